Background: an optimization exercise with open tools, aiming at a short achievable clock period and few clock cycles. Do not read the settings as production practice.
RTL that was checked went through simulation tests only; none was proved equivalent to the original.
The runs stand in the order in which they began. Some may have run side by side, so a run need not build on the results above it, and the first need not be the original design.
Not every run is shown, and edits may drop behaviour that the tests do not exercise.
The RTL of runs 2 and 3 was laid out without a check of its function.

===== design/flow/config.mk =====
export PLATFORM = sky130hd
export DESIGN_NAME = SimTop
export DESIGN_NICKNAME = SimTop
export VERILOG_FILES = /design/flow/design.v
export SDC_FILE = /design/flow/constraint.sdc
export NUM_CORES = 8
export LEC_CHECK = 0
export CAP_MARGIN = 20
export CORE_MARGIN = 2
export CORE_UTILIZATION = 35
export SETUP_SLACK_MARGIN = 5
export SLEW_MARGIN = 20
export TNS_END_PERCENT = 0

===== design/flow/run.sh =====
#!/bin/bash
# synth_recipe.tcl (not shown) runs the flow's synth.tcl, then flattens the netlist and writes it again
# the make line also repeats each setting of config.mk as NAME=value (left out here)
make -C /OpenROAD-flow-scripts/flow DESIGN_CONFIG=/design/flow/config.mk WORK_HOME=/design/flow/orfs CLKGATE_MAP_FILE= SYNTH_SCRIPT=/design/flow/synth_recipe.tcl finish

===== design/flow/design.v =====
`timescale 1ns / 1ps
`timescale 1ns / 1ps
module if_stage(
  input wire clk,
  input wire rst,
  input wire[2 : 0] jump,
  input wire zero,
  input wire [63 : 0]imm,
  input wire [63 : 0] r_data1,
  output wire [63 : 0]pc_o
);
reg [63 : 0]pc;
always@( posedge clk ) begin
  if( rst == 1'b1 )
    pc <= 64'h00000000_80000000;
  else if(jump == 3'b001 || ((jump == 3'b010 || jump == 3'b101) && zero) || ((jump == 3'b011) && ~zero))
    pc <= pc + imm;  
  else if(jump == 3'b100)
    pc <= (r_data1 + imm) & ~64'd1;
  else
    pc <= pc + 4;
end
assign pc_o = pc;
endmodule
`timescale 1ns / 1ps
module id_stage(
  input wire rst,
  input wire [31 : 0]inst,
  input wire [63 : 0]rs1_data,
  input wire [63 : 0]rs2_data,
  input wire [63 : 0]  inst_addr,
  input wire [63 : 0]exe_data,
  output wire rs1_r_ena,
  output wire [4 : 0]rs1_r_addr,
  output wire rs2_r_ena,
  output wire [4 : 0]rs2_r_addr,
  output wire rd_w_ena,
  output wire [4 : 0]rd_w_addr,
  output wire [4 : 0]inst_type,
  output reg [7 : 0]inst_opcode,
  output reg [63 : 0]op1,
  output reg [63 : 0]op2,
  output reg [63 : 0]imm,
  output reg [1  : 0]mpc, 
  output reg [2  : 0]jump_o,         
  output reg [3:0] alumem_reg, 
  output reg mem_wen,        
  output reg[63 : 0] mem_wdata,
  output reg[63 : 0] wmask
);
wire [6  : 0]opcode;
wire [4  : 0]rd;
wire [2  : 0]func3;
wire [4  : 0]rs1;
wire [11 : 0]immi;
wire [6  : 0]func7;
wire [4  : 0]rs2;
reg [2  : 0]rs2_im; 
reg [1  : 0]rs1_pc; 
reg [2  : 0]exop; 
assign opcode = inst[6  :  0];
assign rd     = inst[11 :  7];
assign func3  = inst[14 : 12];
assign func7  = inst[31 : 25];
assign rs1    = inst[19 : 15];
assign rs2    = inst[24 : 20];
assign immi   = inst[31 : 20];
assign inst_type[3] = (~opcode[6] & opcode[5] & ~opcode[4] & ~opcode[3] & ~opcode[2] & opcode[1] & opcode[0]) || (opcode[6] & opcode[5] & ~opcode[4] & ~opcode[3] & ~opcode[2] & opcode[1] & opcode[0]);
assign inst_type[4] = ( rst == 1'b1 ) ? 0 : 1;
assign rs1_r_ena  = ( rst == 1'b1 ) ? 0 : inst_type[4];
assign rs1_r_addr = ( rst == 1'b1 ) ? 0 : ( inst_type[4] == 1'b1 ? rs1 : 0 );
assign rs2_r_ena  = ( rst == 1'b1 ) ? 0 : inst_type[4];
assign rs2_r_addr = ( rst == 1'b1 ) ? 0 : ( inst_type[4] == 1'b1 ? rs2 : 0 );
assign rd_w_ena   = ( rst == 1'b1 ) ? 0 : ~inst_type[3];
assign rd_w_addr  = ( rst == 1'b1 ) ? 0 : ( inst_type[4] == 1'b1 ? rd  : 0 );
always@(*) begin
  rs1_pc = 2'b00;
  mpc = 2'b00;
  mem_wen = 0;
  alumem_reg = 4'b0000;
  jump_o = 3'b000;
  inst_opcode = 8'hFF;
  rs2_im = 3'b000;
  imm = 64'd0;
  wmask = 64'd0;
  mem_wdata = 64'd0;
  case(opcode)
    7'b0010011:begin		 
      rs2_im = 3'b000; 
      case(func3)
        3'b000: begin inst_opcode = 8'h00; end    
        3'b111: begin inst_opcode = 8'h01; end    
        3'b110: begin inst_opcode = 8'h02; end    
        3'b001: begin inst_opcode = 8'h06; end    
        3'b010: begin inst_opcode = 8'h07; end    
        3'b011: begin inst_opcode = 8'h08; end    
        3'b100: begin inst_opcode = 8'h04; end    
        3'b101: begin
          imm = { {58{1'b0}}, inst[25 : 20] };
          inst_opcode = inst[30] ? 8'h09 : 8'h05;
          case(inst[30])
            1: begin rs2_im = 3'b100; end    
            0: begin rs2_im = 3'b100; end    
            default   : begin inst_opcode = 8'hFF; end
          endcase				
        end
        default: begin inst_opcode = 8'hFF; end
      endcase
    end
    7'b0011011:begin		 
      rs2_im = 3'b000; 
      case(func3)
        3'b000: begin   
          inst_opcode = 8'h00; 
          alumem_reg = 4'b0010;
        end    
        3'b101: begin        
          case(func7)
            7'b0100000: begin  
              rs1_pc = 2'b10;
              rs2_im = 3'b100;
              alumem_reg = 4'b0010;
              imm = { {58{inst[25]}}, inst[25 : 20] };
              inst_opcode = 8'h09; 
            end   
            7'b0000000: begin  
              rs1_pc = 2'b11;
              rs2_im = 3'b100;
              alumem_reg = 4'b0010;
              imm = { {58{inst[25]}}, inst[25 : 20] };
              inst_opcode = 8'h05; 
            end   
            default   : begin inst_opcode = 8'hFF; end
          endcase				
        end
        3'b001: begin   
          inst_opcode = 8'h06;
          alumem_reg = 4'b0010;
        end      		  
        default: begin inst_opcode = 8'hFF; end
      endcase
    end
	 7'b0000011:begin    
	   rs1_pc = 2'b00;
	   rs2_im = 3'b100;
	   inst_opcode = 8'h00;
	   imm = {{52{inst[31]}} , inst[31:20]};	   
	   case(func3)
		  3'b000: begin alumem_reg = 4'b0100; end    
		  3'b100: begin alumem_reg = 4'b0101; end    
		  3'b011: begin alumem_reg = 4'b0011; end    
		  3'b001: begin alumem_reg = 4'b0110; end    
		  3'b101: begin alumem_reg = 4'b0111; end    
		  3'b010: begin alumem_reg = 4'b0001; end    
		  3'b110: begin alumem_reg = 4'b1000; end    
		  default: begin inst_opcode = 8'hFF; end
		endcase
	 end
	 7'b0110011:begin    
	   rs2_im = 3'b001;
	   case(func7)
		  7'b0000000:begin
		    case(func3)
		      3'b000: begin inst_opcode = 8'h00; end    
		      3'b111: begin inst_opcode = 8'h01; end    
		      3'b110: begin inst_opcode = 8'h02; end    
		      3'b100: begin inst_opcode = 8'h04; end    
		      3'b101: begin inst_opcode = 8'h05; end    
		      3'b001: begin inst_opcode = 8'h06; end    
		      3'b010: begin inst_opcode = 8'h07; end    
		      3'b011: begin inst_opcode = 8'h08; end    
		      default: begin inst_opcode = 8'hFF; end
		    endcase
		  end		
		  7'b0100000:begin
		    case(func3)
			   3'b000: begin inst_opcode = 8'h03; end    
				3'b101: begin inst_opcode = 8'h09; end    
				default   : begin inst_opcode = 8'hFF; end
		    endcase
		  end	 
		  default   : begin inst_opcode = 8'hFF; end
	   endcase
	 end
	 7'b0111011:begin    
	   rs1_pc = 2'b00;
	   rs2_im = 3'b001;
	   case(func7)
		  7'b0000000:begin
		    case(func3)
		      3'b000: begin  
		        inst_opcode = 8'h00;
		        alumem_reg = 4'b0010;		        
		      end
		      3'b001: begin  
		        inst_opcode = 8'h06;
		        alumem_reg = 4'b0010;		        
		      end
		      3'b101: begin  
		        rs1_pc = 2'b11;
		        inst_opcode = 8'h09;
		        alumem_reg = 4'b0010;		        
		      end
		      default   : begin inst_opcode = 8'hFF; end 		      
		    endcase
		  end
		  7'b0100000:begin
		    case(func3)
		      3'b000: begin  
		        inst_opcode = 8'h03;
		        alumem_reg = 4'b0010;		        
		      end
		      3'b101: begin  
		        rs1_pc = 2'b10;
		        inst_opcode = 8'h09;
		        alumem_reg = 4'b0010;		        
		      end
		      default   : begin inst_opcode = 8'hFF; end		      
		    endcase
		  end
		  default   : begin inst_opcode = 8'hFF; end 		  
	   endcase
	 end
	 7'b1100011:begin    
	   rs1_pc = 2'b00;
	   rs2_im = 3'b001;
	   imm = {{52{inst[31]}}, inst[7], inst[30:25], inst[11:8], 1'b0};	   
	   case(func3)
	     3'b000: begin  
	       inst_opcode = 8'h03;
	       jump_o = 3'b011;
	     end   
	     3'b101: begin  
	       inst_opcode = 8'h0a;
	       jump_o = 3'b101;
	     end   
	     3'b111: begin  
	       inst_opcode = 8'h0c;
	       jump_o = 3'b101;
	     end   
	     3'b100: begin 
	       inst_opcode = 8'h07;
	       jump_o = 3'b101;
	     end    
	     3'b110: begin   
	       inst_opcode = 8'h08; 
	       jump_o = 3'b101;
	     end  
	     3'b001: begin  
	       inst_opcode = 8'h03;
	       jump_o = 3'b010;
	     end   
	     default   : begin inst_opcode = 8'hFF; end
	   endcase
	 end
	 7'b0100011:begin    
	   mem_wen = 1;
	   rs1_pc = 2'b00;
	   rs2_im = 3'b100;
	   inst_opcode = 8'h00;
	   imm = {{52{inst[31]}}, inst[31:25], inst[11:7]};	   
	   case(func3)    
		  3'b000: begin            
		    case(exe_data[2 : 0])
		      3'b000:begin
		        wmask = 64'h00000000_000000ff;
		        mem_wdata = rs2_data;
		      end
		      3'b001:begin
		        wmask = 64'h00000000_0000ff00;
		        mem_wdata = {48'h00000000_0000, rs2_data[7 : 0], 8'h00};
		      end
		      3'b010:begin
		        wmask = 64'h00000000_00ff0000;
		        mem_wdata = {40'h00000000_00, rs2_data[7 : 0], 16'h0000};
		      end
		      3'b011:begin
		        wmask = 64'h00000000_ff000000;
		        mem_wdata = {32'h00000000, rs2_data[7 : 0], 24'h000000};
		      end
		      3'b100:begin
		        wmask = 64'h000000ff_00000000;
		        mem_wdata = {24'h000000, rs2_data[7 : 0], 32'h00000000};
		      end
		      3'b101:begin
		        wmask = 64'h0000ff00_00000000;
		        mem_wdata = {16'h0000, rs2_data[7 : 0], 40'h00_00000000};
		      end
		      3'b110:begin
		        wmask = 64'h00ff0000_00000000;
		        mem_wdata = {8'h00, rs2_data[7 : 0], 48'h0000_00000000};
		      end
		      3'b111:begin
		        wmask = 64'hff000000_00000000;
		        mem_wdata = {rs2_data[7 : 0], 56'h000000_00000000};
		      end
		    endcase	
		  end   
		  3'b011: begin  
		    wmask = 64'hffffffff_ffffffff;	
		    mem_wdata = rs2_data;	    
		  end   
		  3'b001: begin   
		    case(exe_data[2 : 1])
		      2'b00:begin
		        wmask = 64'h00000000_0000ffff;
		        mem_wdata = rs2_data;
		      end
		      2'b01:begin
		        wmask = 64'h00000000_ffff0000;
		        mem_wdata = {32'h00000000, rs2_data[15 : 0], 16'h0000};
		      end
		      2'b10:begin
		        wmask = 64'h0000ffff_00000000;
		        mem_wdata = {16'h0000, rs2_data[15 : 0], 32'h00000000};
		      end
		      2'b11:begin
		        wmask = 64'hffff0000_00000000;
		        mem_wdata = {rs2_data[15 : 0], 48'h0000_00000000};
		      end
		    endcase
		  end  
		  3'b010: begin   
		    case(exe_data[2])
		      0:begin
		        wmask = 64'h00000000_ffffffff;
		        mem_wdata = rs2_data;
		      end
		      1:begin
		        wmask = 64'hffffffff_00000000;
		        mem_wdata = {rs2_data, 32'h00000000};
		      end
		    endcase		    
		  end  
		  default: begin inst_opcode = 8'hFF; end
		endcase
	 end
	 7'b0010111:begin    
	   rs1_pc = 2'b01;
	   rs2_im = 3'b010;
	   inst_opcode = 8'h00;
	 end
	 7'b0110111:begin    
	   imm = {{32{inst[31]}}, inst[31:12], 12'b0};
	   rs2_im = 3'b100;
	   inst_opcode = 8'h0b;
	 end
	 7'b1101111:begin    
	   jump_o = 3'b001;
	   rs1_pc = 2'b01;
	   rs2_im = 3'b011;
	   imm = {{44{inst[31]}}, inst[19:12], inst[20], inst[30:21], 1'b0};
	   inst_opcode = 8'h00;
	 end
	 7'b1100111:begin    
	   case(func3)
	     3'b000:begin 
	       jump_o = 3'b100;
	       rs1_pc = 2'b01;
	       rs2_im = 3'b011;
	       imm = {{52{inst[31]}} , inst[31:20]};
	       inst_opcode = 8'h00;
	     end
	     default   : begin inst_opcode = 8'hFF; end
	   endcase
	 end
	 default   : begin inst_opcode = 8'hFF; end
  endcase
end
always@(*) begin
  if(rst == 1'b1) begin
    op2 = 0;
    op1 = 0; 
  end
  else begin
    case(rs2_im)
      3'b000:       begin op2 = { {52{immi[11]}}, immi }; end   	
      3'b001:       begin op2 = rs2_data;               end
      3'b010:       begin op2 = {{32{inst[31]}}, inst[31:12], 12'b0}; end
      3'b011:       begin op2 = 4; end
      3'b100:       begin op2 = imm; end
      default: begin op2 = 64'h00000000_00000000;             end	 	
    endcase
    case(rs1_pc)
      2'b00:       begin op1 = rs1_data;               end   	
      2'b01:       begin op1 = inst_addr;              end
      2'b10:       begin op1 = {{32{rs1_data[31]}}, rs1_data[31 : 0] };               end
      2'b11:       begin op1 = {{32{1'b0}}, rs1_data[31 : 0] };               end 
      default: begin op1 = 64'h00000000_00000000;             end
	 endcase	
  end
end
endmodule
`timescale 1ns / 1ps
module exe_stage(
  input wire rst,
  input wire [4 : 0]inst_type_i,
  input wire [7 : 0]inst_opcode,
  input wire [63 : 0]op1,
  input wire [63 : 0]op2,
  input wire [3:0] alumem_reg,
  input wire [63 : 0]memr_data,
  input wire [31 : 0]inst,
  output wire [4 : 0]inst_type_o,
  output reg  [63 : 0]exe_data,
  output reg  [63 : 0]rd_data,
  output reg  zero
);
wire [63 : 0] memr_data2;
wire [5 : 0] shamt;
reg sign;
assign inst_type_o = inst_type_i;
assign shamt = (alumem_reg == 4'b0010) ? {1'b0, op2[4 : 0]} : op2[5 : 0];
always@(*)begin
  if( rst == 1'b1 ) begin
    exe_data = 64'h00000000_00000000;
  end
  else begin
    case(inst_opcode)
      8'h00:  begin exe_data = op1 + op2;   end
      8'h01:  begin exe_data = op1 & op2;   end
      8'h02 :  begin exe_data = op1 | op2;   end
      8'h03:  begin exe_data = op1 - op2;   end
      8'h04:  begin exe_data = op1 ^ op2;   end
      8'h05:  begin exe_data = op1 >> shamt;  end
      8'h06:  begin exe_data = op1 << shamt;  end
      8'h08: begin exe_data = (op1 < op2); end
      8'h09    :  begin exe_data = $signed(op1) >>> shamt;  end
      8'h0b    :  begin exe_data = op2;  end
      8'h0c    :  begin exe_data = (op1 >= op2);  end
      default:    begin exe_data = 64'h00000000_00000000;  end
    endcase
  end
  if (inst_opcode == 8'h0a)  begin 
    if(op1[63] == 0 && op2[63] == 1)
      exe_data = 1;
    else if(op1[63] == 1 && op2[63] == 0)
      exe_data = 0;
    else
      exe_data = (op1 >= op2);
  end
  if (inst_opcode == 8'h07)  begin 
    if(op1[63] == 0 && op2[63] == 1)
      exe_data = 0;
    else if(op1[63] == 1 && op2[63] == 0)
      exe_data = 1;
    else
      exe_data = (op1 < op2);
  end
  if(exe_data == 0)
    zero = 0; 
  else zero = 1;
end
assign memr_data2 = exe_data[2] ? memr_data[63 : 32] : memr_data[31 : 0];
always@(*) begin
    case(alumem_reg)
	   4'b0000:  begin rd_data = exe_data;  end
	   4'b0001:  begin rd_data = {{32{memr_data2[31]}}, memr_data2[31 : 0]}; end  	
	   4'b0010:  begin rd_data = {{32{exe_data[31]}}, exe_data[31 : 0]};  end
	   4'b0011:  begin rd_data = memr_data;  end
	   4'b0100:  begin
	     case(exe_data[2 : 0])
	       3'b000: begin rd_data = {{56{memr_data[7]}}, memr_data[7 : 0]}; end
	       3'b001: begin rd_data = {{56{memr_data[15]}}, memr_data[15 : 8]}; end
	       3'b010: begin rd_data = {{56{memr_data[23]}}, memr_data[23 : 16]}; end
	       3'b011: begin rd_data = {{56{memr_data[31]}}, memr_data[31 : 24]}; end
	       3'b100: begin rd_data = {{56{memr_data[39]}}, memr_data[39 : 32]}; end
	       3'b101: begin rd_data = {{56{memr_data[47]}}, memr_data[47 : 40]}; end
	       3'b110: begin rd_data = {{56{memr_data[55]}}, memr_data[55 : 48]}; end
	       3'b111: begin rd_data = {{56{memr_data[63]}}, memr_data[63 : 56]}; end
	     endcase
	   end
	   4'b0101:  begin
	     case(exe_data[2 : 0])
	       3'b000: begin rd_data = {{56{1'b0}}, memr_data[7 : 0]}; end
	       3'b001: begin rd_data = {{56{1'b0}}, memr_data[15 : 8]}; end
	       3'b010: begin rd_data = {{56{1'b0}}, memr_data[23 : 16]}; end
	       3'b011: begin rd_data = {{56{1'b0}}, memr_data[31 : 24]}; end
	       3'b100: begin rd_data = {{56{1'b0}}, memr_data[39 : 32]}; end
	       3'b101: begin rd_data = {{56{1'b0}}, memr_data[47 : 40]}; end
	       3'b110: begin rd_data = {{56{1'b0}}, memr_data[55 : 48]}; end
	       3'b111: begin rd_data = {{56{1'b0}}, memr_data[63 : 56]}; end
	     endcase
	   end
	   4'b0110:  begin
	     case(exe_data[2 : 1])
	       2'b00: begin rd_data = {{48{memr_data[15]}}, memr_data[15 : 0]}; end
	       2'b01: begin rd_data = {{48{memr_data[31]}}, memr_data[31 : 16]}; end
	       2'b10: begin rd_data = {{48{memr_data[47]}}, memr_data[47 : 32]}; end
	       2'b11: begin rd_data = {{48{memr_data[63]}}, memr_data[63 : 48]}; end
	     endcase
	   end
	   4'b0111:  begin
	     case(exe_data[2 : 1])
	       2'b00: begin rd_data = {{48{1'b0}}, memr_data[15 : 0]}; end
	       2'b01: begin rd_data = {{48{1'b0}}, memr_data[31 : 16]}; end
	       2'b10: begin rd_data = {{48{1'b0}}, memr_data[47 : 32]}; end
	       2'b11: begin rd_data = {{48{1'b0}}, memr_data[63 : 48]}; end
	     endcase
	   end
	   4'b1000:  begin rd_data = {{32{1'b0}}, memr_data2[31 : 0]}; end
	   default: begin rd_data = exe_data;  end	 	
    endcase
end
endmodule
`timescale 1ns / 1ps
module regfile(
    input  wire clk,
	input  wire rst,
	input  wire  [4  : 0] w_addr,
	input  wire  [63 : 0] w_data,
	input  wire 		  w_ena,
	input  wire  [4  : 0] r_addr1,
	output reg   [63 : 0] r_data1,
	input  wire 		  r_ena1,
	input  wire  [4  : 0] r_addr2,
	output reg   [63 : 0] r_data2,
	input  wire 		  r_ena2
    );
	reg [63 : 0] 	regs[0 : 31];
	always @(posedge clk) 
	begin
		if ( rst == 1'b1 ) 
		begin
			regs[ 0] <= 64'h00000000_00000000;
			regs[ 1] <= 64'h00000000_00000000;
			regs[ 2] <= 64'h00000000_00000000;
			regs[ 3] <= 64'h00000000_00000000;
			regs[ 4] <= 64'h00000000_00000000;
			regs[ 5] <= 64'h00000000_00000000;
			regs[ 6] <= 64'h00000000_00000000;
			regs[ 7] <= 64'h00000000_00000000;
			regs[ 8] <= 64'h00000000_00000000;
			regs[ 9] <= 64'h00000000_00000000;
			regs[10] <= 64'h00000000_00000000;
			regs[11] <= 64'h00000000_00000000;
			regs[12] <= 64'h00000000_00000000;
			regs[13] <= 64'h00000000_00000000;
			regs[14] <= 64'h00000000_00000000;
			regs[15] <= 64'h00000000_00000000;
			regs[16] <= 64'h00000000_00000000;
			regs[17] <= 64'h00000000_00000000;
			regs[18] <= 64'h00000000_00000000;
			regs[19] <= 64'h00000000_00000000;
			regs[20] <= 64'h00000000_00000000;
			regs[21] <= 64'h00000000_00000000;
			regs[22] <= 64'h00000000_00000000;
			regs[23] <= 64'h00000000_00000000;
			regs[24] <= 64'h00000000_00000000;
			regs[25] <= 64'h00000000_00000000;
			regs[26] <= 64'h00000000_00000000;
			regs[27] <= 64'h00000000_00000000;
			regs[28] <= 64'h00000000_00000000;
			regs[29] <= 64'h00000000_00000000;
			regs[30] <= 64'h00000000_00000000;
			regs[31] <= 64'h00000000_00000000;
		end
		else 
		begin
			if ((w_ena == 1'b1) && (w_addr != 5'h00))	
				regs[w_addr] <= w_data;
		end
	end
	always @(*) begin
		if (rst == 1'b1)
			r_data1 = 64'h00000000_00000000;
		else if (r_ena1 == 1'b1)
			r_data1 = regs[r_addr1];
		else
			r_data1 = 64'h00000000_00000000;
	end
	always @(*) begin
		if (rst == 1'b1)
			r_data2 = 64'h00000000_00000000;
		else if (r_ena2 == 1'b1)
			r_data2 = regs[r_addr2];
		else
			r_data2 = 64'h00000000_00000000;
	end
endmodule
`timescale 1ns / 1ps
module SimTop(
    input         clock,
    input         reset,
    output [63:0] imem_addr,
    input  [63:0] imem_rdata,
    output [63:0] dmem_addr,
    input  [63:0] dmem_rdata,
    output        dmem_wen,
    output [63:0] dmem_wdata,
    output [63:0] dmem_wmask,
    output        commit_valid,
    output [63:0] commit_pc,
    output [31:0] commit_inst,
    output        commit_wen,
    output [4:0]  commit_wdest,
    output [63:0] commit_wdata
);
wire [63 : 0] pc;
wire [31 : 0] inst;
wire inst_ena;
wire rs1_r_ena;
wire [4 : 0]rs1_r_addr;
wire rs2_r_ena;
wire [4 : 0]rs2_r_addr;
wire rd_w_ena;
wire [4 : 0]rd_w_addr;
wire [4 : 0]inst_type;
wire [7 : 0]inst_opcode;
wire [63 : 0]op1;
wire [63 : 0]op2;
wire [3:0] alumem_reg;
wire [1  : 0]mpc;
wire [63 : 0]imm;
wire [2  : 0]jump;
wire wen;
wire[63 : 0] wdata;
wire[63 : 0] wmask;
wire [63 : 0] r_data1;
wire [63 : 0] r_data2;
wire [4 : 0]inst_type_o;
wire [63 : 0]memr_data;
wire [63 : 0]exe_data;
wire zero;
wire [63 : 0]rd_data;
wire [63:0] rdata;
assign imem_addr = pc;
assign rdata     = imem_rdata;
assign inst = pc[2] ? rdata[63 : 32] : rdata[31 : 0];
assign dmem_addr  = exe_data;
assign dmem_wen   = wen & ~reset;
assign dmem_wdata = wdata;
assign dmem_wmask = wmask;
assign memr_data  = dmem_rdata;
if_stage If_stage(
  .clk(clock),
  .rst(reset),
  .imm(imm),
  .jump(jump),
  .pc_o(pc),
  .zero(zero),
  .r_data1         (r_data1)
);
id_stage Id_stage(
  .rst              (reset),
  .inst             (inst),
  .rs1_data         (r_data1),
  .rs2_data         (r_data2),
  .inst_addr        (pc),
  .exe_data(exe_data),
  .rs1_r_ena        (rs1_r_ena),
  .rs1_r_addr       (rs1_r_addr),
  .rs2_r_ena        (rs2_r_ena),
  .rs2_r_addr       (rs2_r_addr),
  .rd_w_ena         (rd_w_ena),
  .rd_w_addr        (rd_w_addr),
  .inst_type        (inst_type),
  .inst_opcode      (inst_opcode),
  .op1              (op1),
  .op2              (op2),
  .mpc              (mpc),
  .imm              (imm),
  .jump_o           (jump),
  .alumem_reg(alumem_reg),
  .mem_wen(wen),        
  .mem_wdata(wdata),
  .wmask            (wmask)
);
exe_stage Exe_stage(
  .rst              (reset),
  .inst_type_i      (inst_type),
  .inst_opcode      (inst_opcode),
  .op1              (op1),
  .op2              (op2),
  .inst             (inst),
  .alumem_reg(alumem_reg),
  .memr_data(memr_data),
  .exe_data(exe_data),
  .inst_type_o      (inst_type_o),
  .rd_data          (rd_data),
  .zero(zero)
);
regfile Regfile(
  .clk              (clock),
  .rst              (reset),
  .w_addr           (rd_w_addr),
  .w_data           (rd_data),
  .w_ena            (rd_w_ena),
  .r_addr1          (rs1_r_addr),
  .r_data1          (r_data1),
  .r_ena1           (rs1_r_ena),
  .r_addr2          (rs2_r_addr),
  .r_data2          (r_data2),
  .r_ena2           (rs2_r_ena)
);
reg cmt_wen;
reg [4:0]cmt_wdest;
reg [63 : 0] cmt_wdata;
reg [63 : 0] cmt_pc;
reg [31:0]cmt_inst;
reg vaild;
always @(posedge clock) begin
  if (reset) begin
    {cmt_wen, cmt_wdest, cmt_wdata, cmt_pc, cmt_inst, vaild} <= 0;
  end
  else begin
    cmt_wen <= rd_w_ena;
    cmt_wdest <= rd_w_addr;
    cmt_wdata <= rd_data;
    cmt_pc <= pc;
    cmt_inst <= inst;
    vaild <= 1'd1;
  end
end
assign commit_valid = vaild;
assign commit_pc    = cmt_pc;
assign commit_inst  = cmt_inst;
assign commit_wen   = cmt_wen;
assign commit_wdest = cmt_wdest;
assign commit_wdata = cmt_wdata;
endmodule

===== design/flow/constraint.sdc =====
create_clock -name core_clock -period 15.5 [get_ports {clock}]
set_input_delay 3.1000 -clock core_clock [delete_from_list [all_inputs] [get_ports {clock}]]
set_output_delay 3.1000 -clock core_clock [all_outputs]
set_load 0.01 [all_outputs]

==> qor.yml, run 1 <==
timing:
  max_freq_mhz: 67.7
  max_slew_margin_pct: 5.74
  fin_crit_sh_pct: 95.3
  hold_viol: 0
  hold_slack_ps: 489
  fin_crit_ps: 14770
  rsz0062_at_grt: "true"
  report.final.slew_viol_count: 0
  worst_slew_pin_slew_ps: 1400
  finalSetupViolCount: 0
  clock_skew_ps: 125
critical_path:
  worst-path-max-fanout: 12
  rr_worst_depth: 36
  critPathCaptureType: "primary output"
  crit_type: "in -> out"
  cp_slowest_cell: "or4_1"
  crit_top_cell: "buf_4"
  critPathArrivalTime_ps: 11670
  cp-start-kind: "input port"
  crit_required_ps: 12400
  cpPeakStageDelay_ps: 870
cells_and_area:
  layout_common_cells: "2840 x nor2_1, 2048 x edfxtp_1, 1785 x nand2_1"
  drive_above_1_share_pct: 17.0
  final_area_um2: 189000
  areaGrowthSynthToFinish_pct: 23.4
  nets: 18733
  fillers: 42526
  regArea_um2: 66100
  final_common_cell: "nor2_1"
  multi_input_area_um2: 82500
global_routing:
  antenna_found_initial: 145
  gr-total-overflow: 0
  grt_usage_pct: 48.3
  grt_pass1_wl_um: 1450000
  grt_max_degree: 161
  grt_pass1_vias: 156251
placed_design:
  portBuffers: 553
  dpl.hpwl_um: 776000
  placed_area_um2: 175000
  gp_congestion: 1.09
clock_tree:
  hold_buffers: 0
  htreeDepth: 5
  root_buffer: "clkbuf_16"
  clock_latency_ps: 1040
  cts_tree: "built"
  max-clock-path-buffers: 4
  clk_pin_slew_worst_paths_ps: 50
  cts_sinks: 2279
  numCtsBuffers: 277
floorplanning:
  std_cell_rows: 242
  die_w_um: 665
  dieHeight_um: 665
  start_util_pct: 35.2
  io-pin-count: 554
  coreArea_um2: 435000
  dieArea_um2: 442000
detailed_routing:
  viasPerCell: 7.08
  drcViolationCount: 0
  dr.pass1.iters: 10
  via_count: 172422
  routed_wl_um: 1120000
  drt_iter0_markers: 32597
  final_antenna_net_count: 0
  wl_per_cell_um: 45.9
yosys:
  synth-seq-cells: 2279
  yosysSeqAreaShare_pct: 43.3
  ys_types: 121
  async_flop_share_pct: 0
  synthFlopType: "edfxtp_1"
  synth.cell_area_um2: 153000
  synth_edf_count: 2048
  syn_avg_cell_area_um2: 8.83
  synthCells: 17307
  yosys_warnings: 5
flow_run:
  drv_cap: 0
status:
  status: "timing/DRC/antenna clean"
hold_path:
  holdCritPathClass: "reg -> reg"
  hold_depth: 1
==> through the flow <==
stage	TNS [ps]	setup slack (ps)	cells	utilization, %
floorplan	0	2300	17370	-
detailed placement	-6830	-436	23537	40.2
CTS	0	1210	24190	43.2
global placement	-23180	-472	23531	40.1
finish	0	726	24352	43.4
global route	0	776	24229	43.3
==> synthesized netlist by cell type (47+ instances only) <==
cell | number | share of area (%)
nand4_1 | 110 | 0.45
ha_1 | 325 | 2.7
nor2b_1 | 143 | 0.59
inv_1 | 249 | 0.61
o22a_1 | 55 | 0.32
nand2b_1 | 71 | 0.29
dfxtp_1 | 231 | 3.0
mux4_2 | 77 | 1.1
buf_6 | 55 | 0.41
mux2i_1 | 600 | 3.9
buf_2 | 189 | 0.62
a221o_1 | 53 | 0.35
a2111oi_0 | 84 | 0.48
and3_1 | 97 | 0.40
and2_1 | 47 | 0.19
o31ai_1 | 57 | 0.28
mux2_2 | 89 | 0.66
a31oi_1 | 193 | 0.79
or2_2 | 87 | 0.36
nor4_1 | 76 | 0.31
a21oi_1 | 942 | 3.1
or3_1 | 53 | 0.22
buf_4 | 81 | 0.40
a311oi_1 | 154 | 0.88
buf_1 | 198 | 0.49
a22oi_1 | 120 | 0.59
nand2_1 | 1867 | 4.6
o21ai_0 | 787 | 2.6
edfxtp_1 | 2048 | 40
o211ai_1 | 95 | 0.47
o221ai_1 | 65 | 0.37
xnor2_1 | 134 | 0.77
nor3_1 | 497 | 1.6
a211oi_1 | 488 | 2.4
nor2_1 | 2902 | 7.1
clkbuf_1 | 1212 | 3.0
o21a_1 | 49 | 0.24
a21o_1 | 141 | 0.69
nand3_1 | 935 | 3.1
a221oi_1 | 476 | 2.7
o22ai_1 | 264 | 1.1
xor2_1 | 75 | 0.43
o21bai_1 | 67 | 0.33
==> registers in the layout, indices dropped and copies added (netlist names) <==
| name | flops |
|---|---|
| Regfile.regs | 2048 |
| If_stage.pc | 64 |
| cmt_wen | 1 |
| cmt_inst | 32 |
| cmt_wdata | 64 |
| vaild | 1 |
| cmt_pc | 64 |
| cmt_wdest | 5 |
==> critical path: cells and delay by family <==
family | cells | cell delay (ps)
AND/OR/NAND/NOR | 8 | 1670
buffers and inverters | 17 | 4160
AO/OA/AOI/OAI | 8 | 2310
multiplexers | 2 | 330
==> layout make-up <==
type	instances	share of cell area [%]
Antenna cell	139	0.184
Clock inverter	144	0.771
Clock buffer	340	3.93
Tap cell	5734	3.80
Timing Repair inverter	8	0.0524
Inverter	263	0.597
Timing Repair Buffer	2350	11.9
Multi-Input combinational cell	13095	43.7
Sequential cell	2279	35.0
==> layer usage <==
| metal | track usage, % | up-vias | routed length, um |
|---|---|---|---|
| met4 | 40.3 | 86 | 118000 |
| met2 | 66.0 | 16889 | 435000 |
| li1 | - | 66434 | - |
| met5 | 1.22 | - | 1260 |
| met3 | 22.6 | 4827 | 178000 |
| met1 | 57.0 | 84186 | 387000 |
==> logic make-up (layout without fill, tap and decap cells) <==
group	Yosys count	after routing	share of synthesized area [%]
xor+xnor	209	209	1.20
compound gates	4627	4627	21.0
fa+ha+maj	329	329	2.71
mux	832	833	6.30
buf+inv	1998	3105	5.53
other cells	1	203	0.00245
flops	2279	2279	43.3
simple gates	7032	7033	20.0
==> worst paths after layout <==
| kind | start | endpoint | slack [ps] |
|---|---|---|---|
| max | imem_rdata[47] | dmem_wdata[38] | 730 |
| min | If_stage.pc[39] | cmt_pc[39] | 490 |
| max reg2reg | If_stage.pc[2] | If_stage.pc[3] | 2670 |
| min reg2reg | If_stage.pc[39] | cmt_pc[39] | 490 |
==> repair_timing <==
item	in CTS	in global routing
resized for setup	483	48
pin swaps	103	33
endpoints found under the setup margin	2304	2304
buffers inserted	127	19
gates cloned	42	1
Testbench counts, summed over its fixed seeds: cycles 42,608.
Power of run 1 is not shown: the default activity estimate is doubtful for this run.
==> inputs of run 2 (changes only) <==
==> design/flow/design.v (replaced) <==
`timescale 1ns / 1ps
 `timescale 1ns / 1ps
module if_stage(
  input  wire [63 : 0] fp,
  input  wire [63 : 0] rdata,
  output wire [31 : 0] inst,
  output wire          pred,
  output wire [15 : 0] tgt
);
  wire [31 : 0] lo = rdata[31 : 0];
  wire [31 : 0] hi = rdata[63 : 32];
  function [15 : 0] joff(input [31 : 0] i);
    joff = {i[15 : 12], i[20], i[30 : 21], 1'b0};
  endfunction
  function [15 : 0] boff(input [31 : 0] i);
    boff = {{4{i[31]}}, i[7], i[30 : 25], i[11 : 8], 1'b0};
  endfunction
  wire [15 : 0] tj_lo = fp[15 : 0] + joff(lo);
  wire [15 : 0] tb_lo = fp[15 : 0] + boff(lo);
  wire [15 : 0] tj_hi = fp[15 : 0] + joff(hi);
  wire [15 : 0] tb_hi = fp[15 : 0] + boff(hi);
  wire pj_lo = (lo[6 : 0] == 7'b1101111);
  wire pb_lo = (lo[6 : 0] == 7'b1100011) & lo[31];
  wire pj_hi = (hi[6 : 0] == 7'b1101111);
  wire pb_hi = (hi[6 : 0] == 7'b1100011) & hi[31];
  assign inst = fp[2] ? hi : lo;
  assign pred = fp[2] ? (pj_hi | pb_hi) : (pj_lo | pb_lo);
  assign tgt  = fp[2] ? (hi[3] ? tj_hi : tb_hi) : (lo[3] ? tj_lo : tb_lo);
endmodule
 `timescale 1ns / 1ps
module id_stage(
  input  wire [31 : 0] inst,
  output wire [4 : 0]  rs1,
  output wire [4 : 0]  rs2,
  output wire [4 : 0]  rd,
  output wire          uses_rs1,
  output wire          uses_rs2,
  output wire          b_is_rs2,    
  output wire [63 : 0] imm,         
  output wire [63 : 0] pcimm,       
  output wire          is_lui,
  output wire          is_auipc,
  output wire          is_jal,
  output wire          is_jalr,
  output wire          is_branch,
  output wire          is_load,
  output wire          is_store,
  output wire          wen,         
  output wire          sub,
  output wire          sel_add,
  output wire          sel_slt,
  output wire          sel_sltu,
  output wire          sel_and,
  output wire          sel_or,
  output wire          sel_xor,
  output wire          sel_sll,
  output wire          sel_sr,
  output wire          sra,
  output wire          word,
  output wire          sel_early
);
  wire [6 : 0] op = inst[6 : 0];
  wire [2 : 0] f3 = inst[14 : 12];
  assign rs1 = inst[19 : 15];
  assign rs2 = inst[24 : 20];
  assign rd  = inst[11 : 7];
  assign is_lui    = (op == 7'b0110111);
  assign is_auipc  = (op == 7'b0010111);
  assign is_jal    = (op == 7'b1101111);
  assign is_jalr   = (op == 7'b1100111);
  assign is_branch = (op == 7'b1100011);
  assign is_load   = (op == 7'b0000011);
  assign is_store  = (op == 7'b0100011);
  wire is_opimm    = (op == 7'b0010011);
  wire is_opimm32  = (op == 7'b0011011);
  wire is_op       = (op == 7'b0110011);
  wire is_op32     = (op == 7'b0111011);
  wire alu_r = is_op | is_op32;
  wire alu_i = is_opimm | is_opimm32;
  wire alu   = alu_r | alu_i;
  assign uses_rs1 = ~(is_lui | is_auipc | is_jal);
  assign uses_rs2 = alu_r | is_branch | is_store;
  assign b_is_rs2 = alu_r | is_branch;
  assign wen      = ~(is_branch | is_store);
  wire [63 : 0] imm_i = {{52{inst[31]}}, inst[31 : 20]};
  wire [63 : 0] imm_s = {{52{inst[31]}}, inst[31 : 25], inst[11 : 7]};
  wire [63 : 0] imm_b = {{52{inst[31]}}, inst[7], inst[30 : 25], inst[11 : 8], 1'b0};
  wire [63 : 0] imm_j = {{44{inst[31]}}, inst[19 : 12], inst[20], inst[30 : 21], 1'b0};
  wire [63 : 0] imm_u = {{32{inst[31]}}, inst[31 : 12], 12'b0};
  assign imm   = is_store ? imm_s : imm_i;
  assign pcimm = is_branch ? imm_b : is_jal ? imm_j : imm_u;
  assign word      = is_op32 | is_opimm32;
  assign sub       = is_op & inst[30] & (f3 == 3'b000) | is_op32 & inst[30] & (f3 == 3'b000);
  assign sel_add   = (alu & (f3 == 3'b000)) | is_load | is_store;
  assign sel_slt   = alu & (f3 == 3'b010);
  assign sel_sltu  = alu & (f3 == 3'b011);
  assign sel_xor   = alu & (f3 == 3'b100);
  assign sel_or    = alu & (f3 == 3'b110);
  assign sel_and   = alu & (f3 == 3'b111);
  assign sel_sll   = alu & (f3 == 3'b001);
  assign sel_sr    = alu & (f3 == 3'b101);
  assign sra       = inst[30];
  assign sel_early = is_lui | is_auipc | is_jal | is_jalr;
endmodule
 `timescale 1ns / 1ps
module exe_stage(
  input  wire [63 : 0] a,           
  input  wire [63 : 0] b,           
  input  wire            sub,         
  input  wire            sel_add,
  input  wire            sel_slt,
  input  wire            sel_sltu,
  input  wire            sel_and,
  input  wire            sel_or,
  input  wire            sel_xor,
  input  wire            sel_sll,
  input  wire            sel_sr,
  input  wire            sra,         
  input  wire            word,        
  input  wire            sel_early,   
  input  wire [63 : 0] early,
  input  wire [2 : 0]    f3,          
  output wire [63 : 0] sum,         
  output wire [63 : 0] result,
  output wire            taken
);
  wire [63 : 0] addsub = sub ? (a - b) : (a + b);
  assign sum = a + b;
  wire eq  = (a == b);
  wire ltu = (a < b);
  wire lt  = ($signed(a) < $signed(b));
  wire [5 : 0]    shamt = word ? {1'b0, b[4 : 0]} : b[5 : 0];
  wire [63 : 0] sa    = word ? {{32{sra & a[31]}}, a[31 : 0]} : a;
  wire [64 : 0]   sr65  = $signed({sra & sa[63], sa}) >>> shamt;
  wire [63 : 0] srv   = sr65[63 : 0];
  wire [63 : 0] slv   = a << shamt;
  wire [63 : 0] r =
      ({64{sel_add}}   & addsub)
    | ({64{sel_slt}}   & {63'd0, lt})
    | ({64{sel_sltu}}  & {63'd0, ltu})
    | ({64{sel_and}}   & (a & b))
    | ({64{sel_or}}    & (a | b))
    | ({64{sel_xor}}   & (a ^ b))
    | ({64{sel_sll}}   & slv)
    | ({64{sel_sr}}    & srv)
    | ({64{sel_early}} & early);
  assign result = word ? {{32{r[31]}}, r[31 : 0]} : r;
  reg t;
  always @(*) begin
    case (f3)
      3'b000:  t = eq;
      3'b001:  t = ~eq;
      3'b100:  t = lt;
      3'b101:  t = ~lt;
      3'b110:  t = ltu;
      3'b111:  t = ~ltu;
      default: t = 1'b0;
    endcase
  end
  assign taken = t;
endmodule
 `timescale 1ns / 1ps
module regfile(
  input  wire            clk,
  input  wire            rst,
  input  wire [4 : 0]    w_addr,
  input  wire [63 : 0] w_data,
  input  wire            w_ena,
  input  wire [4 : 0]    r_addr1,
  output wire [63 : 0] r_data1,
  input  wire [4 : 0]    r_addr2,
  output wire [63 : 0] r_data2
);
  reg [63 : 0] regs [0 : 31];
  integer i;
  always @(posedge clk) begin
    if (rst) begin
      for (i = 0; i < 32; i = i + 1) regs[i] <= 64'h00000000_00000000;
    end else if (w_ena && (w_addr != 5'd0)) begin
      regs[w_addr] <= w_data;
    end
  end
  assign r_data1 = (r_addr1 == 5'd0) ? 64'h00000000_00000000 : regs[r_addr1];
  assign r_data2 = (r_addr2 == 5'd0) ? 64'h00000000_00000000 : regs[r_addr2];
endmodule
 `timescale 1ns / 1ps
module SimTop(
    input         clock,
    input         reset,
    output [63:0] imem_addr,
    input  [63:0] imem_rdata,
    output [63:0] dmem_addr,
    input  [63:0] dmem_rdata,
    output        dmem_wen,
    output [63:0] dmem_wdata,
    output [63:0] dmem_wmask,
    output        commit_valid,
    output [63:0] commit_pc,
    output [31:0] commit_inst,
    output        commit_wen,
    output [4:0]  commit_wdest,
    output [63:0] commit_wdata
);
reg  [63:0] fp;                        
reg         d_valid;
reg  [31:0] d_ir;
reg         d_pred;
reg  [63:0] d_pc;                      
reg         x_valid;
reg  [63:0] x_pc;
reg  [31:0] x_ir;
reg  [4:0]  x_rd;
reg         x_wen, x_rfw;
reg         x_load, x_store, x_branch, x_jalr, x_pred;
reg  [2:0]  x_f3;
reg  [63:0] x_a, x_b, x_sd;
reg         x_fa_m, x_fa_w, x_fb_m, x_fb_w, x_fs_m, x_fs_w;
reg         x_sub, x_sel_add, x_sel_slt, x_sel_sltu, x_sel_and, x_sel_or, x_sel_xor;
reg         x_sel_sll, x_sel_sr, x_sra, x_word, x_sel_early;
reg  [63:0] x_early;
reg  [63:0] x_tgt;                     
reg  [63:0] x_pc4;                     
reg         m_valid;
reg  [63:0] m_pc;
reg  [31:0] m_ir;
reg  [4:0]  m_rd;
reg         m_wen, m_rfw, m_load;
reg  [2:0]  m_f3;
reg  [63:0] m_res;
reg         m_dwen;
reg  [63:0] m_wdata;
reg  [7:0]  m_bmask;
reg         w_valid;
reg  [63:0] w_pc;
reg  [31:0] w_ir;
reg  [4:0]  w_rd;
reg         w_wen, w_rfw;
reg  [63:0] w_data;
wire [31:0] f_inst;
wire        f_pred;
wire [15:0] f_tgt;
if_stage If_stage(
  .fp    (fp),
  .rdata (imem_rdata),
  .inst  (f_inst),
  .pred  (f_pred),
  .tgt   (f_tgt)
);
assign imem_addr = fp;
wire [4:0]  d_rs1, d_rs2, d_rd;
wire        d_uses_rs1, d_uses_rs2, d_b_is_rs2;
wire [63:0] d_imm, d_pcimm;
wire        d_is_lui, d_is_auipc, d_is_jal, d_is_jalr, d_is_branch, d_is_load, d_is_store, d_wen;
wire        d_sub, d_sel_add, d_sel_slt, d_sel_sltu, d_sel_and, d_sel_or, d_sel_xor;
wire        d_sel_sll, d_sel_sr, d_sra, d_word, d_sel_early;
id_stage Id_stage(
  .inst      (d_ir),
  .rs1       (d_rs1),
  .rs2       (d_rs2),
  .rd        (d_rd),
  .uses_rs1  (d_uses_rs1),
  .uses_rs2  (d_uses_rs2),
  .b_is_rs2  (d_b_is_rs2),
  .imm       (d_imm),
  .pcimm     (d_pcimm),
  .is_lui    (d_is_lui),
  .is_auipc  (d_is_auipc),
  .is_jal    (d_is_jal),
  .is_jalr   (d_is_jalr),
  .is_branch (d_is_branch),
  .is_load   (d_is_load),
  .is_store  (d_is_store),
  .wen       (d_wen),
  .sub       (d_sub),
  .sel_add   (d_sel_add),
  .sel_slt   (d_sel_slt),
  .sel_sltu  (d_sel_sltu),
  .sel_and   (d_sel_and),
  .sel_or    (d_sel_or),
  .sel_xor   (d_sel_xor),
  .sel_sll   (d_sel_sll),
  .sel_sr    (d_sel_sr),
  .sra       (d_sra),
  .word      (d_word),
  .sel_early (d_sel_early)
);
wire [63:0] rf_r1, rf_r2;
regfile Regfile(
  .clk     (clock),
  .rst     (reset),
  .w_addr  (w_rd),
  .w_data  (w_data),
  .w_ena   (w_valid & w_rfw),
  .r_addr1 (d_rs1),
  .r_data1 (rf_r1),
  .r_addr2 (d_rs2),
  .r_data2 (rf_r2)
);
wire w_hit1 = w_valid & w_rfw & (w_rd == d_rs1);
wire w_hit2 = w_valid & w_rfw & (w_rd == d_rs2);
wire [63:0] d_r1 = w_hit1 ? w_data : rf_r1;
wire [63:0] d_r2 = w_hit2 ? w_data : rf_r2;
wire x_hit1 = x_valid & x_rfw & (x_rd == d_rs1);
wire x_hit2 = x_valid & x_rfw & (x_rd == d_rs2);
wire m_hit1 = m_valid & m_rfw & (m_rd == d_rs1);
wire m_hit2 = m_valid & m_rfw & (m_rd == d_rs2);
wire stall = d_valid & x_valid & x_load &
             ((d_uses_rs1 & x_hit1) | (d_uses_rs2 & x_hit2));
wire [63:0] d_pcadd = d_pc + d_pcimm;
wire [63:0] d_pc4   = d_pc + 64'd4;
wire [63:0] d_npc   = d_pred ? d_pcadd : d_pc4;
wire [63:0] d_early = d_is_lui ? d_pcimm : d_is_auipc ? d_pcadd : d_pc4;
wire [63:0] x_av = x_fa_m ? m_res : x_fa_w ? w_data : x_a;
wire [63:0] x_bv = x_fb_m ? m_res : x_fb_w ? w_data : x_b;
wire [63:0] x_sv = x_fs_m ? m_res : x_fs_w ? w_data : x_sd;
wire [63:0] x_sum, x_result;
wire        x_taken;
exe_stage Exe_stage(
  .a         (x_av),
  .b         (x_bv),
  .sub       (x_sub),
  .sel_add   (x_sel_add),
  .sel_slt   (x_sel_slt),
  .sel_sltu  (x_sel_sltu),
  .sel_and   (x_sel_and),
  .sel_or    (x_sel_or),
  .sel_xor   (x_sel_xor),
  .sel_sll   (x_sel_sll),
  .sel_sr    (x_sel_sr),
  .sra       (x_sra),
  .word      (x_word),
  .sel_early (x_sel_early),
  .early     (x_early),
  .f3        (x_f3),
  .sum       (x_sum),
  .result    (x_result),
  .taken     (x_taken)
);
wire x_redirect = x_valid & (x_jalr | (x_branch & (x_taken != x_pred)));
wire [63:0] x_target = x_jalr ? {x_sum[63:1], 1'b0} : (x_taken ? x_tgt : x_pc4);
reg [63:0] x_wdata;
reg [7:0]  x_bmask;
always @(*) begin
  case (x_f3[1:0])
    2'b00:   begin x_wdata = {8{x_sv[7:0]}};  x_bmask = 8'b0000_0001 << x_sum[2:0]; end
    2'b01:   begin x_wdata = {4{x_sv[15:0]}}; x_bmask = 8'b0000_0011 << x_sum[2:0]; end
    2'b10:   begin x_wdata = {2{x_sv[31:0]}}; x_bmask = 8'b0000_1111 << x_sum[2:0]; end
    default: begin x_wdata = x_sv;            x_bmask = 8'b1111_1111; end
  endcase
end
assign dmem_addr  = m_res;
assign dmem_wen   = m_dwen;
assign dmem_wdata = m_wdata;
assign dmem_wmask = {{8{m_bmask[7]}}, {8{m_bmask[6]}}, {8{m_bmask[5]}}, {8{m_bmask[4]}},
                     {8{m_bmask[3]}}, {8{m_bmask[2]}}, {8{m_bmask[1]}}, {8{m_bmask[0]}}};
wire [63:0] m_sh = dmem_rdata >> {m_res[2:0], 3'b000};
reg  [63:0] m_ld;
always @(*) begin
  case (m_f3)
    3'b000:  m_ld = {{56{m_sh[7]}},  m_sh[7:0]};
    3'b001:  m_ld = {{48{m_sh[15]}}, m_sh[15:0]};
    3'b010:  m_ld = {{32{m_sh[31]}}, m_sh[31:0]};
    3'b100:  m_ld = {56'd0, m_sh[7:0]};
    3'b101:  m_ld = {48'd0, m_sh[15:0]};
    3'b110:  m_ld = {32'd0, m_sh[31:0]};
    default: m_ld = dmem_rdata;
  endcase
end
wire [63:0] m_data = m_load ? m_ld : m_res;
assign commit_valid = w_valid;
assign commit_pc    = w_pc;
assign commit_inst  = w_ir;
assign commit_wen   = w_wen;
assign commit_wdest = w_rd;
assign commit_wdata = w_data;
always @(posedge clock) begin
  if (reset) begin
    fp      <= 64'h00000000_80000000;
    d_valid <= 1'b0;
    d_pc    <= 64'h00000000_80000000;
    x_valid <= 1'b0;
    m_valid <= 1'b0;
    m_dwen  <= 1'b0;
    w_valid <= 1'b0;
  end else begin
    if (x_redirect)
      fp <= x_target;
    else if (!stall) begin
      if (f_pred) fp[15:0] <= f_tgt;
      else        fp <= fp + 64'd4;
    end
    if (x_redirect) begin
      d_valid <= 1'b0;
      d_pc    <= x_target;
    end else if (!stall) begin
      d_valid <= 1'b1;
      if (d_valid) d_pc <= d_npc;
    end
    x_valid <= d_valid & ~stall & ~x_redirect;
    m_valid <= x_valid;
    m_dwen  <= x_valid & x_store;
    w_valid <= m_valid;
  end
  if (!stall && !x_redirect) begin
    d_ir   <= f_inst;
    d_pred <= f_pred;
  end
  x_pc        <= d_pc;
  x_ir        <= d_ir;
  x_rd        <= d_rd;
  x_wen       <= d_wen;
  x_rfw       <= d_wen & (d_rd != 5'd0);
  x_load      <= d_is_load;
  x_store     <= d_is_store;
  x_branch    <= d_is_branch;
  x_jalr      <= d_is_jalr;
  x_pred      <= d_pred;
  x_f3        <= d_ir[14:12];
  x_a         <= d_r1;
  x_b         <= d_b_is_rs2 ? d_r2 : d_imm;
  x_sd        <= d_r2;
  x_fa_m      <= x_hit1;
  x_fa_w      <= m_hit1;
  x_fb_m      <= d_b_is_rs2 & x_hit2;
  x_fb_w      <= d_b_is_rs2 & m_hit2;
  x_fs_m      <= x_hit2;
  x_fs_w      <= m_hit2;
  x_sub       <= d_sub;
  x_sel_add   <= d_sel_add;
  x_sel_slt   <= d_sel_slt;
  x_sel_sltu  <= d_sel_sltu;
  x_sel_and   <= d_sel_and;
  x_sel_or    <= d_sel_or;
  x_sel_xor   <= d_sel_xor;
  x_sel_sll   <= d_sel_sll;
  x_sel_sr    <= d_sel_sr;
  x_sra       <= d_sra;
  x_word      <= d_word;
  x_sel_early <= d_sel_early;
  x_early     <= d_early;
  x_tgt       <= d_pcadd;
  x_pc4       <= d_pc4;
  m_pc    <= x_pc;
  m_ir    <= x_ir;
  m_rd    <= x_rd;
  m_wen   <= x_wen;
  m_rfw   <= x_rfw;
  m_load  <= x_load;
  m_f3    <= x_f3;
  m_res   <= x_result;
  m_wdata <= x_wdata;
  m_bmask <= x_bmask;
  w_pc   <= m_pc;
  w_ir   <= m_ir;
  w_rd   <= m_rd;
  w_wen  <= m_wen;
  w_rfw  <= m_rfw;
  w_data <= m_data;
end
endmodule
==> run 2 against run 1 <==
Routed wire length is 30% lower. Synthesized area is 13% higher. First-iteration DRC count is 36% lower.
==> qor.yml, run 2 <==
hold_path:
  hold_depth: 0  # -1
  holdCritPathClass: "reg -> reg"
  min-delay-start: "m_ir[3]"
  hold-path-endpoint: "w_ir[3]"
floorplanning:
  start_util_pct: 35.2  # about the same
  die_w_um: 706  # +6.1%
  io-pin-count: 554  # unchanged
  dieArea_um2: 498000  # +13%
  coreArea_um2: 490000  # +13%
  std_cell_rows: 257  # +6.2%
  dieHeight_um: 706  # +6.1%
placed_design:
  placed_area_um2: 185000  # +5.9%
  portBuffers: 553  # unchanged
  dp_slack_ps: 7450  # +7890 ps
  dpl.hpwl_um: 523000  # -33%
  gp_congestion: 1.04  # -4.4%
  post-place-cells: 20437  # -13%
status:
  status: "timing/DRC/antenna clean"
clock_tree:
  htreeDepth: 5  # unchanged
  clock_latency_ps: 1060  # +20 ps
  cts_setup_buffers: 0  # -100%
  cts_tree: "built"
  cts_sinks: 3122  # +37%
  hold_buffers: 0  # unchanged
  numCtsBuffers: 344  # +24%
  root_buffer: "clkbuf_16"
  max-clock-path-buffers: 4  # unchanged
  clk_pin_slew_worst_paths_ps: 60  # about the same
  cts_resized: 0  # -100%
global_routing:
  grt_max_degree: 112  # -30%
  grt_usage_pct: 30.3  # -18 points
  grt_pass1_vias: 125289  # -20%
  antenna_found_initial: 114  # -21%
  grt_pass1_wl_um: 1060000  # -27%
  gr-total-overflow: 0  # unchanged
detailed_routing:
  via_count: 131837  # -24%
  viasPerCell: 6.24  # -12%
  drt_iter0_markers: 20791  # -36%
  wl_per_cell_um: 37.0  # -19%
  dr.pass1.iters: 9  # -1
  routed_wl_um: 781000  # -30%
  drcViolationCount: 0  # unchanged
  final_antenna_net_count: 0  # unchanged
critical_path:
  worst-path-max-fanout: 75  # +63
  rr_startpoint: "x_fa_w"
  crit_type: "reg -> reg"
  r2r_setup_slack_ps: 7230  # +4560 ps
  cp-start-kind: "flip-flop"
  critPathCaptureType: "flip-flop"
  crit_required_ps: 16340  # +3940 ps
  rr_worst_depth: 17  # -53%
  r2r-end: "d_pc[4]"
  critPathArrivalTime_ps: 9110  # -2560 ps
timing:
  hold_viol: 0  # unchanged
  postLayoutSetupSlackWorst_ps: 7230  # +6500 ps
  fin_crit_ps: 8270  # -6500 ps
  max_slew_margin_pct: 11.4  # +5.6 points
  rsz0062_at_grt: "false"
  clock_skew_ps: 136  # +10.7 ps
  report.final.slew_viol_count: 0  # unchanged
  fin_tns_setup_ps: 0  # unchanged
  max_freq_mhz: 121  # +79%
  worst_slew_pin_slew_ps: 1320  # -87.3 ps
  finalSetupViolCount: 0  # unchanged
  fin_crit_sh_pct: 53.4  # -42 points
yosys:
  synth-seq-cells: 3122  # +37%
  synth_common_cells: "2081 x edfxtp_1, 2016 x and2_1, 1298 x mux4_2"
  synth_edf_count: 2081  # +1.6%
  async_flop_share_pct: 0  # unchanged
  syn_avg_cell_area_um2: 12.0  # +36%
  yosysSeqAreaShare_pct: 48.4  # +5.1 points
  synth_top_area_share_pct: 36.3  # -4.0 points
  synthCells: 14310  # -17%
  synthFlopType: "edfxtp_1"
  ys_types: 104  # -14%
  yosys_warnings: 4  # -1
  ys_top_cells_by_area: "edfxtp_1 36%, mux4_2 17%, dfxtp_1 12%, and2_1 7.3%, mux2i_1 3.9%"
  synth.most_common_cell: "edfxtp_1"
  synth_top_area_cell: "edfxtp_1"
  synth.cell_area_um2: 172000  # +13%
cells_and_area:
  areaGrowthSynthToFinish_pct: 13.8
  fillers: 46200  # +8.6%
  instances_no_fill: 21133  # -13%
  largest-register: "Regfile.regs"
  final_common_cell: "edfxtp_1"
  layout_common_cells: "2081 x edfxtp_1, 2015 x and2_1, 1298 x mux4_2"
  drive_above_1_share_pct: 17.6  # +0.61 points
  final_area_um2: 196000  # +3.9%
  largest_reg_flops: 2048  # unchanged
  nets: 14719  # -21%
flow_run:
  drv_cap: 0  # unchanged
[run 2: per-stage QoR]
stage	utilization, %	hold slack [ps]
6_report	40.0	275
5_1_grt	40.0	277
4_1_cts	40.0	272
3_5_place_dp	37.7	312
3_3_place_gp	37.7	311
2_1_floorplan	-	310
[run 2: kinds of logic (layout without fill, tap and decap cells)]
family          count (synthesis)  after routing  synth area share (%)
fa+ha+maj                     281            281                  2.06
mux                          2105           2105                  21.8
xor+xnor                      308            308                  1.57
other cells                     1            134               0.00218
buf+inv                      1689           1904                  3.88
flops                        3122           3122                  48.4
compound gates               2566           2566                  9.44
simple gates                 4238           4238                  12.9
[run 2: final cells by class]
type,instances,area [um2],share of cell area (%)
clock buffer,448,9340,4.76
inverter,302,1140,0.583
multi-input combinational,9562,83300,42.5
clock inverter,178,1660,0.845
timing repair buffer,976,8950,4.56
tap,6475,8100,4.13
antenna,70,175,0.0893
sequential,3122,83400,42.5
[run 2: worst max-delay path by stage]
stage | startpoint | endpoint | cells after the start
5_1_grt | x_fa_w | d_pc[33] | 17
6_report | x_fa_w | d_pc[4] | 17
4_1_cts | x_fa_w | d_pc[23] | 17
2_1_floorplan | reset | Regfile.regs[28][0] | 4
3_3_place_gp | x_fa_w | d_pc[24] | 17
3_5_place_dp | x_fa_w | d_pc[23] | 17
[run 2: per-layer routing]
metal	routed length, um	global-route usage [%]	vias up
li1	-	-	53208
met1	288000	39.0	66943
met2	330000	44.0	9744
met3	112000	11.5	1860
met4	50800	16.4	82
met5	569	0	-
[run 2: critical path: stages, from the launching register on]
cell and delay [ps]:
dfxtp_4 740, buf_4 690, mux2_2 410, mux2i_1 530, ha_1 490, or4_4 560, or3_1 490, or4b_4 660
o41ai_2 490, and4_1 340, nor3_4 70, nor2b_1 260, or3_4 550, o21a_4 500, buf_4 670, o21ai_0 220
o22ai_1 180, nor2_1 60
Power of run 2 is not shown: the default activity estimate is doubtful for this run.
==> inputs of run 3 (changes only) <==
--- a/design/flow/design.v
+++ b/design/flow/design.v
@@ -1,12 +1,33 @@
 `timescale 1ns / 1ps
  `timescale 1ns / 1ps
 module if_stage(
-  input  wire [63 : 0] fp,
+  input  wire          clk,
+  input  wire          rst,
+  input  wire [15 : 0] fp,
   input  wire [63 : 0] rdata,
+  input  wire          upd,
+  input  wire [15 : 0] upd_pc,
+  input  wire          upd_taken,
   output wire [31 : 0] inst,
   output wire          pred,
   output wire [15 : 0] tgt
 );
+  reg  [31 : 0] bt_valid;
+  reg  [31 : 0] bt_bit;
+  reg  [3 : 0]  bt_tag [0 : 31];
+  always @(posedge clk) begin
+    if (rst) begin
+      bt_valid <= 32'd0;
+    end else if (upd) begin
+      bt_valid[upd_pc[6 : 2]] <= 1'b1;
+    end
+    if (upd) begin
+      bt_bit[upd_pc[6 : 2]] <= upd_taken;
+      bt_tag[upd_pc[6 : 2]] <= upd_pc[10 : 7];
+    end
+  end
+  wire bt_hit   = bt_valid[fp[6 : 2]] & (bt_tag[fp[6 : 2]] == fp[10 : 7]);
+  wire bt_taken = bt_bit[fp[6 : 2]];
   wire [31 : 0] lo = rdata[31 : 0];
   wire [31 : 0] hi = rdata[63 : 32];
   function [15 : 0] joff(input [31 : 0] i);
@@ -15,14 +36,17 @@
   function [15 : 0] boff(input [31 : 0] i);
     boff = {{4{i[31]}}, i[7], i[30 : 25], i[11 : 8], 1'b0};
   endfunction
-  wire [15 : 0] tj_lo = fp[15 : 0] + joff(lo);
-  wire [15 : 0] tb_lo = fp[15 : 0] + boff(lo);
-  wire [15 : 0] tj_hi = fp[15 : 0] + joff(hi);
-  wire [15 : 0] tb_hi = fp[15 : 0] + boff(hi);
+  function bpred(input [31 : 0] i, input hit, input taken);
+    bpred = hit ? taken : (i[31] | (i[14 : 12] == 3'b001) | (i[14 : 12] == 3'b111));
+  endfunction
+  wire [15 : 0] tj_lo = fp + joff(lo);
+  wire [15 : 0] tb_lo = fp + boff(lo);
+  wire [15 : 0] tj_hi = fp + joff(hi);
+  wire [15 : 0] tb_hi = fp + boff(hi);
   wire pj_lo = (lo[6 : 0] == 7'b1101111);
-  wire pb_lo = (lo[6 : 0] == 7'b1100011) & lo[31];
+  wire pb_lo = (lo[6 : 0] == 7'b1100011) & bpred(lo, bt_hit, bt_taken);
   wire pj_hi = (hi[6 : 0] == 7'b1101111);
-  wire pb_hi = (hi[6 : 0] == 7'b1100011) & hi[31];
+  wire pb_hi = (hi[6 : 0] == 7'b1100011) & bpred(hi, bt_hit, bt_taken);
   assign inst = fp[2] ? hi : lo;
   assign pred = fp[2] ? (pj_hi | pb_hi) : (pj_lo | pb_lo);
   assign tgt  = fp[2] ? (hi[3] ? tj_hi : tb_hi) : (lo[3] ? tj_lo : tb_lo);
@@ -166,22 +190,29 @@
   input  wire [4 : 0]    w_addr,
   input  wire [63 : 0] w_data,
   input  wire            w_ena,
-  input  wire [4 : 0]    r_addr1,
-  output wire [63 : 0] r_data1,
-  input  wire [4 : 0]    r_addr2,
-  output wire [63 : 0] r_data2
+  input  wire [31 : 0]   r_sel1,      
+  output reg  [63 : 0] r_data1,
+  input  wire [31 : 0]   r_sel2,
+  output reg  [63 : 0] r_data2
 );
-  reg [63 : 0] regs [0 : 31];
-  integer i;
+  reg [64 * 32 - 1 : 0] regs;         
+  integer k;
   always @(posedge clk) begin
-    if (rst) begin
-      for (i = 0; i < 32; i = i + 1) regs[i] <= 64'h00000000_00000000;
-    end else if (w_ena && (w_addr != 5'd0)) begin
-      regs[w_addr] <= w_data;
+    for (k = 1; k < 32; k = k + 1) begin
+      if (rst)
+        regs[k * 64 +: 64] <= 64'h00000000_00000000;
+      else if (w_ena && (w_addr == k))
+        regs[k * 64 +: 64] <= w_data;
+    end
+  end
+  always @(*) begin
+    r_data1 = 64'h00000000_00000000;
+    r_data2 = 64'h00000000_00000000;
+    for (k = 1; k < 32; k = k + 1) begin
+      r_data1 = r_data1 | ({64{r_sel1[k]}} & regs[k * 64 +: 64]);
+      r_data2 = r_data2 | ({64{r_sel2[k]}} & regs[k * 64 +: 64]);
     end
   end
-  assign r_data1 = (r_addr1 == 5'd0) ? 64'h00000000_00000000 : regs[r_addr1];
-  assign r_data2 = (r_addr2 == 5'd0) ? 64'h00000000_00000000 : regs[r_addr2];
 endmodule
  `timescale 1ns / 1ps
 module SimTop(
@@ -201,31 +232,37 @@
     output [4:0]  commit_wdest,
     output [63:0] commit_wdata
 );
-reg  [63:0] fp;                        
+reg  [15:0] fp;                        
 reg         d_valid;
 reg  [31:0] d_ir;
 reg         d_pred;
 reg  [63:0] d_pc;                      
+reg  [63:0] d_imm, d_pcimm;
+reg         d_is_lui, d_is_auipc, d_is_jalr, d_is_load, d_is_store, d_is_branch;
+reg         d_b_is_rs2, d_wen, d_rfw, d_early, d_brx;
+reg         d_sub, d_sel_add, d_sel_slt, d_sel_sltu, d_sel_and, d_sel_or, d_sel_xor;
+reg         d_sel_sll, d_sel_sr, d_sra, d_word;
+reg  [31:0] d_oh1, d_oh2;              
+reg         d_m1x, d_m1m, d_m1w, d_m2x, d_m2m, d_m2w;
+reg         d_e1;                      
+reg         d_l1m;                     
+reg         d_stall;                   
+reg         d_rs1z;                    
 reg         x_valid;
 reg  [63:0] x_pc;
 reg  [31:0] x_ir;
-reg  [4:0]  x_rd;
-reg         x_wen, x_rfw;
-reg         x_load, x_store, x_branch, x_jalr, x_pred;
-reg  [2:0]  x_f3;
+reg         x_wen, x_rfw, x_load, x_store, x_brx, x_jalr, x_pred, x_early_sel;
 reg  [63:0] x_a, x_b, x_sd;
 reg         x_fa_m, x_fa_w, x_fb_m, x_fb_w, x_fs_m, x_fs_w;
 reg         x_sub, x_sel_add, x_sel_slt, x_sel_sltu, x_sel_and, x_sel_or, x_sel_xor;
-reg         x_sel_sll, x_sel_sr, x_sra, x_word, x_sel_early;
+reg         x_sel_sll, x_sel_sr, x_sra, x_word;
 reg  [63:0] x_early;
 reg  [63:0] x_tgt;                     
 reg  [63:0] x_pc4;                     
 reg         m_valid;
 reg  [63:0] m_pc;
 reg  [31:0] m_ir;
-reg  [4:0]  m_rd;
-reg         m_wen, m_rfw, m_load;
-reg  [2:0]  m_f3;
+reg         m_wen, m_rfw, m_load, m_brx, m_taken;
 reg  [63:0] m_res;
 reg         m_dwen;
 reg  [63:0] m_wdata;
@@ -233,57 +270,77 @@
 reg         w_valid;
 reg  [63:0] w_pc;
 reg  [31:0] w_ir;
-reg  [4:0]  w_rd;
 reg         w_wen, w_rfw;
 reg  [63:0] w_data;
+reg         p_x, p_d;
+reg         px_jalr, px_taken;
+reg  [63:0] px_sum, px_tgt, px_pc4;
+reg  [63:0] pd_base, pd_imm;
+wire [4:0] d_rd = d_ir[11:7];
+wire [4:0] x_rd = x_ir[11:7];
+wire [4:0] m_rd = m_ir[11:7];
+wire [4:0] w_rd = w_ir[11:7];
 wire [31:0] f_inst;
 wire        f_pred;
 wire [15:0] f_tgt;
 if_stage If_stage(
-  .fp    (fp),
-  .rdata (imem_rdata),
-  .inst  (f_inst),
-  .pred  (f_pred),
-  .tgt   (f_tgt)
+  .clk       (clock),
+  .rst       (reset),
+  .fp        (fp),
+  .rdata     (imem_rdata),
+  .upd       (m_valid & m_brx),
+  .upd_pc    (m_pc[15:0]),
+  .upd_taken (m_taken),
+  .inst      (f_inst),
+  .pred      (f_pred),
+  .tgt       (f_tgt)
 );
-assign imem_addr = fp;
-wire [4:0]  d_rs1, d_rs2, d_rd;
-wire        d_uses_rs1, d_uses_rs2, d_b_is_rs2;
-wire [63:0] d_imm, d_pcimm;
-wire        d_is_lui, d_is_auipc, d_is_jal, d_is_jalr, d_is_branch, d_is_load, d_is_store, d_wen;
-wire        d_sub, d_sel_add, d_sel_slt, d_sel_sltu, d_sel_and, d_sel_or, d_sel_xor;
-wire        d_sel_sll, d_sel_sr, d_sra, d_word, d_sel_early;
+wire [4:0]  f_rs1, f_rs2, f_rd;
+wire        f_uses_rs1, f_uses_rs2, f_b_is_rs2;
+wire [63:0] f_imm, f_pcimm;
+wire        f_is_lui, f_is_auipc, f_is_jal, f_is_jalr, f_is_branch, f_is_load, f_is_store, f_wen;
+wire        f_sub, f_sel_add, f_sel_slt, f_sel_sltu, f_sel_and, f_sel_or, f_sel_xor;
+wire        f_sel_sll, f_sel_sr, f_sra, f_word, f_sel_early;
 id_stage Id_stage(
-  .inst      (d_ir),
-  .rs1       (d_rs1),
-  .rs2       (d_rs2),
-  .rd        (d_rd),
-  .uses_rs1  (d_uses_rs1),
-  .uses_rs2  (d_uses_rs2),
-  .b_is_rs2  (d_b_is_rs2),
-  .imm       (d_imm),
-  .pcimm     (d_pcimm),
-  .is_lui    (d_is_lui),
-  .is_auipc  (d_is_auipc),
-  .is_jal    (d_is_jal),
-  .is_jalr   (d_is_jalr),
-  .is_branch (d_is_branch),
-  .is_load   (d_is_load),
-  .is_store  (d_is_store),
-  .wen       (d_wen),
-  .sub       (d_sub),
-  .sel_add   (d_sel_add),
-  .sel_slt   (d_sel_slt),
-  .sel_sltu  (d_sel_sltu),
-  .sel_and   (d_sel_and),
-  .sel_or    (d_sel_or),
-  .sel_xor   (d_sel_xor),
-  .sel_sll   (d_sel_sll),
-  .sel_sr    (d_sel_sr),
-  .sra       (d_sra),
-  .word      (d_word),
-  .sel_early (d_sel_early)
+  .inst      (f_inst),
+  .rs1       (f_rs1),
+  .rs2       (f_rs2),
+  .rd        (f_rd),
+  .uses_rs1  (f_uses_rs1),
+  .uses_rs2  (f_uses_rs2),
+  .b_is_rs2  (f_b_is_rs2),
+  .imm       (f_imm),
+  .pcimm     (f_pcimm),
+  .is_lui    (f_is_lui),
+  .is_auipc  (f_is_auipc),
+  .is_jal    (f_is_jal),
+  .is_jalr   (f_is_jalr),
+  .is_branch (f_is_branch),
+  .is_load   (f_is_load),
+  .is_store  (f_is_store),
+  .wen       (f_wen),
+  .sub       (f_sub),
+  .sel_add   (f_sel_add),
+  .sel_slt   (f_sel_slt),
+  .sel_sltu  (f_sel_sltu),
+  .sel_and   (f_sel_and),
+  .sel_or    (f_sel_or),
+  .sel_xor   (f_sel_xor),
+  .sel_sll   (f_sel_sll),
+  .sel_sr    (f_sel_sr),
+  .sra       (f_sra),
+  .word      (f_word),
+  .sel_early (f_sel_early)
 );
+wire f_m1x = d_valid & d_rfw & (d_rd == f_rs1);
+wire f_m1m = x_valid & x_rfw & (x_rd == f_rs1);
+wire f_m1w = m_valid & m_rfw & (m_rd == f_rs1);
+wire f_m2x = d_valid & d_rfw & (d_rd == f_rs2);
+wire f_m2m = x_valid & x_rfw & (x_rd == f_rs2);
+wire f_m2w = m_valid & m_rfw & (m_rd == f_rs2);
+wire [31:0] f_oh1 = 32'd1 << f_rs1;
+wire [31:0] f_oh2 = 32'd1 << f_rs2;
+assign imem_addr = {d_pc[63:16], fp};
 wire [63:0] rf_r1, rf_r2;
 regfile Regfile(
   .clk     (clock),
@@ -291,25 +348,22 @@
   .w_addr  (w_rd),
   .w_data  (w_data),
   .w_ena   (w_valid & w_rfw),
-  .r_addr1 (d_rs1),
+  .r_sel1  (d_oh1),
   .r_data1 (rf_r1),
-  .r_addr2 (d_rs2),
+  .r_sel2  (d_oh2),
   .r_data2 (rf_r2)
 );
-wire w_hit1 = w_valid & w_rfw & (w_rd == d_rs1);
-wire w_hit2 = w_valid & w_rfw & (w_rd == d_rs2);
-wire [63:0] d_r1 = w_hit1 ? w_data : rf_r1;
-wire [63:0] d_r2 = w_hit2 ? w_data : rf_r2;
-wire x_hit1 = x_valid & x_rfw & (x_rd == d_rs1);
-wire x_hit2 = x_valid & x_rfw & (x_rd == d_rs2);
-wire m_hit1 = m_valid & m_rfw & (m_rd == d_rs1);
-wire m_hit2 = m_valid & m_rfw & (m_rd == d_rs2);
-wire stall = d_valid & x_valid & x_load &
-             ((d_uses_rs1 & x_hit1) | (d_uses_rs2 & x_hit2));
+wire [63:0] d_r1 = d_m1w ? w_data : rf_r1;
+wire [63:0] d_r2 = d_m2w ? w_data : rf_r2;
+wire stall = d_valid & d_stall;
+wire d_j_ok = d_is_jalr & ~(d_m1x & ~d_e1) & ~(~d_m1x & d_m1m & d_l1m);
+wire [63:0] d_jbase = d_m1x ? x_early : d_m1m ? m_res : d_r1;
+wire [15:0] d_jlo   = d_jbase[15:0] + d_imm[15:0];
+wire d_redirect = d_valid & d_j_ok;
 wire [63:0] d_pcadd = d_pc + d_pcimm;
 wire [63:0] d_pc4   = d_pc + 64'd4;
 wire [63:0] d_npc   = d_pred ? d_pcadd : d_pc4;
-wire [63:0] d_early = d_is_lui ? d_pcimm : d_is_auipc ? d_pcadd : d_pc4;
+wire [63:0] d_earlyv = d_is_lui ? d_pcimm : d_is_auipc ? d_pcadd : d_pc4;
 wire [63:0] x_av = x_fa_m ? m_res : x_fa_w ? w_data : x_a;
 wire [63:0] x_bv = x_fb_m ? m_res : x_fb_w ? w_data : x_b;
 wire [63:0] x_sv = x_fs_m ? m_res : x_fs_w ? w_data : x_sd;
@@ -329,19 +383,19 @@
   .sel_sr    (x_sel_sr),
   .sra       (x_sra),
   .word      (x_word),
-  .sel_early (x_sel_early),
+  .sel_early (x_early_sel),
   .early     (x_early),
-  .f3        (x_f3),
+  .f3        (x_ir[14:12]),
   .sum       (x_sum),
   .result    (x_result),
   .taken     (x_taken)
 );
-wire x_redirect = x_valid & (x_jalr | (x_branch & (x_taken != x_pred)));
-wire [63:0] x_target = x_jalr ? {x_sum[63:1], 1'b0} : (x_taken ? x_tgt : x_pc4);
+wire x_redirect = x_valid & (x_jalr | (x_brx & (x_taken != x_pred)));
+wire [15:0] x_tlo = x_jalr ? {x_sum[15:1], 1'b0} : (x_taken ? x_tgt[15:0] : x_pc4[15:0]);
 reg [63:0] x_wdata;
 reg [7:0]  x_bmask;
 always @(*) begin
-  case (x_f3[1:0])
+  case (x_ir[13:12])
     2'b00:   begin x_wdata = {8{x_sv[7:0]}};  x_bmask = 8'b0000_0001 << x_sum[2:0]; end
     2'b01:   begin x_wdata = {4{x_sv[15:0]}}; x_bmask = 8'b0000_0011 << x_sum[2:0]; end
     2'b10:   begin x_wdata = {2{x_sv[31:0]}}; x_bmask = 8'b0000_1111 << x_sum[2:0]; end
@@ -356,7 +410,7 @@
 wire [63:0] m_sh = dmem_rdata >> {m_res[2:0], 3'b000};
 reg  [63:0] m_ld;
 always @(*) begin
-  case (m_f3)
+  case (m_ir[14:12])
     3'b000:  m_ld = {{56{m_sh[7]}},  m_sh[7:0]};
     3'b001:  m_ld = {{48{m_sh[15]}}, m_sh[15:0]};
     3'b010:  m_ld = {{32{m_sh[31]}}, m_sh[31:0]};
@@ -375,56 +429,108 @@
 assign commit_wdata = w_data;
 always @(posedge clock) begin
   if (reset) begin
-    fp      <= 64'h00000000_80000000;
+    fp      <= 16'h0000;               
     d_valid <= 1'b0;
     d_pc    <= 64'h00000000_80000000;
     x_valid <= 1'b0;
     m_valid <= 1'b0;
     m_dwen  <= 1'b0;
     w_valid <= 1'b0;
+    p_x     <= 1'b0;
+    p_d     <= 1'b0;
   end else begin
     if (x_redirect)
-      fp <= x_target;
-    else if (!stall) begin
-      if (f_pred) fp[15:0] <= f_tgt;
-      else        fp <= fp + 64'd4;
-    end
-    if (x_redirect) begin
+      fp <= x_tlo;
+    else if (d_redirect)
+      fp <= {d_jlo[15:1], 1'b0};
+    else if (!stall)
+      fp <= f_pred ? f_tgt : fp + 16'd4;
+    if (x_redirect | d_redirect)
       d_valid <= 1'b0;
-      d_pc    <= x_target;
-    end else if (!stall) begin
+    else if (!stall)
       d_valid <= 1'b1;
-      if (d_valid) d_pc <= d_npc;
-    end
+    p_x <= x_redirect;
+    p_d <= d_redirect & ~x_redirect;
+    if (p_x)
+      d_pc <= px_jalr ? {px_sum[63:1], 1'b0} : (px_taken ? px_tgt : px_pc4);
+    else if (p_d)
+      d_pc <= (pd_base + pd_imm) & ~64'd1;
+    else if (d_valid & ~stall & ~d_redirect)
+      d_pc <= d_npc;
     x_valid <= d_valid & ~stall & ~x_redirect;
     m_valid <= x_valid;
     m_dwen  <= x_valid & x_store;
     w_valid <= m_valid;
   end
-  if (!stall && !x_redirect) begin
-    d_ir   <= f_inst;
-    d_pred <= f_pred;
+  if (!stall) begin
+    d_ir        <= f_inst;
+    d_pred      <= f_pred;
+    d_imm       <= f_imm;
+    d_pcimm     <= f_pcimm;
+    d_is_lui    <= f_is_lui;
+    d_is_auipc  <= f_is_auipc;
+    d_is_jalr   <= f_is_jalr;
+    d_is_load   <= f_is_load;
+    d_is_store  <= f_is_store;
+    d_is_branch <= f_is_branch;
+    d_b_is_rs2  <= f_b_is_rs2;
+    d_wen       <= f_wen;
+    d_rfw       <= f_wen & (f_rd != 5'd0);
+    d_early     <= f_sel_early;
+    d_brx       <= f_is_branch & (f_pcimm != 64'd4);
+    d_sub       <= f_sub;
+    d_sel_add   <= f_sel_add;
+    d_sel_slt   <= f_sel_slt;
+    d_sel_sltu  <= f_sel_sltu;
+    d_sel_and   <= f_sel_and;
+    d_sel_or    <= f_sel_or;
+    d_sel_xor   <= f_sel_xor;
+    d_sel_sll   <= f_sel_sll;
+    d_sel_sr    <= f_sel_sr;
+    d_sra       <= f_sra;
+    d_word      <= f_word;
+    d_oh1       <= f_oh1;
+    d_oh2       <= f_oh2;
+    d_m1x       <= f_m1x;
+    d_m1m       <= f_m1m;
+    d_m1w       <= f_m1w;
+    d_m2x       <= f_m2x;
+    d_m2m       <= f_m2m;
+    d_m2w       <= f_m2w;
+    d_e1        <= f_m1x & d_early;
+    d_l1m       <= f_m1m & x_load;
+    d_stall     <= (f_uses_rs1 & f_m1x & d_is_load) | (f_uses_rs2 & f_m2x & d_is_load);
+    d_rs1z      <= (f_rs1 == 5'd0);
+  end else begin
+    d_m1x   <= 1'b0;
+    d_m1m   <= d_m1x;
+    d_m1w   <= d_m1m;
+    d_m2x   <= 1'b0;
+    d_m2m   <= d_m2x;
+    d_m2w   <= d_m2m;
+    d_e1    <= 1'b0;
+    d_l1m   <= d_m1x;                  
+    d_stall <= 1'b0;
   end
   x_pc        <= d_pc;
   x_ir        <= d_ir;
-  x_rd        <= d_rd;
   x_wen       <= d_wen;
-  x_rfw       <= d_wen & (d_rd != 5'd0);
+  x_rfw       <= d_rfw;
   x_load      <= d_is_load;
   x_store     <= d_is_store;
-  x_branch    <= d_is_branch;
-  x_jalr      <= d_is_jalr;
+  x_brx       <= d_brx;
+  x_jalr      <= d_is_jalr & ~d_j_ok;
   x_pred      <= d_pred;
-  x_f3        <= d_ir[14:12];
+  x_early_sel <= d_early;
   x_a         <= d_r1;
   x_b         <= d_b_is_rs2 ? d_r2 : d_imm;
   x_sd        <= d_r2;
-  x_fa_m      <= x_hit1;
-  x_fa_w      <= m_hit1;
-  x_fb_m      <= d_b_is_rs2 & x_hit2;
-  x_fb_w      <= d_b_is_rs2 & m_hit2;
-  x_fs_m      <= x_hit2;
-  x_fs_w      <= m_hit2;
+  x_fa_m      <= d_m1x;
+  x_fa_w      <= ~d_m1x & d_m1m;
+  x_fb_m      <= d_b_is_rs2 & d_m2x;
+  x_fb_w      <= d_b_is_rs2 & ~d_m2x & d_m2m;
+  x_fs_m      <= d_m2x;
+  x_fs_w      <= ~d_m2x & d_m2m;
   x_sub       <= d_sub;
   x_sel_add   <= d_sel_add;
   x_sel_slt   <= d_sel_slt;
@@ -436,23 +542,28 @@
   x_sel_sr    <= d_sel_sr;
   x_sra       <= d_sra;
   x_word      <= d_word;
-  x_sel_early <= d_sel_early;
-  x_early     <= d_early;
+  x_early     <= d_earlyv;
   x_tgt       <= d_pcadd;
   x_pc4       <= d_pc4;
+  pd_base <= d_jbase;
+  pd_imm  <= d_imm;
+  px_jalr  <= x_jalr;
+  px_taken <= x_taken;
+  px_sum   <= x_sum;
+  px_tgt   <= x_tgt;
+  px_pc4   <= x_pc4;
   m_pc    <= x_pc;
   m_ir    <= x_ir;
-  m_rd    <= x_rd;
   m_wen   <= x_wen;
   m_rfw   <= x_rfw;
   m_load  <= x_load;
-  m_f3    <= x_f3;
+  m_brx   <= x_brx;
+  m_taken <= x_taken;
   m_res   <= x_result;
   m_wdata <= x_wdata;
   m_bmask <= x_bmask;
   w_pc   <= m_pc;
   w_ir   <= m_ir;
-  w_rd   <= m_rd;
   w_wen  <= m_wen;
   w_rfw  <= m_rfw;
   w_data <= m_data;
==> design/flow/flow/run.sh (new file) <==
#!/bin/bash
set -euo pipefail
MARGIN=$(cat flow/margin.txt)
sed "s|CLKGATE_MAP_FILE= |CLKGATE_MAP_FILE= SETUP_SLACK_MARGIN=${MARGIN} |" standard.sh > standard_margin.sh
bash standard_margin.sh finish > flow_make.log 2>&1
==> design/flow/flow/margin.txt (new file) <==
11
==> design/flow/standard.sh (new file) <==
#!/bin/bash
# synth_recipe.tcl (not shown) runs the flow's synth.tcl, then flattens the netlist and writes it again
# the make line also repeats each setting of config.mk as NAME=value (left out here)
make -C /OpenROAD-flow-scripts/flow DESIGN_CONFIG=/design/flow/config.mk WORK_HOME=/design/flow/orfs CLKGATE_MAP_FILE= SYNTH_SCRIPT=/design/flow/synth_recipe.tcl "${@:-finish}"
--- a/design/flow/config.mk
+++ b/design/flow/config.mk
@@ -8,6 +8,5 @@
 export CAP_MARGIN = 20
 export CORE_MARGIN = 2
 export CORE_UTILIZATION = 35
-export SETUP_SLACK_MARGIN = 5
 export SLEW_MARGIN = 20
-export TNS_END_PERCENT = 0
+export TNS_END_PERCENT = 100
removed: design/flow/run.sh
==> run 3 against run 2 <==
Now fails the layout checks on antenna rules, capacitance limit. Critical path depth grew 2. Count of clock-buffer cells in the layout grew 93. Non-clock buffer count grew 900. Die area grew 2.2%.
==> qor.yml, run 3 <==
status:
  status: "complete, but fails checks"
  violations: "antenna rules, capacitance limit"
yosys:
  ys_top_cells_by_area: "dfxtp_1 37%, nand2_1 10%, a21oi_1 8.4%, edfxtp_1 5.3%, mux2i_1 4.1%"
  muxShareOfSynthArea_pct: 5.65  # -16 points
  yosysSeqAreaShare_pct: 42.5  # -5.9 points
  synth.most_common_cell: "nand2_1"
  synthCells: 21690  # +52%
  yosys_warnings: 4  # unchanged
  synth_edf_count: 310  # -85%
  synth.cell_area_um2: 176000  # +2.3%
  synth_top_area_share_pct: 37.2  # +0.94 points
  async_flop_share_pct: 0  # unchanged
  ys_types: 91  # -13%
  synthSimpleGateAreaFrac_pct: 16.5  # +3.6 points
  syn_avg_cell_area_um2: 8.12  # -33%
  synthFlopType: "dfxtp_1"
  synth_top_area_cell: "dfxtp_1"
  synth-xor-area-share_pct: 1.74  # +0.18 points
  synth_top_family_by_area: "compound AO/OA/AOI/OAI gates"
  synthAdderAreaFrac_pct: 2.60  # +0.55 points
  synth_common_cells: "4924 x nand2_1, 3275 x dfxtp_1, 2968 x a21oi_1"
  synth-compound-area-share_pct: 25.4  # +16 points
  synth-seq-cells: 3585  # +15%
detailed_routing:
  drt_iter0_markers: 43632  # +110%
  drcViolationCount: 0  # unchanged
  wl_per_cell_um: 41.2  # +12%
  viasPerCell: 6.98  # +12%
  final_antenna_net_count: 1  # +1
  dr.pass1.iters: 17  # +8
  routed_wl_um: 1200000  # +54%
  via_count: 203889  # +55%
cells_and_area:
  areaGrowthSynthToFinish_pct: 23.1
  fillers: 49239  # +6.6%
  nets: 22411  # +52%
  layout_common_cells: "4891 x nand2_1, 2954 x dfxtp_1, 2835 x a21oi_1"
  final_common_cell: "nand2_1"
  largest_reg_flops: 1984  # -3.1%
  largest-register: "Regfile.regs"
  drive_above_1_share_pct: 16.4  # -1.2 points
floorplanning:
  dieHeight_um: 714  # +1.1%
  coreArea_um2: 501000  # +2.3%
  die_w_um: 714  # +1.1%
  dieArea_um2: 509000  # +2.2%
  std_cell_rows: 260  # +1.2%
  io-pin-count: 554  # unchanged
  start_util_pct: 35.1  # about the same
global_routing:
  grt_max_degree: 209  # +87%
  grt_usage_pct: 44.6  # +14 points
  gr-total-overflow: 0  # unchanged
  antenna_found_initial: 188  # +65%
  grt_pass1_wl_um: 1580000  # +49%
  grt_pass1_vias: 178337  # +42%
timing:
  report.final.slew_viol_count: 0  # unchanged
  max_slew_margin_pct: 0.661  # -11 points
  max_freq_mhz: 183  # +51%
  worst_slew_pin_slew_ps: 1480  # +164 ps
  clock_skew_ps: 159  # +22.4 ps
  rsz0062_at_grt: "true"
  hold_viol: 0  # unchanged
  fin_crit_sh_pct: 35.3  # -18 points
  finalSetupViolCount: 0  # unchanged
  fin_tns_setup_ps: 0  # unchanged
  fin_crit_ps: 5470  # -2800 ps
placed_design:
  portBuffers: 553  # unchanged
  gp_congestion: 1.05  # +0.60%
  dpl.hpwl_um: 716000  # +37%
clock_tree:
  clock_latency_ps: 1180  # +120 ps
  clk_pin_slew_worst_paths_ps: 60  # about the same
  numCtsBuffers: 395  # +15%
  htreeDepth: 5  # unchanged
  root_buffer: "clkbuf_16"
  max-clock-path-buffers: 4  # unchanged
  cts_tree: "built"
  hold_buffers: 0  # unchanged
  cts_sinks: 3585  # +15%
critical_path:
  cpPeakStageDelay_ps: 500  # -240 ps
  critPathCaptureType: "flip-flop"
  rr_startpoint: "d_oh1[14]"
  r2r_setup_slack_ps: 10030  # +2800 ps
  cp-start-kind: "flip-flop"
  worst-path-max-fanout: 43  # -43%
  crit_required_ps: 16470  # +130 ps
  crit_top_cell: "o31ai_1"
  critPathArrivalTime_ps: 6440  # -2670 ps
  cp-startpoint: "d_oh1[14]"
  rr_worst_depth: 19  # +2
  r2r-end: "fp[15]"
  crit_type: "reg -> reg"
  path_cells: "buf_12, buf_8, a22oi_1, nand4_1, nor3_1, buf_4, a21oi_1, mux2i_2, o21ai_0, ha_1, and2_1, and4_1, a32o_1, a31oi_2, nor4b_4, o31ai_1, xnor2_1, nor2_1, o31ai_1"
  cp_slowest_cell: "buf_8"
flow_run:
  drv_cap: 1  # +1
hold_path:
  hold-path-endpoint: "m_rfw"
  hold_depth: 0  # unchanged
  holdCritPathClass: "reg -> reg"
  min-delay-start: "x_rfw"
==> run 3: metal layers <==
metal	vias up	global-route usage [%]	share of wire (%)
li1	78017	-	-
met1	96741	49.8	33
met2	21398	58.4	37
met3	7614	24.6	17
met4	119	42.1	13
met5	-	8.40	0.38
==> run 3: cell type report <==
| cell class | instances | area [um2] | area share (%) |
|---|---|---|---|
| flip-flops and latches | 3585 | 75800 | 34.9 |
| clock inverters | 178 | 2310 | 1.07 |
| clock buffers | 541 | 11300 | 5.23 |
| multi-input cells | 15592 | 96000 | 44.2 |
| repair buffers | 1876 | 20600 | 9.48 |
| repair inverters | 2 | 17.5 | 0.00808 |
| well taps | 6681 | 8360 | 3.85 |
| diodes | 305 | 763 | 0.352 |
| inverters | 466 | 1810 | 0.836 |
==> run 3: through the flow <==
step           hold slack, ps  util, %  area, um2  cells  setup WS, ps
2_1_floorplan             310        -     177000  21690          9610
3_3_place_gp              310     37.6     188000  27472          8080
3_5_place_dp              312     37.6     188000  27474          8030
4_1_cts                   301     42.5     213000  28793         10060
5_1_grt                   321     43.2     216000  29045         10040
6_report                  310     43.3     217000  29226         10030
==> run 3: timing repair <==
action,in CTS,in global routing
resized for setup,3427,495
cloned,78,9
pin swaps,102,136
hold endpoints to repair,0,0
buffers inserted,522,112
endpoints found under the setup margin,1582,916
==> run 3: worst max-delay path, delay by kind of cell (launching register included) <==
family          cells  cell delay (ps)
buf+inv             3             1180
fa+ha+maj           1              350
simple gates        6             1060
flops               1              390
mux                 1              220
compound gates      7             1840
xor+xnor            1              280
==> run 3: cell families (layout without fill, tap and decap cells) <==
family,Yosys count,after routing
other,0,305
and+or+nand+nor,7069,7070
muxes,899,899
adders and majority gates,363,363
buffers and inverters,2519,3063
xor gates and xnor gates,351,351
AOI/OAI and AO/OA,6904,6909
DFF,3585,3585
==> run 3: worst max-delay path by stage <==
stage / end / slack, ps
final: fp[15] / 10030
after detailed placement: flip-flop / 8030
after global placement: flip-flop / 8080
after CTS: fp[14] / 10060
after floorplan: fp[14] / 9610
after global routing: fp[14] / 10040
Power of run 3 is not shown: the default activity estimate is doubtful for this run.
==> inputs of run 4 (changes only) <==
--- a/design/flow/design.v
+++ b/design/flow/design.v
@@ -9,8 +9,10 @@
   input  wire [15 : 0] upd_pc,
   input  wire          upd_taken,
   output wire [31 : 0] inst,
-  output wire          pred,
-  output wire [15 : 0] tgt
+  output wire          pred,        
+  output wire [15 : 0] tgt,
+  output wire          far,         
+  output wire          near         
 );
   reg  [31 : 0] bt_valid;
   reg  [31 : 0] bt_bit;
@@ -30,26 +32,47 @@
   wire bt_taken = bt_bit[fp[6 : 2]];
   wire [31 : 0] lo = rdata[31 : 0];
   wire [31 : 0] hi = rdata[63 : 32];
-  function [15 : 0] joff(input [31 : 0] i);
-    joff = {i[15 : 12], i[20], i[30 : 21], 1'b0};
+  wire [7 : 0] up = fp[15 : 8] + 8'd1;
+  wire [7 : 0] dn = fp[15 : 8] - 8'd1;
+  function [8 : 0] jlow(input [15 : 0] f, input [31 : 0] i);
+    jlow = {1'b0, f[7 : 0]} + {1'b0, i[27 : 21], 1'b0};
   endfunction
-  function [15 : 0] boff(input [31 : 0] i);
-    boff = {{4{i[31]}}, i[7], i[30 : 25], i[11 : 8], 1'b0};
+  function [8 : 0] blow(input [15 : 0] f, input [31 : 0] i);
+    blow = {1'b0, f[7 : 0]} + {1'b0, i[27 : 25], i[11 : 8], 1'b0};
+  endfunction
+  function jnear(input [31 : 0] i);
+    jnear = (i[31] ? (&i[19 : 12]) & i[20] & (&i[30 : 28])
+                   : ~((|i[19 : 12]) | i[20] | (|i[30 : 28])));
+  endfunction
+  function bnear(input [31 : 0] i);
+    bnear = (i[31] ? i[7] & (&i[30 : 28]) : ~(i[7] | (|i[30 : 28])));
   endfunction
   function bpred(input [31 : 0] i, input hit, input taken);
     bpred = hit ? taken : (i[31] | (i[14 : 12] == 3'b001) | (i[14 : 12] == 3'b111));
   endfunction
-  wire [15 : 0] tj_lo = fp + joff(lo);
-  wire [15 : 0] tb_lo = fp + boff(lo);
-  wire [15 : 0] tj_hi = fp + joff(hi);
-  wire [15 : 0] tb_hi = fp + boff(hi);
-  wire pj_lo = (lo[6 : 0] == 7'b1101111);
-  wire pb_lo = (lo[6 : 0] == 7'b1100011) & bpred(lo, bt_hit, bt_taken);
-  wire pj_hi = (hi[6 : 0] == 7'b1101111);
-  wire pb_hi = (hi[6 : 0] == 7'b1100011) & bpred(hi, bt_hit, bt_taken);
+  function [15 : 0] target(input [8 : 0] low, input neg, input [15 : 0] f,
+                           input [7 : 0] u, input [7 : 0] d);
+    target = {(low[8] & ~neg) ? u : (~low[8] & neg) ? d : f[15 : 8], low[7 : 0]};
+  endfunction
+  wire [8 : 0] jl_lo = jlow(fp, lo), bl_lo = blow(fp, lo);
+  wire [8 : 0] jl_hi = jlow(fp, hi), bl_hi = blow(fp, hi);
+  wire is_j_lo = (lo[6 : 0] == 7'b1101111);
+  wire is_b_lo = (lo[6 : 0] == 7'b1100011);
+  wire is_j_hi = (hi[6 : 0] == 7'b1101111);
+  wire is_b_hi = (hi[6 : 0] == 7'b1100011);
+  wire bp_lo = bpred(lo, bt_hit, bt_taken);
+  wire bp_hi = bpred(hi, bt_hit, bt_taken);
+  wire pred_lo = is_j_lo & jnear(lo) | is_b_lo & bp_lo & bnear(lo);
+  wire pred_hi = is_j_hi & jnear(hi) | is_b_hi & bp_hi & bnear(hi);
+  wire far_lo  = is_j_lo & ~jnear(lo) | is_b_lo & bp_lo & ~bnear(lo);
+  wire far_hi  = is_j_hi & ~jnear(hi) | is_b_hi & bp_hi & ~bnear(hi);
+  wire [15 : 0] t_lo = lo[3] ? target(jl_lo, lo[31], fp, up, dn) : target(bl_lo, lo[31], fp, up, dn);
+  wire [15 : 0] t_hi = hi[3] ? target(jl_hi, hi[31], fp, up, dn) : target(bl_hi, hi[31], fp, up, dn);
   assign inst = fp[2] ? hi : lo;
-  assign pred = fp[2] ? (pj_hi | pb_hi) : (pj_lo | pb_lo);
-  assign tgt  = fp[2] ? (hi[3] ? tj_hi : tb_hi) : (lo[3] ? tj_lo : tb_lo);
+  assign pred = fp[2] ? pred_hi : pred_lo;
+  assign far  = fp[2] ? far_hi : far_lo;
+  assign tgt  = fp[2] ? t_hi : t_lo;
+  assign near = fp[2] ? bnear(hi) : bnear(lo);
 endmodule
  `timescale 1ns / 1ps
 module id_stage(
@@ -190,29 +213,22 @@
   input  wire [4 : 0]    w_addr,
   input  wire [63 : 0] w_data,
   input  wire            w_ena,
-  input  wire [31 : 0]   r_sel1,      
-  output reg  [63 : 0] r_data1,
-  input  wire [31 : 0]   r_sel2,
-  output reg  [63 : 0] r_data2
+  input  wire [4 : 0]    r_addr1,
+  output wire [63 : 0] r_data1,
+  input  wire [4 : 0]    r_addr2,
+  output wire [63 : 0] r_data2
 );
-  reg [64 * 32 - 1 : 0] regs;         
-  integer k;
+  reg [63 : 0] regs [0 : 31];
+  integer i;
   always @(posedge clk) begin
-    for (k = 1; k < 32; k = k + 1) begin
-      if (rst)
-        regs[k * 64 +: 64] <= 64'h00000000_00000000;
-      else if (w_ena && (w_addr == k))
-        regs[k * 64 +: 64] <= w_data;
-    end
-  end
-  always @(*) begin
-    r_data1 = 64'h00000000_00000000;
-    r_data2 = 64'h00000000_00000000;
-    for (k = 1; k < 32; k = k + 1) begin
-      r_data1 = r_data1 | ({64{r_sel1[k]}} & regs[k * 64 +: 64]);
-      r_data2 = r_data2 | ({64{r_sel2[k]}} & regs[k * 64 +: 64]);
+    if (rst) begin
+      for (i = 0; i < 32; i = i + 1) regs[i] <= 64'h00000000_00000000;
+    end else if (w_ena && (w_addr != 5'd0)) begin
+      regs[w_addr] <= w_data;
     end
   end
+  assign r_data1 = (r_addr1 == 5'd0) ? 64'h00000000_00000000 : regs[r_addr1];
+  assign r_data2 = (r_addr2 == 5'd0) ? 64'h00000000_00000000 : regs[r_addr2];
 endmodule
  `timescale 1ns / 1ps
 module SimTop(
@@ -232,38 +248,51 @@
     output [4:0]  commit_wdest,
     output [63:0] commit_wdata
 );
+function [185-1:0] pack(
+  input [31:0] ir, input [63:0] imm, input [63:0] pcimm,
+  input is_lui, input is_auipc, input is_jal, input is_jalr, input is_load, input is_store,
+  input is_branch, input b_is_rs2, input wen, input rfw, input early, input brx,
+  input sub, input sel_add, input sel_slt, input sel_sltu, input sel_and, input sel_or,
+  input sel_xor, input sel_sll, input sel_sr, input sra, input word, input uses_rs1,
+  input uses_rs2);
+  pack = {ir, imm, pcimm, is_lui, is_auipc, is_jal, is_jalr, is_load, is_store,
+          is_branch, b_is_rs2, wen, rfw, early, brx, sub, sel_add, sel_slt, sel_sltu,
+          sel_and, sel_or, sel_xor, sel_sll, sel_sr, sra, word, uses_rs1, uses_rs2};
+endfunction
 reg  [15:0] fp;                        
 reg         d_valid;
-reg  [31:0] d_ir;
+reg  [185-1:0] d_dec;
 reg         d_pred;
 reg  [63:0] d_pc;                      
-reg  [63:0] d_imm, d_pcimm;
-reg         d_is_lui, d_is_auipc, d_is_jalr, d_is_load, d_is_store, d_is_branch;
-reg         d_b_is_rs2, d_wen, d_rfw, d_early, d_brx;
-reg         d_sub, d_sel_add, d_sel_slt, d_sel_sltu, d_sel_and, d_sel_or, d_sel_xor;
-reg         d_sel_sll, d_sel_sr, d_sra, d_word;
-reg  [31:0] d_oh1, d_oh2;              
 reg         d_m1x, d_m1m, d_m1w, d_m2x, d_m2m, d_m2w;
-reg         d_e1;                      
-reg         d_l1m;                     
 reg         d_stall;                   
-reg         d_rs1z;                    
+reg         d_use_alt;                 
+reg         d_altok;                   
+reg         d_far;                     
+reg         a_valid;
+reg  [185-1:0] a_dec, a2_dec;       
+reg         a_pred, a2_pred;
+reg  [15:0] a_addr, a_off;
+reg         a_m1w, a_m2w;
+wire [15:0] a_next = a_addr + (a_pred ? a_off : 16'd4);    
 reg         x_valid;
 reg  [63:0] x_pc;
 reg  [31:0] x_ir;
-reg         x_wen, x_rfw, x_load, x_store, x_brx, x_jalr, x_pred, x_early_sel;
+reg         x_wen, x_rfw, x_load, x_store, x_jalr, x_early_sel;
 reg  [63:0] x_a, x_b, x_sd;
-reg         x_fa_m, x_fa_w, x_fb_m, x_fb_w, x_fs_m, x_fs_w;
+reg         x_fa_m, x_fb_m, x_fs_m;
 reg         x_sub, x_sel_add, x_sel_slt, x_sel_sltu, x_sel_and, x_sel_or, x_sel_xor;
 reg         x_sel_sll, x_sel_sr, x_sra, x_word;
 reg  [63:0] x_early;
-reg  [63:0] x_tgt;                     
-reg  [63:0] x_pc4;                     
+reg  [63:0] x_rtgt;                    
+reg         x_c_eq, x_c_ne, x_c_lt, x_c_ge, x_c_ltu, x_c_geu;
+reg         x_brx;
 reg         m_valid;
 reg  [63:0] m_pc;
 reg  [31:0] m_ir;
 reg         m_wen, m_rfw, m_load, m_brx, m_taken;
 reg  [63:0] m_res;
+reg  [63:0] m_addr;                    
 reg         m_dwen;
 reg  [63:0] m_wdata;
 reg  [7:0]  m_bmask;
@@ -272,16 +301,34 @@
 reg  [31:0] w_ir;
 reg         w_wen, w_rfw;
 reg  [63:0] w_data;
-reg         p_x, p_d;
-reg         px_jalr, px_taken;
-reg  [63:0] px_sum, px_tgt, px_pc4;
-reg  [63:0] pd_base, pd_imm;
-wire [4:0] d_rd = d_ir[11:7];
+reg         p_x;
+reg         px_jalr;
+reg  [63:0] px_sum, px_rtgt;
 wire [4:0] x_rd = x_ir[11:7];
 wire [4:0] m_rd = m_ir[11:7];
 wire [4:0] w_rd = w_ir[11:7];
+wire [185-1:0] e_dec = d_use_alt ? a2_dec : d_dec;
+wire [31:0] e_ir;
+wire [63:0] e_imm, e_pcimm;
+wire        e_is_lui, e_is_auipc, e_is_jal, e_is_jalr, e_is_load, e_is_store, e_is_branch;
+wire        e_b_is_rs2, e_wen, e_rfw, e_early, e_brx;
+wire        e_sub, e_sel_add, e_sel_slt, e_sel_sltu, e_sel_and, e_sel_or, e_sel_xor;
+wire        e_sel_sll, e_sel_sr, e_sra, e_word, e_uses_rs1, e_uses_rs2;
+assign {e_ir, e_imm, e_pcimm, e_is_lui, e_is_auipc, e_is_jal, e_is_jalr,
+        e_is_load, e_is_store, e_is_branch, e_b_is_rs2, e_wen, e_rfw, e_early, e_brx,
+        e_sub, e_sel_add, e_sel_slt, e_sel_sltu, e_sel_and, e_sel_or, e_sel_xor,
+        e_sel_sll, e_sel_sr, e_sra, e_word, e_uses_rs1, e_uses_rs2} = e_dec;
+wire        e_pred = d_use_alt ? a2_pred : d_pred;
+wire [63:0] e_pc   = d_use_alt ? px_rtgt : d_pc;
+wire        e_m1w  = d_use_alt ? a_m1w : d_m1w;
+wire        e_m2w  = d_use_alt ? a_m2w : d_m2w;
+wire        e_m1x  = d_m1x & ~d_use_alt;
+wire        e_m1m  = d_m1m & ~d_use_alt;
+wire        e_m2x  = d_m2x & ~d_use_alt;
+wire        e_m2m  = d_m2m & ~d_use_alt;
+wire [4:0]  e_rd   = e_ir[11:7];
 wire [31:0] f_inst;
-wire        f_pred;
+wire        f_pred, f_far, f_near;
 wire [15:0] f_tgt;
 if_stage If_stage(
   .clk       (clock),
@@ -293,7 +340,9 @@
   .upd_taken (m_taken),
   .inst      (f_inst),
   .pred      (f_pred),
-  .tgt       (f_tgt)
+  .tgt       (f_tgt),
+  .far       (f_far),
+  .near      (f_near)
 );
 wire [4:0]  f_rs1, f_rs2, f_rd;
 wire        f_uses_rs1, f_uses_rs2, f_b_is_rs2;
@@ -332,14 +381,32 @@
   .word      (f_word),
   .sel_early (f_sel_early)
 );
-wire f_m1x = d_valid & d_rfw & (d_rd == f_rs1);
+wire f_brx = f_is_branch & (f_pcimm != 64'd4);
+wire [185-1:0] f_dec = pack(f_inst, f_imm, f_pcimm,
+  f_is_lui, f_is_auipc, f_is_jal, f_is_jalr, f_is_load, f_is_store, f_is_branch,
+  f_b_is_rs2, f_wen, f_wen & (f_rd != 5'd0), f_sel_early, f_brx, f_sub, f_sel_add,
+  f_sel_slt, f_sel_sltu, f_sel_and, f_sel_or, f_sel_xor, f_sel_sll, f_sel_sr, f_sra,
+  f_word, f_uses_rs1, f_uses_rs2);
+wire f_m1x = d_valid & e_rfw & (e_rd == f_rs1);
 wire f_m1m = x_valid & x_rfw & (x_rd == f_rs1);
 wire f_m1w = m_valid & m_rfw & (m_rd == f_rs1);
-wire f_m2x = d_valid & d_rfw & (d_rd == f_rs2);
+wire f_m2x = d_valid & e_rfw & (e_rd == f_rs2);
 wire f_m2m = x_valid & x_rfw & (x_rd == f_rs2);
 wire f_m2w = m_valid & m_rfw & (m_rd == f_rs2);
-wire [31:0] f_oh1 = 32'd1 << f_rs1;
-wire [31:0] f_oh2 = 32'd1 << f_rs2;
+wire [63:0] e_earlyv;
+wire        f_jnear = (f_imm[11:8] == 4'h0) | (f_imm[11:8] == 4'hf);
+wire        f_jpred = f_is_jalr & ((f_rs1 == 5'd0) | (f_m1x & e_early & f_jnear));
+wire [7:0]  f_jb_up = e_earlyv[15:8] + 8'd1;
+wire [7:0]  f_jb_dn = e_earlyv[15:8] - 8'd1;
+wire [8:0]  f_jl_lo = {1'b0, e_earlyv[7:0]} + {1'b0, imem_rdata[27:20]};
+wire [8:0]  f_jl_hi = {1'b0, e_earlyv[7:0]} + {1'b0, imem_rdata[59:52]};
+wire [8:0]  f_jl    = fp[2] ? f_jl_hi : f_jl_lo;
+wire        f_jneg  = f_inst[31];
+wire [15:0] f_jsum  = (f_rs1 == 5'd0) ? f_imm[15:0] :
+                      {(f_jl[8] & ~f_jneg) ? f_jb_up : (~f_jl[8] & f_jneg) ? f_jb_dn : e_earlyv[15:8],
+                       f_jl[7:0]};
+wire [15:0] f_jtgt  = {f_jsum[15:1], 1'b0};
+wire [15:0] f_alt = (f_pred | f_far) ? fp + 16'd4 : f_tgt;
 assign imem_addr = {d_pc[63:16], fp};
 wire [63:0] rf_r1, rf_r2;
 regfile Regfile(
@@ -348,25 +415,23 @@
   .w_addr  (w_rd),
   .w_data  (w_data),
   .w_ena   (w_valid & w_rfw),
-  .r_sel1  (d_oh1),
+  .r_addr1 (e_ir[19:15]),
   .r_data1 (rf_r1),
-  .r_sel2  (d_oh2),
+  .r_addr2 (e_ir[24:20]),
   .r_data2 (rf_r2)
 );
-wire [63:0] d_r1 = d_m1w ? w_data : rf_r1;
-wire [63:0] d_r2 = d_m2w ? w_data : rf_r2;
-wire stall = d_valid & d_stall;
-wire d_j_ok = d_is_jalr & ~(d_m1x & ~d_e1) & ~(~d_m1x & d_m1m & d_l1m);
-wire [63:0] d_jbase = d_m1x ? x_early : d_m1m ? m_res : d_r1;
-wire [15:0] d_jlo   = d_jbase[15:0] + d_imm[15:0];
-wire d_redirect = d_valid & d_j_ok;
-wire [63:0] d_pcadd = d_pc + d_pcimm;
-wire [63:0] d_pc4   = d_pc + 64'd4;
-wire [63:0] d_npc   = d_pred ? d_pcadd : d_pc4;
-wire [63:0] d_earlyv = d_is_lui ? d_pcimm : d_is_auipc ? d_pcadd : d_pc4;
-wire [63:0] x_av = x_fa_m ? m_res : x_fa_w ? w_data : x_a;
-wire [63:0] x_bv = x_fb_m ? m_res : x_fb_w ? w_data : x_b;
-wire [63:0] x_sv = x_fs_m ? m_res : x_fs_w ? w_data : x_sd;
+wire [63:0] d_r1 = e_m1w ? w_data : rf_r1;
+wire [63:0] d_r2 = e_m2w ? w_data : rf_r2;
+wire stall = d_valid & d_stall & ~d_use_alt;
+wire d_redirect = d_valid & d_far & ~d_use_alt & ~stall;
+wire [63:0] d_jsum  = (e_m1x ? x_early : 64'd0) + e_imm;
+wire [63:0] d_pcadd = e_pc + e_pcimm;
+wire [63:0] d_pc4   = e_pc + 64'd4;
+wire [63:0] d_npc   = e_is_jalr ? {d_jsum[63:1], 1'b0} : e_pred ? d_pcadd : d_pc4;
+assign      e_earlyv = e_is_lui ? e_pcimm : e_is_auipc ? d_pcadd : d_pc4;
+wire [63:0] x_av = x_fa_m ? m_res : x_a;
+wire [63:0] x_bv = x_fb_m ? m_res : x_b;
+wire [63:0] x_sv = x_fs_m ? m_res : x_sd;
 wire [63:0] x_sum, x_result;
 wire        x_taken;
 exe_stage Exe_stage(
@@ -390,8 +455,24 @@
   .result    (x_result),
   .taken     (x_taken)
 );
-wire x_redirect = x_valid & (x_jalr | (x_brx & (x_taken != x_pred)));
-wire [15:0] x_tlo = x_jalr ? {x_sum[15:1], 1'b0} : (x_taken ? x_tgt[15:0] : x_pc4[15:0]);
+function misp(input [63:0] a, input [63:0] b, input c_eq, input c_ne, input c_lt,
+              input c_ge, input c_ltu, input c_geu);
+  reg eq, lt, ltu;
+  begin
+    eq   = (a == b);
+    ltu  = (a < b);
+    lt   = ($signed(a) < $signed(b));
+    misp = (c_eq & eq) | (c_ne & ~eq) | (c_lt & lt) | (c_ge & ~lt) | (c_ltu & ltu) | (c_geu & ~ltu);
+  end
+endfunction
+wire x_misp_rr = misp(x_a,   x_b,   x_c_eq, x_c_ne, x_c_lt, x_c_ge, x_c_ltu, x_c_geu);
+wire x_misp_mr = misp(m_res, x_b,   x_c_eq, x_c_ne, x_c_lt, x_c_ge, x_c_ltu, x_c_geu);
+wire x_misp_rm = misp(x_a,   m_res, x_c_eq, x_c_ne, x_c_lt, x_c_ge, x_c_ltu, x_c_geu);
+wire x_misp_mm = x_c_eq | x_c_ge | x_c_geu;        
+wire x_misp = x_fa_m ? (x_fb_m ? x_misp_mm : x_misp_mr) : (x_fb_m ? x_misp_rm : x_misp_rr);
+wire x_redirect = x_valid & (x_jalr | x_misp);
+wire x_alt = a_valid & ~x_jalr;
+wire [15:0] x_tlo = x_jalr ? {x_sum[15:1], 1'b0} : x_alt ? a_next : x_rtgt[15:0];
 reg [63:0] x_wdata;
 reg [7:0]  x_bmask;
 always @(*) begin
@@ -402,12 +483,13 @@
     default: begin x_wdata = x_sv;            x_bmask = 8'b1111_1111; end
   endcase
 end
-assign dmem_addr  = m_res;
+wire x_mem = x_valid & (x_load | x_store);
+assign dmem_addr  = m_addr;
 assign dmem_wen   = m_dwen;
 assign dmem_wdata = m_wdata;
 assign dmem_wmask = {{8{m_bmask[7]}}, {8{m_bmask[6]}}, {8{m_bmask[5]}}, {8{m_bmask[4]}},
                      {8{m_bmask[3]}}, {8{m_bmask[2]}}, {8{m_bmask[1]}}, {8{m_bmask[0]}}};
-wire [63:0] m_sh = dmem_rdata >> {m_res[2:0], 3'b000};
+wire [63:0] m_sh = dmem_rdata >> {m_addr[2:0], 3'b000};
 reg  [63:0] m_ld;
 always @(*) begin
   case (m_ir[14:12])
@@ -421,41 +503,94 @@
   endcase
 end
 wire [63:0] m_data = m_load ? m_ld : m_res;
+wire [31:0] g_inst = m_addr[2] ? dmem_rdata[63:32] : dmem_rdata[31:0];
+wire [4:0]  g_rs1, g_rs2, g_rd;
+wire        g_uses_rs1, g_uses_rs2, g_b_is_rs2;
+wire [63:0] g_imm, g_pcimm;
+wire        g_is_lui, g_is_auipc, g_is_jal, g_is_jalr, g_is_branch, g_is_load, g_is_store, g_wen;
+wire        g_sub, g_sel_add, g_sel_slt, g_sel_sltu, g_sel_and, g_sel_or, g_sel_xor;
+wire        g_sel_sll, g_sel_sr, g_sra, g_word, g_sel_early;
+id_stage Alt_dec(
+  .inst      (g_inst),
+  .rs1       (g_rs1),
+  .rs2       (g_rs2),
+  .rd        (g_rd),
+  .uses_rs1  (g_uses_rs1),
+  .uses_rs2  (g_uses_rs2),
+  .b_is_rs2  (g_b_is_rs2),
+  .imm       (g_imm),
+  .pcimm     (g_pcimm),
+  .is_lui    (g_is_lui),
+  .is_auipc  (g_is_auipc),
+  .is_jal    (g_is_jal),
+  .is_jalr   (g_is_jalr),
+  .is_branch (g_is_branch),
+  .is_load   (g_is_load),
+  .is_store  (g_is_store),
+  .wen       (g_wen),
+  .sub       (g_sub),
+  .sel_add   (g_sel_add),
+  .sel_slt   (g_sel_slt),
+  .sel_sltu  (g_sel_sltu),
+  .sel_and   (g_sel_and),
+  .sel_or    (g_sel_or),
+  .sel_xor   (g_sel_xor),
+  .sel_sll   (g_sel_sll),
+  .sel_sr    (g_sel_sr),
+  .sra       (g_sra),
+  .word      (g_word),
+  .sel_early (g_sel_early)
+);
+wire g_brx = g_is_branch & (g_pcimm != 64'd4);
+wire [185-1:0] g_dec = pack(g_inst, g_imm, g_pcimm,
+  g_is_lui, g_is_auipc, g_is_jal, g_is_jalr, g_is_load, g_is_store, g_is_branch,
+  g_b_is_rs2, g_wen, g_wen & (g_rd != 5'd0), g_sel_early, g_brx, g_sub, g_sel_add,
+  g_sel_slt, g_sel_sltu, g_sel_and, g_sel_or, g_sel_xor, g_sel_sll,
+  g_sel_sr, g_sra, g_word, g_uses_rs1, g_uses_rs2);
+wire g_pred = g_is_jal | (g_is_branch & g_inst[31]);
+wire [15:0] g_off = g_is_jal ? {g_inst[15:12], g_inst[20], g_inst[30:21], 1'b0}
+                             : {{4{g_inst[31]}}, g_inst[7], g_inst[30:25], g_inst[11:8], 1'b0};
+wire g_take = d_valid & d_altok & e_brx & ~d_use_alt & ~stall & ~x_redirect & ~g_is_jalr;
 assign commit_valid = w_valid;
 assign commit_pc    = w_pc;
 assign commit_inst  = w_ir;
 assign commit_wen   = w_wen;
 assign commit_wdest = w_rd;
 assign commit_wdata = w_data;
+wire use_alt_next = x_redirect & x_alt;
 always @(posedge clock) begin
   if (reset) begin
-    fp      <= 16'h0000;               
-    d_valid <= 1'b0;
-    d_pc    <= 64'h00000000_80000000;
-    x_valid <= 1'b0;
-    m_valid <= 1'b0;
-    m_dwen  <= 1'b0;
-    w_valid <= 1'b0;
-    p_x     <= 1'b0;
-    p_d     <= 1'b0;
+    fp        <= 16'h0000;             
+    d_valid   <= 1'b0;
+    d_pc      <= 64'h00000000_80000000;
+    d_use_alt <= 1'b0;
+    d_altok   <= 1'b0;
+    a_valid   <= 1'b0;
+    x_valid   <= 1'b0;
+    m_valid   <= 1'b0;
+    m_dwen    <= 1'b0;
+    w_valid   <= 1'b0;
+    p_x       <= 1'b0;
   end else begin
     if (x_redirect)
       fp <= x_tlo;
     else if (d_redirect)
-      fp <= {d_jlo[15:1], 1'b0};
+      fp <= d_pcadd[15:0];
     else if (!stall)
-      fp <= f_pred ? f_tgt : fp + 16'd4;
-    if (x_redirect | d_redirect)
+      fp <= f_pred ? f_tgt : f_jpred ? f_jtgt : fp + 16'd4;
+    if (x_redirect)
+      d_valid <= x_alt;
+    else if (d_redirect)
       d_valid <= 1'b0;
     else if (!stall)
       d_valid <= 1'b1;
-    p_x <= x_redirect;
-    p_d <= d_redirect & ~x_redirect;
+    d_use_alt <= use_alt_next;
+    d_altok   <= ~x_mem & ~stall & ~x_redirect & ~d_redirect & (f_pred | f_far | f_near);
+    a_valid   <= g_take;
+    p_x <= x_redirect & ~x_alt;
     if (p_x)
-      d_pc <= px_jalr ? {px_sum[63:1], 1'b0} : (px_taken ? px_tgt : px_pc4);
-    else if (p_d)
-      d_pc <= (pd_base + pd_imm) & ~64'd1;
-    else if (d_valid & ~stall & ~d_redirect)
+      d_pc <= px_jalr ? {px_sum[63:1], 1'b0} : px_rtgt;
+    else if (d_valid & ~stall)
       d_pc <= d_npc;
     x_valid <= d_valid & ~stall & ~x_redirect;
     m_valid <= x_valid;
@@ -463,44 +598,16 @@
     w_valid <= m_valid;
   end
   if (!stall) begin
-    d_ir        <= f_inst;
-    d_pred      <= f_pred;
-    d_imm       <= f_imm;
-    d_pcimm     <= f_pcimm;
-    d_is_lui    <= f_is_lui;
-    d_is_auipc  <= f_is_auipc;
-    d_is_jalr   <= f_is_jalr;
-    d_is_load   <= f_is_load;
-    d_is_store  <= f_is_store;
-    d_is_branch <= f_is_branch;
-    d_b_is_rs2  <= f_b_is_rs2;
-    d_wen       <= f_wen;
-    d_rfw       <= f_wen & (f_rd != 5'd0);
-    d_early     <= f_sel_early;
-    d_brx       <= f_is_branch & (f_pcimm != 64'd4);
-    d_sub       <= f_sub;
-    d_sel_add   <= f_sel_add;
-    d_sel_slt   <= f_sel_slt;
-    d_sel_sltu  <= f_sel_sltu;
-    d_sel_and   <= f_sel_and;
-    d_sel_or    <= f_sel_or;
-    d_sel_xor   <= f_sel_xor;
-    d_sel_sll   <= f_sel_sll;
-    d_sel_sr    <= f_sel_sr;
-    d_sra       <= f_sra;
-    d_word      <= f_word;
-    d_oh1       <= f_oh1;
-    d_oh2       <= f_oh2;
-    d_m1x       <= f_m1x;
-    d_m1m       <= f_m1m;
-    d_m1w       <= f_m1w;
-    d_m2x       <= f_m2x;
-    d_m2m       <= f_m2m;
-    d_m2w       <= f_m2w;
-    d_e1        <= f_m1x & d_early;
-    d_l1m       <= f_m1m & x_load;
-    d_stall     <= (f_uses_rs1 & f_m1x & d_is_load) | (f_uses_rs2 & f_m2x & d_is_load);
-    d_rs1z      <= (f_rs1 == 5'd0);
+    d_dec   <= f_dec;
+    d_pred  <= f_pred | f_jpred | f_far;
+    d_far   <= f_far;
+    d_m1x   <= f_m1x;
+    d_m1m   <= f_m1m;
+    d_m1w   <= f_m1w;
+    d_m2x   <= f_m2x;
+    d_m2m   <= f_m2m;
+    d_m2w   <= f_m2w;
+    d_stall <= (f_uses_rs1 & f_m1x & e_is_load) | (f_uses_rs2 & f_m2x & e_is_load);
   end else begin
     d_m1x   <= 1'b0;
     d_m1m   <= d_m1x;
@@ -508,50 +615,53 @@
     d_m2x   <= 1'b0;
     d_m2m   <= d_m2x;
     d_m2w   <= d_m2m;
-    d_e1    <= 1'b0;
-    d_l1m   <= d_m1x;                  
     d_stall <= 1'b0;
   end
-  x_pc        <= d_pc;
-  x_ir        <= d_ir;
-  x_wen       <= d_wen;
-  x_rfw       <= d_rfw;
-  x_load      <= d_is_load;
-  x_store     <= d_is_store;
-  x_brx       <= d_brx;
-  x_jalr      <= d_is_jalr & ~d_j_ok;
-  x_pred      <= d_pred;
-  x_early_sel <= d_early;
-  x_a         <= d_r1;
-  x_b         <= d_b_is_rs2 ? d_r2 : d_imm;
-  x_sd        <= d_r2;
-  x_fa_m      <= d_m1x;
-  x_fa_w      <= ~d_m1x & d_m1m;
-  x_fb_m      <= d_b_is_rs2 & d_m2x;
-  x_fb_w      <= d_b_is_rs2 & ~d_m2x & d_m2m;
-  x_fs_m      <= d_m2x;
-  x_fs_w      <= ~d_m2x & d_m2m;
-  x_sub       <= d_sub;
-  x_sel_add   <= d_sel_add;
-  x_sel_slt   <= d_sel_slt;
-  x_sel_sltu  <= d_sel_sltu;
-  x_sel_and   <= d_sel_and;
-  x_sel_or    <= d_sel_or;
-  x_sel_xor   <= d_sel_xor;
-  x_sel_sll   <= d_sel_sll;
-  x_sel_sr    <= d_sel_sr;
-  x_sra       <= d_sra;
-  x_word      <= d_word;
-  x_early     <= d_earlyv;
-  x_tgt       <= d_pcadd;
-  x_pc4       <= d_pc4;
-  pd_base <= d_jbase;
-  pd_imm  <= d_imm;
+  a_dec   <= g_dec;
+  a_pred  <= g_pred;
+  a_addr  <= m_addr[15:0];
+  a_off   <= g_off;
+  a2_dec  <= a_dec;
+  a2_pred <= a_pred;
+  a_m1w <= m_valid & m_rfw & (m_rd == a_dec[185-13 -: 5]);
+  a_m2w <= m_valid & m_rfw & (m_rd == a_dec[185-8 -: 5]);
+  x_pc        <= e_pc;
+  x_ir        <= e_ir;
+  x_wen       <= e_wen;
+  x_rfw       <= e_rfw;
+  x_load      <= e_is_load;
+  x_store     <= e_is_store;
+  x_brx       <= e_brx;
+  x_jalr      <= e_is_jalr & ~e_pred;
+  x_early_sel <= e_early;
+  x_a         <= e_m1m ? m_data : d_r1;
+  x_b         <= ~e_b_is_rs2 ? e_imm : e_m2m ? m_data : d_r2;
+  x_sd        <= e_m2m ? m_data : d_r2;
+  x_fa_m      <= e_m1x;
+  x_fb_m      <= e_b_is_rs2 & e_m2x;
+  x_fs_m      <= e_m2x;
+  x_c_eq      <= e_brx & ((e_ir[14:12] == 3'b000) & ~e_pred | (e_ir[14:12] == 3'b001) & e_pred);
+  x_c_ne      <= e_brx & ((e_ir[14:12] == 3'b000) & e_pred | (e_ir[14:12] == 3'b001) & ~e_pred);
+  x_c_lt      <= e_brx & ((e_ir[14:12] == 3'b100) & ~e_pred | (e_ir[14:12] == 3'b101) & e_pred);
+  x_c_ge      <= e_brx & ((e_ir[14:12] == 3'b100) & e_pred | (e_ir[14:12] == 3'b101) & ~e_pred);
+  x_c_ltu     <= e_brx & ((e_ir[14:12] == 3'b110) & ~e_pred | (e_ir[14:12] == 3'b111) & e_pred);
+  x_c_geu     <= e_brx & ((e_ir[14:12] == 3'b110) & e_pred | (e_ir[14:12] == 3'b111) & ~e_pred);
+  x_rtgt      <= e_pred ? d_pc4 : d_pcadd;
+  x_sub       <= e_sub;
+  x_sel_add   <= e_sel_add;
+  x_sel_slt   <= e_sel_slt;
+  x_sel_sltu  <= e_sel_sltu;
+  x_sel_and   <= e_sel_and;
+  x_sel_or    <= e_sel_or;
+  x_sel_xor   <= e_sel_xor;
+  x_sel_sll   <= e_sel_sll;
+  x_sel_sr    <= e_sel_sr;
+  x_sra       <= e_sra;
+  x_word      <= e_word;
+  x_early     <= e_earlyv;
   px_jalr  <= x_jalr;
-  px_taken <= x_taken;
   px_sum   <= x_sum;
-  px_tgt   <= x_tgt;
-  px_pc4   <= x_pc4;
+  px_rtgt  <= x_rtgt;
   m_pc    <= x_pc;
   m_ir    <= x_ir;
   m_wen   <= x_wen;
@@ -560,6 +670,7 @@
   m_brx   <= x_brx;
   m_taken <= x_taken;
   m_res   <= x_result;
+  m_addr  <= x_mem ? x_sum : {x_sum[63:16], f_alt};
   m_wdata <= x_wdata;
   m_bmask <= x_bmask;
   w_pc   <= m_pc;
--- a/design/flow/config.mk
+++ b/design/flow/config.mk
@@ -7,6 +7,6 @@
 export LEC_CHECK = 0
 export CAP_MARGIN = 20
 export CORE_MARGIN = 2
-export CORE_UTILIZATION = 35
+export CORE_UTILIZATION = 55
 export SLEW_MARGIN = 20
 export TNS_END_PERCENT = 100
==> run 4 against run 3 <==
Now clean on timing, DRC and antenna. Cell count up 1.6%. Clock skew down 69 ps. Non-clock buffer count rose by 261. Synthesized area increased by 18%. Largest cell class unchanged.
==> qor.yml, run 4 <==
critical_path:
  cp.depth: 18  # -1
  crit_family: "compound AO/OA/AOI/OAI gates"
  worst-path-max-fanout: 4  # -91%
  critPathArrivalTime_ps: 6230  # -210 ps
  r2r-end: "fp[15]"
  cp-startpoint: "imem_rdata[52]"
  crit_required_ps: 16430  # -40 ps
  cp-start-kind: "input port"
  critPathCaptureType: "flip-flop"
  crit_top_cell: "nand2_2"
  crit_type: "in -> reg"
  path_cells: "buf_8, mux2i_4, inv_2, nand2_2, fa_2, nor2b_4, o21ai_2, a21o_1, a31oi_4, nand2_2, or3_1, mux2i_2, a21boi_2, xnor2_1, a21oi_1, o211ai_1, a311o_1, o21ai_1"
  cp_slowest_cell: "fa_2"
  cpPeakStageDelay_ps: 410  # -90 ps
  rr_startpoint: "d_use_alt"
  path_buf_inv: 2  # -1
  rr_worst_depth: 23  # +4
  crit_end: "fp[15]"
  r2r_setup_slack_ps: 10370  # +340 ps
yosys:
  synth.cell_area_um2: 207000  # +18%
  synth_top_family_by_area: "simple AND/OR/NAND/NOR gates"
  synth_top_area_share_pct: 33.3  # -3.9 points
  async_flop_share_pct: 0  # unchanged
  yosys_warnings: 4  # unchanged
  synthSimpleGateAreaFrac_pct: 25.8  # +9.3 points
  synth_common_cells: "5175 x nand2_1, 2297 x edfxtp_1, 2239 x nand3_1"
  synth.most_common_cell: "nand2_1"
  synthFlopType: "edfxtp_1"
  ys_types: 97  # +6.6%
  syn_avg_cell_area_um2: 8.76  # +7.9%
  synthAdderAreaFrac_pct: 3.53  # +0.92 points
  ys_top_cells_by_area: "edfxtp_1 33%, dfxtp_1 13%, nand2_1 9.4%, and2_1 6.3%, nand3_1 5.4%"
  synthCells: 23648  # +9.0%
  muxShareOfSynthArea_pct: 4.40  # -1.3 points
  yosysSeqAreaShare_pct: 46.0  # +3.5 points
  synth-compound-area-share_pct: 13.3  # -12 points
  synth_edf_count: 2297  # +640%
  synth_top_area_cell: "edfxtp_1"
  synth-xor-area-share_pct: 1.66  # -0.088 points
  synth-seq-cells: 3616  # +0.86%
cells_and_area:
  final_common_cell: "nand2_1"
  layout_common_cells: "5142 x nand2_1, 2297 x edfxtp_1, 2221 x nand3_1"
  areaGrowthSynthToFinish_pct: 23.8
  regArea_um2: 96300  # +27%
  largest_reg_flops: 2048  # +3.2%
  fillers: 28631  # -42%
  nets: 24861  # +11%
  largest-register: "Regfile.regs"
  drive_above_1_share_pct: 19.6  # +3.3 points
  multi_input_area_um2: 112000  # +16%
  finalCoreUtilization_pct: 68.4  # +25 points
timing:
  fin_crit_sh_pct: 34.2  # -1.1 points
  report.final.slew_viol_count: 0  # unchanged
  max_slew_margin_pct: 8.96  # +8.3 points
  fin_tns_setup_ps: 0  # unchanged
  finalSetupViolCount: 0  # unchanged
  max_freq_mhz: 189  # +3.2%
  rsz0062_at_grt: "true"
  clock_skew_ps: 89.1  # -69.4 ps
  hold_viol: 0  # unchanged
  worst_slew_pin_slew_ps: 1360  # -119 ps
  fin_crit_ps: 5300  # -172 ps
hold_path:
  holdCritPathClass: "reg -> reg"
detailed_routing:
  viasPerCell: 7.06  # +1.2%
  drt_iter0_markers: 37651  # -14%
  wl_per_cell_um: 37.4  # -9.3%
  via_count: 209716  # +2.9%
  drcViolationCount: 0  # unchanged
  final_antenna_net_count: 0  # -1
  dr.pass1.iters: 13  # -4
  routed_wl_um: 1110000  # -7.9%
clock_tree:
  max-clock-path-buffers: 4  # unchanged
  cts_tree: "built"
  numCtsBuffers: 393  # -0.51%
  clk_pin_slew_worst_paths_ps: 60  # about the same
  hold_buffers: 0  # unchanged
  root_buffer: "clkbuf_16"
  cts_sinks: 3616  # +0.86%
  clock_latency_ps: 1080  # -100 ps
  htreeDepth: 5  # unchanged
flow_run:
  drv_cap: 0  # -1
placed_design:
  dpl.hpwl_um: 660000  # -7.8%
  portBuffers: 553  # unchanged
  gp_congestion: 1.10  # +4.9%
floorplanning:
  start_util_pct: 55.2  # +20 points
  io-pin-count: 554  # unchanged
  coreArea_um2: 375000  # -25%
  dieHeight_um: 618  # -13%
  dieArea_um2: 382000  # -25%
  die_w_um: 618  # -13%
  std_cell_rows: 225  # -13%
global_routing:
  grt_pass1_vias: 188269  # +5.6%
  grt_max_degree: 150  # -28%
  gr-total-overflow: 0  # unchanged
  grt_pass1_wl_um: 1490000  # -5.6%
  grt_usage_pct: 55.3  # +11 points
  antenna_found_initial: 195  # +3.7%
status:
  status: "timing/DRC/antenna clean"
[run 4: worst register-to-register path, cell delays in order, from the launching register on]
cell      delay, ps
dfxtp_4         440
buf_8           210
mux2i_4         320
inv_1            90
ha_1            300
a21o_1          190
a21oi_1         240
xor2_2          130
nand2_1          70
o21ai_0          80
a21oi_1         550
ha_4            230
nand2_1          50
a21o_1          190
a31oi_4         270
nand2_2         130
or3_1           330
mux2i_2         210
a21boi_2        210
xnor2_1          70
a21oi_1         190
o211ai_1        110
a311o_1         350
o21ai_1          70
[run 4: cell families (layout without fill, tap and decap cells)]
family | Yosys count | in the layout
AOI/OAI and AO/OA | 4089 | 4094
xor gates and xnor gates | 392 | 392
adders and majority gates | 578 | 578
buffers and inverters | 2708 | 3442
DFF | 3616 | 3616
muxes | 811 | 815
other | 1 | 284
and+or+nand+nor | 11453 | 11485
[run 4: timing repair]
item | in CTS | in global routing
hold endpoints to repair | 0 | 0
endpoints found under the setup margin | 4692 | 2802
setup buffers | 690 | 280
gates resized for setup | 4564 | 958
pin swaps | 289 | 303
gates cloned | 166 | 30
[run 4: final cells by class]
cell class / count / area share [%]
multi-input cells: 17428 / 43.5
repair inverters: 10 / 0.0419
clock inverters: 214 / 1.04
flip-flops and latches: 3616 / 37.5
inverters: 567 / 0.920
well taps: 4994 / 2.44
diodes: 220 / 0.215
repair buffers: 2137 / 10.0
clock buffers: 514 / 4.30
[run 4: metal layers]
layer / part of all wire (%) / vias to the layer above / track usage [%]
li1: - / 84376 / -
met3: 17 / 6274 / 26.7
met4: 12 / 120 / 51.8
met2: 39 / 20293 / 75.1
met1: 32 / 98653 / 62.9
met5: 0.28 / - / 2.94
[run 4: worst min-delay path by stage]
stage / slack [ps] / end / start / cells past startpoint
floorplan: 310 / a2_dec[10] / a_dec[10] / 0
global placement: 310 / w_pc[43] / m_pc[43] / 0
detailed placement: 310 / a2_dec[11] / a_dec[11] / 0
CTS: 310 / w_ir[29] / m_ir[29] / 0
global route: 310 / a2_dec[163] / a_dec[163] / 0
finish: 310 / w_ir[29] / m_ir[29] / 0
[run 4: through the flow]
stage	instance area (um2)	hold slack, ps	instances	worst slack, ps
6_report	257000	308	29700	10200
5_1_grt	256000	307	29569	10070
4_1_cts	249000	310	29166	10270
3_5_place_dp	217000	312	27582	7700
3_3_place_gp	217000	310	27578	7730
2_1_floorplan	211000	310	23711	9550
Testbench counts for the RTL of run 4, summed over its fixed seeds: cycles 44,577.
Power of run 4 is not shown: the default activity estimate is doubtful for this run.
==> inputs of run 5 (changes only) <==
--- a/design/flow/design.v
+++ b/design/flow/design.v
@@ -297,16 +297,18 @@
 reg  [63:0] m_wdata;
 reg  [7:0]  m_bmask;
 reg         w_valid;
-reg  [63:0] w_pc;
-reg  [31:0] w_ir;
-reg         w_wen, w_rfw;
+reg  [63:0] c_pc, c_data;
+reg  [31:0] c_inst;
+reg         c_wen;
+reg  [2:0]  m_off;                     
+reg  [4:0]  w_rd;
+reg         w_rfw;
 reg  [63:0] w_data;
 reg         p_x;
 reg         px_jalr;
 reg  [63:0] px_sum, px_rtgt;
 wire [4:0] x_rd = x_ir[11:7];
 wire [4:0] m_rd = m_ir[11:7];
-wire [4:0] w_rd = w_ir[11:7];
 wire [185-1:0] e_dec = d_use_alt ? a2_dec : d_dec;
 wire [31:0] e_ir;
 wire [63:0] e_imm, e_pcimm;
@@ -472,7 +474,8 @@
 wire x_misp = x_fa_m ? (x_fb_m ? x_misp_mm : x_misp_mr) : (x_fb_m ? x_misp_rm : x_misp_rr);
 wire x_redirect = x_valid & (x_jalr | x_misp);
 wire x_alt = a_valid & ~x_jalr;
-wire [15:0] x_tlo = x_jalr ? {x_sum[15:1], 1'b0} : x_alt ? a_next : x_rtgt[15:0];
+wire [15:0] x_tlo = x_alt ? a_next : x_rtgt[15:0];
+wire        p_j   = p_x & px_jalr;
 reg [63:0] x_wdata;
 reg [7:0]  x_bmask;
 always @(*) begin
@@ -489,7 +492,7 @@
 assign dmem_wdata = m_wdata;
 assign dmem_wmask = {{8{m_bmask[7]}}, {8{m_bmask[6]}}, {8{m_bmask[5]}}, {8{m_bmask[4]}},
                      {8{m_bmask[3]}}, {8{m_bmask[2]}}, {8{m_bmask[1]}}, {8{m_bmask[0]}}};
-wire [63:0] m_sh = dmem_rdata >> {m_addr[2:0], 3'b000};
+wire [63:0] m_sh = dmem_rdata >> {m_off, 3'b000};
 reg  [63:0] m_ld;
 always @(*) begin
   case (m_ir[14:12])
@@ -552,11 +555,11 @@
                              : {{4{g_inst[31]}}, g_inst[7], g_inst[30:25], g_inst[11:8], 1'b0};
 wire g_take = d_valid & d_altok & e_brx & ~d_use_alt & ~stall & ~x_redirect & ~g_is_jalr;
 assign commit_valid = w_valid;
-assign commit_pc    = w_pc;
-assign commit_inst  = w_ir;
-assign commit_wen   = w_wen;
-assign commit_wdest = w_rd;
-assign commit_wdata = w_data;
+assign commit_pc    = c_pc;
+assign commit_inst  = c_inst;
+assign commit_wen   = c_wen;
+assign commit_wdest = c_inst[11:7];
+assign commit_wdata = c_data;
 wire use_alt_next = x_redirect & x_alt;
 always @(posedge clock) begin
   if (reset) begin
@@ -574,18 +577,20 @@
   end else begin
     if (x_redirect)
       fp <= x_tlo;
+    else if (p_j)
+      fp <= {px_sum[15:1], 1'b0};
     else if (d_redirect)
       fp <= d_pcadd[15:0];
     else if (!stall)
       fp <= f_pred ? f_tgt : f_jpred ? f_jtgt : fp + 16'd4;
     if (x_redirect)
       d_valid <= x_alt;
-    else if (d_redirect)
+    else if (p_j | d_redirect)
       d_valid <= 1'b0;
     else if (!stall)
       d_valid <= 1'b1;
     d_use_alt <= use_alt_next;
-    d_altok   <= ~x_mem & ~stall & ~x_redirect & ~d_redirect & (f_pred | f_far | f_near);
+    d_altok   <= ~x_mem & ~stall & ~x_redirect & ~p_j & ~d_redirect & (f_pred | f_far | f_near);
     a_valid   <= g_take;
     p_x <= x_redirect & ~x_alt;
     if (p_x)
@@ -671,12 +676,17 @@
   m_taken <= x_taken;
   m_res   <= x_result;
   m_addr  <= x_mem ? x_sum : {x_sum[63:16], f_alt};
+  m_off   <= x_sum[2:0];
   m_wdata <= x_wdata;
   m_bmask <= x_bmask;
-  w_pc   <= m_pc;
-  w_ir   <= m_ir;
-  w_wen  <= m_wen;
   w_rfw  <= m_rfw;
-  w_data <= m_data;
+  if (m_valid & m_rfw) begin
+    w_rd   <= m_ir[11:7];
+    w_data <= m_data;
+  end
+  c_pc   <= m_pc;
+  c_inst <= m_ir;
+  c_wen  <= m_wen;
+  c_data <= m_data;
 end
 endmodule
==> design/flow/flow/run.sh (replaced) <==
#!/bin/bash
# Own layout flow: the standard ORFS flow (standard.sh, unchanged
# synthesis and floorplan), with
#  - after global routing, antenna diodes also where a net comes within
#    30% of its antenna limit (flow/grt_post.tcl), so that detailed routing
#    seldom needs further antenna repair rounds.
# Each ORFS step writes its own log under orfs/logs/; make's output goes to
# flow_make.log.
set -euo pipefail
MARGIN=$(cat flow/margin.txt)
export POST_GLOBAL_ROUTE_TCL=$PWD/flow/grt_post.tcl
sed "s|CLKGATE_MAP_FILE= |CLKGATE_MAP_FILE= SETUP_SLACK_MARGIN=${MARGIN} |" standard.sh > standard_margin.sh
bash standard_margin.sh finish > flow_make.log 2>&1
==> design/flow/flow/grt_post.tcl (new file) <==
# Run after ORFS's global routing (POST_GLOBAL_ROUTE_TCL): add antenna diodes
# with a 30% ratio margin, then rewrite the route guides for detailed routing.
puts "Repair antennas with margin..."
repair_antennas -ratio_margin 30 -iterations 3
check_placement -verbose
check_antennas
write_guides $::env(RESULTS_DIR)/route.guide
--- a/design/flow/config.mk
+++ b/design/flow/config.mk
@@ -5,8 +5,8 @@
 export SDC_FILE = /design/flow/constraint.sdc
 export NUM_CORES = 8
 export LEC_CHECK = 0
-export CAP_MARGIN = 20
+export CAP_MARGIN = 40
 export CORE_MARGIN = 2
 export CORE_UTILIZATION = 55
-export SLEW_MARGIN = 20
+export SLEW_MARGIN = 30
 export TNS_END_PERCENT = 100
==> run 5 against run 4 <==
Now fails the layout checks on capacitance limit, slew limit. Routed wire length decreased by 5.8%. Sequential share of layout area increased by 0.82 points. Cell count increased by 0.52%.
==> qor.yml, run 5 <==
yosys:
  synthCells: 23730  # +0.35%
  synth-seq-cells: 3686  # +1.9%
  synth-compound-area-share_pct: 13.6  # +0.26 points
  synth_top_area_share_pct: 33.9  # +0.58 points
  syn_avg_cell_area_um2: 8.84  # +0.88%
  synth-xor-area-share_pct: 1.65  # -0.012 points
  synth_common_cells: "5115 x nand2_1, 2366 x edfxtp_1, 2195 x nand3_1"
  yosysSeqAreaShare_pct: 46.5  # +0.44 points
  muxShareOfSynthArea_pct: 4.46  # +0.064 points
  ys_types: 97  # unchanged
  ys_top_cells_by_area: "edfxtp_1 34%, dfxtp_1 13%, nand2_1 9.2%, and2_1 6.3%, nand3_1 5.2%"
  synth.most_common_cell: "nand2_1"
  synth_top_family_by_area: "simple AND/OR/NAND/NOR gates"
  synthSimpleGateAreaFrac_pct: 25.2  # -0.63 points
  synthFlopType: "edfxtp_1"
  synth_edf_count: 2366  # +3.0%
  async_flop_share_pct: 0  # unchanged
  yosys_warnings: 4  # unchanged
  synthAdderAreaFrac_pct: 3.48  # -0.043 points
  synth.cell_area_um2: 210000  # +1.2%
  synth_top_area_cell: "edfxtp_1"
floorplanning:
  coreArea_um2: 379000  # +1.0%
  start_util_pct: 55.3  # +0.098 points
  std_cell_rows: 226  # +0.44%
  io-pin-count: 554  # unchanged
  dieHeight_um: 622  # +0.61%
  dieArea_um2: 386000  # +1.2%
  die_w_um: 622  # +0.61%
cells_and_area:
  largest-register: "Regfile.regs"
  areaGrowthSynthToFinish_pct: 22.1
  nets: 25000  # +0.56%
  final_common_cell: "nand2_1"
  layout_common_cells: "5082 x nand2_1, 2366 x edfxtp_1, 2179 x nand3_1"
  largest_reg_flops: 2048  # unchanged
  drive_above_1_share_pct: 20.0  # +0.36 points
placed_design:
  gp_congestion: 1.12  # +1.4%
  dpl.hpwl_um: 659000  # about the same
  portBuffers: 553  # unchanged
timing:
  fin_crit_ps: 5420  # +120 ps
  worst_slew_pin_slew_ps: 2070  # +706 ps
  fin_crit_sh_pct: 35.0  # +0.78 points
  finalSetupViolCount: 0  # unchanged
  max_freq_mhz: 184  # -2.2%
  clock_skew_ps: 117  # +27.7 ps
  max_slew_margin_pct: -37.8  # -47 points
  fin_tns_setup_ps: 0  # unchanged
  report.final.slew_viol_count: 2  # +2
  hold_viol: 0  # unchanged
hold_path:
  min-delay-start: "x_ir[6]"
  holdCritPathClass: "reg -> reg"
status:
  violations: "capacitance limit, slew limit"
  status: "complete, but fails checks"
clock_tree:
  root_buffer: "clkbuf_16"
  cts_resized: 4242  # -7.1%
  cts_sinks: 3686  # +1.9%
  max-clock-path-buffers: 4  # unchanged
  clock_latency_ps: 1080  # about the same
  htreeDepth: 5  # unchanged
  cts_setup_buffers: 643  # -6.8%
  clk_pin_slew_worst_paths_ps: 60  # about the same
  numCtsBuffers: 399  # +1.5%
  hold_buffers: 0  # unchanged
  cts_tree: "built"
detailed_routing:
  final_antenna_net_count: 0  # unchanged
  via_count: 205188  # -2.2%
  viasPerCell: 6.87  # -2.7%
  drcViolationCount: 0  # unchanged
  dr.pass1.iters: 13  # unchanged
  routed_wl_um: 1050000  # -5.8%
  drt_iter0_markers: 36398  # -3.3%
  wl_per_cell_um: 35.0  # -6.3%
critical_path:
  worst-path-max-fanout: 5  # +1
  critPathCaptureType: "flip-flop"
  cp-startpoint: "imem_rdata[22]"
  cp-start-kind: "input port"
  rr_startpoint: "d_use_alt"
  crit_type: "in -> reg"
  r2r_setup_slack_ps: 10100  # -270 ps
  crit_required_ps: 16410  # -20 ps
  critPathArrivalTime_ps: 6330  # +100 ps
global_routing:
  grt_max_degree: 140  # -6.7%
  grt_pass1_wl_um: 1420000  # -4.8%
  gr-total-overflow: 0  # unchanged
  grt_pass1_vias: 185657  # -1.4%
  antenna_found_initial: 103  # -47%
  grt_usage_pct: 51.2  # -4.1 points
flow_run:
  drv_cap: 1  # +1
==> run 5: changes by cell type in the layout (fill, tap and decap cells not counted), moves of 68 or more <==
| cell | delta |
|---|---|
| buf_6 | +75 |
| bufbuf_16 | -73 |
| edfxtp_1 | +69 |
| a21o_1 | +134 |
| buf_4 | +75 |
| a211oi_1 | -68 |
==> run 5: cells by family after synthesis <==
kind of cell,after synthesis
adders and majority gates,578
DFF,3686
and+or+nand+nor,11303
other,1
AOI/OAI and AO/OA,4225
xor gates and xnor gates,394
muxes,846
buffers and inverters,2697
==> run 5: routing by layer <==
metal  vias up  GRT usage (%)  part of all wire [%]
met3      5075           18.1                    15
met4        60           46.1                    12
met2     18297           73.2                    41
met1     96829           60.4                    33
li1      84927              -                     -
met5         -          0.259                 0.059
==> run 5: area by class of cell <==
cell class / instances / area, um2
inverter: 560 / 2340
tap: 5016 / 6280
fill: 29360 / 123000
timing repair buffer: 2190 / 23700
sequential: 3686 / 98300
timing repair inverter: 5 / 42.5
multi-input combinational: 17450 / 112000
antenna: 213 / 533
clock inverter: 214 / 2180
clock buffer: 519 / 10700
==> run 5: path summary, 6_finish.rpt <==
check	endpoint	cells after the start
max	fp[13]	19
min	m_ir[6]	0
max reg2reg	fp[13]	26
min reg2reg	m_ir[6]	0
==> run 5: per-stage QoR <==
stage	setup WS [ps]	cell area [um2]	hold WS, ps	instances	utilization (%)
floorplan	9460	212000	310	23793	-
global placement	8040	220000	310	27735	57.9
detailed placement	8060	221000	312	27841	58.3
CTS	10190	248000	311	29304	65.4
finish	10080	256000	316	29853	67.6
==> run 5: worst max-delay path, cell delays in order <==
cell      delay (ps)
buf_8            110
mux2i_4          290
inv_2            100
ha_4             250
nor2b_4          120
o21a_1           180
o211ai_1         170
buf_4            160
a31oi_4          130
buf_6            160
nor2b_4          160
nand2_2           80
o31ai_4          330
nand2_2          100
xnor2_2          140
a21oi_1          150
o211ai_1         110
a31o_2           230
a221oi_2         250
Testbench counts for the RTL of run 5, summed over its fixed seeds: cycles 44,577.
Power of run 5 is not shown: the default activity estimate is doubtful for this run.
==> inputs of run 6 (changes only) <==
==> design/flow/flow/run.sh (replaced) <==
#!/bin/bash
# Own layout flow: the standard ORFS flow (standard.sh, unchanged
# synthesis and floorplan), with
#  - port buffers of a plain buffer cell (buf_4) rather than the delay cell
#    buffer_ports picks by default; every port is still buffered;
#  - after global routing, antenna diodes also where a net comes within
#    30% of its antenna limit (flow/grt_post.tcl), so that detailed routing
#    seldom needs further antenna repair rounds.
# Each ORFS step writes its own log under orfs/logs/; make's output goes to
# flow_make.log.
set -euo pipefail
MARGIN=$(cat flow/margin.txt)
export POST_GLOBAL_ROUTE_TCL=$PWD/flow/grt_post.tcl
export BUFFER_PORTS_ARGS="-inputs -outputs -buffer_cell sky130_fd_sc_hd__buf_4"
sed "s|CLKGATE_MAP_FILE= |CLKGATE_MAP_FILE= SETUP_SLACK_MARGIN=${MARGIN} |" standard.sh > standard_margin.sh
bash standard_margin.sh finish > flow_make.log 2>&1
==> run 6 against run 5 <==
Via count is 0.24% lower. Hold slack improved by 2.5 ps. Non-clock buffer count is 14 lower. Synthesized area is the same. Routed wire length fell by 0.37%. Clock skew down 12 ps. Die area is the same. Sequential share of layout area is 0.24 points lower. Count of clock-buffer cells in the layout rose by 4. Design area is 0.60% higher. The run now finishes clean. Critical path type unchanged.
==> qor.yml, run 6 <==
critical_path:
  crit_top_cell: "nand2_1"
  worst-path-max-fanout: 4  # -1
  critPathCaptureType: "flip-flop"
  cp-start-kind: "input port"
  crit_type: "in -> reg"
  r2r-end: "fp[13]"
  rr_worst_depth: 23  # -12%
  r2r_setup_slack_ps: 10240  # +140 ps
  cpPeakStageDelay_ps: 410  # +80 ps
  path_cells: "buf_4, mux2i_2, inv_1, ha_1, nor3_1, a31oi_4, nor2b_4, nand2_1, o31ai_4, nand2_1, xnor2_2, a21oi_1, o211ai_1, a31o_2, a221oi_2"
  cp_slowest_cell: "mux2i_2"
  critPathArrivalTime_ps: 6380  # +50 ps
  rr_startpoint: "d_use_alt"
  crit_required_ps: 16400  # about the same
yosys:
  synth_common_cells: "5115 x nand2_1, 2366 x edfxtp_1, 2195 x nand3_1"
  synth_top_area_share_pct: 33.9  # unchanged
  yosys_warnings: 4  # unchanged
  synth.cell_area_um2: 210000  # unchanged
  synth_edf_count: 2366  # unchanged
  synth-seq-cells: 3686  # unchanged
  ys_top_cells_by_area: "edfxtp_1 34%, dfxtp_1 13%, nand2_1 9.2%, and2_1 6.3%, nand3_1 5.2%"
  synth_top_area_cell: "edfxtp_1"
  syn_avg_cell_area_um2: 8.84  # unchanged
  yosysSeqAreaShare_pct: 46.5  # unchanged
  async_flop_share_pct: 0  # unchanged
  synthFlopType: "edfxtp_1"
  ys_types: 97  # unchanged
  synth.most_common_cell: "nand2_1"
  synthCells: 23730  # unchanged
hold_path:
  hold_depth: 0  # unchanged
  min-delay-start: "x_rtgt[34]"
  holdCritPathClass: "reg -> reg"
  hold-path-endpoint: "px_rtgt[34]"
timing:
  max_slew_margin_pct: 26.9  # +65 points
  worst_slew_pin_slew_ps: 1090  # -978 ps
  clock_skew_ps: 104  # -12.4 ps
  postLayoutSetupSlackWorst_ps: 10030  # -50.9 ps
  hold_viol: 0  # unchanged
  fin_crit_sh_pct: 35.3  # +0.33 points
  finalSetupViolCount: 0  # unchanged
  max_freq_mhz: 183  # -0.93%
  fin_crit_ps: 5470  # +50.9 ps
  report.final.slew_viol_count: 0  # -2
  fin_tns_setup_ps: 0  # unchanged
placed_design:
  portBuffers: 553  # unchanged
  dpl.hpwl_um: 652000  # -1.0%
  gp_congestion: 1.08  # -3.5%
  dp_slack_ps: 8010  # -48.2 ps
clock_tree:
  hold_buffers: 0  # unchanged
  cts_sinks: 3686  # unchanged
  root_buffer: "clkbuf_16"
  max-clock-path-buffers: 4  # unchanged
  numCtsBuffers: 399  # unchanged
  clk_pin_slew_worst_paths_ps: 60  # about the same
  cts_resized: 2274  # -46%
  cts_tree: "built"
  htreeDepth: 5  # unchanged
  clock_latency_ps: 1070  # about the same
  cts_setup_buffers: 619  # -3.7%
detailed_routing:
  wl_per_cell_um: 35.0  # -0.17%
  dr.pass1.iters: 10  # -3
  routed_wl_um: 1040000  # -0.37%
  drt_iter0_markers: 36908  # +1.4%
  via_count: 204690  # -0.24%
  final_antenna_net_count: 0  # unchanged
  drcViolationCount: 0  # unchanged
  viasPerCell: 6.87  # about the same
cells_and_area:
  nets: 24985  # -0.060%
  largest_reg_flops: 2048  # unchanged
  layout_common_cells: "5083 x nand2_1, 2366 x edfxtp_1, 2181 x nand3_1"
  areaGrowthSynthToFinish_pct: 22.9
  fillers: 29259  # -0.34%
  largest-register: "Regfile.regs"
  final_common_cell: "nand2_1"
  drive_above_1_share_pct: 20.1  # +0.057 points
global_routing:
  grt_max_degree: 149  # +6.4%
  grt_usage_pct: 50.6  # -0.52 points
  use_met1_pct: 60.4  # about the same
  busiest_layer: "met2"
  grt_pass1_vias: 185413  # -0.13%
  antenna_found_initial: 98  # -4.9%
  met2_usage_pct: 73.7  # +0.54 points
  grt_pass1_wl_um: 1400000  # -0.76%
  use_met3_pct: 15.6  # -2.5 points
  gr-total-overflow: 0  # unchanged
floorplanning:
  dieArea_um2: 386000  # unchanged
  io-pin-count: 554  # unchanged
  start_util_pct: 55.3  # unchanged
  die_w_um: 622  # unchanged
  coreArea_um2: 379000  # unchanged
  std_cell_rows: 226  # unchanged
  dieHeight_um: 622  # unchanged
status:
  status: "timing/DRC/antenna clean"
flow_run:
  drv_cap: 0  # -1
==> run 6: cells by family (layout without fill, tap and decap cells) <==
group                    after synthesis  count (layout)  share of synthesized area, %
AND/OR/NAND/NOR                    11303           11337                          25.2
AO/OA/AOI/OAI                       4225            4226                          13.6
flip-flops                          3686            3686                          46.5
buffers and inverters               2697            3486                          5.17
multiplexers                         846             848                          4.46
adder cells (fa/ha/maj)              578             578                          3.48
XOR/XNOR                             394             394                          1.65
other                                  1             220                       0.00179
==> run 6: layout make-up <==
type / count / area, um2 / share of cell area, %
Clock buffer: 523 / 11100 / 4.32
Sequential cell: 3686 / 98200 / 38.1
Inverter: 560 / 2460 / 0.954
Tap cell: 5016 / 6280 / 2.44
Timing Repair inverter: 7 / 61.3 / 0.0238
Multi-Input combinational cell: 17447 / 111000 / 43.3
Timing Repair Buffer: 2176 / 25200 / 9.77
Clock inverter: 220 / 2490 / 0.966
Antenna cell: 156 / 390 / 0.151
==> run 6: how the worst max path moves through the flow <==
stage                         from                   to  depth (start not counted)
finish              imem_rdata[59]               fp[13]                         15
CTS                 imem_rdata[52]               fp[13]                         20
detailed placement           reset  Regfile.regs[3][39]                          8
global placement             reset  Regfile.regs[3][39]                          8
floorplan           imem_rdata[25]               fp[14]                         15
==> run 6: routing by layer <==
layer,vias up,part of all wire [%]
met5,-,0.045
met4,34,12
met3,5047,15
met2,18256,41
met1,96564,33
li1,84789,-
==> run 6: critical path: cells and delay by family <==
kind	cells	cell delay, ps
AOI/OAI and AO/OA	6	1280
and+or+nand+nor	4	730
muxes	1	410
buffers and inverters	2	380
adders and majority gates	1	300
xor gates and xnor gates	1	160
==> run 6: per-stage QoR <==
step	cell area, um2	utilization, %	hold slack [ps]	cells
6_report	258000	68.0	318	29791
4_1_cts	249000	65.8	317	29294
3_5_place_dp	220000	58.0	312	27837
3_3_place_gp	218000	57.5	310	27718
2_1_floorplan	212000	-	310	23793
Power of run 6 is not shown: the default activity estimate is doubtful for this run.
==> inputs of run 7 (changes only) <==
--- a/design/flow/design.v
+++ b/design/flow/design.v
@@ -3,16 +3,22 @@
 module if_stage(
   input  wire          clk,
   input  wire          rst,
-  input  wire [15 : 0] fp,
   input  wire [63 : 0] rdata,
+  output reg  [15 : 0] fa,           
   input  wire          upd,
   input  wire [15 : 0] upd_pc,
   input  wire          upd_taken,
-  output wire [31 : 0] inst,
-  output wire          pred,        
-  output wire [15 : 0] tgt,
-  output wire          far,         
-  output wire          near         
+  output wire          c_valid,
+  output wire [31 : 0] c_inst,
+  output wire          c_pred,       
+  output wire [15 : 0] c_alt,        
+  output wire          c_fresh,      
+  output wire [31 : 0] q_inst,       
+  output wire [15 : 0] q_alt,        
+  input  wire          take,         
+  input  wire          redir,        
+  input  wire [15 : 0] redir_pc,
+  input  wire          squash        
 );
   reg  [31 : 0] bt_valid;
   reg  [31 : 0] bt_bit;
@@ -28,51 +34,83 @@
       bt_tag[upd_pc[6 : 2]] <= upd_pc[10 : 7];
     end
   end
-  wire bt_hit   = bt_valid[fp[6 : 2]] & (bt_tag[fp[6 : 2]] == fp[10 : 7]);
-  wire bt_taken = bt_bit[fp[6 : 2]];
-  wire [31 : 0] lo = rdata[31 : 0];
-  wire [31 : 0] hi = rdata[63 : 32];
-  wire [7 : 0] up = fp[15 : 8] + 8'd1;
-  wire [7 : 0] dn = fp[15 : 8] - 8'd1;
-  function [8 : 0] jlow(input [15 : 0] f, input [31 : 0] i);
-    jlow = {1'b0, f[7 : 0]} + {1'b0, i[27 : 21], 1'b0};
+  function bpred(input [31 : 0] i, input [15 : 0] pc, input [31 : 0] valid,
+                 input [31 : 0] bits, input [3 : 0] tag);
+    bpred = (valid[pc[6 : 2]] & (tag == pc[10 : 7])) ? bits[pc[6 : 2]]
+          : (i[31] | (i[14 : 12] == 3'b001) | (i[14 : 12] == 3'b111));
   endfunction
-  function [8 : 0] blow(input [15 : 0] f, input [31 : 0] i);
-    blow = {1'b0, f[7 : 0]} + {1'b0, i[27 : 25], i[11 : 8], 1'b0};
+  function [15 : 0] offset(input [31 : 0] i);
+    offset = i[3] ? {i[15 : 12], i[20], i[30 : 21], 1'b0}                     
+                  : {{4{i[31]}}, i[7], i[30 : 25], i[11 : 8], 1'b0};          
   endfunction
-  function jnear(input [31 : 0] i);
-    jnear = (i[31] ? (&i[19 : 12]) & i[20] & (&i[30 : 28])
-                   : ~((|i[19 : 12]) | i[20] | (|i[30 : 28])));
-  endfunction
-  function bnear(input [31 : 0] i);
-    bnear = (i[31] ? i[7] & (&i[30 : 28]) : ~(i[7] | (|i[30 : 28])));
-  endfunction
-  function bpred(input [31 : 0] i, input hit, input taken);
-    bpred = hit ? taken : (i[31] | (i[14 : 12] == 3'b001) | (i[14 : 12] == 3'b111));
-  endfunction
-  function [15 : 0] target(input [8 : 0] low, input neg, input [15 : 0] f,
-                           input [7 : 0] u, input [7 : 0] d);
-    target = {(low[8] & ~neg) ? u : (~low[8] & neg) ? d : f[15 : 8], low[7 : 0]};
-  endfunction
-  wire [8 : 0] jl_lo = jlow(fp, lo), bl_lo = blow(fp, lo);
-  wire [8 : 0] jl_hi = jlow(fp, hi), bl_hi = blow(fp, hi);
-  wire is_j_lo = (lo[6 : 0] == 7'b1101111);
-  wire is_b_lo = (lo[6 : 0] == 7'b1100011);
-  wire is_j_hi = (hi[6 : 0] == 7'b1101111);
-  wire is_b_hi = (hi[6 : 0] == 7'b1100011);
-  wire bp_lo = bpred(lo, bt_hit, bt_taken);
-  wire bp_hi = bpred(hi, bt_hit, bt_taken);
-  wire pred_lo = is_j_lo & jnear(lo) | is_b_lo & bp_lo & bnear(lo);
-  wire pred_hi = is_j_hi & jnear(hi) | is_b_hi & bp_hi & bnear(hi);
-  wire far_lo  = is_j_lo & ~jnear(lo) | is_b_lo & bp_lo & ~bnear(lo);
-  wire far_hi  = is_j_hi & ~jnear(hi) | is_b_hi & bp_hi & ~bnear(hi);
-  wire [15 : 0] t_lo = lo[3] ? target(jl_lo, lo[31], fp, up, dn) : target(bl_lo, lo[31], fp, up, dn);
-  wire [15 : 0] t_hi = hi[3] ? target(jl_hi, hi[31], fp, up, dn) : target(bl_hi, hi[31], fp, up, dn);
-  assign inst = fp[2] ? hi : lo;
-  assign pred = fp[2] ? pred_hi : pred_lo;
-  assign far  = fp[2] ? far_hi : far_lo;
-  assign tgt  = fp[2] ? t_hi : t_lo;
-  assign near = fp[2] ? bnear(hi) : bnear(lo);
+  localparam EW = 49;
+  reg  [EW - 1 : 0] q [0 : 3];
+  reg  [2 : 0]  qn;
+  reg           jp;                  
+  reg  [15 : 0] jp_t;
+  wire [15 : 0] pc_lo = {fa[15 : 3], 3'b000};
+  wire [15 : 0] pc_hi = {fa[15 : 3], 3'b100};
+  wire [31 : 0] w_lo  = rdata[31 : 0];
+  wire [31 : 0] w_hi  = rdata[63 : 32];
+  wire j_lo = (w_lo[6 : 0] == 7'b1101111), b_lo = (w_lo[6 : 0] == 7'b1100011);
+  wire j_hi = (w_hi[6 : 0] == 7'b1101111), b_hi = (w_hi[6 : 0] == 7'b1100011);
+  wire p_lo = j_lo | b_lo & bpred(w_lo, pc_lo, bt_valid, bt_bit, bt_tag[pc_lo[6 : 2]]);
+  wire p_hi = j_hi | b_hi & bpred(w_hi, pc_hi, bt_valid, bt_bit, bt_tag[pc_hi[6 : 2]]);
+  wire [15 : 0] t_lo = pc_lo + offset(w_lo);
+  wire [15 : 0] t_hi = pc_hi + offset(w_hi);
+  wire [15 : 0] alt_lo = p_lo ? pc_lo + 16'd4 : t_lo;
+  wire [15 : 0] alt_hi = p_hi ? pc_hi + 16'd4 : t_hi;
+  wire          av     = ~squash & ~jp;
+  wire [31 : 0] a0_i   = fa[2] ? w_hi : w_lo;
+  wire          a0_p   = fa[2] ? p_hi : p_lo;
+  wire [15 : 0] a0_t   = fa[2] ? t_hi : t_lo;
+  wire [15 : 0] a0_a   = fa[2] ? alt_hi : alt_lo;
+  wire          a1_v   = ~fa[2] & ~p_lo;
+  wire [EW - 1 : 0] a0_e = {a0_i, a0_p, a0_a};
+  wire [EW - 1 : 0] a1_e = {w_hi, p_hi, alt_hi};
+  assign c_fresh = (qn == 3'd0);
+  assign c_valid = ~c_fresh | av;
+  wire [EW - 1 : 0] c_e = c_fresh ? a0_e : q[0];
+  assign c_inst  = c_e[48 : 17];
+  assign c_pred  = c_e[16];
+  assign c_alt   = c_e[15 : 0];
+  assign q_inst  = q[0][48 : 17];
+  assign q_alt   = q[0][15 : 0];
+  wire acc   = av & (qn <= 3'd2);          
+  wire cq    = take & ~c_fresh;            
+  wire cf    = take & c_fresh & av;        
+  wire [2 : 0] nb = cq ? qn - 3'd1 : qn;   
+  wire          w0_v = acc & (cf ? a1_v : 1'b1);
+  wire [EW - 1 : 0] w0 = cf ? a1_e : a0_e;
+  wire          w1_v = acc & ~cf & a1_v;
+  integer k;
+  always @(posedge clk) begin
+    for (k = 0; k < 4; k = k + 1) begin
+      if (k < nb)
+        q[k] <= cq ? q[(k + 1) % 4] : q[k];
+      else if (k == nb)
+        q[k] <= w0;
+      else if (k == nb + 1)
+        q[k] <= a1_e;
+    end
+    if (rst) begin
+      fa <= 16'h0000;                      
+      qn <= 3'd0;
+      jp <= 1'b0;
+    end else if (redir) begin
+      fa <= redir_pc;
+      qn <= 3'd0;
+      jp <= 1'b0;
+    end else begin
+      qn <= nb + {2'b00, w0_v} + {2'b00, w1_v};
+      jp <= acc & (a0_p | a1_v & p_hi);
+      if (jp)
+        fa <= jp_t;
+      else if (acc)
+        fa <= {fa[15 : 3] + 13'd1, 3'b000};
+    end
+    jp_t <= a0_p ? a0_t : t_hi;
+  end
 endmodule
  `timescale 1ns / 1ps
 module id_stage(
@@ -259,7 +297,6 @@
           is_branch, b_is_rs2, wen, rfw, early, brx, sub, sel_add, sel_slt, sel_sltu,
           sel_and, sel_or, sel_xor, sel_sll, sel_sr, sra, word, uses_rs1, uses_rs2};
 endfunction
-reg  [15:0] fp;                        
 reg         d_valid;
 reg  [185-1:0] d_dec;
 reg         d_pred;
@@ -268,7 +305,11 @@
 reg         d_stall;                   
 reg         d_use_alt;                 
 reg         d_altok;                   
-reg         d_far;                     
+reg  [15:0] d_altaddr;                 
+reg         d_altv;                    
+reg         m_late;                    
+reg         d_alt_late;                
+reg  [4:0]  d_rs1, d_rs2;              
 reg         a_valid;
 reg  [185-1:0] a_dec, a2_dec;       
 reg         a_pred, a2_pred;
@@ -309,7 +350,7 @@
 reg  [63:0] px_sum, px_rtgt;
 wire [4:0] x_rd = x_ir[11:7];
 wire [4:0] m_rd = m_ir[11:7];
-wire [185-1:0] e_dec = d_use_alt ? a2_dec : d_dec;
+wire [185-1:0] e_dec = d_use_alt ? (d_alt_late ? a_dec : a2_dec) : d_dec;
 wire [31:0] e_ir;
 wire [63:0] e_imm, e_pcimm;
 wire        e_is_lui, e_is_auipc, e_is_jal, e_is_jalr, e_is_load, e_is_store, e_is_branch;
@@ -320,7 +361,7 @@
         e_is_load, e_is_store, e_is_branch, e_b_is_rs2, e_wen, e_rfw, e_early, e_brx,
         e_sub, e_sel_add, e_sel_slt, e_sel_sltu, e_sel_and, e_sel_or, e_sel_xor,
         e_sel_sll, e_sel_sr, e_sra, e_word, e_uses_rs1, e_uses_rs2} = e_dec;
-wire        e_pred = d_use_alt ? a2_pred : d_pred;
+wire        e_pred = d_use_alt ? (~d_alt_late & a2_pred) : d_pred;
 wire [63:0] e_pc   = d_use_alt ? px_rtgt : d_pc;
 wire        e_m1w  = d_use_alt ? a_m1w : d_m1w;
 wire        e_m2w  = d_use_alt ? a_m2w : d_m2w;
@@ -329,22 +370,32 @@
 wire        e_m2x  = d_m2x & ~d_use_alt;
 wire        e_m2m  = d_m2m & ~d_use_alt;
 wire [4:0]  e_rd   = e_ir[11:7];
+wire [15:0] fa;
 wire [31:0] f_inst;
-wire        f_pred, f_far, f_near;
-wire [15:0] f_tgt;
+wire        f_valid, f_pred, f_fresh;
+wire [15:0] f_alt, fq_alt;
+wire [31:0] fq_inst;
+wire        f_take, f_redir, f_squash;
+wire [15:0] f_redir_pc;
 if_stage If_stage(
   .clk       (clock),
   .rst       (reset),
-  .fp        (fp),
   .rdata     (imem_rdata),
+  .fa        (fa),
   .upd       (m_valid & m_brx),
   .upd_pc    (m_pc[15:0]),
   .upd_taken (m_taken),
-  .inst      (f_inst),
-  .pred      (f_pred),
-  .tgt       (f_tgt),
-  .far       (f_far),
-  .near      (f_near)
+  .c_valid   (f_valid),
+  .c_inst    (f_inst),
+  .c_pred    (f_pred),
+  .c_alt     (f_alt),
+  .c_fresh   (f_fresh),
+  .q_inst    (fq_inst),
+  .q_alt     (fq_alt),
+  .take      (f_take),
+  .redir     (f_redir),
+  .redir_pc  (f_redir_pc),
+  .squash    (f_squash)
 );
 wire [4:0]  f_rs1, f_rs2, f_rd;
 wire        f_uses_rs1, f_uses_rs2, f_b_is_rs2;
@@ -396,20 +447,13 @@
 wire f_m2m = x_valid & x_rfw & (x_rd == f_rs2);
 wire f_m2w = m_valid & m_rfw & (m_rd == f_rs2);
 wire [63:0] e_earlyv;
-wire        f_jnear = (f_imm[11:8] == 4'h0) | (f_imm[11:8] == 4'hf);
-wire        f_jpred = f_is_jalr & ((f_rs1 == 5'd0) | (f_m1x & e_early & f_jnear));
-wire [7:0]  f_jb_up = e_earlyv[15:8] + 8'd1;
-wire [7:0]  f_jb_dn = e_earlyv[15:8] - 8'd1;
-wire [8:0]  f_jl_lo = {1'b0, e_earlyv[7:0]} + {1'b0, imem_rdata[27:20]};
-wire [8:0]  f_jl_hi = {1'b0, e_earlyv[7:0]} + {1'b0, imem_rdata[59:52]};
-wire [8:0]  f_jl    = fp[2] ? f_jl_hi : f_jl_lo;
-wire        f_jneg  = f_inst[31];
-wire [15:0] f_jsum  = (f_rs1 == 5'd0) ? f_imm[15:0] :
-                      {(f_jl[8] & ~f_jneg) ? f_jb_up : (~f_jl[8] & f_jneg) ? f_jb_dn : e_earlyv[15:8],
-                       f_jl[7:0]};
+wire        fq_jalr = (fq_inst[6:0] == 7'b1100111);
+wire        fq_rs10 = (fq_inst[19:15] == 5'd0);
+wire        f_jpred = fq_jalr & ~f_fresh &
+                      (fq_rs10 | (d_valid & e_rfw & e_early & (e_rd == fq_inst[19:15])));
+wire [15:0] f_jsum  = (fq_rs10 ? 16'd0 : e_earlyv[15:0]) + {{4{fq_inst[31]}}, fq_inst[31:20]};
 wire [15:0] f_jtgt  = {f_jsum[15:1], 1'b0};
-wire [15:0] f_alt = (f_pred | f_far) ? fp + 16'd4 : f_tgt;
-assign imem_addr = {d_pc[63:16], fp};
+assign imem_addr = {d_pc[63:16], fa};
 wire [63:0] rf_r1, rf_r2;
 regfile Regfile(
   .clk     (clock),
@@ -417,19 +461,20 @@
   .w_addr  (w_rd),
   .w_data  (w_data),
   .w_ena   (w_valid & w_rfw),
-  .r_addr1 (e_ir[19:15]),
+  .r_addr1 (d_rs1),
   .r_data1 (rf_r1),
-  .r_addr2 (e_ir[24:20]),
+  .r_addr2 (d_rs2),
   .r_data2 (rf_r2)
 );
 wire [63:0] d_r1 = e_m1w ? w_data : rf_r1;
 wire [63:0] d_r2 = e_m2w ? w_data : rf_r2;
 wire stall = d_valid & d_stall & ~d_use_alt;
-wire d_redirect = d_valid & d_far & ~d_use_alt & ~stall;
 wire [63:0] d_jsum  = (e_m1x ? x_early : 64'd0) + e_imm;
 wire [63:0] d_pcadd = e_pc + e_pcimm;
 wire [63:0] d_pc4   = e_pc + 64'd4;
 wire [63:0] d_npc   = e_is_jalr ? {d_jsum[63:1], 1'b0} : e_pred ? d_pcadd : d_pc4;
+wire d_jok = e_is_jalr & ~e_pred & ((e_ir[19:15] == 5'd0) | (e_m1x & x_early_sel));
+wire d_redirect = d_valid & d_jok;
 assign      e_earlyv = e_is_lui ? e_pcimm : e_is_auipc ? d_pcadd : d_pc4;
 wire [63:0] x_av = x_fa_m ? m_res : x_a;
 wire [63:0] x_bv = x_fb_m ? m_res : x_b;
@@ -473,8 +518,9 @@
 wire x_misp_mm = x_c_eq | x_c_ge | x_c_geu;        
 wire x_misp = x_fa_m ? (x_fb_m ? x_misp_mm : x_misp_mr) : (x_fb_m ? x_misp_rm : x_misp_rr);
 wire x_redirect = x_valid & (x_jalr | x_misp);
-wire x_alt = a_valid & ~x_jalr;
-wire [15:0] x_tlo = x_alt ? a_next : x_rtgt[15:0];
+wire x_alt_late = m_late & ~(g_is_jal | g_is_jalr | g_is_branch);
+wire x_alt = (a_valid | x_alt_late) & ~x_jalr;
+wire [15:0] x_tlo = x_alt ? (m_late ? m_addr[15:0] + 16'd4 : a_next) : x_rtgt[15:0];
 wire        p_j   = p_x & px_jalr;
 reg [63:0] x_wdata;
 reg [7:0]  x_bmask;
@@ -554,6 +600,12 @@
 wire [15:0] g_off = g_is_jal ? {g_inst[15:12], g_inst[20], g_inst[30:21], 1'b0}
                              : {{4{g_inst[31]}}, g_inst[7], g_inst[30:25], g_inst[11:8], 1'b0};
 wire g_take = d_valid & d_altok & e_brx & ~d_use_alt & ~stall & ~x_redirect & ~g_is_jalr;
+wire f_jr = f_valid & ~stall & f_jpred & ~x_redirect & ~p_j & ~d_redirect;
+assign f_take     = ~stall;
+assign f_redir    = x_redirect | p_j | d_redirect | f_jr;
+assign f_redir_pc = x_redirect ? x_tlo : p_j ? {px_sum[15:1], 1'b0} :
+                    d_redirect ? {d_jsum[15:1], 1'b0} : f_jtgt;
+assign f_squash   = p_j;
 assign commit_valid = w_valid;
 assign commit_pc    = c_pc;
 assign commit_inst  = c_inst;
@@ -561,14 +613,17 @@
 assign commit_wdest = c_inst[11:7];
 assign commit_wdata = c_data;
 wire use_alt_next = x_redirect & x_alt;
+wire late_next = d_valid & e_brx & ~d_use_alt & ~d_altok & d_altv & ~x_mem & ~stall &
+                 ~x_redirect;
 always @(posedge clock) begin
   if (reset) begin
-    fp        <= 16'h0000;             
     d_valid   <= 1'b0;
     d_pc      <= 64'h00000000_80000000;
     d_use_alt <= 1'b0;
     d_altok   <= 1'b0;
     a_valid   <= 1'b0;
+    m_late    <= 1'b0;
+    d_alt_late <= 1'b0;
     x_valid   <= 1'b0;
     m_valid   <= 1'b0;
     m_dwen    <= 1'b0;
@@ -576,21 +631,15 @@
     p_x       <= 1'b0;
   end else begin
     if (x_redirect)
-      fp <= x_tlo;
-    else if (p_j)
-      fp <= {px_sum[15:1], 1'b0};
-    else if (d_redirect)
-      fp <= d_pcadd[15:0];
-    else if (!stall)
-      fp <= f_pred ? f_tgt : f_jpred ? f_jtgt : fp + 16'd4;
-    if (x_redirect)
       d_valid <= x_alt;
     else if (p_j | d_redirect)
       d_valid <= 1'b0;
     else if (!stall)
-      d_valid <= 1'b1;
+      d_valid <= f_valid;
     d_use_alt <= use_alt_next;
-    d_altok   <= ~x_mem & ~stall & ~x_redirect & ~p_j & ~d_redirect & (f_pred | f_far | f_near);
+    d_alt_late <= use_alt_next & m_late;
+    d_altok   <= ~x_mem & ~stall & ~x_redirect & ~p_j & ~d_redirect & ~f_fresh & ~late_next;
+    m_late    <= late_next;
     a_valid   <= g_take;
     p_x <= x_redirect & ~x_alt;
     if (p_x)
@@ -602,10 +651,18 @@
     m_dwen  <= x_valid & x_store;
     w_valid <= m_valid;
   end
+  if (use_alt_next) begin
+    d_rs1 <= m_late ? g_rs1 : a_dec[185-13 -: 5];
+    d_rs2 <= m_late ? g_rs2 : a_dec[185-8 -: 5];
+  end else if (!stall) begin
+    d_rs1 <= f_rs1;
+    d_rs2 <= f_rs2;
+  end
   if (!stall) begin
     d_dec   <= f_dec;
-    d_pred  <= f_pred | f_jpred | f_far;
-    d_far   <= f_far;
+    d_pred  <= f_pred | f_jpred;
+    d_altaddr <= f_alt;
+    d_altv  <= f_valid;
     d_m1x   <= f_m1x;
     d_m1m   <= f_m1m;
     d_m1w   <= f_m1w;
@@ -628,8 +685,8 @@
   a_off   <= g_off;
   a2_dec  <= a_dec;
   a2_pred <= a_pred;
-  a_m1w <= m_valid & m_rfw & (m_rd == a_dec[185-13 -: 5]);
-  a_m2w <= m_valid & m_rfw & (m_rd == a_dec[185-8 -: 5]);
+  a_m1w <= m_valid & m_rfw & (m_rd == (m_late ? g_rs1 : a_dec[185-13 -: 5]));
+  a_m2w <= m_valid & m_rfw & (m_rd == (m_late ? g_rs2 : a_dec[185-8 -: 5]));
   x_pc        <= e_pc;
   x_ir        <= e_ir;
   x_wen       <= e_wen;
@@ -637,7 +694,7 @@
   x_load      <= e_is_load;
   x_store     <= e_is_store;
   x_brx       <= e_brx;
-  x_jalr      <= e_is_jalr & ~e_pred;
+  x_jalr      <= e_is_jalr & ~e_pred & ~d_jok;
   x_early_sel <= e_early;
   x_a         <= e_m1m ? m_data : d_r1;
   x_b         <= ~e_b_is_rs2 ? e_imm : e_m2m ? m_data : d_r2;
@@ -675,7 +732,7 @@
   m_brx   <= x_brx;
   m_taken <= x_taken;
   m_res   <= x_result;
-  m_addr  <= x_mem ? x_sum : {x_sum[63:16], f_alt};
+  m_addr  <= x_mem ? x_sum : {x_sum[63:16], late_next ? d_altaddr : fq_alt};
   m_off   <= x_sum[2:0];
   m_wdata <= x_wdata;
   m_bmask <= x_bmask;
==> design/flow/flow/run.sh (replaced) <==
#!/bin/bash
# Own layout flow: the standard ORFS flow (standard.sh, unchanged
# synthesis and floorplan), with
#  - port buffers of a plain buffer cell (buf_4) rather than the delay cell
#    buffer_ports picks by default; every port is still buffered.
# Each ORFS step writes its own log under orfs/logs/; make's output goes to
# flow_make.log.
set -euo pipefail
MARGIN=$(cat flow/margin.txt)
export BUFFER_PORTS_ARGS="-inputs -outputs -buffer_cell sky130_fd_sc_hd__buf_4"
sed "s|CLKGATE_MAP_FILE= |CLKGATE_MAP_FILE= SETUP_SLACK_MARGIN=${MARGIN} |" standard.sh > standard_margin.sh
bash standard_margin.sh finish > flow_make.log 2>&1
--- a/design/flow/config.mk
+++ b/design/flow/config.mk
@@ -5,8 +5,8 @@
 export SDC_FILE = /design/flow/constraint.sdc
 export NUM_CORES = 8
 export LEC_CHECK = 0
-export CAP_MARGIN = 40
+export CAP_MARGIN = 20
 export CORE_MARGIN = 2
 export CORE_UTILIZATION = 55
-export SLEW_MARGIN = 30
+export SLEW_MARGIN = 20
 export TNS_END_PERCENT = 100
removed: design/flow/flow/grt_post.tcl
==> run 7 against run 6 <==
Clock skew shrank 20 ps. Fmax grew 9.6%. Cell count shrank 16%. First-iteration DRC count shrank 30%. Critical path depth is the same. Die area grew 3.9%. Sequential share of layout area grew 2.2 points. Critical endpoint is now If_stage.q[3][14].
==> qor.yml, run 7 <==
status:
  status: "timing/DRC/antenna clean"
cells_and_area:
  largest-register: "Regfile.regs"
  largest_reg_flops: 2048  # unchanged
  layout_common_cells: "2588 x edfxtp_1, 2115 x and2_1, 1346 x mux4_2"
  final_common_cell: "edfxtp_1"
  drive_above_1_share_pct: 29.8  # +9.7 points
  nets: 20142  # -19%
  areaGrowthSynthToFinish_pct: 20.1
clock_tree:
  cts_sinks: 3938  # +6.8%
  max-clock-path-buffers: 4  # unchanged
  htreeDepth: 5  # unchanged
  clk_pin_slew_worst_paths_ps: 70  # about the same
  numCtsBuffers: 422  # +5.8%
  cts_tree: "built"
  hold_buffers: 0  # unchanged
  clock_latency_ps: 1070  # about the same
  root_buffer: "clkbuf_16"
yosys:
  synth_top_family_by_area: "multiplexers"
  synth_top_area_share_pct: 35.7  # +1.8 points
  synthFlopType: "edfxtp_1"
  yosys_warnings: 5  # +1
  synth-xor-area-share_pct: 1.65  # +0.0069 points
  muxShareOfSynthArea_pct: 19.4  # +15 points
  synthCells: 18734  # -21%
  synthAdderAreaFrac_pct: 3.41  # -0.077 points
  async_flop_share_pct: 0  # unchanged
  ys_top_cells_by_area: "edfxtp_1 36%, mux4_2 14%, dfxtp_1 12%, and2_1 6.1%, mux2i_1 4.1%"
  syn_avg_cell_area_um2: 11.6  # +32%
  synth.cell_area_um2: 218000  # +3.9%
  synth-compound-area-share_pct: 10.3  # -3.3 points
  synth.most_common_cell: "edfxtp_1"
  synth_common_cells: "2588 x edfxtp_1, 2130 x and2_1, 1350 x dfxtp_1"
  yosysSeqAreaShare_pct: 48.1  # +1.6 points
  synth_top_area_cell: "edfxtp_1"
  synthSimpleGateAreaFrac_pct: 12.9  # -12 points
  synth_edf_count: 2588  # +9.4%
  ys_types: 119  # +23%
  synth-seq-cells: 3938  # +6.8%
detailed_routing:
  drt_iter0_markers: 25707  # -30%
  routed_wl_um: 941000  # -9.7%
  highest_layer: "met5"
  dr_wl_met2_um: 416000  # -2.7%
  final_antenna_net_count: 0  # unchanged
  viasPerCell: 6.84  # -0.45%
  dr.pass1.iters: 6  # -4
  drcViolationCount: 0  # unchanged
  wl_met1_um: 323000  # -5.3%
  wl_per_cell_um: 37.5  # +7.3%
  met3WireLength_um: 107000  # -29%
  via_count: 171498  # -16%
timing:
  report.final.slew_viol_count: 0  # unchanged
  postLayoutSetupSlackWorst_ps: 10510  # +478 ps
  hold_viol: 0  # unchanged
  max_slew_margin_pct: 13.8  # -13 points
  finalSetupViolCount: 0  # unchanged
  fin_crit_sh_pct: 32.2  # -3.1 points
  fin_tns_setup_ps: 0  # unchanged
  max_freq_mhz: 200  # +9.6%
  clock_skew_ps: 84.6  # -19.8 ps
  rsz0062_at_grt: "true"
  worst_slew_pin_slew_ps: 1260  # +171 ps
  fin_crit_ps: 4990  # -478 ps
placed_design:
  gp_congestion: 1.06  # -1.3%
  portBuffers: 553  # unchanged
  dp_slack_ps: 8190  # +175 ps
  dpl.hpwl_um: 612000  # -6.2%
floorplanning:
  die_w_um: 633  # +1.9%
  dieHeight_um: 633  # +1.9%
  std_cell_rows: 231  # +2.2%
  start_util_pct: 55.2  # -0.17 points
  io-pin-count: 554  # unchanged
  coreArea_um2: 395000  # +4.2%
  dieArea_um2: 401000  # +3.9%
global_routing:
  antenna_found_initial: 80  # -18%
  gr-total-overflow: 0  # unchanged
  grt_usage_pct: 45.7  # -5.0 points
  grt_pass1_vias: 162851  # -12%
  grt_max_degree: 129  # -13%
  grt_pass1_wl_um: 1280000  # -8.9%
critical_path:
  critPathArrivalTime_ps: 5740  # -640 ps
  crit_type: "in -> reg"
  worst-path-max-fanout: 5  # +1
  critPathCaptureType: "flip-flop"
  cp-start-kind: "input port"
  crit_required_ps: 16240  # -160 ps
hold_path:
  holdCritPathClass: "reg -> reg"
flow_run:
  drv_cap: 0  # unchanged
run 7: changes by cell type after synthesis, sizes merged, moves of 379 or more:
cell,change
a311oi,-679
clkbuf,-527
mux2i,+379
mux4,+1308
nand2,-3821
nand3,-2005
run 7: path summary, 6_finish.rpt:
| kind | from | to | slack, ps | cells after the start |
|---|---|---|---|---|
| worst min-delay path | a_dec[40] | a2_dec[40] | 300 | 0 |
| worst max-delay path | imem_rdata[3] | If_stage.q[3][14] | 10510 | 15 |
| worst max register to register | d_use_alt | If_stage.fa[14] | 10570 | 30 |
| worst min register to register | a_dec[40] | a2_dec[40] | 300 | 0 |
run 7: through the flow:
| step | std cells | hold WS [ps] | util, % | instance area (um2) |
|---|---|---|---|---|
| 2_1_floorplan | 18797 | 310 | - | 221000 |
| 3_3_place_gp | 23364 | 310 | 57.5 | 227000 |
| 3_5_place_dp | 23371 | 312 | 57.5 | 227000 |
| 4_1_cts | 24745 | 299 | 64.6 | 255000 |
| 5_1_grt | 25045 | 299 | 66.2 | 262000 |
| 6_report | 25072 | 300 | 66.2 | 262000 |
run 7: kinds of logic after synthesis:
family | Yosys count
AOI/OAI and AO/OA | 3536
xor gates and xnor gates | 408
adders and majority gates | 588
buffers and inverters | 2290
DFF | 3938
muxes | 2493
other | 1
and+or+nand+nor | 5480
run 7: worst max-delay path, stage by stage:
cell and delay (ps):
buf_16 100, mux2i_4 300, inv_1 70, ha_1 270, a21o_1 190, a21o_1 190
a21oi_1 190, o21ai_1 140, a41oi_2 230, a21oi_1 110, xor2_1 170, mux2i_1 210
nand2_1 130, o21ai_4 160, o221ai_1 160
run 7: layout make-up:
type / instances / area (um2)
antenna: 36 / 90.1
timing repair buffer: 1813 / 19400
tap: 5242 / 6560
inverter: 634 / 2510
clock buffer: 554 / 11700
clock inverter: 239 / 2770
timing repair inverter: 3 / 33.8
multi-input combinational: 12613 / 113000
sequential: 3938 / 106000
fill: 29517 / 133000
run 7: metal layers:
| layer | GRT usage, % | vias up |
|---|---|---|
| met1 | 55.9 | 85700 |
| li1 | - | 70710 |
| met3 | 11.0 | 3054 |
| met2 | 69.2 | 11992 |
| met5 | 0.0242 | - |
| met4 | 36.9 | 42 |
run 7: what timing repair did:
item	CTS	global route
pin swaps	342	323
setup buffers	501	252
gates cloned	80	17
setup endpoints to repair	4380	1674
resized for setup	2065	831
Testbench counts for the RTL of run 7, summed over its fixed seeds: cycles 44,654.
Power of run 7 is not shown: the default activity estimate is doubtful for this run.
==> inputs of run 8 (changes only) <==
--- a/design/flow/design.v
+++ b/design/flow/design.v
@@ -11,10 +11,10 @@
   output wire          c_valid,
   output wire [31 : 0] c_inst,
   output wire          c_pred,       
-  output wire [15 : 0] c_alt,        
   output wire          c_fresh,      
   output wire [31 : 0] q_inst,       
-  output wire [15 : 0] q_alt,        
+  output wire          q_pred,
+  output wire [15 : 0] q_pc,         
   input  wire          take,         
   input  wire          redir,        
   input  wire [15 : 0] redir_pc,
@@ -47,7 +47,7 @@
   reg  [EW - 1 : 0] q [0 : 3];
   reg  [2 : 0]  qn;
   reg           jp;                  
-  reg  [15 : 0] jp_t;
+  reg  [15 : 0] jp_pc, jp_off;
   wire [15 : 0] pc_lo = {fa[15 : 3], 3'b000};
   wire [15 : 0] pc_hi = {fa[15 : 3], 3'b100};
   wire [31 : 0] w_lo  = rdata[31 : 0];
@@ -56,26 +56,21 @@
   wire j_hi = (w_hi[6 : 0] == 7'b1101111), b_hi = (w_hi[6 : 0] == 7'b1100011);
   wire p_lo = j_lo | b_lo & bpred(w_lo, pc_lo, bt_valid, bt_bit, bt_tag[pc_lo[6 : 2]]);
   wire p_hi = j_hi | b_hi & bpred(w_hi, pc_hi, bt_valid, bt_bit, bt_tag[pc_hi[6 : 2]]);
-  wire [15 : 0] t_lo = pc_lo + offset(w_lo);
-  wire [15 : 0] t_hi = pc_hi + offset(w_hi);
-  wire [15 : 0] alt_lo = p_lo ? pc_lo + 16'd4 : t_lo;
-  wire [15 : 0] alt_hi = p_hi ? pc_hi + 16'd4 : t_hi;
   wire          av     = ~squash & ~jp;
   wire [31 : 0] a0_i   = fa[2] ? w_hi : w_lo;
   wire          a0_p   = fa[2] ? p_hi : p_lo;
-  wire [15 : 0] a0_t   = fa[2] ? t_hi : t_lo;
-  wire [15 : 0] a0_a   = fa[2] ? alt_hi : alt_lo;
+  wire [15 : 0] a0_pc  = fa[2] ? pc_hi : pc_lo;
   wire          a1_v   = ~fa[2] & ~p_lo;
-  wire [EW - 1 : 0] a0_e = {a0_i, a0_p, a0_a};
-  wire [EW - 1 : 0] a1_e = {w_hi, p_hi, alt_hi};
+  wire [EW - 1 : 0] a0_e = {a0_i, a0_p, a0_pc};
+  wire [EW - 1 : 0] a1_e = {w_hi, p_hi, pc_hi};
   assign c_fresh = (qn == 3'd0);
   assign c_valid = ~c_fresh | av;
   wire [EW - 1 : 0] c_e = c_fresh ? a0_e : q[0];
   assign c_inst  = c_e[48 : 17];
   assign c_pred  = c_e[16];
-  assign c_alt   = c_e[15 : 0];
   assign q_inst  = q[0][48 : 17];
-  assign q_alt   = q[0][15 : 0];
+  assign q_pred  = q[0][16];
+  assign q_pc    = q[0][15 : 0];
   wire acc   = av & (qn <= 3'd2);          
   wire cq    = take & ~c_fresh;            
   wire cf    = take & c_fresh & av;        
@@ -105,11 +100,12 @@
       qn <= nb + {2'b00, w0_v} + {2'b00, w1_v};
       jp <= acc & (a0_p | a1_v & p_hi);
       if (jp)
-        fa <= jp_t;
+        fa <= jp_pc + jp_off;
       else if (acc)
         fa <= {fa[15 : 3] + 13'd1, 3'b000};
     end
-    jp_t <= a0_p ? a0_t : t_hi;
+    jp_pc  <= a0_p ? a0_pc : pc_hi;
+    jp_off <= offset(a0_p ? a0_i : w_hi);
   end
 endmodule
  `timescale 1ns / 1ps
@@ -305,8 +301,6 @@
 reg         d_stall;                   
 reg         d_use_alt;                 
 reg         d_altok;                   
-reg  [15:0] d_altaddr;                 
-reg         d_altv;                    
 reg         m_late;                    
 reg         d_alt_late;                
 reg  [4:0]  d_rs1, d_rs2;              
@@ -373,8 +367,9 @@
 wire [15:0] fa;
 wire [31:0] f_inst;
 wire        f_valid, f_pred, f_fresh;
-wire [15:0] f_alt, fq_alt;
+wire [15:0] fq_pc;
 wire [31:0] fq_inst;
+wire        fq_pred;
 wire        f_take, f_redir, f_squash;
 wire [15:0] f_redir_pc;
 if_stage If_stage(
@@ -388,10 +383,10 @@
   .c_valid   (f_valid),
   .c_inst    (f_inst),
   .c_pred    (f_pred),
-  .c_alt     (f_alt),
   .c_fresh   (f_fresh),
   .q_inst    (fq_inst),
-  .q_alt     (fq_alt),
+  .q_pred    (fq_pred),
+  .q_pc      (fq_pc),
   .take      (f_take),
   .redir     (f_redir),
   .redir_pc  (f_redir_pc),
@@ -453,6 +448,8 @@
                       (fq_rs10 | (d_valid & e_rfw & e_early & (e_rd == fq_inst[19:15])));
 wire [15:0] f_jsum  = (fq_rs10 ? 16'd0 : e_earlyv[15:0]) + {{4{fq_inst[31]}}, fq_inst[31:20]};
 wire [15:0] f_jtgt  = {f_jsum[15:1], 1'b0};
+wire [15:0] fq_alt = fq_pred ? fq_pc + 16'd4 :
+                     fq_pc + {{4{fq_inst[31]}}, fq_inst[7], fq_inst[30:25], fq_inst[11:8], 1'b0};
 assign imem_addr = {d_pc[63:16], fa};
 wire [63:0] rf_r1, rf_r2;
 regfile Regfile(
@@ -613,8 +610,7 @@
 assign commit_wdest = c_inst[11:7];
 assign commit_wdata = c_data;
 wire use_alt_next = x_redirect & x_alt;
-wire late_next = d_valid & e_brx & ~d_use_alt & ~d_altok & d_altv & ~x_mem & ~stall &
-                 ~x_redirect;
+wire late_next = d_valid & e_brx & ~d_use_alt & ~d_altok & ~x_mem & ~stall & ~x_redirect;
 always @(posedge clock) begin
   if (reset) begin
     d_valid   <= 1'b0;
@@ -661,8 +657,6 @@
   if (!stall) begin
     d_dec   <= f_dec;
     d_pred  <= f_pred | f_jpred;
-    d_altaddr <= f_alt;
-    d_altv  <= f_valid;
     d_m1x   <= f_m1x;
     d_m1m   <= f_m1m;
     d_m1w   <= f_m1w;
@@ -732,7 +726,7 @@
   m_brx   <= x_brx;
   m_taken <= x_taken;
   m_res   <= x_result;
-  m_addr  <= x_mem ? x_sum : {x_sum[63:16], late_next ? d_altaddr : fq_alt};
+  m_addr  <= x_mem ? x_sum : {x_sum[63:16], late_next ? (e_pred ? d_pc4[15:0] : d_pcadd[15:0]) : fq_alt};
   m_off   <= x_sum[2:0];
   m_wdata <= x_wdata;
   m_bmask <= x_bmask;
==> run 8 against run 7 <==
Still clean. Fmax is 1.2% higher. Flip-flop and latch count is 3 lower. Cell count hardly changed. Worst setup slack better by 61 ps. Critical path depth is 10 higher. Via count is 1.0% lower. Global-route usage is 0.47 points lower. Clock skew is 28 ps higher. Die area is 0.80% lower. Sequential share of layout area is 0.20 points higher. Non-clock buffer count is 73 higher. Highest routed layer unchanged.
==> qor.yml, run 8 <==
clock_tree:
  clk_pin_slew_worst_paths_ps: 60  # about the same
  root_buffer: "clkbuf_16"
  cts_tree: "built"
  cts_sinks: 3935  # -0.076%
  clock_latency_ps: 1070  # about the same
  htreeDepth: 5  # unchanged
  numCtsBuffers: 424  # +0.47%
  max-clock-path-buffers: 4  # unchanged
yosys:
  synth-seq-cells: 3935  # -0.076%
  synthCells: 18668  # -0.35%
  synthSimpleGateAreaFrac_pct: 12.9  # +0.041 points
  synth_common_cells: "2571 x edfxtp_1, 2124 x and2_1, 1394 x nand2_1"
  synth-xor-area-share_pct: 1.80  # +0.15 points
  syn_avg_cell_area_um2: 11.6  # -0.45%
  synth_edf_count: 2571  # -0.66%
  synth_top_family_by_area: "multiplexers"
  synthFlopType: "edfxtp_1"
  muxShareOfSynthArea_pct: 18.9  # -0.49 points
  synth.most_common_cell: "edfxtp_1"
  synth-compound-area-share_pct: 10.3  # -0.011 points
  async_flop_share_pct: 0  # unchanged
  synth.cell_area_um2: 216000  # -0.80%
  synth_top_area_cell: "edfxtp_1"
  synth_top_area_share_pct: 35.7  # +0.053 points
  yosys_warnings: 5  # unchanged
  ys_top_cells_by_area: "edfxtp_1 36%, mux4_2 14%, dfxtp_1 13%, and2_1 6.1%, mux2i_1 3.5%"
  ys_types: 103  # -13%
  synthAdderAreaFrac_pct: 3.45  # +0.046 points
  yosysSeqAreaShare_pct: 48.3  # +0.28 points
critical_path:
  cp_slowest_cell: "a2111o_1"
  critPathCaptureType: "flip-flop"
  critPathArrivalTime_ps: 5850  # +110 ps
  worst-path-max-fanout: 7  # +2
  rr_startpoint: "d_alt_late"
  crit_type: "reg -> reg"
  cp-startpoint: "d_alt_late"
  crit_required_ps: 16420  # +180 ps
  cpPeakStageDelay_ps: 500  # +200 ps
  cp-start-kind: "flip-flop"
cells_and_area:
  instances_no_fill: 25089  # +0.068%
  largest-register: "Regfile.regs"
  final_common_cell: "edfxtp_1"
  nets: 20152  # +0.050%
  finalCoreUtilization_pct: 66.3  # +0.099 points
  layout_common_cells: "2571 x edfxtp_1, 2102 x and2_1, 1360 x nand2_1"
  areaGrowthSynthToFinish_pct: 20.3
  drive_above_1_share_pct: 29.7  # -0.085 points
  largest_reg_flops: 2048  # unchanged
global_routing:
  grt_pass1_vias: 161387  # -0.90%
  grt_usage_pct: 45.2  # -0.47 points
  gr-total-overflow: 0  # unchanged
  antenna_found_initial: 121  # +51%
  grt_pass1_wl_um: 1260000  # -1.3%
  grt_max_degree: 103  # -20%
hold_path:
  min-delay-start: "m_pc[27]"
  holdCritPathClass: "reg -> reg"
floorplanning:
  start_util_pct: 55.1  # about the same
  dieArea_um2: 398000  # -0.80%
  die_w_um: 631  # -0.40%
  dieHeight_um: 631  # -0.40%
  io-pin-count: 554  # unchanged
  std_cell_rows: 230  # -0.43%
  coreArea_um2: 392000  # -0.80%
timing:
  report.final.slew_viol_count: 0  # unchanged
  fin_tns_setup_ps: 0  # unchanged
  clock_skew_ps: 112  # +27.7 ps
  finalSetupViolCount: 0  # unchanged
  hold_viol: 0  # unchanged
  fin_crit_sh_pct: 31.8  # -0.39 points
  rsz0062_at_grt: "true"
  postLayoutSetupSlackWorst_ps: 10570  # +60.8 ps
  max_slew_margin_pct: 8.97  # -4.8 points
  max_freq_mhz: 203  # +1.2%
  fin_crit_ps: 4930  # -60.8 ps
  worst_slew_pin_slew_ps: 1330  # +67.1 ps
detailed_routing:
  dr.pass1.iters: 7  # +1
  final_antenna_net_count: 0  # unchanged
  wl_per_cell_um: 37.1  # -1.2%
  viasPerCell: 6.77  # -1.1%
  drt_iter0_markers: 23881  # -7.1%
  drcViolationCount: 0  # unchanged
  routed_wl_um: 931000  # -1.1%
  via_count: 169762  # -1.0%
flow_run:
  drv_cap: 0  # unchanged
status:
  status: "timing/DRC/antenna clean"
placed_design:
  post-place-cells: 23257  # -0.49%
  portBuffers: 553  # unchanged
  gp_congestion: 1.04  # -2.1%
  dp_slack_ps: 8280  # +90.3 ps
  dpl.hpwl_um: 599000  # -2.1%
run 8: changes by cell type after synthesis, sizes merged, moves of 22 or more:
cell / previous run / this run
a21boi: 81 / 21
a222oi: 34 / 3
a21o: 166 / 195
o221ai: 56 / 28
nand2: 1294 / 1394
a31oi: 131 / 104
o21ai: 957 / 931
o21a: 52 / 124
a211oi: 115 / 173
a22oi: 60 / 36
mux2i: 902 / 774
a21oi: 1026 / 1068
nor3: 160 / 138
run 8: worst paths after layout:
kind,end,slack [ps],cells past startpoint
min,c_pc[27],300,0
min reg2reg,c_pc[27],300,0
max reg2reg,If_stage.fa[15],10570,25
max,If_stage.fa[15],10570,25
run 8: area by class of cell:
cell class,count,area (um2)
Sequential cell,3935,105000
Antenna cell,69,173
Multi-Input combinational cell,12572,112000
Tap cell,5220,6530
Clock buffer,548,11700
Inverter,612,2360
Fill cell,29399,132000
Clock inverter,247,2360
Timing Repair Buffer,1886,19800
run 8: kinds of logic after synthesis:
logic type | count (synthesis)
flops | 3935
fa+ha+maj | 591
other cells | 1
xor+xnor | 445
mux | 2362
simple gates | 5516
compound gates | 3536
buf+inv | 2282
run 8: layer usage:
layer / share of wire [%] / vias up / track usage (%)
met2: 44 / 12016 / 68.7
li1: - / 70304 / -
met1: 34 / 84322 / 55.1
met4: 9.8 / 62 / 35.8
met3: 12 / 3058 / 11.5
met5: 0.066 / - / 0.435
run 8: per-stage QoR:
| stage | hold WS [ps] | instance area (um2) |
|---|---|---|
| floorplan | 310 | 218000 |
| global placement | 310 | 225000 |
| detailed placement | 312 | 225000 |
| CTS | 288 | 252000 |
| global route | 297 | 260000 |
| finish | 302 | 260000 |
run 8: worst max-delay path, delay by kind of cell, from the launching register on:
family | cells | cell delay [ps]
AOI/OAI and AO/OA | 14 | 2670
muxes | 1 | 320
xor gates and xnor gates | 2 | 210
and+or+nand+nor | 4 | 440
adders and majority gates | 2 | 540
buffers and inverters | 2 | 200
DFF | 1 | 440
run 8: timing repair:
item / 4_1_cts / 5_1_grt
gates resized for setup: 1981 / 940
buffers inserted: 473 / 366
hold buffers: 0 / 0
endpoints found under the hold margin: 0 / 0
pin swaps: 249 / 350
gates cloned: 88 / 30
endpoints found under the setup margin: 4591 / 3074
Testbench counts for the RTL of run 8, summed over its fixed seeds: cycles 44,654.
Power of run 8 is not shown: the default activity estimate is doubtful for this run.
==> inputs of run 9 (changes only) <==
--- a/design/flow/design.v
+++ b/design/flow/design.v
@@ -187,6 +187,9 @@
 module exe_stage(
   input  wire [63 : 0] a,           
   input  wire [63 : 0] b,           
+  input  wire [5 : 0]    b_reg,
+  input  wire [5 : 0]    b_fwd,
+  input  wire            b_sel,
   input  wire            sub,         
   input  wire            sel_add,
   input  wire            sel_slt,
@@ -200,21 +203,20 @@
   input  wire            word,        
   input  wire            sel_early,   
   input  wire [63 : 0] early,
-  input  wire [2 : 0]    f3,          
   output wire [63 : 0] sum,         
-  output wire [63 : 0] result,
-  output wire            taken
+  output wire [63 : 0] result
 );
   wire [63 : 0] addsub = sub ? (a - b) : (a + b);
   assign sum = a + b;
-  wire eq  = (a == b);
   wire ltu = (a < b);
   wire lt  = ($signed(a) < $signed(b));
-  wire [5 : 0]    shamt = word ? {1'b0, b[4 : 0]} : b[5 : 0];
+  wire [5 : 0]    sh0   = word ? {1'b0, b_reg[4 : 0]} : b_reg[5 : 0];
+  wire [5 : 0]    sh1   = word ? {1'b0, b_fwd[4 : 0]} : b_fwd[5 : 0];
   wire [63 : 0] sa    = word ? {{32{sra & a[31]}}, a[31 : 0]} : a;
-  wire [64 : 0]   sr65  = $signed({sra & sa[63], sa}) >>> shamt;
-  wire [63 : 0] srv   = sr65[63 : 0];
-  wire [63 : 0] slv   = a << shamt;
+  wire [64 : 0]   sr0   = $signed({sra & sa[63], sa}) >>> sh0;
+  wire [64 : 0]   sr1   = $signed({sra & sa[63], sa}) >>> sh1;
+  wire [63 : 0] srv   = b_sel ? sr1[63 : 0] : sr0[63 : 0];
+  wire [63 : 0] slv   = b_sel ? (a << sh1) : (a << sh0);
   wire [63 : 0] r =
       ({64{sel_add}}   & addsub)
     | ({64{sel_slt}}   & {63'd0, lt})
@@ -226,19 +228,6 @@
     | ({64{sel_sr}}    & srv)
     | ({64{sel_early}} & early);
   assign result = word ? {{32{r[31]}}, r[31 : 0]} : r;
-  reg t;
-  always @(*) begin
-    case (f3)
-      3'b000:  t = eq;
-      3'b001:  t = ~eq;
-      3'b100:  t = lt;
-      3'b101:  t = ~lt;
-      3'b110:  t = ltu;
-      3'b111:  t = ~ltu;
-      default: t = 1'b0;
-    endcase
-  end
-  assign taken = t;
 endmodule
  `timescale 1ns / 1ps
 module regfile(
@@ -293,7 +282,8 @@
           is_branch, b_is_rs2, wen, rfw, early, brx, sub, sel_add, sel_slt, sel_sltu,
           sel_and, sel_or, sel_xor, sel_sll, sel_sr, sra, word, uses_rs1, uses_rs2};
 endfunction
-reg         d_valid;
+reg         d_vreg;
+wire        d_valid;                   
 reg  [185-1:0] d_dec;
 reg         d_pred;
 reg  [63:0] d_pc;                      
@@ -303,6 +293,7 @@
 reg         d_altok;                   
 reg         m_late;                    
 reg         d_alt_late;                
+reg         a_bad;                     
 reg  [4:0]  d_rs1, d_rs2;              
 reg         a_valid;
 reg  [185-1:0] a_dec, a2_dec;       
@@ -322,6 +313,7 @@
 reg  [63:0] x_rtgt;                    
 reg         x_c_eq, x_c_ne, x_c_lt, x_c_ge, x_c_ltu, x_c_geu;
 reg         x_brx;
+reg         x_pred;                    
 reg         m_valid;
 reg  [63:0] m_pc;
 reg  [31:0] m_ir;
@@ -342,8 +334,11 @@
 reg         p_x;
 reg         px_jalr;
 reg  [63:0] px_sum, px_rtgt;
+reg  [63:0] ap_pcadd, ap_pc4;
 wire [4:0] x_rd = x_ir[11:7];
 wire [4:0] m_rd = m_ir[11:7];
+wire d_kill = d_use_alt & d_alt_late & a_bad;
+assign d_valid = d_vreg & ~d_kill;
 wire [185-1:0] e_dec = d_use_alt ? (d_alt_late ? a_dec : a2_dec) : d_dec;
 wire [31:0] e_ir;
 wire [63:0] e_imm, e_pcimm;
@@ -466,9 +461,9 @@
 wire [63:0] d_r1 = e_m1w ? w_data : rf_r1;
 wire [63:0] d_r2 = e_m2w ? w_data : rf_r2;
 wire stall = d_valid & d_stall & ~d_use_alt;
-wire [63:0] d_jsum  = (e_m1x ? x_early : 64'd0) + e_imm;
-wire [63:0] d_pcadd = e_pc + e_pcimm;
-wire [63:0] d_pc4   = e_pc + 64'd4;
+wire [63:0] d_jsum  = (d_m1x ? x_early : 64'd0) + d_dec[185-33 -: 64];    
+wire [63:0] d_pcadd = d_use_alt ? ap_pcadd : d_pc + d_dec[185-97 -: 64];
+wire [63:0] d_pc4   = d_use_alt ? ap_pc4 : d_pc + 64'd4;
 wire [63:0] d_npc   = e_is_jalr ? {d_jsum[63:1], 1'b0} : e_pred ? d_pcadd : d_pc4;
 wire d_jok = e_is_jalr & ~e_pred & ((e_ir[19:15] == 5'd0) | (e_m1x & x_early_sel));
 wire d_redirect = d_valid & d_jok;
@@ -477,10 +472,12 @@
 wire [63:0] x_bv = x_fb_m ? m_res : x_b;
 wire [63:0] x_sv = x_fs_m ? m_res : x_sd;
 wire [63:0] x_sum, x_result;
-wire        x_taken;
 exe_stage Exe_stage(
   .a         (x_av),
   .b         (x_bv),
+  .b_reg     (x_b[5:0]),
+  .b_fwd     (m_res[5:0]),
+  .b_sel     (x_fb_m),
   .sub       (x_sub),
   .sel_add   (x_sel_add),
   .sel_slt   (x_sel_slt),
@@ -494,10 +491,8 @@
   .word      (x_word),
   .sel_early (x_early_sel),
   .early     (x_early),
-  .f3        (x_ir[14:12]),
   .sum       (x_sum),
-  .result    (x_result),
-  .taken     (x_taken)
+  .result    (x_result)
 );
 function misp(input [63:0] a, input [63:0] b, input c_eq, input c_ne, input c_lt,
               input c_ge, input c_ltu, input c_geu);
@@ -515,7 +510,7 @@
 wire x_misp_mm = x_c_eq | x_c_ge | x_c_geu;        
 wire x_misp = x_fa_m ? (x_fb_m ? x_misp_mm : x_misp_mr) : (x_fb_m ? x_misp_rm : x_misp_rr);
 wire x_redirect = x_valid & (x_jalr | x_misp);
-wire x_alt_late = m_late & ~(g_is_jal | g_is_jalr | g_is_branch);
+wire x_alt_late = m_late;
 wire x_alt = (a_valid | x_alt_late) & ~x_jalr;
 wire [15:0] x_tlo = x_alt ? (m_late ? m_addr[15:0] + 16'd4 : a_next) : x_rtgt[15:0];
 wire        p_j   = p_x & px_jalr;
@@ -597,11 +592,11 @@
 wire [15:0] g_off = g_is_jal ? {g_inst[15:12], g_inst[20], g_inst[30:21], 1'b0}
                              : {{4{g_inst[31]}}, g_inst[7], g_inst[30:25], g_inst[11:8], 1'b0};
 wire g_take = d_valid & d_altok & e_brx & ~d_use_alt & ~stall & ~x_redirect & ~g_is_jalr;
-wire f_jr = f_valid & ~stall & f_jpred & ~x_redirect & ~p_j & ~d_redirect;
+wire f_jr = f_valid & ~stall & f_jpred & ~x_redirect & ~p_j & ~d_redirect & ~d_kill;
 assign f_take     = ~stall;
-assign f_redir    = x_redirect | p_j | d_redirect | f_jr;
+assign f_redir    = x_redirect | p_j | d_redirect | d_kill | f_jr;
 assign f_redir_pc = x_redirect ? x_tlo : p_j ? {px_sum[15:1], 1'b0} :
-                    d_redirect ? {d_jsum[15:1], 1'b0} : f_jtgt;
+                    d_redirect ? {d_jsum[15:1], 1'b0} : d_kill ? px_rtgt[15:0] : f_jtgt;
 assign f_squash   = p_j;
 assign commit_valid = w_valid;
 assign commit_pc    = c_pc;
@@ -613,7 +608,7 @@
 wire late_next = d_valid & e_brx & ~d_use_alt & ~d_altok & ~x_mem & ~stall & ~x_redirect;
 always @(posedge clock) begin
   if (reset) begin
-    d_valid   <= 1'b0;
+    d_vreg    <= 1'b0;
     d_pc      <= 64'h00000000_80000000;
     d_use_alt <= 1'b0;
     d_altok   <= 1'b0;
@@ -627,19 +622,22 @@
     p_x       <= 1'b0;
   end else begin
     if (x_redirect)
-      d_valid <= x_alt;
-    else if (p_j | d_redirect)
-      d_valid <= 1'b0;
+      d_vreg <= x_alt;
+    else if (p_j | d_redirect | d_kill)
+      d_vreg <= 1'b0;
     else if (!stall)
-      d_valid <= f_valid;
+      d_vreg <= f_valid;
     d_use_alt <= use_alt_next;
     d_alt_late <= use_alt_next & m_late;
-    d_altok   <= ~x_mem & ~stall & ~x_redirect & ~p_j & ~d_redirect & ~f_fresh & ~late_next;
+    d_altok   <= ~x_mem & ~stall & ~x_redirect & ~p_j & ~d_redirect & ~d_kill & ~f_fresh &
+                 ~late_next;
     m_late    <= late_next;
     a_valid   <= g_take;
     p_x <= x_redirect & ~x_alt;
     if (p_x)
       d_pc <= px_jalr ? {px_sum[63:1], 1'b0} : px_rtgt;
+    else if (d_kill)
+      d_pc <= px_rtgt;
     else if (d_valid & ~stall)
       d_pc <= d_npc;
     x_valid <= d_valid & ~stall & ~x_redirect;
@@ -674,6 +672,7 @@
     d_stall <= 1'b0;
   end
   a_dec   <= g_dec;
+  a_bad   <= g_is_jal | g_is_jalr | g_is_branch | g_is_auipc;
   a_pred  <= g_pred;
   a_addr  <= m_addr[15:0];
   a_off   <= g_off;
@@ -703,6 +702,7 @@
   x_c_ltu     <= e_brx & ((e_ir[14:12] == 3'b110) & ~e_pred | (e_ir[14:12] == 3'b111) & e_pred);
   x_c_geu     <= e_brx & ((e_ir[14:12] == 3'b110) & e_pred | (e_ir[14:12] == 3'b111) & ~e_pred);
   x_rtgt      <= e_pred ? d_pc4 : d_pcadd;
+  x_pred      <= e_pred;
   x_sub       <= e_sub;
   x_sel_add   <= e_sel_add;
   x_sel_slt   <= e_sel_slt;
@@ -718,13 +718,15 @@
   px_jalr  <= x_jalr;
   px_sum   <= x_sum;
   px_rtgt  <= x_rtgt;
+  ap_pcadd <= x_rtgt + a_dec[185-97 -: 64];
+  ap_pc4   <= x_rtgt + 64'd4;
   m_pc    <= x_pc;
   m_ir    <= x_ir;
   m_wen   <= x_wen;
   m_rfw   <= x_rfw;
   m_load  <= x_load;
   m_brx   <= x_brx;
-  m_taken <= x_taken;
+  m_taken <= x_misp ^ x_pred;
   m_res   <= x_result;
   m_addr  <= x_mem ? x_sum : {x_sum[63:16], late_next ? (e_pred ? d_pc4[15:0] : d_pcadd[15:0]) : fq_alt};
   m_off   <= x_sum[2:0];
==> design/flow/flow/run.sh (replaced) <==
#!/bin/bash
# Own layout flow: the standard ORFS flow (standard.sh, unchanged
# synthesis and floorplan), with
#  - port buffers of a plain buffer cell (buf_4) rather than the delay cell
#    buffer_ports picks by default; every port is still buffered;
#  - after global routing, one more slew / capacitance repair
#    (flow/grt_post.tcl), since the aggressive timing repair can leave a net
#    near its limits.
# Each ORFS step writes its own log under orfs/logs/; make's output goes to
# flow_make.log.
set -euo pipefail
MARGIN=$(cat flow/margin.txt)
export BUFFER_PORTS_ARGS="-inputs -outputs -buffer_cell sky130_fd_sc_hd__buf_4"
export POST_GLOBAL_ROUTE_TCL=$PWD/flow/grt_post.tcl
sed "s|CLKGATE_MAP_FILE= |CLKGATE_MAP_FILE= SETUP_SLACK_MARGIN=${MARGIN} |" standard.sh > standard_margin.sh
bash standard_margin.sh finish > flow_make.log 2>&1
==> design/flow/flow/grt_post.tcl (new file) <==
# Run after ORFS's global routing (POST_GLOBAL_ROUTE_TCL): repair slew and
# capacitance once more on global-route parasitics, then legalise and
# re-route the changed nets and rewrite the route guides.
puts "Final slew / capacitance repair..."
estimate_parasitics -global_routing
repair_design -slew_margin 30 -cap_margin 30 -match_cell_footprint -verbose
global_route -start_incremental
detailed_placement
global_route -end_incremental
check_placement -verbose
estimate_parasitics -global_routing
report_check_types -max_slew -max_capacitance
write_guides $::env(RESULTS_DIR)/route.guide
--- a/design/flow/config.mk
+++ b/design/flow/config.mk
@@ -5,8 +5,8 @@
 export SDC_FILE = /design/flow/constraint.sdc
 export NUM_CORES = 8
 export LEC_CHECK = 0
-export CAP_MARGIN = 20
+export CAP_MARGIN = 30
 export CORE_MARGIN = 2
 export CORE_UTILIZATION = 55
-export SLEW_MARGIN = 20
+export SLEW_MARGIN = 30
 export TNS_END_PERCENT = 100
==> run 9 against run 8 <==
Synthesized cell count grew 4.6%. First-iteration DRC count increased by 14%. Cell count increased by 2.9%. Die area is 3.4% higher. Synthesized area up 3.4%. Design area rose by 0.65%. Routed wire length up 5.5%. Via count grew 4.4%. Worst setup slack improved by 98 ps. Non-clock buffer count down 330.
==> qor.yml, run 9 <==
status:
  status: "timing/DRC/antenna clean"
yosys:
  ys_types: 91  # -12%
  synth.most_common_cell: "edfxtp_1"
  yosysSeqAreaShare_pct: 47.9  # -0.44 points
  syn_avg_cell_area_um2: 11.4  # -1.1%
  synthCells: 19518  # +4.6%
  synth.cell_area_um2: 223000  # +3.4%
  synth_top_area_cell: "edfxtp_1"
  async_flop_share_pct: 0  # unchanged
  synth_edf_count: 2571  # unchanged
  synth_common_cells: "2571 x edfxtp_1, 2122 x and2_1, 1491 x dfxtp_1"
  synth_top_area_share_pct: 34.5  # -1.2 points
  ys_top_cells_by_area: "edfxtp_1 35%, mux4_2 14%, dfxtp_1 13%, and2_1 5.9%, ha_1 3.6%"
  synthFlopType: "edfxtp_1"
  synth-seq-cells: 4062  # +3.2%
  yosys_warnings: 4  # -1
clock_tree:
  hold_buffers: 0  # unchanged
  clk_pin_slew_worst_paths_ps: 70  # about the same
  clock_latency_ps: 1060  # about the same
  cts_tree: "built"
  numCtsBuffers: 435  # +2.6%
  cts_setup_buffers: 349  # -26%
  root_buffer: "clkbuf_16"
  cts_resized: 1700  # -14%
  cts_sinks: 4062  # +3.2%
  htreeDepth: 5  # unchanged
  max-clock-path-buffers: 4  # unchanged
critical_path:
  path_cells: "buf_6"
  critPathArrivalTime_ps: 1740  # -4110 ps
  crit_type: "reg -> out"
  cp_slowest_cell: "dfxtp_4"
  rr_worst_depth: 19  # -24%
  r2r-end: "m_res[54]"
  cp-start-kind: "flip-flop"
  path_buf_inv: 1  # -1
  r2r_setup_slack_ps: 10760  # +190 ps
  crit_family: "flip-flops"
  cpPeakStageDelay_ps: 540  # +40 ps
  crit_required_ps: 12400  # -4020 ps
  critPathCaptureType: "primary output"
  worst-path-max-fanout: 1  # -6
  rr_startpoint: "x_fa_m"
global_routing:
  grt_pass1_wl_um: 1340000  # +5.8%
  grt_usage_pct: 46.7  # +1.5 points
  grt_max_degree: 98  # -4.9%
  gr-total-overflow: 0  # unchanged
  antenna_found_initial: 108  # -11%
  grt_pass1_vias: 166266  # +3.0%
cells_and_area:
  fillers: 31325  # +6.6%
  largest-register: "Regfile.regs"
  nets: 20704  # +2.7%
  largest_reg_flops: 2048  # unchanged
  multi_input_area_um2: 113000  # +1.6%
  areaGrowthSynthToFinish_pct: 17.1
  regArea_um2: 108000  # +2.5%
  final_common_cell: "edfxtp_1"
  drive_above_1_share_pct: 25.6  # -4.1 points
  instances_no_fill: 25815  # +2.9%
  layout_common_cells: "2571 x edfxtp_1, 2117 x and2_1, 1355 x mux4_2"
placed_design:
  dp_slack_ps: 8560  # +285 ps
  gp_congestion: 1.08  # +4.3%
  portBuffers: 553  # unchanged
  dpl.hpwl_um: 676000  # +13%
  post-place-cells: 24363  # +4.8%
detailed_routing:
  wl_per_cell_um: 38.0  # +2.5%
  routed_wl_um: 982000  # +5.5%
  via_count: 177194  # +4.4%
  final_antenna_net_count: 0  # unchanged
  dr.pass1.iters: 9  # +2
  drt_iter0_markers: 27291  # +14%
  drcViolationCount: 0  # unchanged
  viasPerCell: 6.86  # +1.4%
floorplanning:
  dieHeight_um: 641  # +1.7%
  coreArea_um2: 406000  # +3.5%
  start_util_pct: 55.1  # about the same
  die_w_um: 641  # +1.7%
  dieArea_um2: 411000  # +3.4%
  io-pin-count: 554  # unchanged
  std_cell_rows: 234  # +1.7%
timing:
  fin_crit_ps: 4840  # -97.5 ps
  max_slew_margin_pct: 23.8  # +15 points
  hold_slack_ps: 310  # +8.24 ps
  finalSetupViolCount: 0  # unchanged
  worst_slew_pin_slew_ps: 1110  # -217 ps
  max_freq_mhz: 207  # +2.0%
  postLayoutSetupSlackWorst_ps: 10660  # +97.5 ps
  clock_skew_ps: 74.0  # -38.3 ps
  fin_tns_setup_ps: 0  # unchanged
  hold_viol: 0  # unchanged
  report.final.slew_viol_count: 0  # unchanged
  fin_crit_sh_pct: 31.2  # -0.63 points
hold_path:
  min-delay-start: "m_pc[19]"
  holdCritPathClass: "reg -> reg"
  hold-path-endpoint: "c_pc[19]"
  hold_depth: 0  # unchanged
flow_run:
  drv_cap: 0  # unchanged
## run 9: how the worst max path moves through the flow
| stage | startpoint | to | slack (ps) | cells after the start |
|---|---|---|---|---|
| global placement | x_fb_m | m_res[62] | 8660 | 16 |
| detailed placement | x_fb_m | m_res[62] | 8560 | 16 |
| CTS | reset | Regfile.regs[30][54] | 10690 | 6 |
| floorplan | reset | Regfile.regs[14][0] | 10250 | 5 |
| finish | c_data[42] | commit_wdata[42] | 10660 | 1 |
## run 9: stage by stage
stage | utilization (%) | area [um2]
floorplan | - | 226000
global placement | 57.6 | 234000
detailed placement | 57.7 | 234000
CTS | 63.7 | 258000
finish | 64.5 | 262000
## run 9: cells by family (layout without fill, tap and decap cells)
| logic type | count (synthesis) | in the layout | share of synthesized area, % |
|---|---|---|---|
| and+or+nand+nor | 5673 | 5679 | 12.9 |
| adders and majority gates | 654 | 654 | 3.70 |
| xor gates and xnor gates | 556 | 556 | 2.18 |
| DFF | 4062 | 4062 | 47.9 |
| AOI/OAI and AO/OA | 3961 | 3969 | 11.0 |
| buffers and inverters | 2249 | 2943 | 4.08 |
| other | 1 | 162 | 0.00168 |
| muxes | 2362 | 2362 | 18.3 |
## run 9: area by class of cell
| type | count | area share [%] |
|---|---|---|
| tap | 5428 | 2.59 |
| clock buffer | 568 | 4.60 |
| timing repair inverter | 2 | 0.0105 |
| sequential | 4062 | 41.3 |
| multi-input combinational | 13284 | 43.3 |
| clock inverter | 238 | 0.944 |
| antenna | 98 | 0.0937 |
| inverter | 579 | 0.858 |
| timing repair buffer | 1556 | 6.26 |
## run 9: metal layers
| metal | vias to the layer above | global-route usage (%) | wire, um |
|---|---|---|---|
| met5 | - | 0 | 280 |
| met4 | 42 | 38.4 | 102000 |
| met3 | 3334 | 12.7 | 117000 |
| met2 | 12732 | 69.2 | 424000 |
| met1 | 88099 | 57.4 | 339000 |
| li1 | 72987 | - | - |
Testbench counts for the RTL of run 9, summed over its fixed seeds: cycles 44,725.
Power of run 9 is not shown: the default activity estimate is doubtful for this run.
==> inputs of run 10 (changes only) <==
--- a/design/flow/config.mk
+++ b/design/flow/config.mk
@@ -8,5 +8,6 @@
 export CAP_MARGIN = 30
 export CORE_MARGIN = 2
 export CORE_UTILIZATION = 55
+export PLACE_DENSITY = 0.65
 export SLEW_MARGIN = 30
 export TNS_END_PERCENT = 100
==> run 10 against run 9 <==
Design area down 0.22%. Fmax down 1.6%. Synthesized area unchanged. Cell count is 0.29% lower. Clock skew increased by 5.0 ps. Flip-flop and latch count is the same. Synthesized cell count did not move. Critical path depth increased by 15. Count of clock-buffer cells in the layout is 11 higher.
==> qor.yml, run 10 <==
timing:
  worst_slew_pin_slew_ps: 1190  # +81.4 ps
  clock_skew_ps: 79.0  # +4.99 ps
  hold_viol: 0  # unchanged
  report.final.slew_viol_count: 0  # unchanged
  fin_crit_sh_pct: 31.7  # +0.50 points
  fin_crit_ps: 4910  # +77.8 ps
  fin_tns_setup_ps: 0  # unchanged
  max_slew_margin_pct: 20.5  # -3.3 points
  finalSetupViolCount: 0  # unchanged
  max_freq_mhz: 203  # -1.6%
yosys:
  async_flop_share_pct: 0  # unchanged
  synthFlopType: "edfxtp_1"
  synth-seq-cells: 4062  # unchanged
  synth_top_area_share_pct: 34.5  # unchanged
  synthCells: 19518  # unchanged
  syn_avg_cell_area_um2: 11.4  # unchanged
  synth.cell_area_um2: 223000  # unchanged
  synth_common_cells: "2571 x edfxtp_1, 2122 x and2_1, 1491 x dfxtp_1"
  synth_top_area_cell: "edfxtp_1"
  yosys_warnings: 4  # unchanged
  ys_types: 91  # unchanged
  synth_edf_count: 2571  # unchanged
  yosysSeqAreaShare_pct: 47.9  # unchanged
  ys_top_cells_by_area: "edfxtp_1 35%, mux4_2 14%, dfxtp_1 13%, and2_1 5.9%, ha_1 3.6%"
  synth.most_common_cell: "edfxtp_1"
critical_path:
  worst-path-max-fanout: 8  # +7
  crit_required_ps: 16360  # +3960 ps
  critPathCaptureType: "flip-flop"
  cp-start-kind: "flip-flop"
  crit_type: "reg -> reg"
  critPathArrivalTime_ps: 5770  # +4030 ps
global_routing:
  grt_pass1_vias: 164652  # -0.97%
  antenna_found_initial: 103  # -4.6%
  grt_pass1_wl_um: 1320000  # -1.0%
  grt_max_degree: 127  # +30%
  grt_usage_pct: 46.1  # -0.60 points
  gr-total-overflow: 0  # unchanged
clock_tree:
  numCtsBuffers: 433  # -0.46%
  root_buffer: "clkbuf_16"
  cts_resized: 1660  # -2.4%
  clock_latency_ps: 1060  # about the same
  max-clock-path-buffers: 4  # unchanged
  cts_tree: "built"
  cts_setup_buffers: 310  # -11%
  clk_pin_slew_worst_paths_ps: 70  # about the same
  htreeDepth: 5  # unchanged
  cts_sinks: 4062  # unchanged
  hold_buffers: 0  # unchanged
floorplanning:
  start_util_pct: 55.1  # unchanged
  std_cell_rows: 234  # unchanged
  dieArea_um2: 411000  # unchanged
  coreArea_um2: 406000  # unchanged
  io-pin-count: 554  # unchanged
  die_w_um: 641  # unchanged
  dieHeight_um: 641  # unchanged
cells_and_area:
  layout_common_cells: "2571 x edfxtp_1, 2116 x and2_1, 1355 x mux4_2"
  largest-register: "Regfile.regs"
  drive_above_1_share_pct: 25.2  # -0.38 points
  nets: 20654  # -0.24%
  areaGrowthSynthToFinish_pct: 16.9
  largest_reg_flops: 2048  # unchanged
  final_common_cell: "edfxtp_1"
detailed_routing:
  dr.pass1.iters: 10  # +1
  drcViolationCount: 0  # unchanged
  routed_wl_um: 967000  # -1.5%
  wl_per_cell_um: 37.6  # -1.2%
  drt_iter0_markers: 26170  # -4.1%
  viasPerCell: 6.81  # -0.76%
  via_count: 175332  # -1.1%
  final_antenna_net_count: 0  # unchanged
placed_design:
  portBuffers: 553  # unchanged
  dpl.hpwl_um: 678000  # +0.24%
  gp_congestion: 1.10  # +1.5%
flow_run:
  drv_cap: 0  # unchanged
hold_path:
  holdCritPathClass: "reg -> reg"
status:
  status: "timing/DRC/antenna clean"
==> run 10: layout make-up <==
class	count	area (um2)
Clock buffer	579	12100
Clock inverter	223	2110
Fill cell	31059	144000
Sequential cell	4062	108000
Multi-Input combinational cell	13288	114000
Tap cell	5428	6790
Inverter	579	2240
Timing Repair Buffer	1506	16000
Antenna cell	74	185
==> run 10: per-layer routing <==
layer	part of all wire [%]	track usage, %
met1	35	57.3
met2	43	68.5
met3	12	11.5
met4	11	37.5
met5	0.023	0
==> run 10: cells by family after synthesis <==
| kind of cell | Yosys count | share of synthesized area [%] |
|---|---|---|
| other cells | 1 | 0.00168 |
| flops | 4062 | 47.9 |
| simple gates | 5673 | 12.9 |
| xor+xnor | 556 | 2.18 |
| buf+inv | 2249 | 4.08 |
| compound gates | 3961 | 11.0 |
| mux | 2362 | 18.3 |
| fa+ha+maj | 654 | 3.70 |
==> run 10: per-stage QoR <==
step	setup WS [ps]	area, um2	util [%]	cells	hold slack, ps
after detailed placement	8810	234000	57.8	24361	312
after CTS	10730	258000	63.5	25519	284
final	10590	261000	64.4	25739	301
after global placement	8600	234000	57.6	24334	310
after floorplan	10250	226000	-	19581	310
==> run 10: path summary, 6_finish.rpt <==
kind / startpoint / endpoint / slack (ps) / depth (start not counted)
max: x_fa_m / m_res[48] / 10590 / 16
min: a_dec[153] / a2_dec[153] / 300 / 0
max reg2reg: x_fa_m / m_res[48] / 10590 / 16
min reg2reg: a_dec[153] / a2_dec[153] / 300 / 0
==> run 10: critical path, cell delays in order, from the launching register on <==
cell,delay [ps]
dfxtp_4,460
buf_12,150
mux2i_4,350
ha_2,400
or2_2,310
or2_0,210
a211oi_2,280
o32ai_4,170
o31ai_4,430
a211oi_4,150
or4_4,450
a31oi_4,260
xnor2_2,130
a2111oi_4,440
buf_6,260
buf_12,180
o22ai_1,110
Power of run 10 is not shown: the default activity estimate is doubtful for this run.
==> inputs of run 11 (changes only) <==
--- a/design/flow/design.v
+++ b/design/flow/design.v
@@ -327,7 +327,8 @@
 reg  [63:0] c_pc, c_data;
 reg  [31:0] c_inst;
 reg         c_wen;
-reg  [2:0]  m_off;                     
+reg  [63:0] m_lsel;
+reg  [7:0]  m_lcov, m_lsgn;
 reg  [4:0]  w_rd;
 reg         w_rfw;
 reg  [63:0] w_data;
@@ -524,26 +525,43 @@
     default: begin x_wdata = x_sv;            x_bmask = 8'b1111_1111; end
   endcase
 end
+reg  [63:0] x_lsel;
+reg  [7:0]  x_lcov, x_lsgn;
+integer xj;
+always @(*) begin
+  x_lsel = 64'd0;
+  x_lcov = 8'd0;
+  x_lsgn = 8'd0;
+  if (x_load) begin
+    for (xj = 0; xj < 8; xj = xj + 1) begin
+      if (xj < (1 << x_ir[13:12])) begin
+        x_lcov[xj] = 1'b1;
+        x_lsel[8 * xj + ((x_sum[2:0] + xj) & 7)] = 1'b1;
+      end
+    end
+    if (~x_ir[14] & (x_ir[13:12] != 2'b11))
+      x_lsgn[(x_sum[2:0] + (1 << x_ir[13:12]) - 1) & 7] = 1'b1;
+  end
+end
 wire x_mem = x_valid & (x_load | x_store);
 assign dmem_addr  = m_addr;
 assign dmem_wen   = m_dwen;
 assign dmem_wdata = m_wdata;
 assign dmem_wmask = {{8{m_bmask[7]}}, {8{m_bmask[6]}}, {8{m_bmask[5]}}, {8{m_bmask[4]}},
                      {8{m_bmask[3]}}, {8{m_bmask[2]}}, {8{m_bmask[1]}}, {8{m_bmask[0]}}};
-wire [63:0] m_sh = dmem_rdata >> {m_off, 3'b000};
+wire [7:0] m_sbits = {dmem_rdata[63], dmem_rdata[55], dmem_rdata[47], dmem_rdata[39],
+                      dmem_rdata[31], dmem_rdata[23], dmem_rdata[15], dmem_rdata[7]};
+wire       m_sign  = |(m_lsgn & m_sbits);
 reg  [63:0] m_ld;
+integer lj, lk;
 always @(*) begin
-  case (m_ir[14:12])
-    3'b000:  m_ld = {{56{m_sh[7]}},  m_sh[7:0]};
-    3'b001:  m_ld = {{48{m_sh[15]}}, m_sh[15:0]};
-    3'b010:  m_ld = {{32{m_sh[31]}}, m_sh[31:0]};
-    3'b100:  m_ld = {56'd0, m_sh[7:0]};
-    3'b101:  m_ld = {48'd0, m_sh[15:0]};
-    3'b110:  m_ld = {32'd0, m_sh[31:0]};
-    default: m_ld = dmem_rdata;
-  endcase
+  for (lj = 0; lj < 8; lj = lj + 1) begin
+    m_ld[8 * lj +: 8] = {8{~m_lcov[lj] & m_sign}};
+    for (lk = 0; lk < 8; lk = lk + 1)
+      m_ld[8 * lj +: 8] = m_ld[8 * lj +: 8] | ({8{m_lsel[8 * lj + lk]}} & dmem_rdata[8 * lk +: 8]);
+  end
 end
-wire [63:0] m_data = m_load ? m_ld : m_res;
+wire [63:0] m_data = m_ld | (m_res & {64{~m_load}});
 wire [31:0] g_inst = m_addr[2] ? dmem_rdata[63:32] : dmem_rdata[31:0];
 wire [4:0]  g_rs1, g_rs2, g_rd;
 wire        g_uses_rs1, g_uses_rs2, g_b_is_rs2;
@@ -729,7 +747,9 @@
   m_taken <= x_misp ^ x_pred;
   m_res   <= x_result;
   m_addr  <= x_mem ? x_sum : {x_sum[63:16], late_next ? (e_pred ? d_pc4[15:0] : d_pcadd[15:0]) : fq_alt};
-  m_off   <= x_sum[2:0];
+  m_lsel  <= x_lsel;
+  m_lcov  <= x_lcov;
+  m_lsgn  <= x_lsgn;
   m_wdata <= x_wdata;
   m_bmask <= x_bmask;
   w_rfw  <= m_rfw;
--- a/design/flow/config.mk
+++ b/design/flow/config.mk
@@ -8,6 +8,5 @@
 export CAP_MARGIN = 30
 export CORE_MARGIN = 2
 export CORE_UTILIZATION = 55
-export PLACE_DENSITY = 0.65
 export SLEW_MARGIN = 30
 export TNS_END_PERCENT = 100
==> run 11 against run 10 <==
Clock skew grew 16 ps. Die area grew 1.9%. Synthesized area rose by 1.9%. Sequential share of layout area about the same. Core utilization decreased by 0.20 points. Hold slack gained 13 ps. Register-to-register slack about the same. Flip-flop and latch count grew 77. Critical endpoint is now If_stage.fa[15]. Largest cell class unchanged. Highest routed layer unchanged.
==> qor.yml, run 11 <==
status:
  status: "timing/DRC/antenna clean"
timing:
  fin_crit_ps: 4900  # -11.2 ps
  max_slew_margin_pct: 25.9  # +5.4 points
  fin_crit_sh_pct: 31.6  # -0.072 points
  hold_viol: 0  # unchanged
  worst_slew_pin_slew_ps: 1110  # -80.4 ps
  report.final.slew_viol_count: 0  # unchanged
  finalSetupViolCount: 0  # unchanged
  fin_tns_setup_ps: 0  # unchanged
  max_freq_mhz: 204  # +0.23%
  clock_skew_ps: 94.7  # +15.7 ps
yosys:
  synth_common_cells: "2571 x edfxtp_1, 2137 x and2_1, 1568 x dfxtp_1"
  synth_top_area_share_pct: 33.9  # -0.65 points
  yosys_warnings: 4  # unchanged
  synthFlopType: "edfxtp_1"
  synth_top_area_cell: "edfxtp_1"
  synthCells: 19951  # +2.2%
  ys_top_cells_by_area: "edfxtp_1 34%, dfxtp_1 14%, mux4_2 13%, and2_1 5.9%, ha_1 3.7%"
  ys_types: 114  # +25%
  syn_avg_cell_area_um2: 11.4  # -0.30%
  synth.cell_area_um2: 228000  # +1.9%
  yosysSeqAreaShare_pct: 47.7  # -0.22 points
  synth.most_common_cell: "edfxtp_1"
  synth_edf_count: 2571  # unchanged
  async_flop_share_pct: 0  # unchanged
  synth-seq-cells: 4139  # +1.9%
critical_path:
  path_cells: "ha_4, fa_2, a21o_4, a31oi_4, o31ai_4, a21o_1, a21o_1, a21o_1, a211oi_1, nor2_1, a21oi_2, o21a_1, o21ai_2, and2_4, ha_1, inv_1, o21bai_1, a21oi_2, xnor3_1, nor2b_1, o221a_2, a2111oi_4, a211oi_1"
  crit_type: "reg -> reg"
  crit_family: "compound AO/OA/AOI/OAI gates"
  crit_top_cell: "a21o_1"
  cp-start-kind: "flip-flop"
  cp_slowest_cell: "edfxtp_1"
  path_buf_inv: 1  # -2
  critPathArrivalTime_ps: 5790  # +20 ps
  critPathCaptureType: "flip-flop"
  crit_required_ps: 16390  # +30 ps
  cpPeakStageDelay_ps: 450  # about the same
  worst-path-max-fanout: 3  # -5
clock_tree:
  cts_tree: "built"
  htreeDepth: 5  # unchanged
  hold_buffers: 0  # unchanged
  max-clock-path-buffers: 4  # unchanged
  root_buffer: "clkbuf_16"
  cts_setup_buffers: 321  # +3.5%
  clk_pin_slew_worst_paths_ps: 70  # about the same
  cts_sinks: 4139  # +1.9%
  numCtsBuffers: 437  # +0.92%
  cts_resized: 1660  # unchanged
  clock_latency_ps: 1060  # about the same
global_routing:
  met2_usage_pct: 71.2  # +2.6 points
  grt_pass1_vias: 172120  # +4.5%
  busiest_layer: "met2"
  antenna_found_initial: 134  # +30%
  use_met1_pct: 56.6  # -0.74 points
  gr-total-overflow: 0  # unchanged
  grt_usage_pct: 47.0  # +0.84 points
  use_met3_pct: 11.5  # +0.049 points
  grt_max_degree: 106  # -17%
  grt_pass1_wl_um: 1370000  # +3.8%
cells_and_area:
  nets: 21011  # +1.7%
  drive_above_1_share_pct: 24.8  # -0.43 points
  layout_common_cells: "2571 x edfxtp_1, 2126 x and2_1, 1408 x nand2_1"
  largest_reg_flops: 2048  # unchanged
  areaGrowthSynthToFinish_pct: 16.4
  largest-register: "Regfile.regs"
  final_common_cell: "edfxtp_1"
  instances_no_fill: 26150  # +1.6%
detailed_routing:
  routed_wl_um: 1010000  # +4.1%
  final_antenna_net_count: 0  # unchanged
  drt_iter0_markers: 28488  # +8.9%
  drcViolationCount: 0  # unchanged
  viasPerCell: 6.95  # +2.0%
  wl_per_cell_um: 38.5  # +2.5%
  via_count: 181751  # +3.7%
  dr.pass1.iters: 9  # -1
floorplanning:
  io-pin-count: 554  # unchanged
  coreArea_um2: 413000  # +1.8%
  dieArea_um2: 419000  # +1.9%
  die_w_um: 647  # +0.95%
  std_cell_rows: 236  # +0.85%
  dieHeight_um: 647  # +0.95%
  start_util_pct: 55.2  # +0.060 points
placed_design:
  gp_congestion: 1.10  # -0.26%
  post-place-cells: 24712  # +1.4%
  dpl.hpwl_um: 679000  # +0.22%
  portBuffers: 553  # unchanged
hold_path:
  holdCritPathClass: "reg -> reg"
flow_run:
  drv_cap: 0  # unchanged
[run 11: kinds of logic after synthesis]
family / Yosys count / share of synthesized area, %
DFF: 4139 / 47.7
buffers and inverters: 2390 / 4.28
adders and majority gates: 679 / 3.76
muxes: 2326 / 17.8
other: 1 / 0.00165
and+or+nand+nor: 5808 / 13.0
xor gates and xnor gates: 550 / 2.12
AOI/OAI and AO/OA: 4058 / 11.4
[run 11: area by class of cell]
class                   instances  area (um2)
clock buffers                 590       12200
well taps                    5474        6850
flip-flops and latches       4139      110000
inverters                     607        2370
multi-input cells           13504      115000
repair buffers               1513       16300
clock inverters               216        2220
diodes                        107         268
fillers                     31576      148000
[run 11: metrics by stage]
stage | area [um2] | worst slack [ps] | util, % | hold WS, ps
floorplan | 229000 | 10300 | - | 310
global placement | 236000 | 8390 | 57.2 | 310
detailed placement | 237000 | 9070 | 57.5 | 312
CTS | 262000 | 10640 | 63.4 | 302
finish | 265000 | 10600 | 64.2 | 313
[run 11: final timing paths]
path | startpoint | endpoint | slack [ps] | cells past startpoint
worst min register to register | x_pc[49] | m_pc[49] | 310 | 0
worst min-delay path | x_pc[49] | m_pc[49] | 310 | 0
worst max-delay path | d_dec[26] | If_stage.fa[15] | 10600 | 23
worst max register to register | d_dec[26] | If_stage.fa[15] | 10600 | 23
[run 11: per-layer routing]
metal	wire, um	share of wire [%]	vias to the layer above
met5	256	0.025	-
met4	105000	10	38
met3	116000	12	3669
met2	443000	44	13585
met1	341000	34	89968
li1	-	-	74491
[run 11: worst register-to-register path, stage by stage (launching register included)]
cell       delay [ps]
edfxtp_1          450
ha_4              200
fa_2              410
a21o_4            230
a31oi_4           290
o31ai_4            90
a21o_1            170
a21o_1            180
a21o_1            190
a211oi_1          240
nor2_1            140
a21oi_2           160
o21a_1            170
o21ai_2           100
and2_4            190
ha_1              310
inv_1             130
o21bai_1          110
a21oi_2           140
xnor3_1           210
nor2b_1           130
o221a_2           260
a2111oi_4         190
a211oi_1           70
Testbench counts for the RTL of run 11, summed over its fixed seeds: cycles 44,725.
Power of run 11 is not shown: the default activity estimate is doubtful for this run.
==> inputs of run 12 (changes only) <==
--- a/design/flow/design.v
+++ b/design/flow/design.v
@@ -442,15 +442,18 @@
 wire        fq_rs10 = (fq_inst[19:15] == 5'd0);
 wire        f_jpred = fq_jalr & ~f_fresh &
                       (fq_rs10 | (d_valid & e_rfw & e_early & (e_rd == fq_inst[19:15])));
-wire [15:0] f_jsum  = (fq_rs10 ? 16'd0 : e_earlyv[15:0]) + {{4{fq_inst[31]}}, fq_inst[31:20]};
+wire [15:0] e_early_lo;
+wire [15:0] f_jsum  = (fq_rs10 ? 16'd0 : e_early_lo) + {{4{fq_inst[31]}}, fq_inst[31:20]};
 wire [15:0] f_jtgt  = {f_jsum[15:1], 1'b0};
 wire [15:0] fq_alt = fq_pred ? fq_pc + 16'd4 :
                      fq_pc + {{4{fq_inst[31]}}, fq_inst[7], fq_inst[30:25], fq_inst[11:8], 1'b0};
 assign imem_addr = {d_pc[63:16], fa};
 wire [63:0] rf_r1, rf_r2;
+reg rf_rst;
+always @(posedge clock) rf_rst <= reset;
 regfile Regfile(
   .clk     (clock),
-  .rst     (reset),
+  .rst     (rf_rst),
   .w_addr  (w_rd),
   .w_data  (w_data),
   .w_ena   (w_valid & w_rfw),
@@ -469,6 +472,10 @@
 wire d_jok = e_is_jalr & ~e_pred & ((e_ir[19:15] == 5'd0) | (e_m1x & x_early_sel));
 wire d_redirect = d_valid & d_jok;
 assign      e_earlyv = e_is_lui ? e_pcimm : e_is_auipc ? d_pcadd : d_pc4;
+wire [15:0] d_pc4_lo = d_pc[15:0] + 16'd4;
+assign      e_early_lo = e_is_lui ? e_pcimm[15:0] :
+                         e_is_auipc ? (d_use_alt ? ap_pcadd[15:0] : {d_pc[15:12] + e_pcimm[15:12], d_pc[11:0]}) :
+                         (d_use_alt ? ap_pc4[15:0] : d_pc4_lo);
 wire [63:0] x_av = x_fa_m ? m_res : x_a;
 wire [63:0] x_bv = x_fb_m ? m_res : x_b;
 wire [63:0] x_sv = x_fs_m ? m_res : x_sd;
==> run 12 against run 11 <==
Global-route usage increased by 2.3 points. Synthesized area increased by 0.40%. Cell count increased by 0.54%. Hold slack got worse by 2.9 ps. Largest cell class unchanged. Critical endpoint is now commit_wdata[8].
==> qor.yml, run 12 <==
critical_path:
  critPathCaptureType: "primary output"
  r2r-end: "x_b[62]"
  cp-start-kind: "flip-flop"
  r2r_setup_slack_ps: 10730  # +130 ps
  crit_end: "commit_wdata[8]"
  crit_family: "flip-flops"
  cpPeakStageDelay_ps: 600  # +150 ps
  crit_type: "reg -> out"
  cp_slowest_cell: "dfxtp_4"
  crit_required_ps: 12400  # -3990 ps
  cp.depth: 1  # -96%
  path_cells: "buf_6"
  critPathArrivalTime_ps: 1850  # -3940 ps
  cp-startpoint: "c_data[8]"
  path_buf_inv: 1  # unchanged
  rr_worst_depth: 8  # -65%
  worst-path-max-fanout: 1  # -2
timing:
  clock_skew_ps: 91.2  # -3.51 ps
  max_freq_mhz: 202  # -0.89%
  hold_slack_ps: 310  # -2.88 ps
  postLayoutSetupSlackWorst_ps: 10550  # -44.2 ps
  finalSetupViolCount: 0  # unchanged
  fin_tns_setup_ps: 0  # unchanged
  max_slew_margin_pct: 17.2  # -8.7 points
  hold_viol: 0  # unchanged
  report.final.slew_viol_count: 0  # unchanged
  worst_slew_pin_slew_ps: 1240  # +130 ps
  fin_crit_sh_pct: 31.9  # +0.29 points
  fin_crit_ps: 4950  # +44.2 ps
cells_and_area:
  areaGrowthSynthToFinish_pct: 15.8
  nets: 21171  # +0.76%
  largest_reg_flops: 2048  # unchanged
  drive_above_1_share_pct: 24.3  # -0.51 points
  final_common_cell: "edfxtp_1"
  layout_common_cells: "2571 x edfxtp_1, 2116 x and2_1, 1341 x mux4_2"
  largest-register: "Regfile.regs"
  final_area_um2: 265000  # about the same
  fillers: 31539  # -0.12%
global_routing:
  grt_pass1_vias: 174835  # +1.6%
  antenna_found_initial: 123  # -8.2%
  grt_max_degree: 119  # +12%
  grt_pass1_wl_um: 1440000  # +4.6%
  gr-total-overflow: 0  # unchanged
  grt_usage_pct: 49.2  # +2.3 points
yosys:
  yosys_warnings: 4  # unchanged
  synth_top_area_cell: "edfxtp_1"
  yosysSeqAreaShare_pct: 47.5  # -0.18 points
  synth_edf_count: 2571  # unchanged
  ys_top_cells_by_area: "edfxtp_1 34%, dfxtp_1 14%, mux4_2 13%, and2_1 5.8%, ha_1 3.7%"
  ys_types: 101  # -11%
  synthCells: 20108  # +0.79%
  syn_avg_cell_area_um2: 11.4  # -0.38%
  synth-seq-cells: 4140  # +0.024%
  synth_common_cells: "2571 x edfxtp_1, 2121 x and2_1, 1569 x dfxtp_1"
  synthFlopType: "edfxtp_1"
  synth_top_area_share_pct: 33.8  # -0.14 points
  async_flop_share_pct: 0  # unchanged
  synth.cell_area_um2: 229000  # +0.40%
  synth.most_common_cell: "edfxtp_1"
placed_design:
  dpl.hpwl_um: 713000  # +5.0%
  dp_slack_ps: 8720  # -353 ps
  gp_congestion: 1.11  # +1.2%
  placed_area_um2: 239000  # +0.47%
  portBuffers: 553  # unchanged
clock_tree:
  clock_latency_ps: 1060  # about the same
  hold_buffers: 0  # unchanged
  cts_setup_buffers: 294  # -8.4%
  cts_sinks: 4140  # +0.024%
  root_buffer: "clkbuf_16"
  max-clock-path-buffers: 4  # unchanged
  cts_resized: 1464  # -12%
  clk_pin_slew_worst_paths_ps: 60  # about the same
  htreeDepth: 5  # unchanged
  numCtsBuffers: 438  # +0.23%
  cts_tree: "built"
detailed_routing:
  viasPerCell: 7.09  # +2.1%
  via_count: 186531  # +2.6%
  drt_iter0_markers: 30787  # +8.1%
  dr.pass1.iters: 10  # +1
  wl_per_cell_um: 40.7  # +5.7%
  drcViolationCount: 0  # unchanged
  final_antenna_net_count: 0  # unchanged
  routed_wl_um: 1070000  # +6.3%
floorplanning:
  dieHeight_um: 649  # +0.20%
  std_cell_rows: 236  # unchanged
  io-pin-count: 554  # unchanged
  start_util_pct: 55.3  # +0.10 points
  dieArea_um2: 421000  # +0.40%
  coreArea_um2: 414000  # +0.21%
  die_w_um: 649  # +0.20%
status:
  status: "timing/DRC/antenna clean"
hold_path:
  holdCritPathClass: "reg -> reg"
flow_run:
  drv_cap: 0  # unchanged
==> run 12: cell count changes in the layout (fill, tap and decap cells not counted), sizes merged, moves of 34 or more <==
| cell | delta |
|---|---|
| o21ai | -67 |
| a21o | +47 |
| nand2 | -71 |
| nor2 | +40 |
| a21oi | +51 |
| mux2i | +98 |
| buf | +34 |
==> run 12: how the worst min path moves through the flow <==
stage	startpoint	to	slack (ps)	cells after the start
final	m_ir[17]	c_inst[17]	310	0
after CTS	x_ir[31]	m_ir[31]	300	0
after detailed placement	x_pc[8]	m_pc[8]	310	0
after global placement	m_pc[60]	c_pc[60]	310	0
after floorplan	m_ir[0]	c_inst[0]	310	0
==> run 12: stage by stage <==
stage,utilization (%),cells
finish,64.0,26291
CTS,63.2,26054
global placement,57.5,24874
detailed placement,57.7,24911
floorplan,-,20171
==> run 12: metal layers <==
metal	global-route usage [%]	vias to the layer above	routed length [um]
li1	-	74932	-
met1	59.7	91756	356000
met2	72.1	15692	454000
met3	15.5	4091	147000
met4	40.8	60	111000
met5	0	-	401
==> run 12: cell families (layout without fill, tap and decap cells) <==
family	Yosys count	after routing	synth area share [%]
adder cells (fa/ha/maj)	683	683	3.77
flip-flops	4140	4140	47.5
AND/OR/NAND/NOR	5838	5850	13.0
multiplexers	2406	2406	18.0
XOR/XNOR	527	527	2.02
AO/OA/AOI/OAI	4067	4070	11.3
other	1	152	0.00164
buffers and inverters	2446	2989	4.31
==> run 12: final cells by class <==
type | count | area [um2] | share of cell area [%]
repair buffers | 1542 | 15800 | 5.97
flip-flops and latches | 4140 | 110000 | 41.4
multi-input cells | 13600 | 115000 | 43.4
clock inverters | 235 | 2540 | 0.959
well taps | 5474 | 6850 | 2.59
inverters | 634 | 2540 | 0.958
diodes | 88 | 220 | 0.0831
repair inverters | 2 | 17.5 | 0.00661
clock buffers | 576 | 12200 | 4.61
Testbench counts for the RTL of run 12, summed over its fixed seeds: cycles 44,725.
Power of run 12 is not shown: the default activity estimate is doubtful for this run.
==> inputs of run 13 (changes only) <==
--- a/design/flow/config.mk
+++ b/design/flow/config.mk
@@ -7,6 +7,6 @@
 export LEC_CHECK = 0
 export CAP_MARGIN = 30
 export CORE_MARGIN = 2
-export CORE_UTILIZATION = 55
+export CORE_UTILIZATION = 50
 export SLEW_MARGIN = 30
 export TNS_END_PERCENT = 100
==> run 13 against run 12 <==
Clock skew up 19 ps. Routed wire length is 1.5% lower. Via count decreased by 2.2%. Synthesized cell count did not move. Flip-flop and latch count is the same. Still clean on timing, DRC and antenna. Non-clock buffer count fell by 97. First-iteration DRC count decreased by 11%. Critical endpoint is now commit_wdata[26]. Critical path type unchanged. Global-route usage down 4.9 points.
==> qor.yml, run 13 <==
global_routing:
  grt_usage_pct: 44.4  # -4.9 points
  gr-total-overflow: 0  # unchanged
  grt_pass1_wl_um: 1430000  # -0.43%
  grt_pass1_vias: 174806  # -0.017%
  grt_max_degree: 108  # -9.2%
  antenna_found_initial: 117  # -4.9%
timing:
  finalSetupViolCount: 0  # unchanged
  hold_viol: 0  # unchanged
  fin_crit_sh_pct: 31.4  # -0.56 points
  worst_slew_pin_slew_ps: 1220  # -19.9 ps
  max_slew_margin_pct: 18.6  # +1.3 points
  max_freq_mhz: 206  # +1.8%
  report.final.slew_viol_count: 0  # unchanged
  clock_skew_ps: 110  # +19.0 ps
  fin_crit_ps: 4860  # -87.2 ps
  fin_tns_setup_ps: 0  # unchanged
floorplanning:
  dieHeight_um: 680  # +4.9%
  coreArea_um2: 456000  # +10%
  dieArea_um2: 463000  # +9.9%
  io-pin-count: 554  # unchanged
  start_util_pct: 50.2  # -5.1 points
  die_w_um: 680  # +4.9%
  std_cell_rows: 248  # +5.1%
detailed_routing:
  wl_met1_um: 368000  # +3.4%
  drcViolationCount: 0  # unchanged
  routed_wl_um: 1050000  # -1.5%
  met3WireLength_um: 110000  # -25%
  final_antenna_net_count: 0  # unchanged
  dr_wl_met2_um: 479000  # +5.3%
  via_count: 182423  # -2.2%
  drt_iter0_markers: 27352  # -11%
  dr.pass1.iters: 7  # -3
  viasPerCell: 6.82  # -3.9%
  highest_layer: "met5"
  wl_per_cell_um: 39.4  # -3.1%
yosys:
  yosys_warnings: 4  # unchanged
  synth_top_area_cell: "edfxtp_1"
  synth_top_area_share_pct: 33.8  # unchanged
  synth.most_common_cell: "edfxtp_1"
  syn_avg_cell_area_um2: 11.4  # unchanged
  synth_common_cells: "2571 x edfxtp_1, 2121 x and2_1, 1569 x dfxtp_1"
  ys_top_cells_by_area: "edfxtp_1 34%, dfxtp_1 14%, mux4_2 13%, and2_1 5.8%, ha_1 3.7%"
  yosysSeqAreaShare_pct: 47.5  # unchanged
  synth.cell_area_um2: 229000  # unchanged
  ys_types: 101  # unchanged
  synth_edf_count: 2571  # unchanged
  async_flop_share_pct: 0  # unchanged
  synth-seq-cells: 4140  # unchanged
  synthCells: 20108  # unchanged
  synthFlopType: "edfxtp_1"
cells_and_area:
  areaGrowthSynthToFinish_pct: 15.7
  final_common_cell: "edfxtp_1"
  drive_above_1_share_pct: 23.8  # -0.44 points
  layout_common_cells: "2571 x edfxtp_1, 2117 x and2_1, 1341 x mux4_2"
  largest_reg_flops: 2048  # unchanged
  nets: 21085  # -0.41%
  largest-register: "Regfile.regs"
  instances_no_fill: 26746  # +1.7%
critical_path:
  cp_slowest_cell: "dfxtp_4"
  critPathCaptureType: "primary output"
  cpPeakStageDelay_ps: 500  # -100 ps
  crit_family: "flip-flops"
  critPathArrivalTime_ps: 1760  # -90 ps
  worst-path-max-fanout: 1  # unchanged
  path_cells: "buf_6"
  crit_type: "reg -> out"
  path_buf_inv: 1  # unchanged
  cp-start-kind: "flip-flop"
  crit_required_ps: 12400  # about the same
hold_path:
  holdCritPathClass: "reg -> reg"
clock_tree:
  clk_pin_slew_worst_paths_ps: 60  # about the same
  cts_setup_buffers: 251  # -15%
  cts_sinks: 4140  # unchanged
  max-clock-path-buffers: 4  # unchanged
  cts_tree: "built"
  root_buffer: "clkbuf_16"
  htreeDepth: 5  # unchanged
  hold_buffers: 0  # unchanged
  cts_resized: 1517  # +3.6%
  clock_latency_ps: 1100  # +40 ps
  numCtsBuffers: 452  # +3.2%
status:
  status: "timing/DRC/antenna clean"
placed_design:
  portBuffers: 553  # unchanged
  post-place-cells: 25393  # +1.9%
  gp_congestion: 1.04  # -6.0%
  dpl.hpwl_um: 704000  # -1.2%
flow_run:
  drv_cap: 0  # unchanged
[run 13: path summary, 6_finish.rpt]
| kind | from | cells past startpoint | to | slack, ps |
|---|---|---|---|---|
| worst max register to register | x_fa_m | 17 | m_res[60] | 10770 |
| worst min register to register | m_ir[19] | 0 | c_inst[19] | 310 |
| worst min-delay path | m_ir[19] | 0 | c_inst[19] | 310 |
| worst max-delay path | c_data[26] | 1 | commit_wdata[26] | 10640 |
[run 13: cells by family after synthesis]
group | synth area share [%]
simple gates | 13.0
compound gates | 11.3
flops | 47.5
buf+inv | 4.31
mux | 18.0
other cells | 0.00164
fa+ha+maj | 3.77
xor+xnor | 2.02
[run 13: per-layer routing]
| layer | track usage, % | vias to the layer above |
|---|---|---|
| met4 | 33.5 | 24 |
| met1 | 53.8 | 91721 |
| met5 | 0.0104 | - |
| met2 | 69.7 | 12547 |
| met3 | 9.32 | 3319 |
| li1 | - | 74812 |
[run 13: layout make-up]
class                   count  area [um2]
well taps                6000        7510
fillers                 37863      191000
multi-input cells       13597      115000
repair buffers           1445       14800
diodes                     89         223
clock inverters           253        2570
inverters                 634        2450
flip-flops and latches   4140      110000
clock buffers             586       12300
repair inverters            2        17.5
[run 13: through the flow]
stage,hold slack [ps],area [um2],util (%),setup slack [ps]
after detailed placement,312,239000,52.4,8950
after floorplan,310,230000,-,10540
after CTS,307,262000,57.4,10650
after global placement,310,238000,52.3,8820
final,309,265000,58.0,10640
Power of run 13 is not shown: the default activity estimate is doubtful for this run.

==> re-timing with driven ports <==
In the flow no input, the clock included, has a driving cell. The finished layouts below were timed again as built, in two steps. Step 1 (the two cells are an assumption about what drives the block):
set clk [get_ports {clock}]
set_driving_cell -lib_cell sky130_fd_sc_hd__clkbuf_16 $clk
set_driving_cell -lib_cell sky130_fd_sc_hd__buf_2 [delete_from_list [all_inputs] $clk]
Step 2 adds t to the input delays and takes it off the output delays; t is the mean of the earliest and latest rising clock arrival at the registers after step 1. Input paths then give back, and output paths get back, about the clock's delay inside the block. a / b / c = ideal / step 1 / step 2; a / b = the first two.
| run | t (ns) | slack for setup (ns) | slew at the worst register clock pin (ns) |
|---|---|---|---|
| run 1 | 1.101 | 0.726 / 0.693 / 0.676 | 0.08 / 0.08 |
| run 2 | 1.118 | 7.228 / 7.228 / 7.228 | 0.08 / 0.08 |
| run 3 | 1.236 | 10.027 / 10.027 / 9.123 | 0.08 / 0.08 |
| run 4 | 1.176 | 10.199 / 10.205 / 9.101 | 0.09 / 0.09 |
| run 5 | 1.158 | 10.078 / 10.080 / 9.005 | 0.08 / 0.08 |
| run 6 | 1.153 | 10.027 / 10.098 / 8.945 | 0.07 / 0.07 |
| run 7 | 1.163 | 10.505 / 10.529 / 9.366 | 0.08 / 0.08 |
| run 8 | 1.149 | 10.566 / 10.566 / 9.544 | 0.07 / 0.07 |
| run 9 | 1.147 | 10.663 / 10.535 / 9.571 | 0.08 / 0.08 |
| run 10 | 1.153 | 10.586 / 10.586 / 9.579 | 0.07 / 0.07 |
| run 11 | 1.155 | 10.597 / 10.526 / 9.668 | 0.07 / 0.07 |
| run 12 | 1.161 | 10.553 / 10.412 / 9.828 | 0.07 / 0.07 |
| run 13 | 1.177 | 10.640 / 10.503 / 9.770 | 0.08 / 0.08 |
The setup slack of run 7, which loses most, moves by +0.024 ns with the drivers and by -1.139 ns with both steps.
